Background: an optimization exercise with open tools, aiming at small area. Do not read the settings as production practice. RTL that was checked went through simulation tests only; none was proved equivalent to the original. The runs stand in the order in which they began. Some may have run side by side, so a run need not build on the results above it, and the first need not be the original design. The series may have gaps, and a smaller design here may also do less where the tests do not look. For run 1, only the layout was checked, not whether the RTL still works. In runs 7 to 14 the design's own scripts or RTL, not TritonCTS, make the clock network. No driver is modelled on the clock port, so clock power and skew are understated where the tree is cut down; a real chip needs a root buffer or a tree. No activity file was given, so power comes from the tool's default toggle rates.

`design/flow/design.v`:
```
module enable_gen (
    input  wire clk_100mhz,
    input  wire reset,
    output reg  en_1hz,
    output reg  en_2hz,
    output reg  en_10hz,
    output reg  en_400hz
);
    localparam integer DIV_1HZ   = 20_000;
    localparam integer DIV_2HZ   = 10_000;
    localparam integer DIV_10HZ  = 2_000;
    localparam integer DIV_400HZ = 50;
    reg [$clog2(DIV_1HZ)  :0] cnt_1hz;
    reg [$clog2(DIV_2HZ)  :0] cnt_2hz;
    reg [$clog2(DIV_10HZ) :0] cnt_10hz;
    reg [$clog2(DIV_400HZ):0] cnt_400hz;
    always @(posedge clk_100mhz or posedge reset) begin
        if (reset) begin
            cnt_1hz   <= 0;
            cnt_2hz   <= 0;
            cnt_10hz  <= 0;
            cnt_400hz <= 0;
            en_1hz    <= 0;
            en_2hz    <= 0;
            en_10hz   <= 0;
            en_400hz  <= 0;
        end else begin
            en_1hz    <= 0;
            en_2hz    <= 0;
            en_10hz   <= 0;
            en_400hz  <= 0;
            if (cnt_1hz == DIV_1HZ - 1) begin
                cnt_1hz <= 0;
                en_1hz  <= 1;
            end else
                cnt_1hz <= cnt_1hz + 1;
            if (cnt_2hz == DIV_2HZ - 1) begin
                cnt_2hz <= 0;
                en_2hz  <= 1;
            end else
                cnt_2hz <= cnt_2hz + 1;
            if (cnt_10hz == DIV_10HZ - 1) begin
                cnt_10hz <= 0;
                en_10hz  <= 1;
            end else
                cnt_10hz <= cnt_10hz + 1;
            if (cnt_400hz == DIV_400HZ - 1) begin
                cnt_400hz <= 0;
                en_400hz  <= 1;
            end else
                cnt_400hz <= cnt_400hz + 1;
        end
    end
endmodule
module top (
    input wire clk,              
    input wire reset,            
    input wire pause,            
    input wire adjust,           
    input wire select,           
    output reg [6:0]  seg,       
    output reg [3:0] anode      
);
    reg [6:0] seg_raw;
    reg [3:0] MinL, MinR, SecL, SecR;
    reg [3:0] display;
    reg [1:0] display_digit;
    wire en_1hz;
    wire en_2hz;
    wire en_10hz;
    wire en_400hz;
    enable_gen clkenbl (
        .clk_100mhz (clk),
        .reset      (reset),
        .en_1hz    (en_1hz),
        .en_2hz    (en_2hz),
        .en_10hz   (en_10hz),
        .en_400hz  (en_400hz)
    );
    reg [3:0] newSecR, newSecL, newMinR, newMinL;
    always @(posedge clk or posedge reset) begin
        if (reset) begin
            MinL <= 0;
            MinR <= 0;
            SecL <= 0;
            SecR <= 0;
        end else if (!pause) begin
            if (adjust == 0) begin
                if (en_1hz) begin  
                    newSecR = SecR + 1;
                    newSecL = SecL;
                    newMinR = MinR;
                    newMinL = MinL;
                    if (newSecR == 10) begin
                        newSecR = 0;
                        newSecL = newSecL + 1;
                    end
                    if (newSecL == 6) begin
                        newSecL = 0;
                        newMinR = newMinR + 1;
                    end
                    if (newMinR == 10) begin
                        newMinR = 0;
                        newMinL = newMinL + 1;
                    end
                    if (newMinL == 6) begin
                        newMinL = 0;
                    end
                    SecR <= newSecR;
                    SecL <= newSecL;
                    MinR <= newMinR;
                    MinL <= newMinL;
                end
            end else begin
                if (en_2hz) begin                
                    if (select == 0) begin
                        newMinR = MinR + 1;
                        newMinL = MinL;
                        if (newMinR == 10) begin
                            newMinR = 0;
                            newMinL = newMinL + 1;
                        end
                        if (newMinL == 6) begin
                            newMinL = 0;
                        end
                        MinR <= newMinR;
                        MinL <= newMinL;
                    end else begin
                        newSecR = SecR + 1;
                        newSecL = SecL;
                        if (newSecR == 10) begin
                            newSecR = 0;
                            newSecL = newSecL + 1;
                        end
                        if (newSecL == 6) begin
                            newSecL = 0;
                        end
                        SecR <= newSecR;
                        SecL <= newSecL;
                    end
                end
            end
        end
    end
    always @(posedge clk or posedge reset) begin
        if (reset)
            display_digit <= 0;
        else if (en_400hz)
            display_digit <= display_digit + 1;
    end
    reg blink_state;
    always @(posedge clk or posedge reset) begin
        if (reset)
            blink_state <= 0;
        else if (en_10hz)
            blink_state <= ~blink_state;
    end
    always @(*) begin
        case (display_digit)
            2'b00: begin
                anode = 4'b0111; 
                if (blink_state && adjust && ~select) begin
                    display = 10;
                end else begin
                    display = MinL;
                end
            end
             2'b01: begin
                anode = 4'b1011;
                if (blink_state && adjust && ~select) begin
                    display = 10;
                end else begin
                    display = MinR;
                end
            end
             2'b10: begin
                anode = 4'b1101;
                if (blink_state && adjust && select) begin
                    display = 10;
                end else begin
                    display = SecL;
                end
            end
            2'b11: begin
                anode = 4'b1110;
                if (blink_state && adjust && select) begin
                    display = 10;
                end else begin
                    display = SecR;
                end
            end
        endcase
    end
    always @(*)
        begin
            case(display)
            4'b0000: seg = 7'b0000001;  
            4'b0001: seg = 7'b1001111;  
            4'b0010: seg = 7'b0010010;  
            4'b0011: seg = 7'b0000110;  
            4'b0100: seg = 7'b1001100;  
            4'b0101: seg = 7'b0100100;  
            4'b0110: seg = 7'b0100000;  
            4'b0111: seg = 7'b0001111;  
            4'b1000: seg = 7'b0000000;  
            4'b1001: seg = 7'b0000100;  
            4'b1010: seg = 7'b1111111;  
            default: seg = 7'b0000001;  
        endcase
    end
endmodule
```
`design/flow/run.sh`:
```
#!/bin/bash
# synth_recipe.tcl (not shown) runs the flow's synth.tcl, then flattens the netlist and writes it again
# the make line also repeats each setting of config.mk as NAME=value (left out here)
make -C /OpenROAD-flow-scripts/flow DESIGN_CONFIG=/design/flow/config.mk WORK_HOME=/design/flow/orfs CLKGATE_MAP_FILE= SYNTH_SCRIPT=/design/flow/synth_recipe.tcl finish
```
`design/flow/config.mk`:
```
export PLATFORM = sky130hd
export DESIGN_NAME = top
export DESIGN_NICKNAME = top
export VERILOG_FILES = /design/flow/design.v
export SDC_FILE = /design/flow/constraint.sdc
export NUM_CORES = 4
export LEC_CHECK = 0
export CAP_MARGIN = 20
export CORE_MARGIN = 2
export CORE_UTILIZATION = 40
export SLEW_MARGIN = 20
```
`design/flow/constraint.sdc`:
```
create_clock -name core_clock -period 10.0 [get_ports {clk}]
set_input_delay 2.0000 -clock core_clock [delete_from_list [all_inputs] [get_ports {clk}]]
set_output_delay 2.0000 -clock core_clock [all_outputs]
set_load 0.01 [all_outputs]
```
==> impl_table.tex, run 1 <==
\begin{tabular}{lr}
\hline
Metric & Value \\
\hline
\multicolumn{2}{l}{\textbf{Routing}} \\
DRC marker count from the first detailed-route iteration & between 100 and 150 \\
Average detailed-routed wire length per instance & roughly 13 um \\
Vias after detailed routing & between 3000 and 4000 \\
Detailed-routing wirelength on met1 & 3760 um \\
Highest metal layer with signal wires & met4 \\
Wire length after detailed routing & approximately 7500 um \\
Via density per instance & 5.11 \\
Remaining antenna violation count after routing & 0 \\
Routed length on met2 & $\sim$3400 um \\
Count of TritonRoute iterations in the first routing pass & 4 \\
Met3 wirelength from detailed routing & $\sim$250 um \\
Number of remaining DRC errors & 0 \\
\multicolumn{2}{l}{\textbf{GRT}} \\
Wire length of the first global-routing pass & between 10000 and 15000 um \\
GRT Overall Usage & 14.9\% \\
Largest net degree at the start of global routing & between 70 and 80 \\
Overflow left after global routing & 0 \\
Initial antenna violation count & 0 \\
Vias in the first global route & approximately 3000 \\
\multicolumn{2}{l}{\textbf{Synthesis}} \\
Post-synth top area share & between 40\% and 50\% \\
Share of synthesized registers carrying an async set or reset & 100\% \\
Synth Register Bits & 73 \\
Avg Synthesized Cell Area & around 9.6 um2 \\
Unique cell type count in the Yosys netlist & between 50 and 60 \\
Syn Inst Count & roughly 430 \\
Proportion of synthesized chip area in sequential cells & 44.3\% \\
Most frequent cells after synthesis & dfrtp\_1 (73), nor2\_1 (51), nand2\_1 (33) \\
Top cell type by total area after synthesis & dfrtp\_1 \\
Most common cell in the netlist & dfrtp\_1 \\
EDFF count, synth & 0 \\
Warning count from the yosys run & 2 \\
Number of nets produced by synthesis & around 460 \\
Synthesized cell area & approximately 4000 um2 \\
Top post-synthesis cells by area & dfrtp\_1 (44\%), ha\_1 (7.3\%), xor2\_1 (6.4\%) \\
Top\_reg\_cell synth & dfrtp\_1 \\
\multicolumn{2}{l}{\textbf{Final layout}} \\
Synth-to-layout area growth & 11.7\% \\
Share of cells above drive strength 1 & 6.59\% \\
Total inserted antenna cells & 0 \\
Layout net count & around 480 \\
\multicolumn{2}{l}{\textbf{Power}} \\
Power density normalized to cell area & $\sim$120 nW/um2 \\
Cell leakage power & roughly 2.1 nW \\
Worst ir drop on vdd & between 0.00006 and 0.00007 V \\
\multicolumn{2}{l}{\textbf{STA}} \\
Worst Hold Margin & between 0.4 and 0.5 ns \\
Post-Route Setup TNS & 0 ns \\
Portion of the clock cycle consumed by the worst path in the final layout & between 60\% and 70\% \\
Final critical delay including setup and external delays & $\sim$7 ns \\
Max Clock Freq & around 140 MHz \\
Total count of hold-check failures in the final report & 0 \\
Worst Skew & $\sim$0.01 ns \\
Transition time of the tightest slew-check pin & roughly 0.90 ns \\
Worst slew slack as a fraction of its limit & between 30\% and 40\% \\
Unrepaired setup endpoints after global routing & no \\
Final Max Slew Viols & 0 \\
Number of failing setup endpoints in the final timing report & 0 \\
\multicolumn{2}{l}{\textbf{Critical path}} \\
Flop2flop setup slack & between 6 and 7 ns \\
Worst setup path class & input port to output pin \\
Critical Path RT & 8.00 ns \\
Cell chain of the critical path & clkdlybuf4s50\_1 -> nand2\_1 -> or2\_2 -> a31oi\_1 -> nor2\_1 -> a31oi\_1 -> ha\_1 -> nand2\_1 -> a21boi\_0 -> a21o\_1 -> clkdlybuf4s50\_1 \\
Family with the most delay on the worst path & buffers and inverters \\
Critical R2R Capture & MinR[3]\$\_DFFE\_PP0P\_ \\
Peak fanout along the critical path & 13 \\
Slowest Stage Delay on Critical Path & between 0.7 and 0.8 ns \\
Reg2reg start & SecR[0]\$\_DFFE\_PP0P\_ \\
Worst EP arrival & between 4 and 5 ns \\
Crit path buf inv count & 2 \\
Crit path launch type & input port \\
Sort of element at the end of the critical path & output pin \\
Cell with the biggest individual delay on the critical path & clkdlybuf4s50\_1 \\
Cell count of the worst reg-to-reg path & 8 \\
\multicolumn{2}{l}{\textbf{Floorplanning}} \\
Die area & 11100 um2 \\
Die extent in y & roughly 110 um \\
Starting utilization of the core area & 40.6\% \\
X dimension of the die & $\sim$110 um \\
Cell row count & 37 \\
Area of the core & a little over 10000 um2 \\
Top Ports & 16 \\
\multicolumn{2}{l}{\textbf{Run status}} \\
Result of the run & finished clean \\
\multicolumn{2}{l}{\textbf{Min path}} \\
Count of cells along the worst hold path & 1 \\
Path type of the worst min-delay path & flip-flop to flip-flop \\
Hold worst-path end & blink\_state\$\_DFFE\_PP0P\_ \\
Min-delay src & clkenbl.en\_10hz\$\_DFF\_PP0\_ \\
\multicolumn{2}{l}{\textbf{Clocking}} \\
CTS tree & built \\
Post CTS Setup Buffer Count & 0 \\
Number of buffers between clock root and the deepest sink & 2 \\
Clock root buffer & clkbuf\_8 \\
Clock slew at reported path FFs & about 0.070 ns \\
CTS buffer count & 9 \\
Cts repair resizes & 0 \\
\# clock sinks & 73 \\
Clk\_lat worst skew & between 0.3 and 0.4 ns \\
Clock H-tree levels & 3 \\
Hold buffer count at cts & 0 \\
\multicolumn{2}{l}{\textbf{Run}} \\
Max-capacitance violation count & 0 \\
\multicolumn{2}{l}{\textbf{Placement}} \\
Placer Congestion & approximately 0.84 \\
Post-detailed-placement half-perimeter wirelength & 5190 um \\
Port bufs & 15 \\
\hline
\end{tabular}
-- metrics by stage --
stage | utilization, % | area (um2) | total power, mW | worst slack (ns) | instances
global placement | 43.6 | 4420 | 0.328 | 3.06 | 575
global route | 45.4 | 4600 | 0.551 | 2.68 | 591
finish | 45.4 | 4600 | 0.530 | 3.01 | 591
CTS | 45.3 | 4600 | 0.540 | 3.00 | 591
floorplan | - | 4120 | 0.317 | 4.47 | 429
detailed placement | 43.6 | 4420 | 0.328 | 3.02 | 575
-- registers in the layout (all words and copies together), names as in the netlist --
| signal | count |
|---|---|
| clkenbl.en_1hz | 1 |
| clkenbl.cnt_10hz | 12 |
| SecR | 4 |
| display_digit | 2 |
| clkenbl.cnt_400hz | 7 |
| MinL | 4 |
| clkenbl.en_2hz | 1 |
| clkenbl.cnt_2hz | 15 |
| clkenbl.en_400hz | 1 |
| MinR | 4 |
| clkenbl.cnt_1hz | 16 |
| SecL | 4 |
| blink_state | 1 |
| clkenbl.en_10hz | 1 |
-- kinds of logic (layout without fill, tap and decap cells) --
| kind of cell | after synthesis | count (layout) | share of synthesized area (%) |
|---|---|---|---|
| buffers and inverters | 24 | 50 | 2.22 |
| AOI/OAI and AO/OA | 77 | 77 | 12.7 |
| and+or+nand+nor | 178 | 178 | 22.0 |
| xor gates and xnor gates | 49 | 49 | 10.4 |
| DFF | 73 | 73 | 44.3 |
| muxes | 4 | 4 | 1.00 |
| adders and majority gates | 24 | 24 | 7.29 |
-- where the power goes --
group | switching, mW | internal (mW) | leakage [nW]
Combinational | 0.0148 | 0.0103 | 1.07
Sequential | 0.00117 | 0.296 | 0.943
Clock | 0.111 | 0.0971 | 0.0826
Total | 0.127 | 0.403 | 2.10
-- per-layer routing --
metal / global-route usage (%) / vias to the layer above
li1: - / 1533
met1: 20.5 / 1436
met2: 23.2 / 44
met3: 3.59 / 7
met4: 4.76 / 0
met5: 0 / -
-- how the worst max path moves through the flow --
stage / startpoint / depth (start not counted) / endpoint
global placement: adjust / 11 / seg[3]
floorplan: adjust / 10 / seg[3]
CTS: adjust / 11 / seg[3]
global route: adjust / 11 / seg[6]
detailed placement: adjust / 11 / seg[3]
finish: adjust / 11 / seg[6]
-- cell type report --
class | count | area (um2)
multi-input cells | 332 | 2210
inverters | 18 | 67.6
well taps | 136 | 170
fillers | 974 | 5540
flip-flops and latches | 73 | 1830
repair buffers | 16 | 158
clock buffers | 12 | 145
clock inverters | 4 | 28.8
-- placed cells by master (no fill, tap or decap), types with 15 or more instances in the layout --
master	netlist	final
inv_1	18	17
dfrtp_1	73	73
nand2_1	33	33
clkdlybuf4s50_1	0	15
o21ai_0	24	24
nor2_1	51	51
ha_1	24	24
a21oi_1	15	15
nand3_1	24	24
xor2_1	30	30
xnor2_1	19	19
==> run 2: changes to the inputs <==
==> design/flow/design.v (replaced) <==
module enable_gen (
    input  wire       clk_100mhz,
    input  wire       reset,
    output reg  [1:0] digit,
    output wire       blink,
    output wire       en_set,
    output wire       en_sec
);
    reg [5:0] p;
    reg [3:0] b;
    reg [3:0] c;
    wire tick  = p[5] & p[4] & p[1];           
    wire carry_a = tick & (digit == 2'd3);
    wire carry_b = carry_a & b[3] & b[0];      
    wire c9      = c[3] & c[0];                
    assign blink  = c[0];
    assign en_sec = carry_b & c9;
    assign en_set = carry_b & (c9 | (c == 4'd4));
    always @(posedge clk_100mhz or posedge reset) begin
        if (reset) begin
            p     <= 6'd0;
            digit <= 2'd0;
            b     <= 4'd0;
            c     <= 4'd0;
        end else begin
            p <= tick ? 6'd1 : p + 6'd1;
            if (tick)
                digit <= digit + 2'd1;
            if (carry_a)
                b <= b[3] & b[0] ? 4'd0 : b + 4'd1;
            if (carry_b)
                c <= c9 ? 4'd0 : c + 4'd1;
        end
    end
endmodule
module top (
    input  wire       clk,
    input  wire       reset,
    input  wire       pause,
    input  wire       adjust,
    input  wire       select,
    output reg  [6:0] seg,
    output reg  [3:0] anode
);
    reg [2:0] MinL, SecL;
    reg [3:0] MinR, SecR;
    wire [1:0] digit;
    wire       blink, en_set, en_sec;
    enable_gen clkenbl (
        .clk_100mhz (clk),
        .reset      (reset),
        .digit      (digit),
        .blink      (blink),
        .en_set     (en_set),
        .en_sec     (en_sec)
    );
    wire run     = ~pause & ~adjust & en_sec;
    wire set_sec = ~pause & adjust & select & en_set;
    wire set_min = ~pause & adjust & ~select & en_set;
    wire secr9 = SecR[3] & SecR[0];
    wire secl5 = SecL[2] & SecL[0];
    wire minr9 = MinR[3] & MinR[0];
    wire minl5 = MinL[2] & MinL[0];
    wire inc_secr = run | set_sec;
    wire inc_secl = inc_secr & secr9;
    wire inc_minr = set_min | (run & secr9 & secl5);
    wire inc_minl = inc_minr & minr9;
    always @(posedge clk or posedge reset) begin
        if (reset) begin
            SecR <= 4'd0;
            SecL <= 3'd0;
            MinR <= 4'd0;
            MinL <= 3'd0;
        end else begin
            if (inc_secr) SecR <= secr9 ? 4'd0 : SecR + 4'd1;
            if (inc_secl) SecL <= secl5 ? 3'd0 : SecL + 3'd1;
            if (inc_minr) MinR <= minr9 ? 4'd0 : MinR + 4'd1;
            if (inc_minl) MinL <= minl5 ? 3'd0 : MinL + 3'd1;
        end
    end
    reg [3:0] display;
    wire blank = blink & adjust & (select == digit[1]);
    always @(*) begin
        case (digit)
            2'd0: begin anode = 4'b0111; display = {1'b0, MinL}; end
            2'd1: begin anode = 4'b1011; display = MinR; end
            2'd2: begin anode = 4'b1101; display = {1'b0, SecL}; end
            default: begin anode = 4'b1110; display = SecR; end
        endcase
    end
    always @(*) begin
        if (blank)
            seg = 7'b1111111;
        else
            casez (display)
                4'd0: seg = 7'b0000001;
                4'd1: seg = 7'b1001111;
                4'd2: seg = 7'b0010010;
                4'd3: seg = 7'b0000110;
                4'd4: seg = 7'b1001100;
                4'd5: seg = 7'b0100100;
                4'd6: seg = 7'b0100000;
                4'd7: seg = 7'b0001111;
                4'b1??0: seg = 7'b0000000;    
                default: seg = 7'b0000100;    
            endcase
    end
endmodule
==> run 2 against run 1 <==
Worst setup slack gained 1.1 ns. Fmax is 19% higher. Via count is 53% lower. Utilization up 3.3 points. Sequential power down 59%. Combinational power down 76%. Flip-flop and latch count shrank 43. Worst hold slack improved by 0.062 ns. Synthesized cell count fell by 58%. Synthesized area decreased by 55%. Critical endpoint is now seg[1]. Largest cell class unchanged.
==> impl_table.tex, run 2 <==
\begin{tabular}{lr}
\hline
Metric & Value \\
\hline
\multicolumn{2}{l}{\textbf{Power}} \\
Worst ir drop on vdd & between 0.00007 and 0.00008 V \\
Proportion of total power due to net switching & between 20\% and 30\% \\
Share of power burned in combinational logic & under 10\% \\
Final Power & approximately 0.22 mW \\
Switching power total & 0.0474 mW \\
Internal power component & between 0.15 and 0.2 mW \\
Portion of total power attributed to the clock network & 41.7\% \\
Cell leakage power & 0.960 nW \\
Sequential cell fraction of total power & 55.5\% \\
Power density normalized to cell area & between 100 and 150 nW/um2 \\
\multicolumn{2}{l}{\textbf{GRT}} \\
Initial antenna violation count & 0 \\
Vias in the first global route & roughly 1400 \\
Overflow left after global routing & 0 \\
Largest net degree at the start of global routing & 31 \\
Grt met1 use & 20.9\% \\
Met3 Use GR & roughly 4.2\% \\
Busiest metal layer after global routing & met2 \\
Wire length of the first global-routing pass & about 6700 um \\
GRT Overall Usage & between 10\% and 20\% \\
Grt met2 use & around 27\% \\
\multicolumn{2}{l}{\textbf{Final layout}} \\
Synth-to-layout area growth & 15.6\% \\
Most frequent standard cell in the layout excluding fill and tap cells & dfrtp\_1 \\
Share of cells above drive strength 1 & under 10\% \\
Layout net count & between 200 and 250 \\
Flip-flop count of the largest register, all copies and words added & 6 \\
Largest register by flop count & clkenbl.p \\
Total inserted antenna cells & 0 \\
End-of-flow core utilization & roughly half \\
Commonest cells after routing, fill and taps aside & dfrtp\_1 (30), nand2\_1 (17), clkdlybuf4s50\_1 (15), inv\_1 (14) \\
Post-Layout Inst Area & 2150 um2 \\
Fin cells & about 260 \\
\multicolumn{2}{l}{\textbf{Routing}} \\
Via density per instance & between 5 and 6 \\
Number of remaining DRC errors & 0 \\
Count of TritonRoute iterations in the first routing pass & 4 \\
DRC marker count from the first detailed-route iteration & 54 \\
Average detailed-routed wire length per instance & roughly 15 um \\
Vias after detailed routing & about 1400 \\
Wire length after detailed routing & approximately 3800 um \\
Remaining antenna violation count after routing & 0 \\
\multicolumn{2}{l}{\textbf{Synthesis}} \\
Syn Inst Count & around 180 \\
Synthesized cell area & 1860 um2 \\
Share of synthesized registers carrying an async set or reset & 100\% \\
Top cell type by total area after synthesis & dfrtp\_1 \\
Top post-synthesis cells by area & dfrtp\_1 (40\%), ha\_1 (8.8\%), xnor2\_1 (5.7\%) \\
Top\_reg\_cell synth & dfrtp\_1 \\
Most common cell in the netlist & dfrtp\_1 \\
EDFF count, synth & 0 \\
Unique cell type count in the Yosys netlist & 50 \\
Synth Register Bits & 30 \\
Number of nets produced by synthesis & 200 \\
Proportion of synthesized chip area in sequential cells & a little over 40\% \\
Most frequent cells after synthesis & dfrtp\_1 (30), nand2\_1 (17), inv\_1 (14) \\
Post-synth top area share & 40.4\% \\
Avg Synthesized Cell Area & around 10 um2 \\
Warning count from the yosys run & 2 \\
\multicolumn{2}{l}{\textbf{Critical path}} \\
Worst EP arrival & $\sim$3.9 ns \\
Sort of element at the end of the critical path & output pin \\
Most prevalent standard cell on the critical path & clkdlybuf4s50\_1 \\
Cell chain of the critical path & clkdlybuf4s50\_1 -> xnor2\_1 -> nand3\_1 -> and2\_1 -> a31oi\_1 -> clkdlybuf4s50\_1 \\
Crit path buf inv count & 2 \\
Slowest Stage Delay on Critical Path & 0.57 ns \\
Worst setup path class & input port to output pin \\
Peak fanout along the critical path & 8 \\
Critical Path RT & approximately 8.0 ns \\
Crit path launch type & input port \\
Cell with the biggest individual delay on the critical path & clkdlybuf4s50\_1 \\
Family with the most delay on the worst path & buffers and inverters \\
\multicolumn{2}{l}{\textbf{STA}} \\
PnR worst setup slack & just over 4 ns \\
Total count of hold-check failures in the final report & 0 \\
Portion of the clock cycle consumed by the worst path in the final layout & between 50\% and 60\% \\
Transition time of the tightest slew-check pin & between 0.7 and 0.8 ns \\
Max Clock Freq & approximately 170 MHz \\
Number of failing setup endpoints in the final timing report & 0 \\
Post-Route Setup TNS & 0 ns \\
Worst Skew & 0.00263 ns \\
Worst Hold Margin & about 0.5 ns \\
Final critical delay including setup and external delays & just under 6 ns \\
Unrepaired setup endpoints after global routing & no \\
Worst slew slack as a fraction of its limit & 48.4\% \\
Final Max Slew Viols & 0 \\
\multicolumn{2}{l}{\textbf{Clocking}} \\
CTS buffer count & 5 \\
Clock root buffer & clkbuf\_8 \\
CTS tree & built \\
Clock H-tree levels & 2 \\
Number of buffers between clock root and the deepest sink & 2 \\
\# clock sinks & 30 \\
Clk\_lat worst skew & $\sim$0.28 ns \\
Post CTS Setup Buffer Count & 0 \\
Hold buffer count at cts & 0 \\
Clock slew at reported path FFs & around 0.06 ns \\
Cts repair resizes & 0 \\
\multicolumn{2}{l}{\textbf{Floorplanning}} \\
Starting utilization of the core area & around 42\% \\
Area of the core & roughly 4400 um2 \\
X dimension of the die & 72.2 um \\
Top Ports & 16 \\
Cell row count & 24 \\
Die area & approximately 5200 um2 \\
Die extent in y & 72.2 um \\
\multicolumn{2}{l}{\textbf{Run}} \\
Max-capacitance violation count & 0 \\
\multicolumn{2}{l}{\textbf{Placement}} \\
Worst-case setup slack after placement & 4.10 ns \\
Port bufs & 15 \\
Placer Congestion & 0.801 \\
Post-detailed-placement half-perimeter wirelength & between 2000 and 3000 um \\
Total cell area at the placement stage & approximately 2100 um2 \\
Number of cells in the design after placement & 248 \\
\multicolumn{2}{l}{\textbf{Min path}} \\
Path type of the worst min-delay path & flip-flop to flip-flop \\
\multicolumn{2}{l}{\textbf{Run status}} \\
Result of the run & finished clean \\
\hline
\end{tabular}
-- run 2: cell types whose count changed after synthesis, moves of 7 or more --
cell / delta
nor2_1: -45
dfrtp_1: -43
xor2_1: -28
o21ai_0: -17
nand2_1: -16
a21oi_1: -12
ha_1: -11
nand3_1: -11
and3_1: -10
nand2b_1: -8
xnor2_1: -7
-- run 2: final timing paths --
check	slack (ns)	from	to	cells after the start
max in group asynchronous	7.62	reset	SecR[0]$_DFFE_PP0N_	3
setup reg to reg	7.76	clkenbl.digit[1]$_DFFE_PP0N_	SecL[1]$_DFFE_PP0P_	5
hold / removal	0.50	clkenbl.p[0]$_DFF_PP0_	clkenbl.p[0]$_DFF_PP0_	1
setup / recovery	4.11	select	seg[1]	6
hold reg to reg	0.50	clkenbl.p[0]$_DFF_PP0_	clkenbl.p[0]$_DFF_PP0_	1
min in group asynchronous	2.10	reset	clkenbl.b[3]$_DFFE_PP0N_	3
-- run 2: cells by family (layout without fill, tap and decap cells) --
kind of cell               Yosys count  count (layout)  synth area share, %
and+or+nand+nor                     57              57                 17.0
adders and majority gates           13              13                 8.75
DFF                                 30              30                 40.4
xor gates and xnor gates            14              14                 6.60
muxes                               11              11                 6.73
buffers and inverters               17              38                 3.50
AOI/OAI and AO/OA                   40              40                 17.0
-- run 2: power groups by stage --
| stage | sequential [mW] | combinational, mW | clock, mW |
|---|---|---|---|
| 2_1_floorplan | 0.124 | 0.00260 | 0 |
| 3_3_place_gp | 0.124 | 0.00604 | 0 |
| 3_5_place_dp | 0.124 | 0.00630 | 0 |
| 4_1_cts | 0.121 | 0.00629 | 0.0949 |
| 5_1_grt | 0.121 | 0.00686 | 0.0999 |
| 6_report | 0.121 | 0.00605 | 0.0911 |
-- run 2: final cells by class --
type / instances / area (um2)
Fill cell: 407 / 2270
Multi-Input combinational cell: 135 / 1040
Sequential cell: 30 / 751
Timing Repair Buffer: 16 / 158
Clock buffer: 7 / 76.3
Tap cell: 52 / 65.1
Inverter: 15 / 56.3
-- run 2: metal layers --
layer / share of wire [%] / up-vias
met1: 46 / 683
met2: 48 / 27
li1: - / 706
met3: 3.3 / 7
met4: 2.0 / 0
met5: 0 / -
-- run 2: worst register-to-register path, cell delays in order, from the launching register on --
cell     delay (ns)
dfrtp_1        0.45
ha_1           0.29
nand3_1        0.13
nor2_2         0.61
nand4_1        0.32
mux2_2         0.34
==> run 3: changes to the inputs <==
==> design/flow/design.v (replaced) <==
module enable_gen (
    input  wire       clk_100mhz,
    input  wire       reset,
    output reg  [1:0] digit,
    output wire       blink,
    output wire       en_set,    
    output wire       c9         
);
    reg [5:0] p;
    reg [3:0] b;
    reg [3:0] c;
    wire tick    = p[5] & p[4] & p[1];         
    wire carry_a = tick & digit[1] & digit[0];
    wire carry_b = carry_a & b[3] & b[0];      
    assign blink  = c[0];
    assign c9     = c[3] & c[0];
    assign en_set = carry_b & ~c[1] & (c[0] ? c[3] : c[2]);     
    always @(posedge clk_100mhz or posedge reset) begin
        if (reset) begin
            p     <= 6'd0;
            digit <= 2'd0;
            b     <= 4'd0;
            c     <= 4'd0;
        end else begin
            p[0] <= ~p[0];
            p[1] <= (p[1] ^ p[0]) & ~tick;
            p[2] <= p[2] ^ (p[1] & p[0]);
            p[3] <= p[3] ^ (p[2] & p[1] & p[0]);
            p[4] <= (p[4] ^ (p[3] & p[2] & p[1] & p[0])) & ~tick;
            p[5] <= (p[5] ^ (p[4] & p[3] & p[2] & p[1] & p[0])) & ~tick;
            digit[0] <= digit[0] ^ tick;
            digit[1] <= digit[1] ^ (tick & digit[0]);
            b[0] <= b[0] ^ carry_a;
            b[1] <= b[1] ^ (carry_a & b[0] & ~b[3]);
            b[2] <= b[2] ^ (carry_a & b[0] & b[1]);
            b[3] <= b[3] ^ (carry_a & b[0] & (b[3] | b[1] & b[2]));
            c[0] <= c[0] ^ carry_b;
            c[1] <= c[1] ^ (carry_b & c[0] & ~c[3]);
            c[2] <= c[2] ^ (carry_b & c[0] & c[1]);
            c[3] <= c[3] ^ (carry_b & c[0] & (c[3] | c[1] & c[2]));
        end
    end
endmodule
module top (
    input  wire       clk,
    input  wire       reset,
    input  wire       pause,
    input  wire       adjust,
    input  wire       select,
    output reg  [6:0] seg,
    output reg  [3:0] anode
);
    reg [2:0] MinL, SecL;
    reg [3:0] MinR, SecR;
    wire [1:0] digit;
    wire       blink, en_set, c9;
    enable_gen clkenbl (
        .clk_100mhz (clk),
        .reset      (reset),
        .digit      (digit),
        .blink      (blink),
        .en_set     (en_set),
        .c9         (c9)
    );
    wire go    = ~pause & en_set;
    wire secr9 = SecR[3] & SecR[0];
    wire secl5 = SecL[2] & SecL[0];
    wire e_sr = go & (adjust ? select : c9);
    wire e_sl = e_sr & secr9;
    wire e_mr = go & (adjust ? ~select : c9 & secr9 & secl5);
    wire e_ml = e_mr & MinR[3] & MinR[0];
    always @(posedge clk or posedge reset) begin
        if (reset) begin
            SecR <= 4'd0;
            SecL <= 3'd0;
            MinR <= 4'd0;
            MinL <= 3'd0;
        end else begin
            SecR[0] <= SecR[0] ^ e_sr;
            SecR[1] <= SecR[1] ^ (e_sr & SecR[0] & ~SecR[3]);
            SecR[2] <= SecR[2] ^ (e_sr & SecR[0] & SecR[1]);
            SecR[3] <= SecR[3] ^ (e_sr & SecR[0] & (SecR[3] | SecR[1] & SecR[2]));
            SecL[0] <= SecL[0] ^ e_sl;
            SecL[1] <= SecL[1] ^ (e_sl & SecL[0] & ~SecL[2]);
            SecL[2] <= SecL[2] ^ (e_sl & SecL[0] & (SecL[2] | SecL[1]));
            MinR[0] <= MinR[0] ^ e_mr;
            MinR[1] <= MinR[1] ^ (e_mr & MinR[0] & ~MinR[3]);
            MinR[2] <= MinR[2] ^ (e_mr & MinR[0] & MinR[1]);
            MinR[3] <= MinR[3] ^ (e_mr & MinR[0] & (MinR[3] | MinR[1] & MinR[2]));
            MinL[0] <= MinL[0] ^ e_ml;
            MinL[1] <= MinL[1] ^ (e_ml & MinL[0] & ~MinL[2]);
            MinL[2] <= MinL[2] ^ (e_ml & MinL[0] & (MinL[2] | MinL[1]));
        end
    end
    reg [3:0] d;
    always @(*) begin
        case (digit)
            2'd0: begin anode = 4'b0111; d = {1'b0, MinL}; end
            2'd1: begin anode = 4'b1011; d = MinR; end
            2'd2: begin anode = 4'b1101; d = {1'b0, SecL}; end
            default: begin anode = 4'b1110; d = SecR; end
        endcase
    end
    wire blank = blink & adjust & (select == digit[1]);
    always @(*) begin
        seg[6] = ~d[3] & ~d[1] & (d[2] ^ d[0]);           
        seg[5] = ~d[3] & d[2] & (d[1] ^ d[0]);            
        seg[4] = ~d[3] & ~d[2] & d[1] & ~d[0];            
        seg[3] = ~d[3] & (d[2] ? ~(d[1] ^ d[0]) : ~d[1] & d[0]);  
        seg[2] = d[0] | ~d[3] & d[2] & ~d[1];             
        seg[1] = ~d[3] & (d[1] & d[0] | ~d[2] & (d[1] | d[0]));  
        seg[0] = ~d[3] & (d[2] ? d[1] & d[0] : ~d[1]);        
        seg = seg | {7{blank}};
    end
endmodule
==> run 3 against run 2 <==
Count of clock-buffer cells in the layout unchanged. Routed wire length is 30% lower. Worst hold slack worse by 0.015 ns. Critical endpoint is now seg[5]. Critical path depth shrank 1. Combinational power up 77%. Cell count down 18%. Largest power group unchanged. Sequential share of layout area rose by 5.2 points. Synthesized area is 16% lower. Register-to-register slack better by 0.37 ns. Utilization grew 1.6 points.
==> impl_table.tex, run 3 <==
\begin{tabular}{lr}
\hline
Metric & Value \\
\hline
\multicolumn{2}{l}{\textbf{Run status}} \\
Result of the run & finished clean \\
\multicolumn{2}{l}{\textbf{Power}} \\
Proportion of total power due to net switching & between 10\% and 20\% \\
Power density normalized to cell area & between 100 and 150 nW/um2 \\
Share of power burned in combinational logic & under 10\% \\
Portion of total power attributed to the clock network & between 40\% and 50\% \\
Worst ir drop on vdd & between 0.00007 and 0.00008 V \\
Sequential cell fraction of total power & a little under 50\% \\
Internal power component & slightly above 0.2 mW \\
Cell leakage power & 0.813 nW \\
Switching power total & approximately 0.05 mW \\
\multicolumn{2}{l}{\textbf{STA}} \\
Final critical delay including setup and external delays & $\sim$5.7 ns \\
Portion of the clock cycle consumed by the worst path in the final layout & between 50 and 60\% \\
Total count of hold-check failures in the final report & 0 \\
Final Max Slew Viols & 0 \\
Unrepaired setup endpoints after global routing & no \\
Transition time of the tightest slew-check pin & 0.602 ns \\
Number of failing setup endpoints in the final timing report & 0 \\
Worst Hold Margin & between 0.4 and 0.5 ns \\
Worst slew slack as a fraction of its limit & 59.8\% \\
Max Clock Freq & between 150 and 200 MHz \\
Post-Route Setup TNS & 0 ns \\
Worst Skew & $\sim$0.0048 ns \\
\multicolumn{2}{l}{\textbf{Critical path}} \\
Cell chain of the critical path & clkdlybuf4s50\_1 -> xnor2\_1 -> nand3\_1 -> o31ai\_1 -> clkdlybuf4s50\_1 \\
Start point of the critical path & select \\
Crit path buf inv count & 2 \\
Slowest Stage Delay on Critical Path & roughly 0.60 ns \\
Critical Path RT & about 8 ns \\
Sort of element at the end of the critical path & output pin \\
Peak fanout along the critical path & 7 \\
Most prevalent standard cell on the critical path & clkdlybuf4s50\_1 \\
Worst setup path class & input port to output pin \\
Family with the most delay on the worst path & buffers and inverters \\
Reg2reg start & clkenbl.digit[1]\$\_DFF\_PP0\_ \\
Cell with the biggest individual delay on the critical path & clkdlybuf4s50\_1 \\
Worst EP arrival & 3.66 ns \\
Crit path launch type & input port \\
\multicolumn{2}{l}{\textbf{Synthesis}} \\
Most common cell in the netlist & dfrtp\_1 \\
Most frequent cells after synthesis & dfrtp\_1 (30), xnor2\_1 (13), ha\_1 (11), inv\_1 (11), nand2\_1 (11) \\
Avg Synthesized Cell Area & 11.3 um2 \\
Synth Register Bits & 30 \\
Top\_reg\_cell synth & dfrtp\_1 \\
Unique cell type count in the Yosys netlist & 33 \\
Proportion of synthesized chip area in sequential cells & 47.8\% \\
Post-synth top area share & a little under half \\
Syn Inst Count & $\sim$140 \\
Synthesized cell area & 1570 um2 \\
Warning count from the yosys run & 2 \\
Top cell type by total area after synthesis & dfrtp\_1 \\
Number of nets produced by synthesis & between 150 and 200 \\
EDFF count, synth & 0 \\
Share of synthesized registers carrying an async set or reset & 100\% \\
Top post-synthesis cells by area & dfrtp\_1 (48\%), ha\_1 (8.8\%), xnor2\_1 (7.3\%) \\
\multicolumn{2}{l}{\textbf{Final layout}} \\
Most frequent standard cell in the layout excluding fill and tap cells & dfrtp\_1 \\
Flip-flop count of the largest register, all copies and words added & 6 \\
Total inserted antenna cells & 0 \\
Share of cells above drive strength 1 & under 10\% \\
Largest register by flop count & clkenbl.p \\
Commonest cells after routing, fill and taps aside & dfrtp\_1 (30), clkdlybuf4s50\_1 (15), xnor2\_1 (13), nand2\_1 (11), ha\_1 (11) \\
Layout net count & 175 \\
Synth-to-layout area growth & 19.1\% \\
\multicolumn{2}{l}{\textbf{Clocking}} \\
Clock slew at reported path FFs & around 0.060 ns \\
CTS buffer count & 5 \\
\# clock sinks & 30 \\
Hold buffer count at cts & 0 \\
Clock H-tree levels & 2 \\
Post CTS Setup Buffer Count & 0 \\
Clk\_lat worst skew & around 0.28 ns \\
Clock root buffer & clkbuf\_8 \\
Cts repair resizes & 0 \\
Number of buffers between clock root and the deepest sink & 2 \\
CTS tree & built \\
\multicolumn{2}{l}{\textbf{Routing}} \\
Number of remaining DRC errors & 0 \\
Via density per instance & about 5.0 \\
Wire length after detailed routing & approximately 2600 um \\
DRC marker count from the first detailed-route iteration & 16 \\
Average detailed-routed wire length per instance & approximately 13 um \\
Count of TritonRoute iterations in the first routing pass & 4 \\
Remaining antenna violation count after routing & 0 \\
Vias after detailed routing & approximately 1000 \\
\multicolumn{2}{l}{\textbf{GRT}} \\
Wire length of the first global-routing pass & 4800 um \\
Overflow left after global routing & 0 \\
GRT Overall Usage & 14.6\% \\
Initial antenna violation count & 0 \\
Vias in the first global route & about 1100 \\
Largest net degree at the start of global routing & 31 \\
\multicolumn{2}{l}{\textbf{Floorplanning}} \\
Cell row count & 22 \\
Area of the core & $\sim$3700 um2 \\
Top Ports & 16 \\
Die area & roughly 4400 um2 \\
X dimension of the die & around 67 um \\
Die extent in y & roughly 67 um \\
Starting utilization of the core area & 42.2\% \\
\multicolumn{2}{l}{\textbf{Min path}} \\
Path type of the worst min-delay path & flip-flop to flip-flop \\
Min-delay src & clkenbl.b[0]\$\_DFF\_PP0\_ \\
\multicolumn{2}{l}{\textbf{Run}} \\
Max-capacitance violation count & 0 \\
\multicolumn{2}{l}{\textbf{Placement}} \\
Placer Congestion & between 0.7 and 0.8 \\
Post-detailed-placement half-perimeter wirelength & about 2000 um \\
Port bufs & 15 \\
\hline
\end{tabular}
run 3: cell types whose count changed after synthesis, sizes merged, moves of 4 or more:
cell,delta
nand2b,+10
o211ai,-6
nand2,-6
inv,-4
nand3,-6
nor2,-6
mux2,-5
run 3: power by group through the flow:
stage	Combinational, mW	Sequential [mW]	Clock [mW]
5_1_grt	0.0122	0.123	0.128
3_5_place_dp	0.0110	0.125	0
6_report	0.0107	0.123	0.118
2_1_floorplan	0.00570	0.125	0
4_1_cts	0.0110	0.123	0.123
3_3_place_gp	0.0106	0.125	0
run 3: path summary, 6_finish.rpt:
kind | depth (start not counted) | to | slack (ns)
min in group asynchronous | 2 | clkenbl.c[1]$_DFF_PP0_ | 2.11
hold reg to reg | 1 | clkenbl.b[0]$_DFF_PP0_ | 0.48
setup / recovery | 5 | seg[5] | 4.34
setup reg to reg | 6 | SecL[1]$_DFF_PP0_ | 8.13
max in group asynchronous | 2 | SecR[2]$_DFF_PP0_ | 7.50
hold / removal | 1 | clkenbl.b[0]$_DFF_PP0_ | 0.48
run 3: worst register-to-register path, delay by kind of cell, from the launching register on:
| family | cells | cell delay (ns) |
|---|---|---|
| adder cells (fa/ha/maj) | 1 | 0.25 |
| flip-flops | 1 | 0.57 |
| AND/OR/NAND/NOR | 4 | 0.84 |
| XOR/XNOR | 1 | 0.12 |
run 3: routing by layer:
layer / global-route usage (%) / wire, um / part of all wire (%)
met1: 18.9 / 1250 / 48
met2: 23.0 / 1250 / 48
met3: 4.05 / 78 / 3.0
met4: 6.12 / 52 / 2.0
met5: 0 / 0 / 0
run 3: area by class of cell:
class / count / area (um2)
Timing Repair Buffer: 15 / 150
Inverter: 11 / 41.3
Multi-Input combinational cell: 96 / 761
Sequential cell: 30 / 751
Tap cell: 48 / 60.1
Clock inverter: 1 / 30.0
Clock buffer: 7 / 76.3
Fill cell: 335 / 1850
run 3: cell families after synthesis:
logic type	share of synthesized area [%]
and+or+nand+nor	14.7
DFF	47.8
AOI/OAI and AO/OA	6.94
xor gates and xnor gates	8.37
buffers and inverters	3.67
muxes	9.73
adders and majority gates	8.77
run 3: per-stage QoR:
step	setup slack [ns]	instance area (um2)	power (mW)	utilization [%]	std cells
final	4.34	1870	0.252	50.3	208
after global routing	4.23	1870	0.263	50.3	208
after CTS	4.33	1870	0.257	50.3	208
after detailed placement	4.34	1760	0.136	47.4	200
after global placement	4.38	1760	0.136	47.4	200
after floorplan	5.51	1570	0.131	-	139
==> run 4: changes to the inputs <==
==> design/flow/flow/run.sh (new file) <==
#!/bin/bash
# Standard ORFS layout, with the smallest port buffers and a lean clock tree.
set -euo pipefail
export BUFFER_PORTS_ARGS="-buffer_cell sky130_fd_sc_hd__buf_1"
export CTS_ARGS="-sink_clustering_enable -repair_clock_nets -root_buf sky130_fd_sc_hd__clkbuf_4 -buf_list sky130_fd_sc_hd__clkbuf_4 -sink_clustering_size 30 -dont_use_dummy_load"
bash standard.sh > standard.log 2>&1
==> design/flow/standard.sh (new file) <==
#!/bin/bash
# synth_recipe.tcl (not shown) runs the flow's synth.tcl, then flattens the netlist and writes it again
# the make line also repeats each setting of config.mk as NAME=value (left out here)
make -C /OpenROAD-flow-scripts/flow DESIGN_CONFIG=/design/flow/config.mk WORK_HOME=/design/flow/orfs CLKGATE_MAP_FILE= SYNTH_SCRIPT=/design/flow/synth_recipe.tcl "${@:-finish}"
removed: design/flow/run.sh
==> run 4 against run 3 <==
Fmax up 15%. Worst setup slack better by 0.74 ns. Largest cell class unchanged. Global-route usage about the same. Critical path type unchanged. Flip-flop and latch count unchanged.
==> impl_table.tex, run 4 <==
\begin{tabular}{lr}
\hline
Metric & Value \\
\hline
\multicolumn{2}{l}{\textbf{Placement}} \\
Port bufs & 15 \\
Post-detailed-placement half-perimeter wirelength & 2070 um \\
Number of cells in the design after placement & 201 \\
Placer Congestion & $\sim$0.77 \\
Worst-case setup slack after placement & about 5.1 ns \\
\multicolumn{2}{l}{\textbf{Floorplanning}} \\
Top Ports & 16 \\
Starting utilization of the core area & between 40\% and 50\% \\
Area of the core & 3720 um2 \\
Cell row count & 22 \\
Die area & 4440 um2 \\
X dimension of the die & 66.6 um \\
Die extent in y & 66.6 um \\
\multicolumn{2}{l}{\textbf{Routing}} \\
Via density per instance & roughly 5.1 \\
Count of TritonRoute iterations in the first routing pass & 4 \\
Vias after detailed routing & about 1100 \\
Average detailed-routed wire length per instance & $\sim$13 um \\
Wire length after detailed routing & 2700 um \\
Number of remaining DRC errors & 0 \\
Remaining antenna violation count after routing & 0 \\
DRC marker count from the first detailed-route iteration & 38 \\
\multicolumn{2}{l}{\textbf{STA}} \\
Transition time of the tightest slew-check pin & a little over 0.7 ns \\
Post-Route Setup TNS & 0 ns \\
PnR worst setup slack & 5.08 ns \\
Worst Skew & between 0.02 and 0.025 ns \\
Number of failing setup endpoints in the final timing report & 0 \\
Final critical delay including setup and external delays & around 5 ns \\
Worst Hold Margin & 0.474 ns \\
Total count of hold-check failures in the final report & 0 \\
Worst slew slack as a fraction of its limit & between 50\% and 60\% \\
Portion of the clock cycle consumed by the worst path in the final layout & between 40\% and 50\% \\
Final Max Slew Viols & 0 \\
Unrepaired setup endpoints after global routing & no \\
Max Clock Freq & $\sim$200 MHz \\
\multicolumn{2}{l}{\textbf{Power}} \\
Cell leakage power & roughly 0.75 nW \\
Worst ir drop on vdd & 0.0000647 V \\
Power density normalized to cell area & between 100 and 150 nW/um2 \\
\multicolumn{2}{l}{\textbf{GRT}} \\
GRT Overall Usage & 14.7\% \\
Initial antenna violation count & 0 \\
Overflow left after global routing & 0 \\
Wire length of the first global-routing pass & $\sim$4900 um \\
Vias in the first global route & 1113 \\
Largest net degree at the start of global routing & 19 \\
\multicolumn{2}{l}{\textbf{Clocking}} \\
Hold buffer count at cts & 0 \\
Clock H-tree levels & 2 \\
Clock slew at reported path FFs & 0.08 ns \\
Number of buffers between clock root and the deepest sink & 2 \\
Post CTS Setup Buffer Count & 0 \\
Cts repair resizes & 0 \\
CTS buffer count & 5 \\
Clk\_lat worst skew & approximately 0.32 ns \\
\# clock sinks & 30 \\
Clock root buffer & clkbuf\_4 \\
CTS tree & built \\
\multicolumn{2}{l}{\textbf{Min path}} \\
Count of cells along the worst hold path & 1 \\
Path type of the worst min-delay path & flip-flop to flip-flop \\
\multicolumn{2}{l}{\textbf{Run}} \\
Max-capacitance violation count & 0 \\
\multicolumn{2}{l}{\textbf{Final layout}} \\
Synth-to-layout area growth & 9.73\% \\
Largest register by flop count & clkenbl.p \\
Share of cells above drive strength 1 & $\sim$7.6\% \\
Total inserted antenna cells & 0 \\
Most frequent standard cell in the layout excluding fill and tap cells & dfrtp\_1 \\
Flip-flop count of the largest register, all copies and words added & 6 \\
Fin cells & approximately 200 \\
Layout net count & 176 \\
Commonest cells after routing, fill and taps aside & dfrtp\_1 (30), buf\_1 (15), xnor2\_1 (13) \\
\multicolumn{2}{l}{\textbf{Critical path}} \\
Crit path launch type & input port \\
Worst EP arrival & 2.92 ns \\
Cell chain of the critical path & buf\_1 -> xnor2\_1 -> nand3\_1 -> o311ai\_1 -> buf\_1 \\
Cell count of the worst reg-to-reg path & 6 \\
Most prevalent standard cell on the critical path & buf\_1 \\
Cell with the biggest individual delay on the critical path & nand3\_1 \\
Slowest Stage Delay on Critical Path & between 0.2 and 0.3 ns \\
Worst setup path class & input port to output pin \\
Peak fanout along the critical path & 7 \\
Critical Path RT & 8.00 ns \\
Sort of element at the end of the critical path & output pin \\
\multicolumn{2}{l}{\textbf{Synthesis}} \\
Top post-synthesis cells by area & dfrtp\_1 (48\%), ha\_1 (8.8\%), xnor2\_1 (7.3\%) \\
Proportion of synthesized chip area in sequential cells & 47.8\% \\
Synth Register Bits & 30 \\
Most frequent cells after synthesis & dfrtp\_1 (30), xnor2\_1 (13), ha\_1 (11), inv\_1 (11), nand2\_1 (11) \\
Syn Inst Count & 139 \\
Warning count from the yosys run & 2 \\
Post-synth top area share & 47.8\% \\
Top cell type by total area after synthesis & dfrtp\_1 \\
Number of nets produced by synthesis & roughly 160 \\
EDFF count, synth & 0 \\
Share of synthesized registers carrying an async set or reset & between 90\% and 100\% \\
Top\_reg\_cell synth & dfrtp\_1 \\
Avg Synthesized Cell Area & around 11 um2 \\
Most common cell in the netlist & dfrtp\_1 \\
Unique cell type count in the Yosys netlist & 33 \\
Synthesized cell area & roughly 1600 um2 \\
\multicolumn{2}{l}{\textbf{Run status}} \\
Result of the run & finished clean \\
\hline
\end{tabular}
## run 4: cell counts after synthesis
Identical to the previous run, type by type.
## run 4: worst paths after layout
kind                                                  from  slack (ns)                     end
min in group asynchronous                            reset        1.75  clkenbl.p[1]$_DFF_PP0_
max in group asynchronous                            reset        7.69       MinL[0]$_DFF_PP0_
worst max register to register  clkenbl.digit[1]$_DFF_PP0_        8.11       SecL[1]$_DFF_PP0_
worst min-delay path                clkenbl.b[2]$_DFF_PP0_        0.47  clkenbl.b[2]$_DFF_PP0_
worst min register to register      clkenbl.b[2]$_DFF_PP0_        0.47  clkenbl.b[2]$_DFF_PP0_
worst max-delay path                                select        5.08                  seg[2]
## run 4: kinds of logic (layout without fill, tap and decap cells)
logic type / count (synthesis) / after routing / share of synthesized area (%)
compound gates: 16 / 16 / 6.94
mux: 11 / 11 / 9.73
buf+inv: 13 / 32 / 3.67
xor+xnor: 15 / 15 / 8.37
flops: 30 / 30 / 47.8
fa+ha+maj: 11 / 11 / 8.77
simple gates: 43 / 43 / 14.7
## run 4: final cells by class
| cell class | instances | area, um2 |
|---|---|---|
| flip-flops and latches | 30 | 751 |
| inverters | 11 | 41.3 |
| clock buffers | 5 | 37.5 |
| repair buffers | 16 | 71.3 |
| well taps | 48 | 60.1 |
| multi-input cells | 96 | 761 |
| fillers | 355 | 1990 |
## run 4: power by group
part | switching [mW] | internal, mW | leakage, nW | total (mW)
combinational | 0.00584 | 0.00335 | 0.327 | 0.00918
sequential | 0.000641 | 0.122 | 0.401 | 0.123
clock | 0.0360 | 0.0234 | 0.0230 | 0.0594
total | 0.0425 | 0.149 | 0.751 | 0.191
## run 4: critical path, delay by kind of cell
family | cells | cell delay, ns
AOI/OAI and AO/OA | 1 | 0.20
buffers and inverters | 2 | 0.33
xor gates and xnor gates | 1 | 0.13
and+or+nand+nor | 1 | 0.26
## run 4: metrics by stage
| stage | util (%) | power [mW] | instance area, um2 |
|---|---|---|---|
| floorplan | - | 0.131 | 1570 |
| finish | 46.3 | 0.191 | 1720 |
| detailed placement | 45.3 | 0.135 | 1680 |
| CTS | 46.3 | 0.195 | 1720 |
| global placement | 44.9 | 0.133 | 1670 |
| global route | 46.3 | 0.202 | 1720 |
## run 4: metal layers
metal / up-vias / wire length (um) / track usage, %
met4: 0 / 41 / 4.85
met5: - / 0 / 0
li1: 518 / - / -
met2: 15 / 1300 / 23.6
met1: 520 / 1270 / 18.6
met3: 6 / 89 / 4.73
==> run 5: changes to the inputs <==
==> design/flow/flow/run.sh (replaced) <==
#!/bin/bash
# Standard ORFS layout with three changes:
#  - after the standard synthesis, the combinational cells are mapped again
#    with an area-only ABC script (registers, their names and cells untouched);
#  - the smallest buffer on each port;
#  - a lean clock tree.
set -euo pipefail
export BUFFER_PORTS_ARGS="-buffer_cell sky130_fd_sc_hd__buf_1"
export CTS_ARGS="-sink_clustering_enable -repair_clock_nets -root_buf sky130_fd_sc_hd__clkbuf_4 -buf_list sky130_fd_sc_hd__clkbuf_4 -sink_clustering_size 30 -dont_use_dummy_load"

R=orfs/results/sky130hd/top/base
LIB=$FLOW_HOME/platforms/sky130hd/lib/sky130_fd_sc_hd__tt_025C_1v80.lib
YOSYS=$FLOW_HOME/../tools/install/yosys/bin/yosys
[[ -x $YOSYS ]] || YOSYS=yosys

bash standard.sh synth > synth.log 2>&1

cp $R/1_2_yosys.v std_synth.v
DU=$(sed -n 's/^export DONT_USE_CELLS.*//; /^ *sky130/p' $FLOW_HOME/platforms/sky130hd/config.mk | tr -d '\\' | xargs -n1 | sed 's/^/-dont_use /' | xargs)
cat > remap.ys <<EOY
read_liberty -ignore_miss_func $LIB
read_verilog std_synth.v
hierarchy -top top
setattr -mod -set blackbox 1 sky130_fd_sc_hd__df*
flatten
rename -hide w:*.*
opt_clean -purge
abc -liberty $LIB $DU -script $PWD/flow/area.abc
opt_clean -purge
hilomap -singleton -hicell sky130_fd_sc_hd__conb_1 HI -locell sky130_fd_sc_hd__conb_1 LO
insbuf -buf sky130_fd_sc_hd__buf_4 A X
opt_clean -purge
tee -o remap_stat.txt stat -liberty $LIB
write_verilog -noexpr -noattr -nohex -nodec remap.v
EOY
$YOSYS -s remap.ys > remap.log 2>&1
cp remap.v $R/1_2_yosys.v
rm -f $R/1_synth.odb $R/1_synth.sdc

bash standard.sh > standard.log 2>&1
==> design/flow/flow/area.abc (new file) <==
strash
dch -f
amap
==> run 5 against run 4 <==
Still clean on timing, DRC and antenna. Synthesized cell count rose by 23%. Critical endpoint is now seg[1]. Combinational power fell by about 40%. First-iteration DRC count increased by 50%. Cell count grew 15%.
==> impl_table.tex, run 5 <==
\begin{tabular}{lr}
\hline
Metric & Value \\
\hline
\multicolumn{2}{l}{\textbf{STA}} \\
Final critical delay including setup and external delays & just under 5 ns \\
Max Clock Freq & between 200 and 250 MHz \\
Portion of the clock cycle consumed by the worst path in the final layout & about 49\% \\
Final Max Slew Viols & 0 \\
Post-Route Setup TNS & 0 ns \\
Total count of hold-check failures in the final report & 0 \\
Transition time of the tightest slew-check pin & 0.616 ns \\
Worst slew slack as a fraction of its limit & 58.8\% \\
Worst Skew & 0.0118 ns \\
Number of failing setup endpoints in the final timing report & 0 \\
Unrepaired setup endpoints after global routing & no \\
\multicolumn{2}{l}{\textbf{Power}} \\
Portion of total power attributed to the clock network & around a third \\
Share of power burned in combinational logic & about 2.9\% \\
Power density normalized to cell area & between 100 and 150 nW/um2 \\
Sequential cell fraction of total power & 65.6\% \\
Proportion of total power due to net switching & 21.5\% \\
Switching power total & a little over 0.04 mW \\
Worst ir drop on vdd & about 0.000056 V \\
Cell leakage power & roughly 0.65 nW \\
Final Power & between 0.15 and 0.2 mW \\
Internal power component & 0.147 mW \\
\multicolumn{2}{l}{\textbf{GRT}} \\
Met3 Use GR & $\sim$6\% \\
Busiest metal layer after global routing & met2 \\
Wire length of the first global-routing pass & $\sim$5000 um \\
GRT Overall Usage & between 15 and 20\% \\
Grt met1 use & between 15 and 20\% \\
Vias in the first global route & approximately 1200 \\
Grt met2 use & a little over a quarter \\
Largest net degree at the start of global routing & 31 \\
Overflow left after global routing & 0 \\
Initial antenna violation count & 0 \\
\multicolumn{2}{l}{\textbf{Clocking}} \\
Number of buffers between clock root and the deepest sink & 2 \\
CTS buffer count & 5 \\
Clock root buffer & clkbuf\_4 \\
Cts repair resizes & 0 \\
CTS tree & built \\
Post CTS Setup Buffer Count & 0 \\
\# clock sinks & 30 \\
Clock H-tree levels & 2 \\
Clock slew at reported path FFs & 0.07 ns \\
Hold buffer count at cts & 0 \\
Clk\_lat worst skew & between 0.3 and 0.4 ns \\
\multicolumn{2}{l}{\textbf{Final layout}} \\
Synth-to-layout area growth & 10.6\% \\
Flip-flop count of the largest register, all copies and words added & 6 \\
Layout net count & just under 200 \\
Share of cells above drive strength 1 & between 3 and 4\% \\
Total inserted antenna cells & 0 \\
End-of-flow core utilization & a little under half \\
Commonest cells after routing, fill and taps aside & dfrtp\_1 (30), clkinv\_1 (30), nor2\_1 (28), nand2\_1 (19), a21oi\_1 (18) \\
Largest register by flop count & clkenbl.p \\
\multicolumn{2}{l}{\textbf{Floorplanning}} \\
X dimension of the die & roughly 64 um \\
Top Ports & 16 \\
Cell row count & 21 \\
Die area & 4050 um2 \\
Area of the core & 3360 um2 \\
Starting utilization of the core area & between 40\% and 50\% \\
Die extent in y & 63.6 um \\
\multicolumn{2}{l}{\textbf{Run status}} \\
Result of the run & finished clean \\
\multicolumn{2}{l}{\textbf{Placement}} \\
Port bufs & 15 \\
Post-detailed-placement half-perimeter wirelength & $\sim$2200 um \\
Placer Congestion & 0.804 \\
\multicolumn{2}{l}{\textbf{Critical path}} \\
Worst setup path class & input port to output pin \\
Cell count of the worst reg-to-reg path & 16 \\
Critical R2R Capture & SecL[1]\$\_DFF\_PP0\_ \\
Peak fanout along the critical path & 7 \\
Worst EP arrival & around 2.9 ns \\
Crit path launch type & input port \\
Reg2reg start & clkenbl.p[1]\$\_DFF\_PP0\_ \\
Flop2flop setup slack & 6.94 ns \\
Sort of element at the end of the critical path & output pin \\
Critical Path RT & 8.00 ns \\
\multicolumn{2}{l}{\textbf{Min path}} \\
Hold worst-path end & MinL[2]\$\_DFF\_PP0\_ \\
Min-delay src & MinL[2]\$\_DFF\_PP0\_ \\
Path type of the worst min-delay path & flip-flop to flip-flop \\
Count of cells along the worst hold path & 1 \\
\multicolumn{2}{l}{\textbf{Routing}} \\
Remaining antenna violation count after routing & 0 \\
Via density per instance & slightly above 5 \\
Average detailed-routed wire length per instance & 11.7 um \\
Number of remaining DRC errors & 0 \\
DRC marker count from the first detailed-route iteration & 57 \\
Vias after detailed routing & around 1200 \\
Count of TritonRoute iterations in the first routing pass & 5 \\
Wire length after detailed routing & around 2800 um \\
\multicolumn{2}{l}{\textbf{Synthesis}} \\
Avg Synthesized Cell Area & 8.32 um2 \\
Warning count from the yosys run & 2 \\
Number of nets produced by synthesis & around 180 \\
Synthesized cell area & 1420 um2 \\
Syn Inst Count & around 170 \\
\multicolumn{2}{l}{\textbf{Run}} \\
Max-capacitance violation count & 0 \\
\hline
\end{tabular}
## run 5: power by group through the flow
stage | Combinational (mW) | Sequential (mW) | Clock, mW
final | 0.00551 | 0.123 | 0.0588
after global routing | 0.00655 | 0.123 | 0.0679
after CTS | 0.00569 | 0.123 | 0.0630
after detailed placement | 0.00568 | 0.125 | 0
after global placement | 0.00549 | 0.125 | 0
after floorplan | 0.00367 | 0.125 | 0
## run 5: how the worst max path moves through the flow
stage               slack [ns]  depth (start not counted)  endpoint    from
global placement          5.20                          6    seg[1]  select
CTS                       5.13                          6    seg[1]  select
finish                    5.14                          6    seg[1]  select
global route              5.00                          6    seg[5]  select
detailed placement        5.13                          6    seg[1]  select
floorplan                 5.45                          4    seg[0]  select
## run 5: area by class of cell
type / instances / area [um2]
fill: 362 / 1790
multi-input combinational: 110 / 556
sequential: 30 / 751
inverter: 31 / 116
clock buffer: 5 / 37.5
tap: 46 / 57.6
timing repair buffer: 15 / 56.3
## run 5: metrics by stage
stage | area, um2 | hold slack [ns] | std cells | setup slack (ns)
2_1_floorplan | 1420 | 0.454 | 171 | 5.45
3_3_place_gp | 1540 | 0.469 | 232 | 5.20
3_5_place_dp | 1540 | 0.475 | 232 | 5.13
4_1_cts | 1570 | 0.493 | 237 | 5.13
5_1_grt | 1570 | 0.523 | 237 | 5.00
6_report | 1570 | 0.486 | 237 | 5.14
## run 5: metal layers
| metal | vias up | part of all wire (%) |
|---|---|---|
| met5 | - | 0 |
| met1 | 551 | 45 |
| met3 | 4 | 4.3 |
| met2 | 26 | 48 |
| met4 | 0 | 1.9 |
| li1 | 625 | - |
## run 5: worst max-delay path: stages
cell and delay [ns]:
buf_1 0.11, clkinv_1 0.11, o22ai_1 0.13, nand3_1 0.20, o31ai_1 0.13, buf_1 0.18
==> run 6: changes to the inputs <==
--- a/design/flow/design.v
+++ b/design/flow/design.v
@@ -10,5 +10,5 @@
     reg [3:0] b;
     reg [3:0] c;
-    wire tick    = p[5] & p[4] & p[1];         
+    wire tick    = p[0] & p[1] & p[2] & ~p[4];    
     wire carry_a = tick & digit[1] & digit[0];
     wire carry_b = carry_a & b[3] & b[0];      
@@ -18,15 +18,15 @@
     always @(posedge clk_100mhz or posedge reset) begin
         if (reset) begin
-            p     <= 6'd0;
+            p     <= 6'd14;
             digit <= 2'd0;
             b     <= 4'd0;
             c     <= 4'd0;
         end else begin
-            p[0] <= ~p[0];
-            p[1] <= (p[1] ^ p[0]) & ~tick;
-            p[2] <= p[2] ^ (p[1] & p[0]);
-            p[3] <= p[3] ^ (p[2] & p[1] & p[0]);
-            p[4] <= (p[4] ^ (p[3] & p[2] & p[1] & p[0])) & ~tick;
-            p[5] <= (p[5] ^ (p[4] & p[3] & p[2] & p[1] & p[0])) & ~tick;
+            p[0] <= ~(p[5] ^ p[4]);
+            p[1] <= p[0] & ~tick;
+            p[2] <= p[1];
+            p[3] <= p[2];
+            p[4] <= p[3] | tick;
+            p[5] <= p[4];
             digit[0] <= digit[0] ^ tick;
             digit[1] <= digit[1] ^ (tick & digit[0]);
@@ -103,13 +103,14 @@
     end
     wire blank = blink & adjust & (select == digit[1]);
+    wire t7 = d[2] & d[1] & d[0];
+    wire sa = ~d[3] & ~d[1] & (d[2] ^ d[0]);               
     always @(*) begin
-        seg[6] = ~d[3] & ~d[1] & (d[2] ^ d[0]);           
-        seg[5] = ~d[3] & d[2] & (d[1] ^ d[0]);            
-        seg[4] = ~d[3] & ~d[2] & d[1] & ~d[0];            
-        seg[3] = ~d[3] & (d[2] ? ~(d[1] ^ d[0]) : ~d[1] & d[0]);  
-        seg[2] = d[0] | ~d[3] & d[2] & ~d[1];             
-        seg[1] = ~d[3] & (d[1] & d[0] | ~d[2] & (d[1] | d[0]));  
-        seg[0] = ~d[3] & (d[2] ? d[1] & d[0] : ~d[1]);        
-        seg = seg | {7{blank}};
+        seg[6] = blank | sa;
+        seg[5] = blank | d[2] & (d[1] ^ d[0]);              
+        seg[4] = blank | ~d[2] & d[1] & ~d[0];              
+        seg[3] = blank | sa | t7;                           
+        seg[2] = blank | d[0] | d[2] & ~d[1];               
+        seg[1] = blank | ~d[3] & ~d[2] & (d[1] | d[0]) | t7;  
+        seg[0] = blank | ~(d[3] | d[2] | d[1]) | t7;        
     end
 endmodule
==> design/flow/flow/area.abc (replaced) <==
strash
dc2
dch -f
amap
==> run 6 against run 5 <==
Sequential share of layout area is 2.4 points higher. Non-clock buffer count unchanged. Cell count fell by 7.6%. Worst setup slack lost 0.12 ns. First-iteration DRC count decreased by 35%. Utilization decreased by 0.93 points. Global-route usage decreased by 0.097 points. Combinational power up 1%. Synthesized area is 4.7% lower. Final area shrank 4.3%. Critical path type unchanged. Largest power group unchanged.
==> impl_table.tex, run 6 <==
\begin{tabular}{lr}
\hline
Metric & Value \\
\hline
\multicolumn{2}{l}{\textbf{Critical path}} \\
Reg2reg start & clkenbl.digit[1]\$\_DFF\_PP0\_ \\
Start point of the critical path & select \\
Cell with the biggest individual delay on the critical path & o2111ai\_1 \\
Worst setup path class & input port to output pin \\
Critical Path RT & 8.00 ns \\
Crit path launch type & input port \\
Worst EP arrival & between 2 and 3 ns \\
Peak fanout along the critical path & 5 \\
Flop2flop setup slack & about 6.8 ns \\
Cell chain of the critical path & buf\_1 -> o2111ai\_1 -> o31ai\_1 -> or2\_0 -> buf\_1 \\
Cell count of the worst reg-to-reg path & 12 \\
Crit path buf inv count & 2 \\
Family with the most delay on the worst path & compound AO/OA/AOI/OAI gates \\
Most prevalent standard cell on the critical path & buf\_1 \\
Total number of cells along the worst setup path & 5 \\
CP Capture Point & seg[3] \\
Critical R2R Capture & SecL[1]\$\_DFF\_PP0\_ \\
Slowest Stage Delay on Critical Path & about 0.38 ns \\
Sort of element at the end of the critical path & output pin \\
\multicolumn{2}{l}{\textbf{STA}} \\
Final Max Slew Viols & 0 \\
Final critical delay including setup and external delays & $\sim$5 ns \\
Number of failing setup endpoints in the final timing report & 0 \\
Total count of hold-check failures in the final report & 0 \\
Worst slew slack as a fraction of its limit & between 50\% and 60\% \\
Unrepaired setup endpoints after global routing & no \\
Worst Hold Margin & $\sim$0.37 ns \\
Max Clock Freq & between 200 and 250 MHz \\
Transition time of the tightest slew-check pin & roughly 0.61 ns \\
PnR worst setup slack & approximately 5 ns \\
Post-Route Setup TNS & 0 ns \\
Worst Skew & between 0.015 and 0.02 ns \\
Portion of the clock cycle consumed by the worst path in the final layout & between 40\% and 50\% \\
\multicolumn{2}{l}{\textbf{Clocking}} \\
\# clock sinks & 30 \\
CTS buffer count & 5 \\
Post CTS Setup Buffer Count & 0 \\
Clock H-tree levels & 2 \\
CTS tree & built \\
Cts repair resizes & 0 \\
Hold buffer count at cts & 0 \\
Clk\_lat worst skew & 0.33 ns \\
Number of buffers between clock root and the deepest sink & 2 \\
Clock slew at reported path FFs & 0.08 ns \\
Clock root buffer & clkbuf\_4 \\
\multicolumn{2}{l}{\textbf{Run status}} \\
Result of the run & finished clean \\
\multicolumn{2}{l}{\textbf{Placement}} \\
Number of cells in the design after placement & between 200 and 250 \\
Port bufs & 15 \\
Total cell area at the placement stage & roughly 1500 um2 \\
Post-detailed-placement half-perimeter wirelength & slightly below 2000 um \\
Worst-case setup slack after placement & 5.02 ns \\
Placer Congestion & approximately 0.80 \\
\multicolumn{2}{l}{\textbf{Floorplanning}} \\
Cell row count & 21 \\
Starting utilization of the core area & just over 40\% \\
Area of the core & between 3000 and 4000 um2 \\
X dimension of the die & roughly 62 um \\
Die extent in y & approximately 62 um \\
Die area & 3870 um2 \\
Top Ports & 16 \\
\multicolumn{2}{l}{\textbf{Final layout}} \\
Synth-to-layout area growth & 11.2\% \\
Total inserted antenna cells & 0 \\
Share of cells above drive strength 1 & 5.20\% \\
Layout net count & 180 \\
Fin cells & about 220 \\
End-of-flow core utilization & 45.9\% \\
Post-Layout Inst Area & 1510 um2 \\
FILL cells & 325 \\
Most frequent standard cell in the layout excluding fill and tap cells & nor2\_1 \\
Largest register by flop count & clkenbl.p \\
Flip-flop count of the largest register, all copies and words added & 6 \\
Commonest cells after routing, fill and taps aside & nor2\_1 (30), dfrtp\_1 (27), nand2\_1 (18), clkinv\_1 (16), buf\_1 (15) \\
\multicolumn{2}{l}{\textbf{Power}} \\
Worst ir drop on vdd & 0.0000827 V \\
Internal power component & 0.147 mW \\
Share of power burned in combinational logic & under 10\% \\
Proportion of total power due to net switching & between 20\% and 30\% \\
Switching power total & roughly 0.042 mW \\
Power density normalized to cell area & 125 nW/um2 \\
Portion of total power attributed to the clock network & 32.4\% \\
Sequential cell fraction of total power & 64.7\% \\
Cell leakage power & 0.647 nW \\
Final Power & between 0.15 and 0.2 mW \\
\multicolumn{2}{l}{\textbf{Min path}} \\
Min-delay src & clkenbl.p[2]\$\_DFF\_PP1\_ \\
Count of cells along the worst hold path & 0 \\
Path type of the worst min-delay path & flip-flop to flip-flop \\
\multicolumn{2}{l}{\textbf{Routing}} \\
Average detailed-routed wire length per instance & approximately 12 um \\
Via density per instance & around 5 \\
Remaining antenna violation count after routing & 0 \\
Count of TritonRoute iterations in the first routing pass & 3 \\
Wire length after detailed routing & approximately 2500 um \\
Number of remaining DRC errors & 0 \\
DRC marker count from the first detailed-route iteration & 37 \\
Vias after detailed routing & approximately 1100 \\
\multicolumn{2}{l}{\textbf{Synthesis}} \\
Warning count from the yosys run & 2 \\
Syn Inst Count & $\sim$150 \\
Number of nets produced by synthesis & 158 \\
Avg Synthesized Cell Area & about 8.9 um2 \\
Synthesized cell area & roughly 1400 um2 \\
\multicolumn{2}{l}{\textbf{GRT}} \\
GRT Overall Usage & 15.8\% \\
Largest net degree at the start of global routing & 31 \\
Wire length of the first global-routing pass & about 4700 um \\
Initial antenna violation count & 0 \\
Overflow left after global routing & 0 \\
Vias in the first global route & about 1100 \\
\multicolumn{2}{l}{\textbf{Run}} \\
Max-capacitance violation count & 0 \\
\hline
\end{tabular}
run 6: worst min path at each step:
stage / to / slack (ns)
after floorplan: clkenbl.p[3]$_DFF_PP1_ / 0.35
after global placement: clkenbl.p[2]$_DFF_PP1_ / 0.36
after detailed placement: clkenbl.p[3]$_DFF_PP1_ / 0.36
after CTS: clkenbl.p[3]$_DFF_PP1_ / 0.37
after global routing: clkenbl.p[3]$_DFF_PP1_ / 0.38
final: clkenbl.p[3]$_DFF_PP1_ / 0.37
run 6: layout make-up:
cell class              count  area [um2]  share of cell area [%]
inverters                  17        63.8                    4.24
multi-input cells         106         537                    35.6
repair buffers             15        56.3                    3.74
clock buffers               5        37.5                    2.49
well taps                  46        57.6                    3.82
flip-flops and latches     30         754                    50.1
run 6: power groups by stage:
stage	sequential (mW)	clock, mW	combinational, mW
after floorplan	0.124	0	0.00381
after global placement	0.125	0	0.00555
after detailed placement	0.125	0	0.00580
after CTS	0.122	0.0632	0.00582
after global routing	0.122	0.0700	0.00672
final	0.122	0.0611	0.00557
run 6: worst reg2reg max path: cells and delay by family, from the launching register on:
kind | cells | cell delay, ns
AOI/OAI and AO/OA | 1 | 0.04
buffers and inverters | 2 | 0.44
DFF | 1 | 0.36
and+or+nand+nor | 9 | 2.24
run 6: metal layers:
metal | up-vias | global-route usage, % | share of wire (%)
li1 | 576 | - | -
met1 | 499 | 19.2 | 47
met2 | 16 | 25.3 | 46
met3 | 5 | 6.52 | 4.5
met4 | 0 | 5.83 | 1.9
met5 | - | 0 | 0
==> run 7: changes to the inputs <==
--- a/design/flow/flow/run.sh
+++ b/design/flow/flow/run.sh
@@ -4,5 +4,6 @@
 #    with an area-only ABC script (registers, their names and cells untouched);
 #  - the smallest buffer on each port;
-#  - a lean clock tree.
+#  - the clock tree rebuilt as NBUF buffers fed by the clock port, each
+#    driving one cluster of registers (flow/kbuf.tcl).
 set -euo pipefail
 export BUFFER_PORTS_ARGS="-buffer_cell sky130_fd_sc_hd__buf_1"
@@ -38,3 +39,9 @@
 rm -f $R/1_synth.odb $R/1_synth.sdc
 
+bash standard.sh $PWD/$R/4_1_cts.odb > standard_to_cts.log 2>&1
+PLATFORM_DIR=$FLOW_HOME/platforms/sky130hd IN_ODB=$R/4_1_cts.odb IN_SDC=$R/4_cts.sdc \
+  OUT_ODB=$PWD/kbuf.odb NBUF=${NBUF:-2} BUF_CELL=sky130_fd_sc_hd__${BUF:-buf_6} \
+  openroad -no_init -exit flow/kbuf.tcl > kbuf.log 2>&1
+cp kbuf.odb $R/4_1_cts.odb
+
 bash standard.sh > standard.log 2>&1
==> design/flow/flow/kbuf.tcl (new file) <==
# Rebuild the clock net as K buffers of one cell type, each fed by the clock
# port and driving one cluster of the registers (clustered by location).
set P $::env(PLATFORM_DIR)
read_lef $P/lef/sky130_fd_sc_hd.tlef
read_lef $P/lef/sky130_fd_sc_hd_merged.lef
read_liberty $P/lib/sky130_fd_sc_hd__tt_025C_1v80.lib
read_db $::env(IN_ODB)
read_sdc $::env(IN_SDC)
source $P/setRC.tcl
set block [ord::get_db_block]
set db [ord::get_db]
set K $::env(NBUF)
set master [$db findMaster $::env(BUF_CELL)]
set clk [$block findNet clk]

# collect the clock buffers (driven from clk, transitively) and the sinks
set bufs {}
set sinks {}
set todo [list $clk]
while {[llength $todo]} {
  set net [lindex $todo 0]; set todo [lrange $todo 1 end]
  foreach it [$net getITerms] {
    if {[$it isOutputSignal]} continue
    set inst [$it getInst]
    set mn [[$inst getMaster] getName]
    if {[string match "*clkbuf*" $mn] || [string match "*clkinv*" $mn]} {
      lappend bufs $inst
      lappend todo [[$inst findITerm X] getNet]
    } else {
      lappend sinks $it
    }
  }
}
puts "found [llength $bufs] clock buffers, [llength $sinks] sinks"
foreach b $bufs {
  set onet [[$b findITerm X] getNet]
  foreach it [$onet getITerms] { if {[$it getInst] ne $b} { $it disconnect } }
  [$b findITerm A] disconnect
  [$b findITerm X] disconnect
  odb::dbInst_destroy $b
  odb::dbNet_destroy $onet
}
# k-means on sink locations
set pts {}
foreach it $sinks { set l [[$it getInst] getLocation]; lappend pts [list [lindex $l 0] [lindex $l 1]] }
set n [llength $pts]
set sorted [lsort -integer -index 0 $pts]
set cents {}
for {set k 0} {$k < $K} {incr k} { lappend cents [lindex $sorted [expr {int(($k + 0.5) * $n / $K)}]] }
for {set iter 0} {$iter < 50} {incr iter} {
  set asg {}
  foreach p $pts {
    set best 0; set bd 1e30
    for {set k 0} {$k < $K} {incr k} {
      set c [lindex $cents $k]
      set d [expr {abs([lindex $p 0]-[lindex $c 0]) + abs([lindex $p 1]-[lindex $c 1])}]
      if {$d < $bd} { set bd $d; set best $k }
    }
    lappend asg $best
  }
  set new {}
  for {set k 0} {$k < $K} {incr k} {
    set sx 0; set sy 0; set m 0
    foreach p $pts a $asg { if {$a == $k} { set sx [expr {$sx + [lindex $p 0]}]; set sy [expr {$sy + [lindex $p 1]}]; incr m } }
    if {$m} { lappend new [list [expr {$sx / $m}] [expr {$sy / $m}]] } else { lappend new [lindex $cents $k] }
  }
  set cents $new
}
for {set k 0} {$k < $K} {incr k} {
  set net [odb::dbNet_create $block "clknet_$k"]
  $net setSigType CLOCK
  set b [odb::dbInst_create $block $master "clkbuf_$k"]
  [$b findITerm A] connect $clk
  [$b findITerm X] connect $net
  set c [lindex $cents $k]
  $b setLocation [expr {int([lindex $c 0])}] [expr {int([lindex $c 1])}]
  $b setPlacementStatus PLACED
  foreach it $sinks a $asg { if {$a == $k} { $it connect $net } }
}
foreach it $sinks { if {[$it getNet] eq "NULL"} { error "unconnected sink" } }
detailed_placement
check_placement
set_propagated_clock [all_clocks]
estimate_parasitics -placement
set m 0
foreach pin [get_pins -hierarchical */CLK] { set s [get_property $pin slew_max]; if {$s > $m} {set m $s} }
puts "MAXCLKSLEW $m"
report_clock_skew
report_check_types -max_slew -max_capacitance -violators
write_db $::env(OUT_ODB)
==> run 7 against run 6 <==
Still clean on timing, DRC and antenna. Synthesized area unchanged. Utilization is 0.46 points lower. Critical path depth did not move. Fmax hardly changed. Largest power group unchanged.
==> impl_table.tex, run 7 <==
\begin{tabular}{lr}
\hline
Metric & Value \\
\hline
\multicolumn{2}{l}{\textbf{Run status}} \\
Result of the run & finished clean \\
\multicolumn{2}{l}{\textbf{Final layout}} \\
Commonest cells after routing, fill and taps aside & nor2\_1 (30), dfrtp\_1 (27), nand2\_1 (18), clkinv\_1 (16), buf\_1 (15) \\
Largest register by flop count & clkenbl.p \\
Synth-to-layout area growth & 10.1\% \\
Total inserted antenna cells & 0 \\
Share of cells above drive strength 1 & about 3.5\% \\
Fin cells & 216 \\
Layout net count & about 180 \\
End-of-flow core utilization & between 40\% and 50\% \\
Post-Layout Inst Area & between 1000 and 1500 um2 \\
Flip-flop count of the largest register, all copies and words added & 6 \\
FILL cells & $\sim$320 \\
Most frequent standard cell in the layout excluding fill and tap cells & nor2\_1 \\
\multicolumn{2}{l}{\textbf{Critical path}} \\
Flop2flop setup slack & approximately 6.8 ns \\
Total number of cells along the worst setup path & 5 \\
Family with the most delay on the worst path & compound AO/OA/AOI/OAI gates \\
Most prevalent standard cell on the critical path & buf\_1 \\
Cell chain of the critical path & buf\_1 -> o2111ai\_1 -> o31ai\_1 -> or2\_0 -> buf\_1 \\
Crit path buf inv count & 2 \\
Worst EP arrival & about 3.0 ns \\
Crit path launch type & input port \\
Critical Path RT & $\sim$8.0 ns \\
Cell count of the worst reg-to-reg path & 12 \\
Peak fanout along the critical path & 5 \\
Sort of element at the end of the critical path & output pin \\
Slowest Stage Delay on Critical Path & 0.38 ns \\
Cell with the biggest individual delay on the critical path & o2111ai\_1 \\
Worst setup path class & input port to output pin \\
\multicolumn{2}{l}{\textbf{STA}} \\
Worst slew slack as a fraction of its limit & roughly 60\% \\
PnR worst setup slack & roughly 5 ns \\
Final critical delay including setup and external delays & around 5 ns \\
Max Clock Freq & 201 MHz \\
Post-Route Setup TNS & 0 ns \\
Transition time of the tightest slew-check pin & 0.609 ns \\
Portion of the clock cycle consumed by the worst path in the final layout & between 40\% and 50\% \\
Total count of hold-check failures in the final report & 0 \\
Worst Hold Margin & $\sim$0.37 ns \\
Worst Skew & 0.0210 ns \\
Unrepaired setup endpoints after global routing & no \\
Number of failing setup endpoints in the final timing report & 0 \\
Final Max Slew Viols & 0 \\
\multicolumn{2}{l}{\textbf{Floorplanning}} \\
Die area & 3870 um2 \\
Die extent in y & roughly 62 um \\
Cell row count & 21 \\
Top Ports & 16 \\
Area of the core & $\sim$3300 um2 \\
Starting utilization of the core area & 41.3\% \\
X dimension of the die & 62.2 um \\
\multicolumn{2}{l}{\textbf{Clocking}} \\
Clk\_lat worst skew & approximately 0.14 ns \\
Hold buffer count at cts & 0 \\
Clock slew at reported path FFs & 0.11 ns \\
Cts repair resizes & 0 \\
Post CTS Setup Buffer Count & 0 \\
\# clock sinks & 30 \\
\multicolumn{2}{l}{\textbf{Routing}} \\
Wire length after detailed routing & about 2500 um \\
Average detailed-routed wire length per instance & between 10 and 15 um \\
Via density per instance & around 5 \\
Vias after detailed routing & approximately 1100 \\
DRC marker count from the first detailed-route iteration & between 40 and 50 \\
Remaining antenna violation count after routing & 0 \\
Count of TritonRoute iterations in the first routing pass & 3 \\
Number of remaining DRC errors & 0 \\
\multicolumn{2}{l}{\textbf{Power}} \\
Final Power & 0.174 mW \\
Sequential cell fraction of total power & a little over two thirds \\
Proportion of total power due to net switching & about a fifth \\
Power density normalized to cell area & $\sim$120 nW/um2 \\
Share of power burned in combinational logic & 3.2\% \\
Cell leakage power & 0.636 nW \\
Switching power total & around 0.035 mW \\
Internal power component & 0.139 mW \\
Worst ir drop on vdd & 0.0000662 V \\
Portion of total power attributed to the clock network & between 20\% and 30\% \\
\multicolumn{2}{l}{\textbf{Synthesis}} \\
Avg Synthesized Cell Area & about 9 um2 \\
Warning count from the yosys run & 2 \\
Syn Inst Count & around 150 \\
Synthesized cell area & 1360 um2 \\
Number of nets produced by synthesis & around 160 \\
\multicolumn{2}{l}{\textbf{Placement}} \\
Port bufs & 15 \\
Worst-case setup slack after placement & around 5 ns \\
Total cell area at the placement stage & 1470 um2 \\
Placer Congestion & roughly 0.80 \\
Post-detailed-placement half-perimeter wirelength & 1970 um \\
Number of cells in the design after placement & 214 \\
\multicolumn{2}{l}{\textbf{GRT}} \\
Wire length of the first global-routing pass & around 4600 um \\
Largest net degree at the start of global routing & 31 \\
Vias in the first global route & around 1100 \\
Overflow left after global routing & 0 \\
Initial antenna violation count & 0 \\
GRT Overall Usage & around 15\% \\
\multicolumn{2}{l}{\textbf{Min path}} \\
Count of cells along the worst hold path & 0 \\
Path type of the worst min-delay path & flip-flop to flip-flop \\
\multicolumn{2}{l}{\textbf{Run}} \\
Max-capacitance violation count & 0 \\
\hline
\end{tabular}
## run 7: area by class of cell
class                      count  area (um2)  share of cell area [%]
multi-input combinational    106         537                    36.0
inverter                      17        63.8                    4.28
sequential                    30         754                    50.6
tap                           46        57.6                    3.86
buffer                         2        22.5                    1.51
timing repair buffer          15        56.3                    3.78
## run 7: final timing paths
check                                           start                      to
min reg2reg                    clkenbl.p[2]$_DFF_PP1_  clkenbl.p[3]$_DFF_PP1_
max reg2reg                clkenbl.digit[1]$_DFF_PP0_       SecL[1]$_DFF_PP0_
min in group asynchronous                       reset  clkenbl.b[1]$_DFF_PP0_
max in group asynchronous                       reset       SecR[1]$_DFF_PP0_
min                            clkenbl.p[2]$_DFF_PP1_  clkenbl.p[3]$_DFF_PP1_
max                                            select                  seg[3]
## run 7: power by group through the flow
stage               combinational (mW)  sequential [mW]  clock (mW)
floorplan                      0.00381            0.124           0
global placement               0.00555            0.125           0
detailed placement             0.00580            0.125           0
CTS                            0.00582            0.122      0.0632
global route                   0.00672            0.122      0.0528
finish                         0.00556            0.122      0.0466
## run 7: layer usage
metal	share of wire, %	global-route usage, %	vias up
li1	-	-	567
met1	49	19.7	496
met2	47	25.1	12
met3	2.9	2.17	3
met4	1.2	3.33	0
met5	0	0	-
==> run 8: changes to the inputs <==
==> design/flow/flow/area.abc (replaced) <==
strash
&get -n
&st
&syn2
&put
dch -f
amap
==> run 8 against run 7 <==
Sequential share of layout area grew 1.0 points. Largest cell class unchanged. Power fell by 0.80%. Critical endpoint is now seg[5]. Worst setup slack worse by 0.49 ns.
==> impl_table.tex, run 8 <==
\begin{tabular}{lr}
\hline
Metric & Value \\
\hline
\multicolumn{2}{l}{\textbf{Power}} \\
Proportion of total power due to net switching & around 20\% \\
Worst ir drop on vdd & between 0.00008 and 0.00009 V \\
Portion of total power attributed to the clock network & between 20\% and 30\% \\
Share of power burned in combinational logic & under 10\% \\
Internal power component & around 0.14 mW \\
Power density normalized to cell area & around 120 nW/um2 \\
Cell leakage power & about 0.60 nW \\
Switching power total & 0.0343 mW \\
Sequential cell fraction of total power & between 70\% and 80\% \\
\multicolumn{2}{l}{\textbf{Synthesis}} \\
Syn Inst Count & approximately 140 \\
Synthesized cell area & 1330 um2 \\
Number of nets produced by synthesis & roughly 150 \\
Avg Synthesized Cell Area & 9.29 um2 \\
Warning count from the yosys run & 2 \\
\multicolumn{2}{l}{\textbf{Final layout}} \\
FILL cells & $\sim$330 \\
Flip-flop count of the largest register, all copies and words added & 6 \\
Total inserted antenna cells & 0 \\
Fin cells & $\sim$200 \\
Most frequent standard cell in the layout excluding fill and tap cells & dfrtp\_1 \\
Layout net count & 167 \\
Largest register by flop count & clkenbl.p \\
Share of cells above drive strength 1 & between 3 and 4\% \\
Commonest cells after routing, fill and taps aside & dfrtp\_1 (27), nor2\_1 (22), nand2\_1 (17), clkinv\_1 (15), buf\_1 (15) \\
Synth-to-layout area growth & 10.1\% \\
\multicolumn{2}{l}{\textbf{Critical path}} \\
Worst EP arrival & 3.46 ns \\
Flop2flop setup slack & roughly 7.1 ns \\
Worst setup path class & input port to output pin \\
Critical R2R Capture & MinL[1]\$\_DFF\_PP0\_ \\
Critical Path RT & 8.00 ns \\
Reg2reg start & clkenbl.p[2]\$\_DFF\_PP1\_ \\
Crit path launch type & input port \\
Cell count of the worst reg-to-reg path & 11 \\
Peak fanout along the critical path & 4 \\
Sort of element at the end of the critical path & output pin \\
\multicolumn{2}{l}{\textbf{Routing}} \\
Via density per instance & slightly above 5 \\
Remaining antenna violation count after routing & 0 \\
Average detailed-routed wire length per instance & 12.1 um \\
Vias after detailed routing & between 1000 and 1500 \\
Count of TritonRoute iterations in the first routing pass & 4 \\
Wire length after detailed routing & 2460 um \\
Number of remaining DRC errors & 0 \\
DRC marker count from the first detailed-route iteration & $\sim$60 \\
\multicolumn{2}{l}{\textbf{Placement}} \\
Number of cells in the design after placement & between 200 and 250 \\
Post-detailed-placement half-perimeter wirelength & $\sim$1900 um \\
Port bufs & 15 \\
Placer Congestion & roughly 0.78 \\
\multicolumn{2}{l}{\textbf{STA}} \\
Post-Route Setup TNS & 0 ns \\
Final Max Slew Viols & 0 \\
Worst Skew & roughly 0.0032 ns \\
Final critical delay including setup and external delays & between 5 and 6 ns \\
Worst slew slack as a fraction of its limit & a little over half \\
Total count of hold-check failures in the final report & 0 \\
Unrepaired setup endpoints after global routing & no \\
Worst Hold Margin & 0.373 ns \\
Portion of the clock cycle consumed by the worst path in the final layout & between 50\% and 60\% \\
Number of failing setup endpoints in the final timing report & 0 \\
Transition time of the tightest slew-check pin & between 0.6 and 0.7 ns \\
Max Clock Freq & between 150 and 200 MHz \\
\multicolumn{2}{l}{\textbf{Clocking}} \\
Cts repair resizes & 0 \\
Hold buffer count at cts & 0 \\
Clock slew at reported path FFs & approximately 0.10 ns \\
Clk\_lat worst skew & 0.13 ns \\
\# clock sinks & 30 \\
Post CTS Setup Buffer Count & 0 \\
\multicolumn{2}{l}{\textbf{Floorplanning}} \\
X dimension of the die & around 62 um \\
Die area & 3800 um2 \\
Area of the core & $\sim$3100 um2 \\
Die extent in y & 61.6 um \\
Cell row count & 20 \\
Top Ports & 16 \\
Starting utilization of the core area & $\sim$43\% \\
\multicolumn{2}{l}{\textbf{Min path}} \\
Path type of the worst min-delay path & flip-flop to flip-flop \\
Hold worst-path end & clkenbl.p[2]\$\_DFF\_PP1\_ \\
Count of cells along the worst hold path & 0 \\
Min-delay src & clkenbl.p[1]\$\_DFF\_PP1\_ \\
\multicolumn{2}{l}{\textbf{GRT}} \\
Largest net degree at the start of global routing & 31 \\
Overflow left after global routing & 0 \\
Wire length of the first global-routing pass & $\sim$4300 um \\
GRT Overall Usage & between 10\% and 20\% \\
Initial antenna violation count & 0 \\
Vias in the first global route & roughly 960 \\
\multicolumn{2}{l}{\textbf{Run status}} \\
Result of the run & finished clean \\
\multicolumn{2}{l}{\textbf{Run}} \\
Max-capacitance violation count & 0 \\
\hline
\end{tabular}
## run 8: worst max-delay path, stage by stage
cell,delay [ns]
buf_1,0.10
clkinv_1,0.11
a2111oi_0,0.65
clkinv_1,0.27
o21ai_0,0.15
buf_1,0.17
## run 8: power groups by stage
stage | Sequential, mW | Clock [mW] | Combinational, mW
6_report | 0.122 | 0.0467 | 0.00441
2_1_floorplan | 0.124 | 0 | 0.00289
4_1_cts | 0.122 | 0.0637 | 0.00465
3_3_place_gp | 0.124 | 0 | 0.00440
3_5_place_dp | 0.124 | 0 | 0.00466
5_1_grt | 0.122 | 0.0536 | 0.00523
## run 8: cell type report
class                      instances  area, um2  area share [%]
multi-input combinational         97        514            35.2
buffer                             2       22.5            1.54
inverter                          16       60.1            4.11
timing repair buffer              15       56.3            3.85
sequential                        30        754            51.6
tap                               44       55.1            3.76
## run 8: routing by layer
layer	up-vias	GRT usage, %	wire, um
li1	542	-	-
met1	478	21.1	1240
met2	18	25.1	1110
met3	3	1.89	74
met4	0	4.56	31
met5	-	0	0
## run 8: how the worst max path moves through the flow
stage,start,end,slack [ns]
floorplan,adjust,seg[2],5.04
global placement,adjust,seg[2],4.58
detailed placement,adjust,seg[5],4.54
CTS,adjust,seg[5],4.53
global route,adjust,seg[2],4.24
finish,adjust,seg[5],4.54
## run 8: through the flow
step           total power, mW  util, %  worst slack, ns  instance area [um2]
2_1_floorplan            0.127        -             5.04                 1330
3_3_place_gp             0.129     46.4             4.58                 1440
3_5_place_dp             0.129     46.4             4.54                 1440
4_1_cts                  0.190     47.6             4.53                 1480
5_1_grt                  0.181     47.1             4.24                 1460
6_report                 0.173     47.1             4.54                 1460
==> run 9: changes to the inputs <==
--- a/design/flow/flow/run.sh
+++ b/design/flow/flow/run.sh
@@ -40,8 +40,17 @@
 
 bash standard.sh $PWD/$R/4_1_cts.odb > standard_to_cts.log 2>&1
-PLATFORM_DIR=$FLOW_HOME/platforms/sky130hd IN_ODB=$R/4_1_cts.odb IN_SDC=$R/4_cts.sdc \
-  OUT_ODB=$PWD/kbuf.odb NBUF=${NBUF:-2} BUF_CELL=sky130_fd_sc_hd__${BUF:-buf_6} \
-  openroad -no_init -exit flow/kbuf.tcl > kbuf.log 2>&1
-cp kbuf.odb $R/4_1_cts.odb
+# Try the clock buffer options from the smallest area up, and keep the first
+# whose worst register clock slew (placement estimate) is at most 100 ps; if
+# none qualifies, keep the standard clock tree.
+for opt in "1 buf_8" "2 buf_4" "1 buf_12" "2 buf_6" "2 clkbuf_8"; do
+  set -- $opt
+  rm -f kbuf.odb
+  if PLATFORM_DIR=$FLOW_HOME/platforms/sky130hd IN_ODB=$R/4_1_cts.odb IN_SDC=$R/4_cts.sdc \
+      OUT_ODB=$PWD/kbuf.odb NBUF=$1 BUF_CELL=sky130_fd_sc_hd__$2 MAX_SLEW=0.100 \
+      openroad -no_init -exit flow/kbuf.tcl > kbuf_$1_$2.log 2>&1 && [[ -f kbuf.odb ]]; then
+    cp kbuf.odb $R/4_1_cts.odb
+    break
+  fi
+done
 
 bash standard.sh > standard.log 2>&1
--- a/design/flow/flow/kbuf.tcl
+++ b/design/flow/flow/kbuf.tcl
@@ -86,4 +86,6 @@
 foreach pin [get_pins -hierarchical */CLK] { set s [get_property $pin slew_max]; if {$s > $m} {set m $s} }
 puts "MAXCLKSLEW $m"
+if {$m > $::env(MAX_SLEW)} { puts "KBUF_REJECT"; exit 1 }
+puts "KBUF_OK"
 report_clock_skew
 report_check_types -max_slew -max_capacitance -violators
--- a/design/flow/config.mk
+++ b/design/flow/config.mk
@@ -8,4 +8,5 @@
 export CAP_MARGIN = 20
 export CORE_MARGIN = 2
-export CORE_UTILIZATION = 40
+export CORE_UTILIZATION = 70
+export PLACE_DENSITY = 0.8
 export SLEW_MARGIN = 20
==> run 9 against run 8 <==
Worst setup slack better by 0.041 ns. Critical path depth unchanged. Power up 0.37%. Sequential power about the same. Cell count down 9.3%. Combinational power down 1%. Global-route usage up 9.8 points. Register-to-register slack worse by 0.14 ns. Clock power up 1%. Worst hold slack worse by 0.00071 ns. Largest cell class unchanged.
==> impl_table.tex, run 9 <==
\begin{tabular}{lr}
\hline
Metric & Value \\
\hline
\multicolumn{2}{l}{\textbf{GRT}} \\
Wire length of the first global-routing pass & between 3000 and 4000 um \\
Busiest metal layer after global routing & met2 \\
Vias in the first global route & 955 \\
Met3 Use GR & approximately 4.5\% \\
Grt met1 use & a little under a third \\
Overflow left after global routing & 0 \\
Initial antenna violation count & 0 \\
Grt met2 use & roughly 47\% \\
GRT Overall Usage & between 20\% and 30\% \\
Largest net degree at the start of global routing & 31 \\
\multicolumn{2}{l}{\textbf{Floorplanning}} \\
Die area & between 2000 and 2500 um2 \\
X dimension of the die & roughly 48 um \\
Top Ports & 16 \\
Cell row count & 15 \\
Starting utilization of the core area & around three quarters \\
Die extent in y & approximately 48 um \\
Area of the core & approximately 1800 um2 \\
\multicolumn{2}{l}{\textbf{Critical path}} \\
Worst EP arrival & 3.42 ns \\
Slowest Stage Delay on Critical Path & 0.61 ns \\
Cell with the biggest individual delay on the critical path & a2111oi\_0 \\
Crit path buf inv count & 4 \\
Peak fanout along the critical path & 4 \\
Cell chain of the critical path & buf\_1 -> clkinv\_1 -> a2111oi\_0 -> clkinv\_1 -> o21ai\_0 -> buf\_1 \\
Worst setup path class & input port to output pin \\
Crit path launch type & input port \\
Critical Path RT & approximately 8 ns \\
Sort of element at the end of the critical path & output pin \\
Family with the most delay on the worst path & compound AO/OA/AOI/OAI gates \\
\multicolumn{2}{l}{\textbf{Final layout}} \\
Largest register by flop count & clkenbl.p \\
Total inserted antenna cells & 0 \\
Storage element area & about 750 um2 \\
Most frequent standard cell in the layout excluding fill and tap cells & dfrtp\_1 \\
Commonest cells after routing, fill and taps aside & dfrtp\_1 (27), nor2\_1 (22), nand2\_1 (17), clkinv\_1 (15), buf\_1 (15) \\
Flip-flop count of the largest register, all copies and words added & 6 \\
Area of the multi-input gates & between 500 and 600 um2 \\
Synth-to-layout area growth & 8.66\% \\
FILL cells & between 100 and 150 \\
Layout net count & between 150 and 200 \\
Share of cells above drive strength 1 & under 10\% \\
\multicolumn{2}{l}{\textbf{Clocking}} \\
Clk\_lat worst skew & 0.15 ns \\
Hold buffer count at cts & 0 \\
Post CTS Setup Buffer Count & 0 \\
Cts repair resizes & 0 \\
\# clock sinks & 30 \\
Clock slew at reported path FFs & about 0.090 ns \\
\multicolumn{2}{l}{\textbf{Power}} \\
Worst ir drop on vdd & about 0.00014 V \\
Cell leakage power & between 0.6 and 0.7 nW \\
Share of power burned in combinational logic & 2.5\% \\
Power density normalized to cell area & 120 nW/um2 \\
Internal power component & 0.141 mW \\
Portion of total power attributed to the clock network & 27.3\% \\
Final Power & about 0.17 mW \\
Proportion of total power due to net switching & about a fifth \\
Sequential cell fraction of total power & between 70\% and 80\% \\
Switching power total & $\sim$0.033 mW \\
\multicolumn{2}{l}{\textbf{Synthesis}} \\
Warning count from the yosys run & 2 \\
Syn Inst Count & 143 \\
Synthesized cell area & $\sim$1300 um2 \\
Number of nets produced by synthesis & between 100 and 150 \\
Avg Synthesized Cell Area & slightly above 9 um2 \\
\multicolumn{2}{l}{\textbf{Placement}} \\
Placer Congestion & slightly below 0.9 \\
Port bufs & 15 \\
Post-detailed-placement half-perimeter wirelength & 1920 um \\
Worst-case setup slack after placement & $\sim$4.6 ns \\
\multicolumn{2}{l}{\textbf{Routing}} \\
Wire length after detailed routing & between 2000 and 3000 um \\
Number of remaining DRC errors & 0 \\
Via density per instance & about 5.8 \\
Vias after detailed routing & approximately 1100 \\
DRC marker count from the first detailed-route iteration & 29 \\
Average detailed-routed wire length per instance & 13.7 um \\
Count of TritonRoute iterations in the first routing pass & 4 \\
Remaining antenna violation count after routing & 0 \\
\multicolumn{2}{l}{\textbf{STA}} \\
PnR worst setup slack & 4.58 ns \\
Final Max Slew Viols & 0 \\
Post-Route Setup TNS & 0 ns \\
Worst slew slack as a fraction of its limit & a little under 60\% \\
Total count of hold-check failures in the final report & 0 \\
Final critical delay including setup and external delays & between 5 and 6 ns \\
Worst Skew & around 0.0028 ns \\
Number of failing setup endpoints in the final timing report & 0 \\
Unrepaired setup endpoints after global routing & no \\
Transition time of the tightest slew-check pin & between 0.6 and 0.7 ns \\
Max Clock Freq & 184 MHz \\
Portion of the clock cycle consumed by the worst path in the final layout & a little over half \\
\multicolumn{2}{l}{\textbf{Run}} \\
Max-capacitance violation count & 0 \\
\multicolumn{2}{l}{\textbf{Run status}} \\
Result of the run & finished clean \\
\multicolumn{2}{l}{\textbf{Min path}} \\
Path type of the worst min-delay path & flip-flop to flip-flop \\
\hline
\end{tabular}
## run 9: final timing paths
check	cells past startpoint	from	end	slack, ns
worst max-delay path	6	adjust	seg[6]	4.58
worst min-delay path	0	clkenbl.p[2]$_DFF_PP1_	clkenbl.p[3]$_DFF_PP1_	0.37
worst max register to register	11	clkenbl.p[2]$_DFF_PP1_	MinL[1]$_DFF_PP0_	6.98
worst min register to register	0	clkenbl.p[2]$_DFF_PP1_	clkenbl.p[3]$_DFF_PP1_	0.37
max in group asynchronous	2	reset	SecR[1]$_DFF_PP0_	7.72
min in group asynchronous	2	reset	clkenbl.p[0]$_DFF_PP0_	1.88
## run 9: stage by stage
step | hold slack, ns | utilization (%) | instances | cell area [um2]
6_report | 0.372 | 81.8 | 185 | 1440
5_1_grt | 0.379 | 81.8 | 185 | 1440
4_1_cts | 0.372 | 82.4 | 188 | 1450
3_5_place_dp | 0.357 | 80.3 | 183 | 1420
3_3_place_gp | 0.357 | 80.3 | 183 | 1420
2_1_floorplan | 0.354 | - | 143 | 1330
## run 9: area by class of cell
class	count	area share [%]
timing repair buffer	15	3.90
sequential	30	52.3
buffer	2	1.91
tap	25	2.17
multi-input combinational	97	35.6
inverter	16	4.16
## run 9: power groups by stage
stage,clock network (mW),registers (mW),logic [mW]
after floorplan,0,0.124,0.00289
after global placement,0,0.124,0.00427
after detailed placement,0,0.124,0.00446
after CTS,0.0597,0.122,0.00448
after global routing,0.0510,0.122,0.00508
final,0.0474,0.122,0.00435
## run 9: worst register-to-register path, delay by kind of cell, from the launching register on
family,cells,cell delay (ns)
simple gates,10,2.27
compound gates,1,0.13
flops,1,0.54
## run 9: per-layer routing
layer  wire length [um]  share of wire, %
met3                121               4.8
met4                  7              0.28
met1               1070                42
met2               1350                53
met5                  0                 0
==> run 10: changes to the inputs <==
--- a/design/flow/flow/run.sh
+++ b/design/flow/flow/run.sh
@@ -41,11 +41,11 @@
 bash standard.sh $PWD/$R/4_1_cts.odb > standard_to_cts.log 2>&1
 # Try the clock buffer options from the smallest area up, and keep the first
-# whose worst register clock slew (placement estimate) is at most 100 ps; if
+# whose worst register clock slew (placement estimate) is at most 112 ps; if
 # none qualifies, keep the standard clock tree.
-for opt in "1 buf_8" "2 buf_4" "1 buf_12" "2 buf_6" "2 clkbuf_8"; do
+for opt in "1 buf_8" "2 buf_4" "1 buf_12" "2 buf_6" "1 clkbuf_16" "2 clkbuf_8"; do
   set -- $opt
   rm -f kbuf.odb
   if PLATFORM_DIR=$FLOW_HOME/platforms/sky130hd IN_ODB=$R/4_1_cts.odb IN_SDC=$R/4_cts.sdc \
-      OUT_ODB=$PWD/kbuf.odb NBUF=$1 BUF_CELL=sky130_fd_sc_hd__$2 MAX_SLEW=0.100 \
+      OUT_ODB=$PWD/kbuf.odb NBUF=$1 BUF_CELL=sky130_fd_sc_hd__$2 MAX_SLEW=0.112 \
       openroad -no_init -exit flow/kbuf.tcl > kbuf_$1_$2.log 2>&1 && [[ -f kbuf.odb ]]; then
     cp kbuf.odb $R/4_1_cts.odb
==> design/flow/flow/area.abc (replaced) <==
strash
&get -n
&st
&syn2
&put
dch -f
amap
mfs3 -a
==> run 10 against run 9 <==
Die area shrank 0.36%. Combinational power rose by 0.9%. Worst hold slack better by 0.0013 ns. Sequential share of layout area is 0.36 points higher. Final area is 0.69% lower. Register-to-register slack worse by 0.02 ns. Utilization grew 0.31 points. Synthesized area down 0.38%. Critical path type unchanged.
==> impl_table.tex, run 10 <==
\begin{tabular}{lr}
\hline
Metric & Value \\
\hline
\multicolumn{2}{l}{\textbf{STA}} \\
Final Max Slew Viols & 0 \\
Unrepaired setup endpoints after global routing & no \\
Total count of hold-check failures in the final report & 0 \\
Post-Route Setup TNS & 0 ns \\
Worst slew slack as a fraction of its limit & between 50 and 60\% \\
Portion of the clock cycle consumed by the worst path in the final layout & roughly 55\% \\
Number of failing setup endpoints in the final timing report & 0 \\
Final critical delay including setup and external delays & 5.45 ns \\
Max Clock Freq & roughly 180 MHz \\
Transition time of the tightest slew-check pin & a little under 0.7 ns \\
Worst Skew & approximately 0.019 ns \\
\multicolumn{2}{l}{\textbf{Routing}} \\
Wire length after detailed routing & 2680 um \\
Met3 wirelength from detailed routing & about 130 um \\
Highest metal layer with signal wires & met4 \\
Via density per instance & between 5 and 6 \\
DRC marker count from the first detailed-route iteration & 29 \\
Average detailed-routed wire length per instance & about 15 um \\
Detailed-routing wirelength on met1 & 1100 um \\
Count of TritonRoute iterations in the first routing pass & 4 \\
Routed length on met2 & roughly 1400 um \\
Vias after detailed routing & between 1000 and 1500 \\
Number of remaining DRC errors & 0 \\
Remaining antenna violation count after routing & 0 \\
\multicolumn{2}{l}{\textbf{Final layout}} \\
Post-Layout Inst Area & $\sim$1400 um2 \\
Commonest cells after routing, fill and taps aside & dfrtp\_1 (27), nor2\_1 (21), nand2\_1 (17), buf\_1 (15), clkinv\_1 (13) \\
Layout net count & between 150 and 200 \\
Synth-to-layout area growth & 8.32\% \\
Most frequent standard cell in the layout excluding fill and tap cells & dfrtp\_1 \\
Largest register by flop count & clkenbl.p \\
End-of-flow core utilization & $\sim$82\% \\
Fin cells & roughly 180 \\
FILL cells & between 100 and 150 \\
Flip-flop count of the largest register, all copies and words added & 6 \\
Share of cells above drive strength 1 & 3.80\% \\
Total inserted antenna cells & 0 \\
\multicolumn{2}{l}{\textbf{Power}} \\
Power density normalized to cell area & 119 nW/um2 \\
Cell leakage power & about 0.60 nW \\
Worst ir drop on vdd & $\sim$0.00012 V \\
\multicolumn{2}{l}{\textbf{Floorplanning}} \\
Die extent in y & roughly 47 um \\
Cell row count & 15 \\
Area of the core & 1750 um2 \\
Die area & approximately 2300 um2 \\
Top Ports & 16 \\
Starting utilization of the core area & between 70 and 80\% \\
X dimension of the die & between 40 and 50 um \\
\multicolumn{2}{l}{\textbf{GRT}} \\
Overflow left after global routing & 0 \\
Wire length of the first global-routing pass & 4400 um \\
Initial antenna violation count & 0 \\
GRT Overall Usage & 28.2\% \\
Largest net degree at the start of global routing & 31 \\
Vias in the first global route & just over 1000 \\
\multicolumn{2}{l}{\textbf{Clocking}} \\
Clk\_lat worst skew & $\sim$0.13 ns \\
Post CTS Setup Buffer Count & 0 \\
Clock slew at reported path FFs & $\sim$0.080 ns \\
Hold buffer count at cts & 0 \\
Cts repair resizes & 0 \\
\# clock sinks & 30 \\
\multicolumn{2}{l}{\textbf{Synthesis}} \\
Warning count from the yosys run & 2 \\
Number of nets produced by synthesis & roughly 150 \\
Synthesized cell area & approximately 1300 um2 \\
Syn Inst Count & 141 \\
Avg Synthesized Cell Area & 9.39 um2 \\
\multicolumn{2}{l}{\textbf{Placement}} \\
Placer Congestion & 0.887 \\
Port bufs & 15 \\
Number of cells in the design after placement & approximately 180 \\
Post-detailed-placement half-perimeter wirelength & $\sim$2100 um \\
Total cell area at the placement stage & 1410 um2 \\
\multicolumn{2}{l}{\textbf{Critical path}} \\
Peak fanout along the critical path & 4 \\
Sort of element at the end of the critical path & output pin \\
Worst EP arrival & between 3 and 4 ns \\
Worst setup path class & input port to output pin \\
Critical Path RT & roughly 8 ns \\
Crit path launch type & input port \\
\multicolumn{2}{l}{\textbf{Run}} \\
Max-capacitance violation count & 0 \\
\multicolumn{2}{l}{\textbf{Run status}} \\
Result of the run & finished clean \\
\multicolumn{2}{l}{\textbf{Min path}} \\
Path type of the worst min-delay path & flip-flop to flip-flop \\
\hline
\end{tabular}
-- run 10: cell types whose count changed in the layout (fill, tap and decap cells not counted), sizes merged --
cell / change
or2: -1
nor2: -1
nor2b: -1
nand2b: +1
and2: +2
clkbuf: -2
clkinv: -2
buf: +2
-- run 10: final cells by class --
cell class / instances / area (um2) / area share (%)
Timing Repair Buffer: 15 / 56.3 / 3.93
Inverter: 14 / 52.6 / 3.66
Buffer: 2 / 22.5 / 1.57
Sequential cell: 30 / 754 / 52.6
Tap cell: 25 / 31.3 / 2.18
Multi-Input combinational cell: 97 / 517 / 36.0
-- run 10: routing by layer --
| layer | vias to the layer above | GRT usage [%] |
|---|---|---|
| li1 | 535 | - |
| met1 | 514 | 33.9 |
| met2 | 32 | 49.5 |
| met3 | 8 | 5.66 |
| met4 | 0 | 11.7 |
| met5 | - | 0 |
-- run 10: path summary, 6_finish.rpt --
kind / from / endpoint / slack [ns] / cells after the start
worst max-delay path: adjust / seg[2] / 4.55 / 6
worst min-delay path: clkenbl.p[2]$_DFF_PP1_ / clkenbl.p[3]$_DFF_PP1_ / 0.37 / 0
worst max register to register: clkenbl.p[2]$_DFF_PP1_ / MinL[2]$_DFF_PP0_ / 6.96 / 10
worst min register to register: clkenbl.p[2]$_DFF_PP1_ / clkenbl.p[3]$_DFF_PP1_ / 0.37 / 0
max in group asynchronous: reset / MinL[0]$_DFF_PP0_ / 7.68 / 2
min in group asynchronous: reset / clkenbl.b[1]$_DFF_PP0_ / 1.90 / 2
-- run 10: report_power, final --
part           switching, mW  internal [mW]
sequential          0.000292          0.122
clock                 0.0284         0.0161
combinational        0.00345       0.000941
-- run 10: critical path, cell delays in order --
cell       delay, ns
buf_1           0.10
clkinv_1        0.11
a2111oi_0       0.63
clkinv_1        0.27
o211ai_1        0.16
buf_1           0.18
-- run 10: metrics by stage --
stage | hold slack [ns] | power [mW] | worst slack (ns)
3_5_place_dp | 0.361 | 0.129 | 4.61
5_1_grt | 0.377 | 0.176 | 4.38
3_3_place_gp | 0.358 | 0.128 | 4.67
6_report | 0.373 | 0.171 | 4.55
2_1_floorplan | 0.354 | 0.127 | 5.04
4_1_cts | 0.360 | 0.187 | 4.60
==> run 11: changes to the inputs <==
--- a/design/flow/design.v
+++ b/design/flow/design.v
@@ -7,5 +7,6 @@
     output wire       c9         
 );
-    reg [5:0] p;
+    reg [5:0] q;
+    wire [5:0] p = q ^ 6'b001110;
     reg [3:0] b;
     reg [3:0] c;
@@ -18,15 +19,15 @@
     always @(posedge clk_100mhz or posedge reset) begin
         if (reset) begin
-            p     <= 6'd14;
+            q     <= 6'd0;
             digit <= 2'd0;
             b     <= 4'd0;
             c     <= 4'd0;
         end else begin
-            p[0] <= ~(p[5] ^ p[4]);
-            p[1] <= p[0] & ~tick;
-            p[2] <= p[1];
-            p[3] <= p[2];
-            p[4] <= p[3] | tick;
-            p[5] <= p[4];
+            q[0] <= ~(p[5] ^ p[4]);
+            q[1] <= ~(p[0] & ~tick);
+            q[2] <= q[1];
+            q[3] <= q[2];
+            q[4] <= p[3] | tick;
+            q[5] <= p[4];
             digit[0] <= digit[0] ^ tick;
             digit[1] <= digit[1] ^ (tick & digit[0]);
--- a/design/flow/flow/run.sh
+++ b/design/flow/flow/run.sh
@@ -2,7 +2,8 @@
 # Standard ORFS layout with three changes:
 #  - after the standard synthesis, the combinational cells are mapped again
-#    with an area-only ABC script (registers, their names and cells untouched);
+#    with area-only ABC scripts, keeping the smallest result (registers, their
+#    names and cells untouched);
 #  - the smallest buffer on each port;
-#  - the clock tree rebuilt as NBUF buffers fed by the clock port, each
+#  - the clock tree rebuilt as one or two buffers fed by the clock port, each
 #    driving one cluster of registers (flow/kbuf.tcl).
 set -euo pipefail
@@ -19,5 +20,10 @@
 cp $R/1_2_yosys.v std_synth.v
 DU=$(sed -n 's/^export DONT_USE_CELLS.*//; /^ *sky130/p' $FLOW_HOME/platforms/sky130hd/config.mk | tr -d '\\' | xargs -n1 | sed 's/^/-dont_use /' | xargs)
-cat > remap.ys <<EOY
+# Map the combinational logic again with each ABC script in flow/abc and keep
+# the smallest result.
+best=""; best_area=""
+for s in flow/abc/*.abc; do
+  n=$(basename $s .abc)
+  cat > remap_$n.ys <<EOY
 read_liberty -ignore_miss_func $LIB
 read_verilog std_synth.v
@@ -27,14 +33,22 @@
 rename -hide w:*.*
 opt_clean -purge
-abc -liberty $LIB $DU -script $PWD/flow/area.abc
+abc -liberty $LIB $DU -script $PWD/$s
 opt_clean -purge
 hilomap -singleton -hicell sky130_fd_sc_hd__conb_1 HI -locell sky130_fd_sc_hd__conb_1 LO
 insbuf -buf sky130_fd_sc_hd__buf_4 A X
 opt_clean -purge
-tee -o remap_stat.txt stat -liberty $LIB
-write_verilog -noexpr -noattr -nohex -nodec remap.v
+tee -o remap_$n.stat stat -liberty $LIB
+write_verilog -noexpr -noattr -nohex -nodec remap_$n.v
 EOY
-$YOSYS -s remap.ys > remap.log 2>&1
-cp remap.v $R/1_2_yosys.v
+  if $YOSYS -s remap_$n.ys > remap_$n.log 2>&1; then
+    a=$(grep "Chip area for module" remap_$n.stat | head -1 | awk '{print $NF}')
+    echo "$n $a" >> remap_areas.txt
+    if [[ -n "$a" ]] && { [[ -z "$best_area" ]] || awk "BEGIN{exit !($a < $best_area)}"; }; then
+      best=$n; best_area=$a
+    fi
+  fi
+done
+echo "best $best $best_area" >> remap_areas.txt
+cp remap_$best.v $R/1_2_yosys.v
 rm -f $R/1_synth.odb $R/1_synth.sdc
 
==> design/flow/flow/abc/s01.abc (new file) <==
strash
&get -n
&st
&syn2
&put
dch -f
amap
mfs3 -a
==> design/flow/flow/abc/s02.abc (new file) <==
strash
&get -n
&st
&syn4
&put
dch -f
amap
mfs3 -a
==> design/flow/flow/abc/s03.abc (new file) <==
strash
&get -n
&st
&syn3
&put
dch -f
amap
mfs3 -a
==> design/flow/flow/abc/s04.abc (new file) <==
strash
balance
fraig
&get -n
&st
&syn4
&put
dch -f
amap
mfs3 -a
==> design/flow/flow/abc/s05.abc (new file) <==
strash
&get -n
&st
&syn3
&put
dc2
dch -f
amap
mfs3 -a
==> design/flow/flow/abc/s06.abc (new file) <==
strash
dc2
dch -f
amap
mfs3 -a
==> design/flow/flow/abc/s07.abc (new file) <==
strash
&get -n
&st
&syn2
&syn2
&put
dch -f
amap
mfs3 -a
==> design/flow/flow/abc/s08.abc (new file) <==
strash
&get -n
&st
&syn2
&dch -f
&put
amap
mfs3 -a
==> design/flow/flow/abc/s09.abc (new file) <==
strash
dc2
resub -K 8
dch -f
amap
mfs3 -a
==> design/flow/flow/abc/s10.abc (new file) <==
strash
dch -f
amap
mfs3 -a
--- a/design/flow/config.mk
+++ b/design/flow/config.mk
@@ -8,5 +8,4 @@
 export CAP_MARGIN = 20
 export CORE_MARGIN = 2
-export CORE_UTILIZATION = 70
-export PLACE_DENSITY = 0.8
+export CORE_UTILIZATION = 40
 export SLEW_MARGIN = 20
removed: design/flow/flow/area.abc
==> run 11 against run 10 <==
Routed wire length decreased by 9.7%. Worst hold slack improved by 0.025 ns. Clock power about the same. Cell count increased by 11%. Worst setup slack got worse by 0.033 ns. Clock skew decreased by 0.017 ns.
==> impl_table.tex, run 11 <==
\begin{tabular}{lr}
\hline
Metric & Value \\
\hline
\multicolumn{2}{l}{\textbf{Run status}} \\
Result of the run & finished clean \\
\multicolumn{2}{l}{\textbf{Routing}} \\
Vias after detailed routing & just over 1000 \\
Remaining antenna violation count after routing & 0 \\
Average detailed-routed wire length per instance & between 10 and 15 um \\
DRC marker count from the first detailed-route iteration & 25 \\
Number of remaining DRC errors & 0 \\
Count of TritonRoute iterations in the first routing pass & 4 \\
Via density per instance & between 5 and 6 \\
Wire length after detailed routing & 2420 um \\
\multicolumn{2}{l}{\textbf{Critical path}} \\
Cell with the biggest individual delay on the critical path & a2111oi\_0 \\
Peak fanout along the critical path & 4 \\
Worst EP arrival & around 3.5 ns \\
Sort of element at the end of the critical path & output pin \\
Slowest Stage Delay on Critical Path & 0.66 ns \\
Crit path buf inv count & 4 \\
Worst setup path class & input port to output pin \\
Crit path launch type & input port \\
Family with the most delay on the worst path & compound AO/OA/AOI/OAI gates \\
Critical Path RT & 8.00 ns \\
Cell chain of the critical path & buf\_1 -> clkinv\_1 -> a2111oi\_0 -> clkinv\_1 -> o211ai\_1 -> buf\_1 \\
\multicolumn{2}{l}{\textbf{Final layout}} \\
Largest register by flop count & clkenbl.q \\
Total inserted antenna cells & 0 \\
Most frequent standard cell in the layout excluding fill and tap cells & dfrtp\_1 \\
End-of-flow core utilization & 47.1\% \\
Share of cells above drive strength 1 & 1.89\% \\
Synth-to-layout area growth & 10.2\% \\
Flip-flop count of the largest register, all copies and words added & 6 \\
Commonest cells after routing, fill and taps aside & dfrtp\_1 (30), nor2\_1 (21), nand2\_1 (20), buf\_1 (15), clkinv\_1 (13) \\
Layout net count & between 150 and 200 \\
\multicolumn{2}{l}{\textbf{STA}} \\
Number of failing setup endpoints in the final timing report & 0 \\
Post-Route Setup TNS & 0 ns \\
Worst Skew & around 0.0022 ns \\
Portion of the clock cycle consumed by the worst path in the final layout & between 50\% and 60\% \\
Total count of hold-check failures in the final report & 0 \\
Transition time of the tightest slew-check pin & 0.695 ns \\
Worst slew slack as a fraction of its limit & 52.4\% \\
Unrepaired setup endpoints after global routing & no \\
Max Clock Freq & 182 MHz \\
Final Max Slew Viols & 0 \\
Final critical delay including setup and external delays & between 5 and 6 ns \\
\multicolumn{2}{l}{\textbf{Floorplanning}} \\
Starting utilization of the core area & a little over two fifths \\
Die area & 3760 um2 \\
Die extent in y & between 60 and 70 um \\
Top Ports & 16 \\
Cell row count & 20 \\
Area of the core & 3080 um2 \\
X dimension of the die & roughly 61 um \\
\multicolumn{2}{l}{\textbf{Synthesis}} \\
Avg Synthesized Cell Area & approximately 9.3 um2 \\
Syn Inst Count & $\sim$140 \\
Number of nets produced by synthesis & 147 \\
Synthesized cell area & 1320 um2 \\
Warning count from the yosys run & 2 \\
\multicolumn{2}{l}{\textbf{Placement}} \\
Port bufs & 15 \\
Post-detailed-placement half-perimeter wirelength & between 1500 and 2000 um \\
Placer Congestion & roughly 0.7 \\
\multicolumn{2}{l}{\textbf{GRT}} \\
Overflow left after global routing & 0 \\
GRT Overall Usage & between 15 and 20\% \\
Wire length of the first global-routing pass & 4280 um \\
Largest net degree at the start of global routing & 31 \\
Vias in the first global route & approximately 940 \\
Initial antenna violation count & 0 \\
\multicolumn{2}{l}{\textbf{Run}} \\
Max-capacitance violation count & 0 \\
\multicolumn{2}{l}{\textbf{Power}} \\
Cell leakage power & 0.615 nW \\
Power density normalized to cell area & about 120 nW/um2 \\
Worst ir drop on vdd & between 0.0001 and 0.00015 V \\
\multicolumn{2}{l}{\textbf{Clocking}} \\
Clock slew at reported path FFs & approximately 0.10 ns \\
Post CTS Setup Buffer Count & 0 \\
\# clock sinks & 30 \\
Clk\_lat worst skew & $\sim$0.12 ns \\
Cts repair resizes & 0 \\
Hold buffer count at cts & 0 \\
\multicolumn{2}{l}{\textbf{Min path}} \\
Path type of the worst min-delay path & flip-flop to flip-flop \\
\hline
\end{tabular}
## run 11: path summary, 6_finish.rpt
kind / from / end / slack, ns / cells past startpoint
setup reg to reg: clkenbl.q[4]$_DFF_PP0_ / MinL[1]$_DFF_PP0_ / 7.12 / 12
setup / recovery: adjust / seg[2] / 4.51 / 6
hold reg to reg: clkenbl.q[2]$_DFF_PP0_ / clkenbl.q[3]$_DFF_PP0_ / 0.40 / 0
max in group asynchronous: reset / clkenbl.c[2]$_DFF_PP0_ / 7.70 / 2
hold / removal: clkenbl.q[2]$_DFF_PP0_ / clkenbl.q[3]$_DFF_PP0_ / 0.40 / 0
min in group asynchronous: reset / clkenbl.q[3]$_DFF_PP0_ / 1.91 / 2
## run 11: report_power, final
group	switching, mW	total [mW]	internal, mW
Combinational	0.00311	0.00390	0.000793
Sequential	0.000327	0.122	0.122
Clock	0.0285	0.0446	0.0161
## run 11: layout make-up
cell class                 instances  area, um2
buffer                             2       22.5
tap                               44       55.1
inverter                          14       52.6
timing repair buffer              15       56.3
fill                             320       1630
sequential                        30        751
multi-input combinational         98        512
## run 11: per-layer routing
layer  global-route usage [%]  share of wire, %  vias up
met5                        0                 0        -
met4                     4.56               1.2        0
met3                     2.10               3.1        3
met2                     24.8                47       15
met1                     21.7                49      479
li1                         -                 -      535
## run 11: through the flow
step | instances | power, mW | hold slack [ns] | setup WS (ns) | area [um2]
finish | 203 | 0.170 | 0.399 | 4.51 | 1450
global route | 203 | 0.178 | 0.407 | 4.27 | 1450
CTS | 206 | 0.188 | 0.393 | 4.46 | 1460
detailed placement | 201 | 0.128 | 0.369 | 4.47 | 1430
global placement | 201 | 0.128 | 0.361 | 4.56 | 1430
floorplan | 142 | 0.127 | 0.355 | 5.04 | 1320
==> run 12: changes to the inputs <==
--- a/design/flow/design.v
+++ b/design/flow/design.v
@@ -105,5 +105,5 @@
     wire blank = blink & adjust & (select == digit[1]);
     wire t7 = d[2] & d[1] & d[0];
-    wire sa = ~d[3] & ~d[1] & (d[2] ^ d[0]);               
+    wire sa = ~d[1] & (d[2] ? ~d[0] : d[0] & ~d[3]);        
     always @(*) begin
         seg[6] = blank | sa;
==> run 12 against run 11 <==
Final area down 0.43%. Highest routed layer unchanged. Clock skew up 0.011 ns. Global-route usage down 0.78 points. Still clean on timing, DRC and antenna. Cell count down 0.99%. Critical endpoint is now seg[3]. Flip-flop and latch count unchanged. Fmax up 9.9%. Worst setup slack better by 0.49 ns. Sequential power about the same. Synthesized cell count down 1.4%. Utilization down 0.20 points. Critical path depth up 1.
==> impl_table.tex, run 12 <==
\begin{tabular}{lr}
\hline
Metric & Value \\
\hline
\multicolumn{2}{l}{\textbf{Power}} \\
Cell leakage power & roughly 0.62 nW \\
Worst ir drop on vdd & $\sim$0.00012 V \\
Power density normalized to cell area & 118 nW/um2 \\
\multicolumn{2}{l}{\textbf{Placement}} \\
Number of cells in the design after placement & 199 \\
Total cell area at the placement stage & about 1400 um2 \\
Placer Congestion & approximately 0.75 \\
Post-detailed-placement half-perimeter wirelength & approximately 1900 um \\
Port bufs & 15 \\
\multicolumn{2}{l}{\textbf{Critical path}} \\
Slowest Stage Delay on Critical Path & approximately 0.19 ns \\
Family with the most delay on the worst path & compound AO/OA/AOI/OAI gates \\
Cell with the biggest individual delay on the critical path & nand3\_1 \\
Critical Path RT & around 8.0 ns \\
Start point of the critical path & select \\
Peak fanout along the critical path & 5 \\
Sort of element at the end of the critical path & output pin \\
Most prevalent standard cell on the critical path & buf\_1 \\
Reg2reg start & clkenbl.q[4]\$\_DFF\_PP0\_ \\
Crit path buf inv count & 3 \\
Flop2flop setup slack & roughly 6.8 ns \\
Cell chain of the critical path & buf\_1 -> clkinv\_1 -> o22ai\_1 -> nand3\_1 -> o21a\_1 -> o21ai\_0 -> buf\_1 \\
Crit path launch type & input port \\
Worst EP arrival & about 3 ns \\
Worst setup path class & input port to output pin \\
\multicolumn{2}{l}{\textbf{Clocking}} \\
\# clock sinks & 30 \\
Clk\_lat worst skew & 0.13 ns \\
Hold buffer count at cts & 0 \\
Clock slew at reported path FFs & 0.10 ns \\
Cts repair resizes & 0 \\
Post CTS Setup Buffer Count & 0 \\
\multicolumn{2}{l}{\textbf{Routing}} \\
Count of TritonRoute iterations in the first routing pass & 4 \\
DRC marker count from the first detailed-route iteration & 23 \\
Via density per instance & 5.06 \\
Number of remaining DRC errors & 0 \\
Wire length after detailed routing & between 2000 and 2500 um \\
Average detailed-routed wire length per instance & approximately 12 um \\
Remaining antenna violation count after routing & 0 \\
Vias after detailed routing & a little over 1000 \\
\multicolumn{2}{l}{\textbf{Final layout}} \\
Total inserted antenna cells & 0 \\
Fin cells & 201 \\
Storage element area & between 700 and 800 um2 \\
Largest register by flop count & clkenbl.q \\
Flip-flop count of the largest register, all copies and words added & 6 \\
Most frequent standard cell in the layout excluding fill and tap cells & dfrtp\_1 \\
End-of-flow core utilization & between 40\% and 50\% \\
Commonest cells after routing, fill and taps aside & dfrtp\_1 (30), nand2\_1 (21), nor2\_1 (20), buf\_1 (15) \\
Layout net count & 164 \\
Post-Layout Inst Area & $\sim$1400 um2 \\
Area of the multi-input gates & 509 um2 \\
Share of cells above drive strength 1 & about 1.9\% \\
Synth-to-layout area growth & 10.2\% \\
FILL cells & between 300 and 400 \\
\multicolumn{2}{l}{\textbf{STA}} \\
Worst Skew & 0.0135 ns \\
Portion of the clock cycle consumed by the worst path in the final layout & about half \\
Max Clock Freq & approximately 200 MHz \\
Total count of hold-check failures in the final report & 0 \\
Worst Hold Margin & between 0.3 and 0.4 ns \\
Worst slew slack as a fraction of its limit & between 60\% and 70\% \\
Unrepaired setup endpoints after global routing & no \\
Final Max Slew Viols & 0 \\
Number of failing setup endpoints in the final timing report & 0 \\
Post-Route Setup TNS & 0 ns \\
Transition time of the tightest slew-check pin & $\sim$0.6 ns \\
Final critical delay including setup and external delays & 4.99 ns \\
\multicolumn{2}{l}{\textbf{GRT}} \\
Largest net degree at the start of global routing & 31 \\
Wire length of the first global-routing pass & around 4000 um \\
Overflow left after global routing & 0 \\
GRT Overall Usage & 14.6\% \\
Vias in the first global route & 950 \\
Initial antenna violation count & 0 \\
\multicolumn{2}{l}{\textbf{Floorplanning}} \\
Top Ports & 16 \\
Cell row count & 20 \\
Starting utilization of the core area & between 40\% and 50\% \\
X dimension of the die & $\sim$61 um \\
Die area & between 3000 and 4000 um2 \\
Die extent in y & a little over 60 um \\
Area of the core & 3080 um2 \\
\multicolumn{2}{l}{\textbf{Synthesis}} \\
Warning count from the yosys run & 2 \\
Syn Inst Count & between 100 and 150 \\
Avg Synthesized Cell Area & 9.35 um2 \\
Synthesized cell area & 1310 um2 \\
Number of nets produced by synthesis & 145 \\
\multicolumn{2}{l}{\textbf{Min path}} \\
Min-delay src & clkenbl.q[2]\$\_DFF\_PP0\_ \\
Path type of the worst min-delay path & flip-flop to flip-flop \\
\multicolumn{2}{l}{\textbf{Run}} \\
Max-capacitance violation count & 0 \\
\multicolumn{2}{l}{\textbf{Run status}} \\
Result of the run & finished clean \\
\hline
\end{tabular}
## run 12: path summary, 6_finish.rpt
path	to	cells after the start
setup / recovery	seg[3]	7
hold / removal	clkenbl.q[3]$_DFF_PP0_	0
setup reg to reg	SecL[1]$_DFF_PP0_	12
hold reg to reg	clkenbl.q[3]$_DFF_PP0_	0
max in group asynchronous	clkenbl.c[3]$_DFF_PP0_	2
min in group asynchronous	clkenbl.b[2]$_DFF_PP0_	2
## run 12: through the flow
stage               worst slack (ns)  power [mW]
floorplan                       5.42       0.127
global placement                5.07       0.128
detailed placement              4.99       0.128
CTS                             4.99       0.188
global route                    4.93       0.178
finish                          5.01       0.170
## run 12: layout make-up
class	count	share of cell area [%]
timing repair buffer	15	3.90
buffer	2	1.56
tap	44	3.82
sequential	30	52.0
inverter	13	3.38
multi-input combinational	97	35.3
## run 12: power breakdown
part | total, mW | internal (mW) | switching [mW]
clock | 0.0442 | 0.0161 | 0.0281
sequential | 0.122 | 0.122 | 0.000357
combinational | 0.00389 | 0.000952 | 0.00294
## run 12: metal layers
metal	wire, um	vias to the layer above	GRT usage (%)	part of all wire, %
met1	1070	476	17.3	45
met3	50	3	3.15	2.1
li1	-	532	-	-
met2	1230	6	26.1	51
met5	0	-	0	0
met4	30	0	4.66	1.3
## run 12: worst reg2reg max path: cells and delay by family (launching register included)
kind            cells  cell delay [ns]
buf+inv             2             0.38
flops               1             0.42
simple gates        8             2.00
compound gates      2             0.35
==> run 13: changes to the inputs <==
--- a/design/flow/config.mk
+++ b/design/flow/config.mk
@@ -9,3 +9,4 @@
 export CORE_MARGIN = 2
 export CORE_UTILIZATION = 40
+export PLACE_DENSITY = 0.9
 export SLEW_MARGIN = 20
==> run 13 against run 12 <==
Sequential share of layout area unchanged. Worst hold slack gained 0.0035 ns. Critical path type unchanged. Register-to-register slack got worse by 0.03 ns. Still clean on timing, DRC and antenna. Final area did not move.
==> impl_table.tex, run 13 <==
\begin{tabular}{lr}
\hline
Metric & Value \\
\hline
\multicolumn{2}{l}{\textbf{STA}} \\
Post-Route Setup TNS & 0 ns \\
Max Clock Freq & 200 MHz \\
Total count of hold-check failures in the final report & 0 \\
Final Max Slew Viols & 0 \\
Worst slew slack as a fraction of its limit & between 50\% and 60\% \\
Final critical delay including setup and external delays & around 5.0 ns \\
Portion of the clock cycle consumed by the worst path in the final layout & between 40 and 50\% \\
Number of failing setup endpoints in the final timing report & 0 \\
Unrepaired setup endpoints after global routing & no \\
Transition time of the tightest slew-check pin & between 0.6 and 0.7 ns \\
Worst Skew & slightly above 0.005 ns \\
\multicolumn{2}{l}{\textbf{Critical path}} \\
Critical Path RT & 8.00 ns \\
Peak fanout along the critical path & 5 \\
Cell count of the worst reg-to-reg path & 12 \\
Critical R2R Capture & SecL[1]\$\_DFF\_PP0\_ \\
CP Capture Point & seg[3] \\
Worst EP arrival & approximately 3 ns \\
Sort of element at the end of the critical path & output pin \\
Start point of the critical path & select \\
Worst setup path class & input port to output pin \\
Flop2flop setup slack & about 6.7 ns \\
Crit path launch type & input port \\
Reg2reg start & clkenbl.q[4]\$\_DFF\_PP0\_ \\
\multicolumn{2}{l}{\textbf{Placement}} \\
Number of cells in the design after placement & about 200 \\
Port bufs & 15 \\
Placer Congestion & $\sim$0.85 \\
Post-detailed-placement half-perimeter wirelength & 1840 um \\
\multicolumn{2}{l}{\textbf{GRT}} \\
GRT Overall Usage & $\sim$15\% \\
Wire length of the first global-routing pass & 4260 um \\
Overflow left after global routing & 0 \\
Initial antenna violation count & 0 \\
Vias in the first global route & 996 \\
Largest net degree at the start of global routing & 31 \\
\multicolumn{2}{l}{\textbf{Min path}} \\
Path type of the worst min-delay path & flip-flop to flip-flop \\
Count of cells along the worst hold path & 0 \\
\multicolumn{2}{l}{\textbf{Final layout}} \\
Total inserted antenna cells & 0 \\
Layout net count & between 150 and 200 \\
Commonest cells after routing, fill and taps aside & dfrtp\_1 (30), nand2\_1 (21), nor2\_1 (20), buf\_1 (15) \\
Share of cells above drive strength 1 & between 1.5 and 2\% \\
Synth-to-layout area growth & 10.2\% \\
Most frequent standard cell in the layout excluding fill and tap cells & dfrtp\_1 \\
Largest register by flop count & clkenbl.q \\
FILL cells & 287 \\
Flip-flop count of the largest register, all copies and words added & 6 \\
Fin cells & 201 \\
\multicolumn{2}{l}{\textbf{Routing}} \\
Via density per instance & about 5 \\
Number of remaining DRC errors & 0 \\
Average detailed-routed wire length per instance & roughly 12 um \\
Vias after detailed routing & 1029 \\
Count of TritonRoute iterations in the first routing pass & 4 \\
Wire length after detailed routing & roughly 2400 um \\
DRC marker count from the first detailed-route iteration & between 70 and 80 \\
Remaining antenna violation count after routing & 0 \\
\multicolumn{2}{l}{\textbf{Power}} \\
Cell leakage power & $\sim$0.62 nW \\
Worst ir drop on vdd & about 0.000065 V \\
Power density normalized to cell area & 119 nW/um2 \\
\multicolumn{2}{l}{\textbf{Floorplanning}} \\
Die area & approximately 3700 um2 \\
X dimension of the die & $\sim$60 um \\
Starting utilization of the core area & between 40\% and 50\% \\
Area of the core & between 3000 and 4000 um2 \\
Die extent in y & around 61 um \\
Top Ports & 16 \\
Cell row count & 20 \\
\multicolumn{2}{l}{\textbf{Clocking}} \\
Cts repair resizes & 0 \\
Clock slew at reported path FFs & $\sim$0.090 ns \\
Post CTS Setup Buffer Count & 0 \\
Hold buffer count at cts & 0 \\
Clk\_lat worst skew & approximately 0.13 ns \\
\# clock sinks & 30 \\
\multicolumn{2}{l}{\textbf{Synthesis}} \\
Warning count from the yosys run & 2 \\
Number of nets produced by synthesis & 145 \\
Avg Synthesized Cell Area & 9.35 um2 \\
Synthesized cell area & around 1300 um2 \\
Syn Inst Count & between 100 and 150 \\
\multicolumn{2}{l}{\textbf{Run status}} \\
Result of the run & finished clean \\
\multicolumn{2}{l}{\textbf{Run}} \\
Max-capacitance violation count & 0 \\
\hline
\end{tabular}
==> run 13: worst max-delay path, cell delays in order <==
cell and delay, ns:
buf_1 0.13, clkinv_1 0.10, o22ai_1 0.13, nand3_1 0.19, o21a_1 0.18, o21ai_0 0.09, buf_1 0.17
==> run 13: worst min-delay path by stage <==
stage                                start                     end
floorplan           clkenbl.q[2]$_DFF_PP0_  clkenbl.q[3]$_DFF_PP0_
global placement    clkenbl.q[2]$_DFF_PP0_  clkenbl.q[3]$_DFF_PP0_
detailed placement  clkenbl.q[2]$_DFF_PP0_  clkenbl.q[3]$_DFF_PP0_
CTS                 clkenbl.q[1]$_DFF_PP0_  clkenbl.q[2]$_DFF_PP0_
global route        clkenbl.q[1]$_DFF_PP0_  clkenbl.q[2]$_DFF_PP0_
finish              clkenbl.q[1]$_DFF_PP0_  clkenbl.q[2]$_DFF_PP0_
==> run 13: metal layers <==
layer	part of all wire [%]	global-route usage, %	up-vias
met3	3.5	2.73	4
met4	1.7	7.14	0
met1	48	19.5	467
met2	47	25.1	24
li1	-	-	534
met5	0	0	-
==> run 13: layout make-up <==
class                           count  area (um2)  share of cell area [%]
Inverter                           13        48.8                    3.38
Multi-Input combinational cell     97         509                    35.3
Timing Repair Buffer               15        56.3                    3.90
Sequential cell                    30         751                    52.0
Tap cell                           44        55.1                    3.82
Buffer                              2        22.5                    1.56
==> run 13: power by group <==
part / total, mW / internal [mW] / switching, mW
sequential: 0.122 / 0.122 / 0.000308
combinational: 0.00394 / 0.000951 / 0.00299
clock: 0.0455 / 0.0161 / 0.0294
total: 0.171 / 0.139 / 0.0327
==> run 13: metrics by stage <==
| step | area (um2) | util [%] | hold WS [ns] | setup slack (ns) | total power [mW] |
|---|---|---|---|---|---|
| 2_1_floorplan | 1310 | - | 0.355 | 5.42 | 0.127 |
| 3_3_place_gp | 1420 | 46.1 | 0.360 | 5.07 | 0.128 |
| 3_5_place_dp | 1420 | 46.1 | 0.371 | 5.01 | 0.128 |
| 4_1_cts | 1460 | 47.4 | 0.377 | 5.00 | 0.187 |
| 5_1_grt | 1440 | 46.9 | 0.406 | 4.86 | 0.180 |
| 6_report | 1440 | 46.9 | 0.392 | 5.01 | 0.171 |
==> run 14: changes to the inputs <==
--- a/design/flow/design.v
+++ b/design/flow/design.v
@@ -9,18 +9,22 @@
     reg [5:0] q;
     wire [5:0] p = q ^ 6'b001110;
-    reg [3:0] b;
-    reg [3:0] c;
+    reg       b0;
+    reg [4:0] m;
+    reg       ct;
     wire tick    = p[0] & p[1] & p[2] & ~p[4];    
     wire carry_a = tick & digit[1] & digit[0];
-    wire carry_b = carry_a & b[3] & b[0];      
-    assign blink  = c[0];
-    assign c9     = c[3] & c[0];
-    assign en_set = carry_b & ~c[1] & (c[0] ? c[3] : c[2]);     
+    wire carry_b = carry_a & b0;
+    wire m24     = m[4] & m[3];                   
+    wire m5odd = (m >= 5'd5 && m <= 5'd9) || (m >= 5'd15 && m <= 5'd19);
+    assign blink  = m5odd ^ ct;
+    assign c9     = ct;
+    assign en_set = carry_b & m24;
     always @(posedge clk_100mhz or posedge reset) begin
         if (reset) begin
             q     <= 6'd0;
             digit <= 2'd0;
-            b     <= 4'd0;
-            c     <= 4'd0;
+            b0    <= 1'b0;
+            m     <= 5'd0;
+            ct    <= 1'b0;
         end else begin
             q[0] <= ~(p[5] ^ p[4]);
@@ -32,12 +36,11 @@
             digit[0] <= digit[0] ^ tick;
             digit[1] <= digit[1] ^ (tick & digit[0]);
-            b[0] <= b[0] ^ carry_a;
-            b[1] <= b[1] ^ (carry_a & b[0] & ~b[3]);
-            b[2] <= b[2] ^ (carry_a & b[0] & b[1]);
-            b[3] <= b[3] ^ (carry_a & b[0] & (b[3] | b[1] & b[2]));
-            c[0] <= c[0] ^ carry_b;
-            c[1] <= c[1] ^ (carry_b & c[0] & ~c[3]);
-            c[2] <= c[2] ^ (carry_b & c[0] & c[1]);
-            c[3] <= c[3] ^ (carry_b & c[0] & (c[3] | c[1] & c[2]));
+            b0 <= b0 ^ carry_a;
+            m[0] <= m[0] ^ (carry_b & ~m24);
+            m[1] <= m[1] ^ (carry_b & m[0]);
+            m[2] <= m[2] ^ (carry_b & m[0] & m[1]);
+            m[3] <= m[3] ^ (carry_b & (m[0] & m[1] & m[2] | m24));
+            m[4] <= m[4] ^ (carry_b & (m[0] & m[1] & m[2] & m[3] | m24));
+            ct <= ct ^ (carry_b & m24);
         end
     end
--- a/design/flow/config.mk
+++ b/design/flow/config.mk
@@ -9,4 +9,3 @@
 export CORE_MARGIN = 2
 export CORE_UTILIZATION = 40
-export PLACE_DENSITY = 0.9
 export SLEW_MARGIN = 20
==> run 14 against run 13 <==
Still clean on timing, DRC and antenna. Die area down 0.98%. Worst setup slack worse by 0.30 ns. Sequential power down 3%. Largest cell class unchanged.
==> impl_table.tex, run 14 <==
\begin{tabular}{lr}
\hline
Metric & Value \\
\hline
\multicolumn{2}{l}{\textbf{GRT}} \\
Largest net degree at the start of global routing & 30 \\
GRT Overall Usage & about 15\% \\
Wire length of the first global-routing pass & around 4300 um \\
Overflow left after global routing & 0 \\
Vias in the first global route & approximately 1000 \\
Initial antenna violation count & 0 \\
\multicolumn{2}{l}{\textbf{Routing}} \\
Detailed-routing wirelength on met1 & 1210 um \\
Vias after detailed routing & a little over 1000 \\
DRC marker count from the first detailed-route iteration & just over 70 \\
Routed length on met2 & roughly 1300 um \\
Count of TritonRoute iterations in the first routing pass & 4 \\
Wire length after detailed routing & 2580 um \\
Remaining antenna violation count after routing & 0 \\
Average detailed-routed wire length per instance & around 13 um \\
Met3 wirelength from detailed routing & around 70 um \\
Number of remaining DRC errors & 0 \\
Highest metal layer with signal wires & met4 \\
Via density per instance & approximately 5.1 \\
\multicolumn{2}{l}{\textbf{Synthesis}} \\
Number of nets produced by synthesis & 147 \\
Avg Synthesized Cell Area & $\sim$9 um2 \\
Synthesized cell area & around 1300 um2 \\
Syn Inst Count & 142 \\
Warning count from the yosys run & 2 \\
\multicolumn{2}{l}{\textbf{Power}} \\
Proportion of total power due to net switching & between 10\% and 20\% \\
Internal power component & roughly 0.14 mW \\
Sequential cell fraction of total power & between 70\% and 80\% \\
Worst ir drop on vdd & a little under 0.00006 V \\
Switching power total & between 0.03 and 0.04 mW \\
Power density normalized to cell area & between 100 and 150 nW/um2 \\
Share of power burned in combinational logic & under 10\% \\
Portion of total power attributed to the clock network & 27.5\% \\
Cell leakage power & 0.604 nW \\
Final Power & 0.168 mW \\
\multicolumn{2}{l}{\textbf{Clocking}} \\
Clk\_lat worst skew & around 0.16 ns \\
Hold buffer count at cts & 0 \\
\# clock sinks & 29 \\
Cts repair resizes & 0 \\
Clock slew at reported path FFs & about 0.1 ns \\
Post CTS Setup Buffer Count & 0 \\
\multicolumn{2}{l}{\textbf{Floorplanning}} \\
Die extent in y & 60.9 um \\
Cell row count & 20 \\
X dimension of the die & between 60 and 70 um \\
Starting utilization of the core area & a little over two fifths \\
Top Ports & 16 \\
Area of the core & 3080 um2 \\
Die area & 3710 um2 \\
\multicolumn{2}{l}{\textbf{STA}} \\
Total count of hold-check failures in the final report & 0 \\
Worst Skew & between 0.005 and 0.006 ns \\
Post-Route Setup TNS & 0 ns \\
Final critical delay including setup and external delays & 5.29 ns \\
Worst slew slack as a fraction of its limit & slightly above 60\% \\
Max Clock Freq & 189 MHz \\
Transition time of the tightest slew-check pin & between 0.5 and 0.6 ns \\
Number of failing setup endpoints in the final timing report & 0 \\
Final Max Slew Viols & 0 \\
Worst Hold Margin & approximately 0.39 ns \\
Portion of the clock cycle consumed by the worst path in the final layout & 52.9\% \\
Unrepaired setup endpoints after global routing & no \\
\multicolumn{2}{l}{\textbf{Critical path}} \\
Peak fanout along the critical path & 4 \\
Worst EP arrival & around 3.3 ns \\
Crit path launch type & input port \\
Cell count of the worst reg-to-reg path & 13 \\
Critical R2R Capture & SecL[1]\$\_DFF\_PP0\_ \\
Sort of element at the end of the critical path & output pin \\
Worst setup path class & input port to output pin \\
Reg2reg start & clkenbl.q[1]\$\_DFF\_PP0\_ \\
Critical Path RT & 8.00 ns \\
Flop2flop setup slack & a little under 7 ns \\
\multicolumn{2}{l}{\textbf{Placement}} \\
Port bufs & 15 \\
Placer Congestion & approximately 0.78 \\
Post-detailed-placement half-perimeter wirelength & $\sim$2000 um \\
\multicolumn{2}{l}{\textbf{Min path}} \\
Hold worst-path end & clkenbl.q[2]\$\_DFF\_PP0\_ \\
Path type of the worst min-delay path & flip-flop to flip-flop \\
Min-delay src & clkenbl.q[1]\$\_DFF\_PP0\_ \\
Count of cells along the worst hold path & 0 \\
\multicolumn{2}{l}{\textbf{Final layout}} \\
Commonest cells after routing, fill and taps aside & dfrtp\_1 (29), nor2\_1 (25), nand2\_1 (20), buf\_1 (15), clkinv\_1 (14) \\
Largest registers & clkenbl.q (6), clkenbl.m (5) \\
Total inserted antenna cells & 0 \\
Synth-to-layout area growth & 10.5\% \\
Largest register by flop count & clkenbl.q \\
Flip-flop count of the largest register, all copies and words added & 6 \\
Layout net count & about 170 \\
Share of cells above drive strength 1 & under 10\% \\
Most frequent standard cell in the layout excluding fill and tap cells & dfrtp\_1 \\
\multicolumn{2}{l}{\textbf{Run}} \\
Max-capacitance violation count & 0 \\
\multicolumn{2}{l}{\textbf{Run status}} \\
Result of the run & finished clean \\
\hline
\end{tabular}
[run 14: stage by stage]
stage               cells  setup slack, ns  utilization, %  cell area (um2)
global route          202             4.56            46.5             1430
CTS                   206             4.73            46.9             1440
floorplan             142             4.98               -             1290
detailed placement    201             4.72            45.7             1410
global placement      201             4.82            45.7             1410
finish                202             4.71            46.5             1430
[run 14: area by class of cell]
class | instances | area (um2)
fillers | 326 | 1650
flip-flops and latches | 29 | 726
multi-input cells | 98 | 513
repair buffers | 15 | 56.3
inverters | 15 | 56.3
well taps | 44 | 55.1
plain buffers | 1 | 25.0
[run 14: worst max path at each step]
| stage | start | to | slack (ns) | cells after the start |
|---|---|---|---|---|
| 2_1_floorplan | select | seg[3] | 4.98 | 6 |
| 3_3_place_gp | select | seg[3] | 4.82 | 8 |
| 3_5_place_dp | select | seg[3] | 4.72 | 8 |
| 4_1_cts | select | seg[3] | 4.73 | 8 |
| 5_1_grt | select | seg[3] | 4.56 | 8 |
| 6_report | select | seg[3] | 4.71 | 8 |
[run 14: power by group through the flow]
stage / clock network [mW] / registers (mW) / logic, mW
after floorplan: 0 / 0.120 / 0.00263
after global placement: 0 / 0.120 / 0.00411
after detailed placement: 0 / 0.120 / 0.00429
after CTS: 0.0627 / 0.118 / 0.00429
after global routing: 0.0550 / 0.118 / 0.00487
final: 0.0463 / 0.118 / 0.00410
[run 14: worst max-delay path: stages]
cell	delay, ns
buf_1	0.14
clkinv_1	0.10
a22oi_1	0.17
o2111ai_1	0.24
o211ai_1	0.18
o31a_1	0.18
or2_0	0.12
buf_1	0.16
[run 14: metal layers]
metal / global-route usage, % / vias to the layer above
met2: 28.0 / 14
met1: 20.0 / 495
met4: 1.86 / 0
met5: 0 / -
li1: - / 528
met3: 2.56 / 2

## port drivers added, routing unchanged
In the flow no input, the clock included, has a driving cell. The finished layouts below were timed again as built, in two steps. Step 1 sets driving cells, clkbuf_16 on the clock port and buf_2 on the other inputs (assumed; they add their load-dependent delay and slew). Step 2 also shifts input and output timing later by t, the mid clock arrival at the registers, as if the neighbouring blocks saw the same clock. a / b / c = ideal ports / drivers / drivers and shift; a / b = the first two.
run | t, ns | setup WS [ns] | slew at the worst register clock pin (ns)
run 1 | 0.370 | 3.013 / 2.987 / 2.987 | 0.08 / 0.08
run 2 | 0.305 | 4.107 / 4.082 / 4.082 | 0.06 / 0.06
run 3 | 0.299 | 4.341 / 4.320 / 4.320 | 0.06 / 0.06
run 4 | 0.330 | 5.084 / 5.063 / 5.063 | 0.10 / 0.10
run 5 | 0.341 | 5.139 / 5.116 / 5.116 | 0.09 / 0.09
run 6 | 0.341 | 5.023 / 5.003 / 5.003 | 0.09 / 0.09
run 7 | 0.161 | 5.023 / 5.003 / 5.003 | 0.11 / 0.11
run 8 | 0.161 | 4.538 / 4.511 / 4.511 | 0.10 / 0.10
run 9 | 0.178 | 4.579 / 4.553 / 4.553 | 0.09 / 0.09
run 10 | 0.157 | 4.546 / 4.521 / 4.521 | 0.11 / 0.11
run 11 | 0.157 | 4.513 / 4.490 / 4.490 | 0.10 / 0.10
run 12 | 0.159 | 5.007 / 4.986 / 4.986 | 0.10 / 0.10
run 13 | 0.161 | 5.012 / 4.990 / 4.990 | 0.10 / 0.10
run 14 | 0.190 | 4.713 / 4.689 / 4.689 | 0.10 / 0.10
After both steps every run listed still meets setup and hold. The setup slack of run 8, which loses most, moves by -0.027 ns with the drivers and by -0.027 ns with both steps.
